From an optimization exercise on the open Yosys and OpenROAD flow, aimed at small area; shortcuts taken in it are not production practice.
At most, simulation tests tie the RTL to the original design; equivalence was not proved.
The runs stand in the order in which they began. Some may have run side by side, so a run need not build on the results above it, and the first need not be the original design.
The series may have gaps, and a smaller design here may also do less where the tests do not look.
The RTL of runs 2 to 5 was laid out without a check of its function.
Power and IR drop assume default switching activity.

**config.mk**
```make
export PLATFORM = sky130hd
export DESIGN_NAME = quad_spi_top
export DESIGN_NICKNAME = quad_spi_top
export VERILOG_FILES = /design/flow/design.v
export SDC_FILE = /design/flow/constraint.sdc
export NUM_CORES = 4
export LEC_CHECK = 0
export CAP_MARGIN = 20
export CORE_MARGIN = 2
export CORE_UTILIZATION = 60
export SLEW_MARGIN = 20
```
**constraint.sdc**
```tcl
create_clock -name core_clock -period 10.0 [get_ports {hclk_i}]
set_input_delay 2.0000 -clock core_clock [delete_from_list [all_inputs] [get_ports {hclk_i}]]
set_output_delay 2.0000 -clock core_clock [all_outputs]
set_load 0.01 [all_outputs]
```
**design.v**
```verilog
module ffdc_128x8 (clk, rst_n, clr, wr, d, rd, q, nfull, nempty, used);
parameter CLR = 1;
input            clk;
input            rst_n;
input            clr;
input            wr;
input  [7:0]     d;
input            rd;
output reg [7:0] q;
output           nfull;
output           nempty;
output [4:0]     used;
reg  [7:0]  mem [0:15];
reg  [3:0]  rptr;
reg  [4:0]  cnt;
wire [3:0]  wptr = rptr + cnt[3:0];
wire        c    = CLR ? clr : 1'b0;
wire        do_wr = wr & ~cnt[4];
wire        do_rd = rd & (cnt != 5'd0);
assign nfull  = ~cnt[4];
assign nempty = (cnt != 5'd0);
assign used   = cnt;
always @(posedge clk) begin
  if (do_wr && !c)
    mem[wptr] <= d;
end
always @(posedge clk or negedge rst_n) begin
  if (!rst_n) begin
    rptr <= 4'd0;
    cnt  <= 5'd0;
    q    <= 8'h00;
  end
  else if (c) begin
    rptr <= 4'd0;
    cnt  <= 5'd0;
  end
  else begin
    if (do_rd) begin
      rptr <= rptr + 1'b1;
      q    <= mem[rptr];
    end
    cnt <= cnt + {4'd0, do_wr} - {4'd0, do_rd};
  end
end
endmodule
module qspi_clk_div (clk, rst_n, prescal, sclk, rise, fall);
input        clk;
input        rst_n;
input  [7:0] prescal;
output reg   sclk;
output       rise;
output       fall;
reg  [7:0] cnt;
wire [7:0] eff  = (prescal == 8'h0) ? 8'h1 : prescal;
wire       tick = (cnt == eff);
assign rise = tick & ~sclk;
assign fall = tick &  sclk;
always @(posedge clk or negedge rst_n) begin
  if (!rst_n) begin
    cnt  <= 8'h1;
    sclk <= 1'b0;
  end
  else begin
    if (cnt < eff)
      cnt <= cnt + 1'b1;
    else
      cnt <= 8'h1;
    if (tick)
      sclk <= ~sclk;
  end
end
endmodule
module qspi_ahb_slave_itf (
  clk, rst_n, hsel_i, haddr_i, htrans_i, hwrite_i, hsize_i, hburst_i,
  hready_o, hresp_o, hrdata_o,
  val_o, asel_o, rd_o, ben_o, rdata_i, ack_i
);
input         clk;
input         rst_n;
input         hsel_i;
input  [31:0] haddr_i;
input  [1:0]  htrans_i;
input         hwrite_i;
input  [2:0]  hsize_i;
input  [2:0]  hburst_i;
output        hready_o;
output [1:0]  hresp_o;
output [31:0] hrdata_o;
output        val_o;
output reg [2:0] asel_o;
output reg    rd_o;
output reg [3:0] ben_o;
input  [31:0] rdata_i;
input         ack_i;
reg        st_data;      
reg        st_err;       
reg [31:0] hrdata_r;
wire nseq  = (htrans_i == 2'b10);
wire seq   = (htrans_i == 2'b11);
wire legal = (hburst_i[2:1] == 2'b00) & ((hsize_i == 3'b000) | (hsize_i == 3'b001) | (hsize_i == 3'b010));
wire idle  = ~st_data & ~st_err;
wire start_ok  = idle & hsel_i & nseq & legal;
wire start_err = idle & hsel_i & (htrans_i[0] | (nseq & ~legal));
reg [2:0] asel_c;
reg [3:0] ben_c;
always @(*) begin
  case (haddr_i[15:2])
    14'h0000: asel_c = 3'd0;
    14'h0004: asel_c = 3'd1;
    14'h0005: asel_c = 3'd2;
    14'h0006: asel_c = 3'd3;
    14'h0008: asel_c = 3'd4;
    default:  asel_c = 3'd7;
  endcase
  case (hsize_i)
    3'b000:  ben_c = 4'b0001 << haddr_i[1:0];
    3'b001:  ben_c = haddr_i[1] ? 4'b1100 : 4'b0011;
    default: ben_c = 4'b1111;
  endcase
end
assign val_o    = st_data;
assign hready_o = st_data ? ack_i : ~(idle & hsel_i & htrans_i[0]);
assign hresp_o  = {1'b0, start_err | st_err};
assign hrdata_o = (st_data & ack_i) ? rdata_i : hrdata_r;
always @(posedge clk or negedge rst_n) begin
  if (!rst_n) begin
    st_data  <= 1'b0;
    st_err   <= 1'b0;
    hrdata_r <= 32'h0;
    rd_o     <= 1'b0;
    asel_o   <= 3'd0;
    ben_o    <= 4'b0000;
  end
  else begin
    hrdata_r <= hrdata_o;
    st_err   <= start_err;
    if (start_ok)
      st_data <= 1'b1;
    else if (st_data & ack_i & ~(hsel_i & seq))
      st_data <= 1'b0;
    if (start_ok)
      rd_o <= ~hwrite_i;
    if (start_ok | (st_data & seq)) begin
      asel_o <= asel_c;
      ben_o  <= ben_c;
    end
  end
end
endmodule
module qspi_ctrl_reg (
  clk, rst_n, val, asel, rd, ben, wdata, rdata, ack, busy, op_st,
  prescal, dlr, fmode, dmode, adsize, admode, imode, instr, faddr,
  tx_wr, tx_d, tx_nfull, rx_rd, rx_q, rx_nempty, cs_n
);
input             clk;
input             rst_n;
input             val;
input  [2:0]      asel;
input             rd;
input  [3:0]      ben;
input  [31:0]     wdata;
output [31:0]     rdata;
output reg        ack;
input             busy;
output reg        op_st;
output reg [7:0]  prescal;
output reg [31:0] dlr;
output reg [1:0]  fmode, dmode, adsize, admode, imode;
output reg [7:0]  instr;
output reg [31:0] faddr;
output reg        tx_wr;
output [7:0]      tx_d;
input             tx_nfull;
output reg        rx_rd;
input  [7:0]      rx_q;
input             rx_nempty;
input             cs_n;
localparam IDLE = 3'd0, RD_DAT = 3'd1, RD_ACK = 3'd2, WR_DAT = 3'd5, WR_ACK = 3'd6;
reg [2:0]  fst;
reg [3:0]  fcnt;
reg [31:0] rd_dat_r;
reg [31:0] wr_dat_r;
reg        rx_rd_r;
reg        wr_dr_r;
wire a_cr  = (asel == 3'd0);
wire a_dlr = (asel == 3'd1);
wire a_ccr = (asel == 3'd2);
wire a_ar  = (asel == 3'd3);
wire a_dr  = (asel == 3'd4);
wire wr_en = val & ~rd;
wire wr_dr = wr_en & a_dr;
wire rd_dr = val & rd & a_dr;
wire cfg   = wr_en & ~busy;     
assign rdata = ~rd ? 32'h0 : a_ccr ? {22'h0, imode, instr} : a_dr ? rd_dat_r : 32'h0;
assign tx_d  = wr_dat_r[7:0];
wire [1:0] imode_n  = (cfg & a_ccr & ben[1]) ? wdata[9:8]   : imode;
wire [1:0] admode_n = (cfg & a_ccr & ben[1]) ? wdata[11:10] : admode;
wire [1:0] fmode_n  = (cfg & a_ccr & ben[3]) ? wdata[27:26] : fmode;
wire [1:0] dmode_n  = (cfg & a_ccr & ben[3]) ? wdata[25:24] : dmode;
always @(posedge clk or negedge rst_n) begin
  if (!rst_n) begin
    prescal <= 8'h0;
    dlr     <= 32'h0;
    faddr   <= 32'h0;
    fmode   <= 2'h0;
    dmode   <= 2'h0;
    adsize  <= 2'h0;
    admode  <= 2'h0;
    imode   <= 2'h0;
    instr   <= 8'h0;
    op_st   <= 1'b0;
  end
  else begin
    if (cfg & a_cr & ben[3]) prescal <= wdata[31:24];
    if (cfg & a_dlr & ben[3]) dlr[31:24] <= wdata[31:24];
    if (cfg & a_dlr & ben[2]) dlr[23:16] <= wdata[23:16];
    if (cfg & a_dlr & ben[1]) dlr[15:8]  <= wdata[15:8];
    if (cfg & a_dlr & ben[0]) dlr[7:0]   <= wdata[7:0];
    if (cfg & a_ar & ben[3]) faddr[31:24] <= wdata[31:24];
    if (cfg & a_ar & ben[2]) faddr[23:16] <= wdata[23:16];
    if (cfg & a_ar & ben[1]) faddr[15:8]  <= wdata[15:8];
    if (cfg & a_ar & ben[0]) faddr[7:0]   <= wdata[7:0];
    fmode  <= fmode_n;
    dmode  <= dmode_n;
    imode  <= imode_n;
    admode <= admode_n;
    if (cfg & a_ccr & ben[1]) adsize <= wdata[13:12];
    if (cfg & a_ccr & ben[0]) instr  <= wdata[7:0];
    op_st <= (cfg & a_ccr & ben[0] & (imode_n != 2'b00) & (admode_n == 2'b00) &
              ((fmode_n == 2'b01) | (dmode_n == 2'b00))) |
             (cfg & a_ar & (ben != 4'h0) & (admode != 2'b00) &
              ((fmode == 2'b01) | (dmode == 2'b00))) |
             (cfg & a_dr & (ben != 4'h0) & (admode != 2'b00) &
              ((fmode == 2'b00) | (dmode != 2'b00)));
  end
end
reg [3:0] lim;    
reg       lim_ok;
always @(*) begin
  lim_ok = 1'b1;
  case (ben)
    4'hf:    lim = 4'h4;
    4'h3:    lim = 4'h2;
    4'h1:    lim = 4'h1;
    default: begin lim = 4'h0; lim_ok = 1'b0; end
  endcase
end
wire at_lim = (fcnt == lim);
always @(posedge clk or negedge rst_n) begin
  if (!rst_n) begin
    fst  <= IDLE;
    fcnt <= 4'h0;
  end
  else begin
    case (fst)
      IDLE: begin
        fcnt <= 4'h0;
        if (rd_dr && (fmode == 2'b01))
          fst <= RD_DAT;
        else if (wr_dr && (fmode == 2'b00))
          fst <= WR_DAT;
      end
      RD_DAT: begin
        if (!lim_ok || at_lim)
          fst <= RD_ACK;
        else if (ben != 4'hf || rx_nempty)
          fcnt <= fcnt + 1'b1;
        else if (cs_n)
          fst <= RD_ACK;
      end
      WR_DAT: begin
        if (!lim_ok || at_lim)
          fst <= WR_ACK;
        else if (tx_nfull)
          fcnt <= fcnt + 1'b1;
      end
      default: begin
        fcnt <= 4'h0;
        fst  <= IDLE;
      end
    endcase
  end
end
always @(*) begin
  rx_rd = 1'b0;
  tx_wr = 1'b0;
  case (fst)
    IDLE:   rx_rd = rd_dr & rx_nempty;
    RD_DAT: rx_rd = lim_ok & ~at_lim & rx_nempty;
    WR_DAT: tx_wr = lim_ok & ~at_lim & tx_nfull;
    default: ;
  endcase
end
always @(posedge clk or negedge rst_n) begin
  if (!rst_n) begin
    rx_rd_r  <= 1'b0;
    rd_dat_r <= 32'h0;
    wr_dr_r  <= 1'b0;
  end
  else begin
    rx_rd_r <= rx_rd;
    wr_dr_r <= wr_dr;
    if (rx_rd_r)
      rd_dat_r <= {rd_dat_r[23:0], rx_q};
  end
end
always @(posedge clk) begin
  if (wr_dr && !wr_dr_r)
    wr_dat_r <= wdata;
  else if (tx_wr)
    wr_dat_r <= {8'h00, wr_dat_r[31:8]};
end
always @(*) begin
  if (rd_dr)
    ack = (fst == RD_ACK) | ((fst == IDLE) & (fmode != 2'b01));
  else if (wr_dr)
    ack = (fst == WR_ACK) | ((fst == IDLE) & (fmode != 2'b00));
  else
    ack = 1'b1;
end
endmodule
module qspi_shifter (
  clk, rst_n, sclk, rise, fall, op_st, fmode, admode, imode, dmode,
  instr, faddr, adsize, dlr,
  busy, qspi_clk_o, qspi_cs_n_o, qspi_d_o, qspi_d_i, qspi_d_oe,
  rx_clr, rx_wr, rx_d, tx_rd, tx_q
);
input            clk;
input            rst_n;
input            sclk;
input            rise;
input            fall;
input            op_st;
input  [1:0]     fmode, admode, imode, dmode, adsize;
input  [7:0]     instr;
input  [31:0]    faddr;
input  [31:0]    dlr;
output           busy;
output           qspi_clk_o;
output           qspi_cs_n_o;
output reg [3:0] qspi_d_o;
input  [3:0]     qspi_d_i;
output reg [3:0] qspi_d_oe;
output           rx_clr;
output           rx_wr;
output reg [7:0] rx_d;
output           tx_rd;
input  [7:0]     tx_q;
localparam IDLE = 3'd0, START = 3'd1, INSTR = 3'd2, ADDR = 3'd3, WR_DA = 3'd4, RD_DA = 3'd5;
reg [2:0]  state, nst;
reg        start_pend;
reg        cs_n_r, cs_n_r1;
reg [2:0]  phase;
reg [7:0]  instr_r;
reg [31:0] addr_r;
reg [31:0] tcnt;
reg [7:0]  data_r;
reg        eo_instr, eo_addr, eo_wr, eo_rd;
reg        tx_rd_n;
reg        clk_oe;
reg [3:0]  d_o_c, d_oe_c;
reg        clk_oe_c;
wire start_req = op_st | start_pend;
assign busy = (state != IDLE) | start_req;
wire [2:0] ph_inst = (imode == 2'b01) ? 3'd7 : (imode == 2'b10) ? 3'd3 : (imode == 2'b11) ? 3'd1 : 3'd0;
wire [2:0] ph_addr = (admode == 2'b01) ? 3'd7 : (admode == 2'b10) ? 3'd3 : (admode == 2'b11) ? 3'd1 : 3'd0;
wire [2:0] ph_dat  = (dmode == 2'b01) ? 3'd7 : (dmode == 2'b10) ? 3'd3 : (dmode == 2'b11) ? 3'd1 : 3'd0;
wire       ph0     = (phase == 3'd0);
wire       tz      = (tcnt == 32'h0);
wire       byte_st = (phase == ph_dat);
always @(posedge clk or negedge rst_n) begin
  if (!rst_n)
    start_pend <= 1'b0;
  else
    start_pend <= start_req & ~(rise & (state == IDLE));
end
always @(posedge clk or negedge rst_n) begin
  if (!rst_n)
    state <= IDLE;
  else if (rise)
    state <= nst;
end
always @(*) begin
  case (state)
    IDLE:  nst = start_req ? START : IDLE;
    START: nst = (imode != 2'b00) ? INSTR : (admode != 2'b00) ? ADDR : IDLE;
    INSTR: begin
      if (!eo_instr)
        nst = INSTR;
      else if (admode != 2'b00)
        nst = ADDR;
      else if (dmode == 2'b00)
        nst = IDLE;
      else if (fmode == 2'b00)
        nst = WR_DA;
      else if (fmode == 2'b01)
        nst = RD_DA;
      else
        nst = IDLE;
    end
    ADDR: begin
      if (!eo_addr)
        nst = ADDR;
      else if ((dmode != 2'b00) && (fmode == 2'b00))
        nst = WR_DA;
      else if ((dmode != 2'b00) && (fmode == 2'b01))
        nst = RD_DA;
      else
        nst = IDLE;
    end
    WR_DA: nst = eo_wr ? IDLE : WR_DA;
    RD_DA: nst = eo_rd ? IDLE : RD_DA;
    default: nst = IDLE;
  endcase
end
always @(posedge clk or negedge rst_n) begin
  if (!rst_n) begin
    phase    <= 3'd0;
    cs_n_r   <= 1'b1;
    eo_instr <= 1'b0;
    addr_r   <= 32'h0;
    eo_addr  <= 1'b0;
    eo_wr    <= 1'b0;
    eo_rd    <= 1'b0;
    data_r   <= 8'hff;
    tx_rd_n  <= 1'b1;
    rx_d     <= 8'h00;
  end
  else if (rise) begin
    case (nst)
      IDLE: begin
        phase    <= 3'd0;
        cs_n_r   <= 1'b1;
        eo_instr <= 1'b0;
        eo_addr  <= 1'b0;
      end
      START: begin
        cs_n_r <= 1'b0;
        if (imode != 2'b00)
          phase <= ph_inst;
        else if (admode != 2'b00) begin
          phase <= ph_addr;
          case (adsize)
            2'b00: addr_r[31:24] <= faddr[7:0];
            2'b01: addr_r[31:16] <= faddr[15:0];
            2'b10: addr_r[31:8]  <= faddr[23:0];
            2'b11: addr_r[31:0]  <= faddr[31:0];
          endcase
        end
        else if (dmode != 2'b00)
          phase <= ph_dat;
        tx_rd_n <= ~((dmode != 2'b00) && (fmode == 2'b00));
      end
      INSTR: begin
        tx_rd_n <= 1'b1;
        if (ph0) begin
          eo_instr <= 1'b1;
          if (admode != 2'b00)
            phase <= ph_addr;
          else if (dmode != 2'b00)
            phase <= ph_dat;
        end
        else begin
          phase    <= phase - 1'b1;
          eo_instr <= 1'b0;
        end
      end
      ADDR: begin
        eo_instr <= 1'b0;
        tx_rd_n  <= 1'b1;
        if (ph0) begin
          if (tz) begin
            eo_addr <= 1'b1;
            if (dmode != 2'b00)
              phase <= ph_dat;
          end
          else begin
            phase   <= ph_addr;
            eo_addr <= 1'b0;
          end
        end
        else
          phase <= phase - 1'b1;
        case (admode)
          2'b00: addr_r <= 32'h0;
          2'b01: addr_r <= {addr_r[30:0], 1'b0};
          2'b10: addr_r <= {addr_r[29:0], 2'b00};
          2'b11: addr_r <= {addr_r[27:0], 4'b0000};
        endcase
      end
      WR_DA: begin
        eo_instr <= 1'b0;
        eo_addr  <= 1'b0;
        if (ph0) begin
          if (tz)
            eo_wr <= 1'b1;
          else begin
            phase <= ph_dat;
            eo_wr <= 1'b0;
          end
        end
        else
          phase <= phase - 1'b1;
        if (byte_st) begin
          case (dmode)
            2'b01: data_r <= {tx_q[6:0], 1'b0};
            2'b10: data_r <= {tx_q[5:0], 2'b00};
            2'b11: data_r <= {tx_q[3:0], 4'b0000};
            default: ;
          endcase
        end
        else begin
          case (dmode)
            2'b01: data_r <= {data_r[6:0], 1'b0};
            2'b10: data_r <= {data_r[5:0], 2'b00};
            2'b11: data_r <= {data_r[3:0], 4'b0000};
            default: ;
          endcase
        end
      end
      RD_DA: begin
        eo_instr <= 1'b0;
        eo_addr  <= 1'b0;
        if (ph0) begin
          if (tz)
            eo_rd <= 1'b1;
          else begin
            phase <= ph_dat;
            eo_rd <= 1'b0;
          end
        end
        else
          phase <= phase - 1'b1;
        case (dmode)
          2'b01: rx_d <= {rx_d[6:0], qspi_d_i[1]};
          2'b10: rx_d <= {rx_d[5:0], qspi_d_i[1:0]};
          2'b11: rx_d <= {rx_d[3:0], qspi_d_i[3:0]};
          default: ;
        endcase
      end
      default: ;
    endcase
  end
end
always @(posedge clk) begin
  if (rise) begin
    case (nst)
      IDLE: tcnt <= 32'h0;
      START: begin
        if (imode != 2'b00) begin
          instr_r <= instr;
          tcnt    <= 32'h0;
        end
        else if (admode != 2'b00)
          tcnt <= {30'h0, adsize};
        else if (dmode != 2'b00)
          tcnt <= dlr;
      end
      INSTR: begin
        if (ph0) begin
          if (admode != 2'b00)
            tcnt <= {30'h0, adsize};
          else if (dmode != 2'b00)
            tcnt <= dlr;
        end
        case (imode)
          2'b00: instr_r <= 8'h0;
          2'b01: instr_r <= {instr_r[6:0], 1'b0};
          2'b10: instr_r <= {instr_r[5:0], 2'b00};
          2'b11: instr_r <= {instr_r[3:0], 4'b0000};
        endcase
      end
      ADDR: begin
        if (ph0) begin
          if (tz) begin
            if (dmode != 2'b00)
              tcnt <= dlr;
          end
          else
            tcnt <= tcnt - 1'b1;
        end
      end
      WR_DA, RD_DA: begin
        if (ph0 && !tz)
          tcnt <= tcnt - 1'b1;
      end
      default: ;
    endcase
  end
end
always @(*) begin
  d_o_c    = 4'hf;
  d_oe_c   = 4'h0;
  clk_oe_c = 1'b0;
  case (nst)
    INSTR: begin
      clk_oe_c = 1'b1;
      case (imode)
        2'b01: begin d_o_c = {3'b111, instr_r[7]};   d_oe_c = 4'hd; end
        2'b10: begin d_o_c = {2'b11, instr_r[7:6]};  d_oe_c = 4'hf; end
        2'b11: begin d_o_c = instr_r[7:4];           d_oe_c = 4'hf; end
        default: ;
      endcase
    end
    ADDR: begin
      clk_oe_c = 1'b1;
      case (admode)
        2'b01: d_o_c = {3'b111, addr_r[31]};
        2'b10: d_o_c = {2'b11, addr_r[31:30]};
        2'b11: d_o_c = addr_r[31:28];
        default: ;
      endcase
    end
    RD_DA: clk_oe_c = 1'b1;
    WR_DA: begin
      clk_oe_c = 1'b1;
      case (dmode)
        2'b01: d_o_c = {3'b111, byte_st ? tx_q[7]   : data_r[7]};
        2'b10: d_o_c = {2'b11,  byte_st ? tx_q[7:6] : data_r[7:6]};
        2'b11: d_o_c = byte_st ? tx_q[7:4] : data_r[7:4];
        default: ;
      endcase
    end
    default: ;
  endcase
end
always @(posedge clk or negedge rst_n) begin
  if (!rst_n) begin
    cs_n_r1   <= 1'b1;
    qspi_d_o  <= 4'hf;
    qspi_d_oe <= 4'h0;
    clk_oe    <= 1'b1;
  end
  else if (fall) begin
    cs_n_r1   <= cs_n_r;
    qspi_d_o  <= d_o_c;
    qspi_d_oe <= d_oe_c;
    clk_oe    <= clk_oe_c;
  end
end
assign rx_clr      = rise & (nst == START) & (fmode == 2'b01);
assign rx_wr       = rise & (state == RD_DA) & (phase == 3'd7);
assign tx_rd       = ~tx_rd_n & rise;
assign qspi_clk_o  = clk_oe & sclk;
assign qspi_cs_n_o = cs_n_r & cs_n_r1;
endmodule
module quad_spi_top (
  hclk_i, hresetn_i, hsel_i, haddr_i, htrans_i, hwrite_i, hsize_i, hburst_i,
  hwdata_i, hrdata_o, hready_o, hresp_o,
  tx_fifo_space, rx_fifo_fill,
  qspi_clk_o, qspi_d_i, qspi_d_o, qspi_d_oe, qspi_cs_n_o
);
input            hclk_i;
input            hresetn_i;
input            hsel_i;
input   [31:0]   haddr_i;
input   [1:0]    htrans_i;
input            hwrite_i;
input   [2:0]    hsize_i;
input   [2:0]    hburst_i;
input   [31:0]   hwdata_i;
output  [31:0]   hrdata_o;
output           hready_o;
output  [1:0]    hresp_o;
output  [3:0]    tx_fifo_space;
output  [3:0]    rx_fifo_fill;
output           qspi_clk_o;
input   [3:0]    qspi_d_i;
output  [3:0]    qspi_d_o;
output  [3:0]    qspi_d_oe;
output           qspi_cs_n_o;
wire        val;
wire [2:0]  asel;
wire        rd;
wire [3:0]  ben;
wire [31:0] rdata;
wire        ack;
wire        busy;
wire        op_st;
wire [7:0]  prescal;
wire [1:0]  fmode, dmode, adsize, admode, imode;
wire [7:0]  instr;
wire [31:0] dlr, faddr;
wire        sclk, rise, fall;
wire        tx_wr, tx_rd, tx_nfull;
wire [7:0]  tx_d, tx_q;
wire [4:0]  tx_used;
wire        rx_wr, rx_rd, rx_nempty, rx_clr;
wire [7:0]  rx_d, rx_q;
wire [4:0]  rx_used;
assign tx_fifo_space = (tx_used == 5'd0) ? 4'hf : (4'd0 - tx_used[3:0]);
assign rx_fifo_fill  = rx_used[4] ? 4'hf : rx_used[3:0];
qspi_clk_div u_clk_div (
  .clk(hclk_i), .rst_n(hresetn_i), .prescal(prescal),
  .sclk(sclk), .rise(rise), .fall(fall));
qspi_ahb_slave_itf u_ahb_if (
  .clk(hclk_i), .rst_n(hresetn_i), .hsel_i(hsel_i), .haddr_i(haddr_i),
  .htrans_i(htrans_i), .hwrite_i(hwrite_i), .hsize_i(hsize_i), .hburst_i(hburst_i),
  .hready_o(hready_o), .hresp_o(hresp_o), .hrdata_o(hrdata_o),
  .val_o(val), .asel_o(asel), .rd_o(rd), .ben_o(ben), .rdata_i(rdata), .ack_i(ack));
qspi_ctrl_reg u_ctrl_reg (
  .clk(hclk_i), .rst_n(hresetn_i), .val(val), .asel(asel), .rd(rd), .ben(ben),
  .wdata(hwdata_i), .rdata(rdata), .ack(ack), .busy(busy), .op_st(op_st),
  .prescal(prescal), .dlr(dlr), .fmode(fmode), .dmode(dmode), .adsize(adsize),
  .admode(admode), .imode(imode), .instr(instr), .faddr(faddr),
  .tx_wr(tx_wr), .tx_d(tx_d), .tx_nfull(tx_nfull),
  .rx_rd(rx_rd), .rx_q(rx_q), .rx_nempty(rx_nempty), .cs_n(qspi_cs_n_o));
ffdc_128x8 #(.CLR(0)) u_wr_dat_fifo (
  .clk(hclk_i), .rst_n(hresetn_i), .clr(1'b0),
  .wr(tx_wr), .d(tx_d), .rd(tx_rd), .q(tx_q),
  .nfull(tx_nfull), .nempty(), .used(tx_used));
ffdc_128x8 #(.CLR(1)) u_rd_dat_fifo (
  .clk(hclk_i), .rst_n(hresetn_i), .clr(rx_clr),
  .wr(rx_wr), .d(rx_d), .rd(rx_rd), .q(rx_q),
  .nfull(), .nempty(rx_nempty), .used(rx_used));
qspi_shifter u_qspi_shifter (
  .clk(hclk_i), .rst_n(hresetn_i), .sclk(sclk), .rise(rise), .fall(fall),
  .op_st(op_st), .fmode(fmode), .admode(admode), .imode(imode), .dmode(dmode),
  .instr(instr), .faddr(faddr), .adsize(adsize), .dlr(dlr),
  .busy(busy), .qspi_clk_o(qspi_clk_o), .qspi_cs_n_o(qspi_cs_n_o),
  .qspi_d_o(qspi_d_o), .qspi_d_i(qspi_d_i), .qspi_d_oe(qspi_d_oe),
  .rx_clr(rx_clr), .rx_wr(rx_wr), .rx_d(rx_d), .tx_rd(tx_rd), .tx_q(tx_q));
endmodule
```
**run.sh**
```bash
#!/bin/bash
# synth_recipe.tcl (not shown) runs the flow's synth.tcl, then flattens the netlist and writes it again
# the make line also repeats each setting of config.mk as NAME=value (left out here)
make -C /OpenROAD-flow-scripts/flow DESIGN_CONFIG=/design/flow/config.mk WORK_HOME=/design/flow/orfs CLKGATE_MAP_FILE= SYNTH_SCRIPT=/design/flow/synth_recipe.tcl finish
```
==> parameters.txt, run 1 <==
Parameter                              Value

Run status
  Run status    finished clean

Floorplanning
  Initial standard-cell utilization of the core    61.2%
  Full die area    a little under 0.05 mm^2
  Number of placement rows    79
  Core region area    ~0.047 mm^2
  Chip Height    ~220 um
  Number of ports placed on the die boundary    133
  X dimension of the die    roughly 220 um

Cells and area
  # diodes    0
  Share of final-layout standard cells stronger than drive strength 1    18.8%
  Post-route cell area    about 0.033 mm^2
  Layout Area Growth over Synthesis    13.9%
  Net count of the finished layout    approximately 2,400
  Fill cell total of the finished layout    approximately 3,300

Timing
  Max-slew violations    0
  Headroom to the max-slew limit    between 20% and 30%
  Time the worst path needs with I/O delays and setup    6.10 ns
  Final setup violation count    0
  Tcrit/Tclk final    between 60 and 70%
  Pin slew with the least headroom to its limit    1.14 ns
  Fin Setup TNS    0 ns
  Hold slack final    between 0.4 and 0.5 ns
  Unrepaired setup endpoints after global routing    no
  Max Fclk    164 MHz
  Number of endpoints with negative hold slack in the final report    0
  Final worst setup slack    a little under 4 ns
  Post-Route Skew    around 0.019 ns

Pwr
  Peak supply drop    0.124 mV
  Pwr/cell area    about 190 mW/mm^2
  Total Power Consumption    approximately 0.0063 W
  Total leakage power    12.3 nW

Global routing
  Antenna violations before repair    3
  Vias in the first global route    roughly 18,000
  Aggregate global-route resource usage    28.5%
  Pin count of the biggest net entering global routing    172
  Global route total overflow    0
  Global-route wire length before repair    108,000 um

Clock network
  Post-CTS setup repair buffer count    0
  Clock transition at path regs    roughly 0.05 ns
  CTS sink count    around 610
  Total of hold buffers inserted after clock tree synthesis    0
  Post-CTS Resized    0
  CTS Buffer Depth    3
  Maximum level of the CTS H-tree    3
  TritonCTS clock tree    yes
  Later-pin clock latency in the skew report    around 0.60 ns
  CTS root buffer    sky130_fd_sc_hd__clkbuf_16
  Number of CTS-inserted buffers    66

Logic synthesis
  Post-synthesis area per instance    around 13 um^2
  Post-synth EDFFs    approximately 330
  Number of nets in the synthesized netlist    between 2,000 and 2,500
  Gate Count Post-Synth    between 2,000 and 2,500
  Post-synth top flop    sky130_fd_sc_hd__edfxtp_1
  Multiplexer area fraction after synthesis    approximately 14%
  Netlist cell types    90
  Synthesized-area fraction occupied by and/or/nand/nor cells    a little under a tenth
  Combinational family with the most area after synthesis    multiplexers
  Post-synthesis share of cell area spent on xor and xnor gates    between 1 and 1.5%
  Share of flip-flops with an asynchronous set or reset after synthesis    a little under half
  Complex-gate fraction of the synthesized area    between 10% and 20%
  Syn Std Cell Area    ~0.029 mm^2
  Area share of fa/ha/maj cells after synthesis    ~2.7%
  Synth Register Bits    between 600 and 700
  Register area share after synthesis    between 50% and 60%
  Warnings from Yosys    6

Worst setup path
  Cell with the most instances on the worst path    sky130_fd_sc_hd__clkdlybuf4s50_1
  Type of origin of the critical path    input port
  Worst-path cell with the longest stage delay    sky130_fd_sc_hd__a2111o_1
  Capturing element type of the critical path    output port
  Cell Chain, Critical Path    clkdlybuf4s50_1 > a2111o_1 > a21oi_1 > nor2b_1 > or2_2 > clkdlybuf4s50_1
  WS Path Type    in -> out
  Max FO, Critical Path    4
  CP required    8.00 ns
  Crit path largest cell delay    approximately 0.6 ns
  Arr. time, crit path    between 4 and 5 ns

Route
  Count of routing violations after the opening detailed-route iteration    2,141
  Vias per cell    around 6.4
  Total via count in the routed design    between 15,000 and 20,000
  Total DRC errors in the routed layout    0
  Antenna violation net count after detailed routing    0
  Wirelength, routed    around 70,000 um
  Average wire per cell in the routed design    roughly 24 um
  Pre-antenna DRT Iters    9

Hold path
  Worst hold path type    reg -> reg

Place
  Placed cell area    0.0302 mm^2
  Buffers on Ports    114
  HPWL after detailed placement    around 47,000 um
  Final estimated routing congestion in global placement    ~0.9
  Setup slack at placement    about 3.9 ns

Job
  Number of max-cap violations    0
==> cell usage after synthesis, types with 19 or more instances <==
library cell	instances	area share (%)
sky130_fd_sc_hd__edfxtp_1	328	34
sky130_fd_sc_hd__dfrtp_1	269	24
sky130_fd_sc_hd__nand2_1	173	2.3
sky130_fd_sc_hd__mux2_2	163	6.4
sky130_fd_sc_hd__nor2_1	130	1.7
sky130_fd_sc_hd__o21ai_0	99	1.7
sky130_fd_sc_hd__inv_1	84	1.1
sky130_fd_sc_hd__mux4_2	80	6.3
sky130_fd_sc_hd__clkbuf_1	72	0.95
sky130_fd_sc_hd__a21oi_1	68	1.2
sky130_fd_sc_hd__ha_1	55	2.4
sky130_fd_sc_hd__nor3_1	47	0.82
sky130_fd_sc_hd__nand3_1	44	0.77
sky130_fd_sc_hd__a222oi_1	40	1.4
sky130_fd_sc_hd__a22oi_1	32	0.84
sky130_fd_sc_hd__buf_2	30	0.53
sky130_fd_sc_hd__o21a_1	26	0.68
sky130_fd_sc_hd__mux2i_1	22	0.77
sky130_fd_sc_hd__nand2b_1	20	0.44
sky130_fd_sc_hd__xnor2_1	20	0.61
sky130_fd_sc_hd__and2_1	19	0.42
sky130_fd_sc_hd__o311ai_0	19	0.58
==> placed cells by master (no fill, tap or decap), types with 26 or more instances in the layout <==
| master | instances |
|---|---|
| sky130_fd_sc_hd__edfxtp_1 | 328 |
| sky130_fd_sc_hd__dfrtp_1 | 266 |
| sky130_fd_sc_hd__nand2_1 | 173 |
| sky130_fd_sc_hd__mux2_2 | 163 |
| sky130_fd_sc_hd__nor2_1 | 128 |
| sky130_fd_sc_hd__clkdlybuf4s50_1 | 113 |
| sky130_fd_sc_hd__o21ai_0 | 99 |
| sky130_fd_sc_hd__inv_1 | 84 |
| sky130_fd_sc_hd__mux4_2 | 80 |
| sky130_fd_sc_hd__clkbuf_16 | 71 |
| sky130_fd_sc_hd__a21oi_1 | 66 |
| sky130_fd_sc_hd__ha_1 | 53 |
| sky130_fd_sc_hd__nor3_1 | 46 |
| sky130_fd_sc_hd__nand3_1 | 44 |
| sky130_fd_sc_hd__a222oi_1 | 40 |
| sky130_fd_sc_hd__a22oi_1 | 32 |
| sky130_fd_sc_hd__o21a_1 | 26 |
==> metrics by stage <==
step | cells | utilization [%]
6_report | 2909 | 69.7
5_1_grt | 2909 | 69.7
4_1_cts | 2906 | 69.6
3_5_place_dp | 2786 | 64.7
3_3_place_gp | 2784 | 64.6
2_1_floorplan | 2164 | -
==> worst paths after layout <==
| check | from | end | slack (ns) | cells past startpoint |
|---|---|---|---|---|
| worst max register to register | u_ctrl_reg.prescal[5] | u_wr_dat_fifo.cnt[4] | 5.53 | 15 |
| worst min register to register | u_qspi_shifter.cs_n_r1 | u_qspi_shifter.cs_n_r1 | 0.46 | 2 |
| max in group asynchronous | hresetn_i | u_ctrl_reg.dlr[16] | 6.99 | 2 |
| min in group asynchronous | hresetn_i | u_qspi_shifter.rx_d[1] | 1.47 | 1 |
| worst min-delay path | u_qspi_shifter.cs_n_r1 | u_qspi_shifter.cs_n_r1 | 0.46 | 2 |
| worst max-delay path | hsize_i[0] | hresp_o[0] | 3.90 | 6 |
==> cell type report <==
type / count / area (um^2) / area share, %
Sequential cell: 614 / 17000 / 52.3
Multi-Input combinational cell: 1345 / 10800 / 33.1
Clock buffer: 95 / 1980 / 6.07
Timing Repair Buffer: 139 / 1400 / 4.30
Tap cell: 607 / 759 / 2.33
Inverter: 84 / 315 / 0.968
Clock inverter: 25 / 312 / 0.956
==> cells by family after synthesis <==
family,count (synthesis)
adders and majority gates,59
DFF,614
other,1
xor gates and xnor gates,34
buffers and inverters,205
AOI/OAI and AO/OA,432
and+or+nand+nor,545
muxes,274
==> routing by layer <==
metal / routed length, um / GRT usage (%) / part of all wire (%)
met4: 1230 / 6.26 / 1.8
met1: 31200 / 42.8 / 45
met3: 4890 / 5.18 / 7.0
met5: 0 / 0 / 0
met2: 32400 / 44.0 / 46
==> where the power goes <==
part	switching (W)	leakage, nW	internal (W)
clock network	0.000992	1.13	0.00156
registers	0.000110	6.68	0.00276
logic	0.000532	4.48	0.000332
==> state kept, by name, indices dropped and copies added, names as in the netlist, 32 cells and up <==
| register | flops |
|---|---|
| u_qspi_shifter.tcnt | 32 |
| u_ahb_if.hrdata_r | 32 |
| u_qspi_shifter.addr_r | 32 |
| u_wr_dat_fifo.mem | 128 |
| u_rd_dat_fifo.mem | 128 |
| u_ctrl_reg.faddr | 32 |
| u_ctrl_reg.dlr | 32 |
| u_ctrl_reg.wr_dat_r | 32 |
| u_ctrl_reg.rd_dat_r | 32 |
==> critical path, delay by kind of cell <==
family                 cells  cell delay [ns]
buffers and inverters      2             0.95
AO/OA/AOI/OAI              2             0.81
AND/OR/NAND/NOR            2             0.34
==> inputs of run 2 (changes only) <==
--- a/design.v
+++ b/design.v
@@ -17,6 +17,14 @@
 wire        c    = CLR ? clr : 1'b0;
 wire        do_wr = wr & ~cnt[4];
 wire        do_rd = rd & (cnt != 5'd0);
+wire [15:0] rsel  = 16'd1 << rptr;
+reg  [7:0]  rdata;
+integer     k;
+always @(*) begin
+  rdata = 8'h00;
+  for (k = 0; k < 16; k = k + 1)
+    rdata = rdata | (mem[k] & {8{rsel[k]}});
+end
 assign nfull  = ~cnt[4];
 assign nempty = (cnt != 5'd0);
 assign used   = cnt;
@@ -37,7 +45,7 @@
   else begin
     if (do_rd) begin
       rptr <= rptr + 1'b1;
-      q    <= mem[rptr];
+      q    <= rdata;
     end
     cnt <= cnt + {4'd0, do_wr} - {4'd0, do_rd};
   end
@@ -101,23 +109,14 @@
 wire idle  = ~st_data & ~st_err;
 wire start_ok  = idle & hsel_i & nseq & legal;
 wire start_err = idle & hsel_i & (htrans_i[0] | (nseq & ~legal));
-reg [2:0] asel_c;
-reg [3:0] ben_c;
-always @(*) begin
-  case (haddr_i[15:2])
-    14'h0000: asel_c = 3'd0;
-    14'h0004: asel_c = 3'd1;
-    14'h0005: asel_c = 3'd2;
-    14'h0006: asel_c = 3'd3;
-    14'h0008: asel_c = 3'd4;
-    default:  asel_c = 3'd7;
-  endcase
-  case (hsize_i)
-    3'b000:  ben_c = 4'b0001 << haddr_i[1:0];
-    3'b001:  ben_c = haddr_i[1] ? 4'b1100 : 4'b0011;
-    default: ben_c = 4'b1111;
-  endcase
-end
+wire [13:0] aw = haddr_i[15:2];
+wire [2:0]  asel_c = (aw == 14'h0000) ? 3'd0 :
+                     (aw == 14'h0004) ? 3'd1 :
+                     (aw == 14'h0005) ? 3'd2 :
+                     (aw == 14'h0006) ? 3'd3 :
+                     (aw == 14'h0008) ? 3'd4 : 3'd7;
+wire [3:0]  ben_c  = (hsize_i == 3'b000) ? (4'b0001 << haddr_i[1:0]) :
+                     (hsize_i == 3'b001) ? (haddr_i[1] ? 4'b1100 : 4'b0011) : 4'b1111;
 assign val_o    = st_data;
 assign hready_o = st_data ? ack_i : ~(idle & hsel_i & htrans_i[0]);
 assign hresp_o  = {1'b0, start_err | st_err};
@@ -351,10 +350,9 @@
 reg        start_pend;
 reg        cs_n_r, cs_n_r1;
 reg [2:0]  phase;
-reg [7:0]  instr_r;
-reg [31:0] addr_r;
+reg [7:0]  addr_t;      
+reg [23:0] addr_l;      
 reg [31:0] tcnt;
-reg [7:0]  data_r;
 reg        eo_instr, eo_addr, eo_wr, eo_rd;
 reg        tx_rd_n;
 reg        clk_oe;
@@ -367,7 +365,6 @@
 wire [2:0] ph_dat  = (dmode == 2'b01) ? 3'd7 : (dmode == 2'b10) ? 3'd3 : (dmode == 2'b11) ? 3'd1 : 3'd0;
 wire       ph0     = (phase == 3'd0);
 wire       tz      = (tcnt == 32'h0);
-wire       byte_st = (phase == ph_dat);
 always @(posedge clk or negedge rst_n) begin
   if (!rst_n)
     start_pend <= 1'b0;
@@ -418,11 +415,11 @@
     phase    <= 3'd0;
     cs_n_r   <= 1'b1;
     eo_instr <= 1'b0;
-    addr_r   <= 32'h0;
+    addr_t   <= 8'h0;
+    addr_l   <= 24'h0;
     eo_addr  <= 1'b0;
     eo_wr    <= 1'b0;
     eo_rd    <= 1'b0;
-    data_r   <= 8'hff;
     tx_rd_n  <= 1'b1;
     rx_d     <= 8'h00;
   end
@@ -441,14 +438,12 @@
         else if (admode != 2'b00) begin
           phase <= ph_addr;
           case (adsize)
-            2'b00: addr_r[31:24] <= faddr[7:0];
-            2'b01: addr_r[31:16] <= faddr[15:0];
-            2'b10: addr_r[31:8]  <= faddr[23:0];
-            2'b11: addr_r[31:0]  <= faddr[31:0];
+            2'b00: addr_t <= faddr[7:0];
+            2'b01: {addr_t, addr_l[23:16]} <= faddr[15:0];
+            2'b10: {addr_t, addr_l[23:8]}  <= faddr[23:0];
+            2'b11: {addr_t, addr_l}        <= faddr[31:0];
           endcase
         end
-        else if (dmode != 2'b00)
-          phase <= ph_dat;
         tx_rd_n <= ~((dmode != 2'b00) && (fmode == 2'b00));
       end
       INSTR: begin
@@ -457,7 +452,7 @@
           eo_instr <= 1'b1;
           if (admode != 2'b00)
             phase <= ph_addr;
-          else if (dmode != 2'b00)
+          else
             phase <= ph_dat;
         end
         else begin
@@ -471,8 +466,7 @@
         if (ph0) begin
           if (tz) begin
             eo_addr <= 1'b1;
-            if (dmode != 2'b00)
-              phase <= ph_dat;
+            phase   <= ph_dat;
           end
           else begin
             phase   <= ph_addr;
@@ -481,12 +475,10 @@
         end
         else
           phase <= phase - 1'b1;
-        case (admode)
-          2'b00: addr_r <= 32'h0;
-          2'b01: addr_r <= {addr_r[30:0], 1'b0};
-          2'b10: addr_r <= {addr_r[29:0], 2'b00};
-          2'b11: addr_r <= {addr_r[27:0], 4'b0000};
-        endcase
+        if (ph0) begin
+          addr_t <= addr_l[23:16];
+          addr_l <= {addr_l[15:0], 8'h00};
+        end
       end
       WR_DA: begin
         eo_instr <= 1'b0;
@@ -501,22 +493,6 @@
         end
         else
           phase <= phase - 1'b1;
-        if (byte_st) begin
-          case (dmode)
-            2'b01: data_r <= {tx_q[6:0], 1'b0};
-            2'b10: data_r <= {tx_q[5:0], 2'b00};
-            2'b11: data_r <= {tx_q[3:0], 4'b0000};
-            default: ;
-          endcase
-        end
-        else begin
-          case (dmode)
-            2'b01: data_r <= {data_r[6:0], 1'b0};
-            2'b10: data_r <= {data_r[5:0], 2'b00};
-            2'b11: data_r <= {data_r[3:0], 4'b0000};
-            default: ;
-          endcase
-        end
       end
       RD_DA: begin
         eo_instr <= 1'b0;
@@ -545,37 +521,20 @@
 always @(posedge clk) begin
   if (rise) begin
     case (nst)
-      IDLE: tcnt <= 32'h0;
-      START: begin
-        if (imode != 2'b00) begin
-          instr_r <= instr;
-          tcnt    <= 32'h0;
-        end
-        else if (admode != 2'b00)
-          tcnt <= {30'h0, adsize};
-        else if (dmode != 2'b00)
-          tcnt <= dlr;
-      end
+      START:
+        tcnt <= {30'h0, adsize};
       INSTR: begin
         if (ph0) begin
           if (admode != 2'b00)
             tcnt <= {30'h0, adsize};
-          else if (dmode != 2'b00)
+          else
             tcnt <= dlr;
         end
-        case (imode)
-          2'b00: instr_r <= 8'h0;
-          2'b01: instr_r <= {instr_r[6:0], 1'b0};
-          2'b10: instr_r <= {instr_r[5:0], 2'b00};
-          2'b11: instr_r <= {instr_r[3:0], 4'b0000};
-        endcase
       end
       ADDR: begin
         if (ph0) begin
-          if (tz) begin
-            if (dmode != 2'b00)
-              tcnt <= dlr;
-          end
+          if (tz)
+            tcnt <= dlr;
           else
             tcnt <= tcnt - 1'b1;
         end
@@ -588,6 +547,21 @@
     endcase
   end
 end
+reg [7:0] obyte;
+reg [1:0] omode;
+reg [3:0] obits;
+always @(*) begin
+  case (nst)
+    INSTR:   begin obyte = instr;  omode = imode;  end
+    ADDR:    begin obyte = addr_t; omode = admode; end
+    default: begin obyte = tx_q;   omode = dmode;  end
+  endcase
+  case (omode)
+    2'b10:   obits = {2'b11, obyte[{phase[1:0], 1'b1}], obyte[{phase[1:0], 1'b0}]};
+    2'b11:   obits = phase[0] ? obyte[7:4] : obyte[3:0];
+    default: obits = {3'b111, obyte[phase]};
+  endcase
+end
 always @(*) begin
   d_o_c    = 4'hf;
   d_oe_c   = 4'h0;
@@ -595,32 +569,14 @@
   case (nst)
     INSTR: begin
       clk_oe_c = 1'b1;
-      case (imode)
-        2'b01: begin d_o_c = {3'b111, instr_r[7]};   d_oe_c = 4'hd; end
-        2'b10: begin d_o_c = {2'b11, instr_r[7:6]};  d_oe_c = 4'hf; end
-        2'b11: begin d_o_c = instr_r[7:4];           d_oe_c = 4'hf; end
-        default: ;
-      endcase
+      d_o_c    = obits;
+      d_oe_c   = (imode == 2'b01) ? 4'hd : 4'hf;
     end
-    ADDR: begin
+    ADDR, WR_DA: begin
       clk_oe_c = 1'b1;
-      case (admode)
-        2'b01: d_o_c = {3'b111, addr_r[31]};
-        2'b10: d_o_c = {2'b11, addr_r[31:30]};
-        2'b11: d_o_c = addr_r[31:28];
-        default: ;
-      endcase
+      d_o_c    = obits;
     end
     RD_DA: clk_oe_c = 1'b1;
-    WR_DA: begin
-      clk_oe_c = 1'b1;
-      case (dmode)
-        2'b01: d_o_c = {3'b111, byte_st ? tx_q[7]   : data_r[7]};
-        2'b10: d_o_c = {2'b11,  byte_st ? tx_q[7:6] : data_r[7:6]};
-        2'b11: d_o_c = byte_st ? tx_q[7:4] : data_r[7:4];
-        default: ;
-      endcase
-    end
     default: ;
   endcase
 end
--- a/config.mk
+++ b/config.mk
@@ -8,4 +8,7 @@
 export CAP_MARGIN = 20
 export CORE_MARGIN = 2
 export CORE_UTILIZATION = 60
+export CTS_BUF_LIST = sky130_fd_sc_hd__clkbuf_8
+export CTS_CLUSTER_DIAMETER = 60
+export CTS_CLUSTER_SIZE = 16
 export SLEW_MARGIN = 20
==> run 2 against run 1 <==
First-iteration DRC count shrank 18%; critical path depth grew 2; sequential power fell by 6%; synthesized cell count grew 2.3%; clock power fell by 44%; clock skew up 0.016 ns; final cell count up 0.52%; area after synthesis down 4.5%; largest cell class unchanged.
==> parameters.txt, run 2 <==
Parameter                              Value

Route
  Total DRC errors in the routed layout    0 (unchanged)
  Average wire per cell in the routed design    22.6 um (was 23.9 um)
  Wirelength, routed    66,000 um (was 69,700 um)
  Pre-antenna DRT Iters    8 (was 9)
  Vias per cell    6.17 (was 6.42)
  Total via count in the routed design    18,100 (was 18,700)
  Count of routing violations after the opening detailed-route iteration    1,758 (was 2,141)
  Antenna violation net count after detailed routing    0 (unchanged)

Floorplanning
  Chip Height    217 um (was 222 um)
  X dimension of the die    217 um (was 222 um)
  Number of ports placed on the die boundary    133 (unchanged)
  Full die area    0.0472 mm^2 (was 0.0494 mm^2)
  Core region area    0.0452 mm^2 (was 0.0468 mm^2)
  Number of placement rows    78 (was 79)
  Initial standard-cell utilization of the core    60.4% (was 61.2%)

Timing
  Post-Route Skew    0.0359 ns (was 0.0195 ns)
  Max-slew violations    0 (unchanged)
  Number of endpoints with negative hold slack in the final report    0 (unchanged)
  Time the worst path needs with I/O delays and setup    6.14 ns (was 6.10 ns)
  Hold slack final    0.464 ns (about the same)
  Tcrit/Tclk final    61.4% (was 61.0%)
  Max Fclk    163 MHz (was 164 MHz)
  Headroom to the max-slew limit    25.2% (was 23.9%)
  Pin slew with the least headroom to its limit    1.12 ns (was 1.14 ns)
  Unrepaired setup endpoints after global routing    no (unchanged)
  Final setup violation count    0 (unchanged)
  Fin Setup TNS    0 ns (unchanged)

Clock network
  CTS sink count    598 (was 614)
  CTS Buffer Depth    3 (unchanged)
  Number of CTS-inserted buffers    48 (was 66)
  Post-CTS Resized    0 (unchanged)
  TritonCTS clock tree    yes (unchanged)
  Clock transition at path regs    0.10 ns (was 0.05 ns)
  Maximum level of the CTS H-tree    2 (was 3)
  Total of hold buffers inserted after clock tree synthesis    0 (unchanged)
  Post-CTS setup repair buffer count    0 (unchanged)
  CTS root buffer    sky130_fd_sc_hd__clkbuf_8 (was sky130_fd_sc_hd__clkbuf_16)
  Later-pin clock latency in the skew report    0.68 ns (was 0.60 ns)

Hold path
  Instance count along the most critical hold path    2 (unchanged)
  Worst hold path type    reg -> reg (unchanged)

Place
  Final estimated routing congestion in global placement    0.930 (was 0.880)
  HPWL after detailed placement    44,600 um (was 46,800 um)
  Buffers on Ports    114 (unchanged)
  Number of instances in the placed design    2,836 (was 2,786)

Logic synthesis
  Syn Std Cell Area    0.0273 mm^2 (was 0.0286 mm^2)
  Netlist cell types    102 (was 90)
  Post-synth EDFFs    320 (was 328)
  Multiplexer area fraction after synthesis    8.78% (was 13.8%)
  Post-synth top area share    35.2% (was 34.4%)
  Cell type with the largest total area after synthesis    sky130_fd_sc_hd__edfxtp_1 (unchanged)
  Area share of fa/ha/maj cells after synthesis    3.12% (was 2.69%)
  Complex-gate fraction of the synthesized area    11.9% (was 10.8%)
  Register area share after synthesis    60.7% (was 59.5%)
  Gate Count Post-Synth    2,213 (was 2,164)
  Synthesized-area fraction occupied by and/or/nand/nor cells    10.8% (was 9.19%)
  Combinational family with the most area after synthesis    compound AO/OA/AOI/OAI gates (was multiplexers)
  Synth Register Bits    598 (was 614)
  Share of flip-flops with an asynchronous set or reset after synthesis    46.5% (was 46.6%)
  Number of nets in the synthesized netlist    2,358 (was 2,303)
  Post-synthesis area per instance    12.3 um^2 (was 13.2 um^2)
  Post-synth top flop    sky130_fd_sc_hd__edfxtp_1 (unchanged)
  Ranking of synthesized cells by instance count    sky130_fd_sc_hd__edfxtp_1, sky130_fd_sc_hd__dfrtp_1, sky130_fd_sc_hd__nand2_1 (unchanged)
  Post-synthesis share of cell area spent on xor and xnor gates    1.89% (was 1.04%)
  Warnings from Yosys    6 (unchanged)
  Library cell with the highest instance count after synthesis    sky130_fd_sc_hd__edfxtp_1 (unchanged)
  Largest cells by area after synthesis    sky130_fd_sc_hd__edfxtp_1, sky130_fd_sc_hd__dfrtp_1, sky130_fd_sc_hd__mux2_2 (unchanged)

Worst setup path
  Setup slack of the worst register-to-register path    5.58 ns (was 5.53 ns)
  Arr. time, crit path    4.14 ns (was 4.10 ns)
  Capturing element type of the critical path    output port (unchanged)
  Critical path startpoint    u_ctrl_reg.fmode[0] (was hsize_i[0])
  WS Path Type    reg -> out (was in -> out)
  Last element of the critical path    hrdata_o[8] (was hresp_o[0])
  Worst R2R Path Depth    17 (was 15)
  CP required    8.00 ns (about the same)
  R2r startpoint    u_ctrl_reg.prescal[5] (unchanged)
  Max FO, Critical Path    64 (was 4)
  Type of origin of the critical path    flop (was input port)
  Reg-to-reg critical path endpoint    u_wr_dat_fifo.cnt[4] (unchanged)

Global routing
  Pin count of the biggest net entering global routing    83 (was 172)
  Aggregate global-route resource usage    28.3% (was 28.5%)
  Vias in the first global route    17,600 (was 18,000)
  Global route total overflow    0 (unchanged)
  Antenna violations before repair    0 (was 3)
  Global-route wire length before repair    103,000 um (was 108,000 um)

Pwr
  Peak supply drop    0.149 mV (was 0.124 mV)
  Total leakage power    11.7 nW (was 12.3 nW)
  Pwr/cell area    151 mW/mm^2 (was 193 mW/mm^2)

Cells and area
  Commonest non-fill, non-tap cell in the layout    sky130_fd_sc_hd__edfxtp_1 (unchanged)
  Number of non-filler instances in the completed layout    2,924 (was 2,909)
  Most frequent cells in the layout    sky130_fd_sc_hd__edfxtp_1, sky130_fd_sc_hd__dfrtp_1, sky130_fd_sc_hd__nand2_1 (unchanged)
  # diodes    0 (unchanged)
  Net count of the finished layout    2,431 (was 2,389)
  Share of final-layout standard cells stronger than drive strength 1    14.0% (was 18.8%)
  Largest registers ranked by flip-flop count    u_rd_dat_fifo.mem (128), u_wr_dat_fifo.mem (128) (unchanged)
  Layout Area Growth over Synthesis    9.54% (was 13.9%)

Run status
  Run status    finished clean (unchanged)

Job
  Number of max-cap violations    0 (unchanged)
-- run 2: through the flow --
stage,instance area (um^2),utilization (%),worst slack (ns),power [W]
2_1_floorplan,27300,-,4.97,0.00298
3_3_place_gp,28900,64.0,3.93,0.00314
3_5_place_dp,28900,64.0,3.92,0.00316
4_1_cts,29900,66.2,3.80,0.00456
5_1_grt,29900,66.2,3.49,0.00470
6_report,29900,66.2,3.86,0.00453
-- run 2: kinds of logic after synthesis --
logic type,count (synthesis)
buf+inv,179
compound gates,481
mux,216
xor+xnor,59
fa+ha+maj,66
other cells,1
flops,598
simple gates,613
-- run 2: how the worst min path moves through the flow --
stage	startpoint	to	slack, ns
finish	u_qspi_shifter.cs_n_r1	u_qspi_shifter.cs_n_r1	0.46
global route	u_qspi_shifter.cs_n_r1	u_qspi_shifter.cs_n_r1	0.50
CTS	u_qspi_shifter.cs_n_r1	u_qspi_shifter.cs_n_r1	0.46
detailed placement	u_qspi_shifter.cs_n_r1	u_qspi_shifter.cs_n_r1	0.45
global placement	u_qspi_shifter.cs_n_r1	u_qspi_shifter.cs_n_r1	0.45
floorplan	u_qspi_shifter.cs_n_r1	u_qspi_shifter.cs_n_r1	0.44
-- run 2: critical path: stages (launching register included) --
cell                              delay [ns]
sky130_fd_sc_hd__dfrtp_1                0.57
sky130_fd_sc_hd__xor2_1                 0.19
sky130_fd_sc_hd__nor2_1                 0.05
sky130_fd_sc_hd__nor2_1                 0.09
sky130_fd_sc_hd__o21ai_0                0.08
sky130_fd_sc_hd__o21ai_0                0.51
sky130_fd_sc_hd__nand2_2                0.70
sky130_fd_sc_hd__o31ai_1                0.64
sky130_fd_sc_hd__clkdlybuf4s50_1        0.62
-- run 2: layout make-up --
| type | count | area [um^2] |
|---|---|---|
| Fill cell | 3471 | 15300 |
| Inverter | 64 | 240 |
| Clock buffer | 52 | 716 |
| Clock inverter | 36 | 292 |
| Tap cell | 600 | 751 |
| Timing Repair Buffer | 138 | 1330 |
| Sequential cell | 598 | 16600 |
| Multi-Input combinational cell | 1436 | 10000 |
-- run 2: power by group --
part	switching (W)	internal, W	total, W	leakage [nW]
Clock	0.000821	0.000601	0.00142	0.586
Sequential	0.0000817	0.00263	0.00271	6.59
Combinational	0.000220	0.000177	0.000397	4.51
Total	0.00112	0.00341	0.00453	11.7
-- run 2: metal layers --
layer  global-route usage [%]  vias to the layer above  share of wire (%)
met1                     41.3                     9046                 45
met4                     8.22                        0                2.7
met5                        0                        -                  0
met2                     44.9                      575                 47
li1                         -                     8319                  -
met3                     3.98                      114                5.7
==> inputs of run 3 (changes only) <==
--- a/config.mk
+++ b/config.mk
@@ -8,7 +8,7 @@
 export CAP_MARGIN = 20
 export CORE_MARGIN = 2
 export CORE_UTILIZATION = 60
-export CTS_BUF_LIST = sky130_fd_sc_hd__clkbuf_8
-export CTS_CLUSTER_DIAMETER = 60
-export CTS_CLUSTER_SIZE = 16
+export CTS_BUF_LIST = sky130_fd_sc_hd__clkbuf_16
+export CTS_CLUSTER_DIAMETER = 100
+export CTS_CLUSTER_SIZE = 30
 export SLEW_MARGIN = 20
==> run 3 against run 2 <==
Worst hold slack better by 0.0017 ns; sequential share of layout area grew 0.68 points; maximum frequency is 0.87% higher; clock skew shrank 0.012 ns; critical path depth down 2; highest routed layer unchanged; sequential power hardly changed; die area is the same; first-iteration DRC count is 7.9% higher; global-route usage fell by 0.51 points.
==> parameters.txt, run 3 <==
Parameter                              Value

Worst setup path
  Crit path largest cell delay    0.56 ns (was 0.70 ns)
  Max FO, Critical Path    3 (was 64)
  Capturing element type of the critical path    output port (unchanged)
  Cell Chain, Critical Path    clkdlybuf4s50_1 > a2111oi_0 > nor2b_1 > o21a_1 > or2_2 > clkdlybuf4s50_1 (was xor2_1 > nor2_1 > nor2_1 > o21ai_0 > o21ai_0 > nand2_2 > o31ai_1 > clkdlybuf4s50_1)
  Cell with the most instances on the worst path    sky130_fd_sc_hd__clkdlybuf4s50_1
  Type of origin of the critical path    input port (was flop)
  Worst-path cell with the longest stage delay    sky130_fd_sc_hd__a2111oi_0 (was sky130_fd_sc_hd__nand2_2)
  Arr. time, crit path    4.09 ns (was 4.14 ns)
  CP required    8.00 ns (about the same)
  WS Path Type    in -> out (was reg -> out)

Timing
  Time the worst path needs with I/O delays and setup    6.09 ns (was 6.14 ns)
  Max Fclk    164 MHz (was 163 MHz)
  Headroom to the max-slew limit    25.7% (was 25.2%)
  Pin slew with the least headroom to its limit    1.11 ns (was 1.12 ns)
  Number of endpoints with negative hold slack in the final report    0 (unchanged)
  Tcrit/Tclk final    60.9% (was 61.4%)
  Post-Route Skew    0.0243 ns (was 0.0359 ns)
  Final setup violation count    0 (unchanged)
  Unrepaired setup endpoints after global routing    no (unchanged)
  Fin Setup TNS    0 ns (unchanged)
  Hold slack final    0.466 ns (was 0.464 ns)
  Max-slew violations    0 (unchanged)

Clock network
  Post-CTS setup repair buffer count    0 (unchanged)
  Maximum level of the CTS H-tree    1 (was 2)
  CTS sink count    598 (unchanged)
  CTS Buffer Depth    3 (unchanged)
  TritonCTS clock tree    yes (unchanged)
  Total of hold buffers inserted after clock tree synthesis    0 (unchanged)
  CTS root buffer    sky130_fd_sc_hd__clkbuf_16 (was sky130_fd_sc_hd__clkbuf_8)
  Clock transition at path regs    0.11 ns (was 0.10 ns)
  Later-pin clock latency in the skew report    0.59 ns (was 0.68 ns)
  Post-CTS Resized    0 (unchanged)
  Number of CTS-inserted buffers    23 (was 48)

Cells and area
  Fill cell total of the finished layout    3,484 (was 3,471)
  Post-route core utilization    65.4% (was 66.2%)
  Most frequent cells in the layout    sky130_fd_sc_hd__edfxtp_1, sky130_fd_sc_hd__dfrtp_1, sky130_fd_sc_hd__nand2_1 (unchanged)
  Multi-input gate area in the final layout    0.0100 mm^2 (unchanged)
  Commonest non-fill, non-tap cell in the layout    sky130_fd_sc_hd__edfxtp_1 (unchanged)
  Sequential standard cell area    0.0166 mm^2 (unchanged)
  # diodes    0 (unchanged)
  Share of final-layout standard cells stronger than drive strength 1    12.3% (was 14.0%)
  Layout Area Growth over Synthesis    8.21% (was 9.54%)
  Net count of the finished layout    2,406 (was 2,431)
  Largest registers ranked by flip-flop count    u_rd_dat_fifo.mem (128), u_wr_dat_fifo.mem (128) (unchanged)

Job
  Number of max-cap violations    0 (unchanged)

Global routing
  Global-route wire length before repair    102,000 um (was 103,000 um)
  Antenna violations before repair    0 (unchanged)
  Aggregate global-route resource usage    27.8% (was 28.3%)
  Pin count of the biggest net entering global routing    83 (unchanged)
  Vias in the first global route    17,300 (was 17,600)
  Global route total overflow    0 (unchanged)

Pwr
  Int Power    0.00323 W (was 0.00341 W)
  Switching power    0.00102 W (was 0.00112 W)
  Peak supply drop    0.129 mV (was 0.149 mV)
  Share of power burned in registers    63.7% (was 59.9%)
  Fraction of power consumed by the clock network    26.9% (was 31.4%)
  Net Sw Frac    24.0% (was 24.8%)
  Total leakage power    11.5 nW (was 11.7 nW)
  Total Power Consumption    0.00425 W (was 0.00453 W)
  Pwr/cell area    144 mW/mm^2 (was 151 mW/mm^2)
  Logic pwr share    9.3% (was 8.8%)

Logic synthesis
  Register area share after synthesis    60.7% (unchanged)
  Post-synth top flop    sky130_fd_sc_hd__edfxtp_1 (unchanged)
  Post-synth top area share    35.2% (unchanged)
  Library cell with the highest instance count after synthesis    sky130_fd_sc_hd__edfxtp_1 (unchanged)
  Syn Std Cell Area    0.0273 mm^2 (unchanged)
  Ranking of synthesized cells by instance count    sky130_fd_sc_hd__edfxtp_1, sky130_fd_sc_hd__dfrtp_1, sky130_fd_sc_hd__nand2_1 (unchanged)
  Post-synthesis area per instance    12.3 um^2 (unchanged)
  Netlist cell types    102 (unchanged)
  Largest cells by area after synthesis    sky130_fd_sc_hd__edfxtp_1, sky130_fd_sc_hd__dfrtp_1, sky130_fd_sc_hd__mux2_2 (unchanged)
  Warnings from Yosys    6 (unchanged)
  Post-synth EDFFs    320 (unchanged)
  Cell type with the largest total area after synthesis    sky130_fd_sc_hd__edfxtp_1 (unchanged)
  Gate Count Post-Synth    2,213 (unchanged)
  Number of nets in the synthesized netlist    2,358 (unchanged)
  Share of flip-flops with an asynchronous set or reset after synthesis    46.5% (unchanged)
  Synth Register Bits    598 (unchanged)

Floorplanning
  Initial standard-cell utilization of the core    60.4% (unchanged)
  Number of placement rows    78 (unchanged)
  X dimension of the die    217 um (unchanged)
  Number of ports placed on the die boundary    133 (unchanged)
  Chip Height    217 um (unchanged)
  Core region area    0.0452 mm^2 (unchanged)
  Full die area    0.0472 mm^2 (unchanged)

Route
  Pre-antenna DRT Iters    9 (was 8)
  Antenna violation net count after detailed routing    0 (unchanged)
  Total via count in the routed design    17,900 (was 18,100)
  Total DRC errors in the routed layout    0 (unchanged)
  Wirelength, routed    65,100 um (was 66,000 um)
  Vias per cell    6.22 (was 6.17)
  Average wire per cell in the routed design    22.6 um (about the same)
  Count of routing violations after the opening detailed-route iteration    1,897 (was 1,758)

Run status
  Run status    finished clean (unchanged)

Hold path
  Worst hold path type    reg -> reg (unchanged)

Place
  HPWL after detailed placement    44,600 um (unchanged)
  Buffers on Ports    114 (unchanged)
  Final estimated routing congestion in global placement    0.930 (unchanged)
[run 3: cell counts after synthesis]
Identical to the previous run, type by type.
[run 3: cells by family (layout without fill, tap and decap cells)]
group,count (synthesis),count (layout),synth area share [%]
AO/OA/AOI/OAI,481,481,11.9
XOR/XNOR,59,59,1.89
adder cells (fa/ha/maj),66,66,3.12
buffers and inverters,179,243,2.78
flip-flops,598,598,60.7
multiplexers,216,216,8.78
other,1,1,0.0137
AND/OR/NAND/NOR,613,613,10.8
[run 3: per-layer routing]
metal	vias to the layer above	GRT usage, %	routed length, um
li1	8254	-	-
met1	8992	41.1	29200
met2	570	44.7	30800
met3	86	3.02	3620
met4	0	6.78	1520
met5	-	0	0
[run 3: worst paths after layout]
kind / startpoint / end / slack [ns] / cells past startpoint
worst min-delay path: u_qspi_shifter.cs_n_r1 / u_qspi_shifter.cs_n_r1 / 0.47 / 2
worst max-delay path: hsize_i[0] / hresp_o[0] / 3.91 / 6
min in group asynchronous: hresetn_i / u_ahb_if.hrdata_r[18] / 1.40 / 1
worst max register to register: u_ctrl_reg.prescal[5] / u_wr_dat_fifo.cnt[4] / 5.57 / 17
max in group asynchronous: hresetn_i / u_ctrl_reg.dlr[27] / 6.69 / 3
worst min register to register: u_qspi_shifter.cs_n_r1 / u_qspi_shifter.cs_n_r1 / 0.47 / 2
[run 3: power groups by stage]
stage	Combinational, W	Clock [W]	Sequential [W]
after global placement	0.000385	0	0.00276
after detailed placement	0.000395	0	0.00276
after CTS	0.000399	0.00117	0.00271
after global routing	0.000441	0.00125	0.00272
final	0.000397	0.00114	0.00271
after floorplan	0.000264	0	0.00272
[run 3: area by class of cell]
type | instances | area share (%)
sequential | 598 | 56.1
tap | 600 | 2.54
clock inverter | 18 | 0.229
inverter | 64 | 0.813
clock buffer | 23 | 1.95
timing repair buffer | 138 | 4.50
multi-input combinational | 1436 | 33.9
[run 3: metrics by stage]
stage	cell area (um^2)	setup slack (ns)	std cells
after floorplan	27300	4.97	2213
after global placement	28900	3.93	2836
after detailed placement	28900	3.92	2836
after CTS	29500	3.90	2877
after global routing	29600	3.58	2877
final	29600	3.91	2877
[run 3: critical path: cells and delay by family]
family                 cells  cell delay [ns]
AO/OA/AOI/OAI              2             0.77
buffers and inverters      2             0.93
AND/OR/NAND/NOR            2             0.39
==> inputs of run 4 (changes only) <==
--- a/config.mk
+++ b/config.mk
@@ -7,8 +7,8 @@
 export LEC_CHECK = 0
 export CAP_MARGIN = 20
 export CORE_MARGIN = 2
-export CORE_UTILIZATION = 60
+export CORE_UTILIZATION = 75
 export CTS_BUF_LIST = sky130_fd_sc_hd__clkbuf_16
 export CTS_CLUSTER_DIAMETER = 100
-export CTS_CLUSTER_SIZE = 30
+export CTS_CLUSTER_SIZE = 24
 export SLEW_MARGIN = 20
==> run 4 against run 3 <==
Setup slack got worse by 0.021 ns; critical path type unchanged; area after synthesis is the same; clock skew rose by 0.0050 ns; first-iteration DRC count grew 31%; maximum frequency down 0.34%; clock power grew 11%; largest cell class unchanged; worst hold slack lost 0.0032 ns; power rose by 3.2%; final cell count shrank 4.5%; via count grew 4.7%; still clean; synthesized cell count unchanged; sequential cell count unchanged.
==> parameters.txt, run 4 <==
Parameter                              Value

Logic synthesis
  Post-synthesis area per instance    12.3 um^2 (unchanged)
  Register area share after synthesis    60.7% (unchanged)
  Number of nets in the synthesized netlist    2,358 (unchanged)
  Cell type with the largest total area after synthesis    sky130_fd_sc_hd__edfxtp_1 (unchanged)
  Post-synth top area share    35.2% (unchanged)
  Netlist cell types    102 (unchanged)
  Syn Std Cell Area    0.0273 mm^2 (unchanged)
  Post-synth EDFFs    320 (unchanged)
  Share of flip-flops with an asynchronous set or reset after synthesis    46.5% (unchanged)
  Synth Register Bits    598 (unchanged)
  Largest cells by area after synthesis    sky130_fd_sc_hd__edfxtp_1, sky130_fd_sc_hd__dfrtp_1, sky130_fd_sc_hd__mux2_2 (unchanged)
  Gate Count Post-Synth    2,213 (unchanged)
  Ranking of synthesized cells by instance count    sky130_fd_sc_hd__edfxtp_1, sky130_fd_sc_hd__dfrtp_1, sky130_fd_sc_hd__nand2_1 (unchanged)
  Library cell with the highest instance count after synthesis    sky130_fd_sc_hd__edfxtp_1 (unchanged)
  Warnings from Yosys    6 (unchanged)
  Post-synth top flop    sky130_fd_sc_hd__edfxtp_1 (unchanged)

Cells and area
  # diodes    0 (unchanged)
  Commonest non-fill, non-tap cell in the layout    sky130_fd_sc_hd__edfxtp_1 (unchanged)
  Number of non-filler instances in the completed layout    2,747 (was 2,877)
  Largest registers ranked by flip-flop count    u_rd_dat_fifo.mem (128), u_wr_dat_fifo.mem (128) (unchanged)
  Post-route core utilization    82.6% (was 65.4%)
  Layout Area Growth over Synthesis    8.14% (was 8.21%)
  Most frequent cells in the layout    sky130_fd_sc_hd__edfxtp_1, sky130_fd_sc_hd__dfrtp_1, sky130_fd_sc_hd__nand2_1 (unchanged)
  Net count of the finished layout    2,409 (was 2,406)
  Share of final-layout standard cells stronger than drive strength 1    12.4% (was 12.3%)

Run status
  Run status    finished clean (unchanged)

Timing
  Final setup violation count    0 (unchanged)
  Time the worst path needs with I/O delays and setup    6.11 ns (was 6.09 ns)
  Unrepaired setup endpoints after global routing    no (unchanged)
  Number of endpoints with negative hold slack in the final report    0 (unchanged)
  Max Fclk    164 MHz (about the same)
  Final worst setup slack    3.89 ns (was 3.91 ns)
  Post-Route Skew    0.0293 ns (was 0.0243 ns)
  Headroom to the max-slew limit    26.4% (was 25.7%)
  Hold slack final    0.463 ns (was 0.466 ns)
  Fin Setup TNS    0 ns (unchanged)
  Tcrit/Tclk final    61.1% (was 60.9%)
  Max-slew violations    0 (unchanged)
  Pin slew with the least headroom to its limit    1.10 ns (was 1.11 ns)

Worst setup path
  CP required    8.00 ns (about the same)
  Arr. time, crit path    4.11 ns (was 4.09 ns)
  Capturing element type of the critical path    output port (unchanged)
  Setup slack of the worst register-to-register path    5.56 ns (was 5.57 ns)
  WS Path Type    in -> out (unchanged)
  Worst R2R Path Depth    17 (unchanged)
  Type of origin of the critical path    input port (unchanged)
  Max FO, Critical Path    3 (unchanged)

Place
  Setup slack at placement    3.88 ns (was 3.92 ns)
  Number of instances in the placed design    2,695 (was 2,836)
  Final estimated routing congestion in global placement    0.934 (was 0.930)
  Buffers on Ports    114 (unchanged)
  HPWL after detailed placement    44,100 um (was 44,600 um)

Floorplanning
  Chip Height    195 um (was 217 um)
  Initial standard-cell utilization of the core    76.4% (was 60.4%)
  Number of ports placed on the die boundary    133 (unchanged)
  Number of placement rows    69 (was 78)
  X dimension of the die    195 um (was 217 um)
  Core region area    0.0357 mm^2 (was 0.0452 mm^2)
  Full die area    0.0380 mm^2 (was 0.0472 mm^2)

Clock network
  TritonCTS clock tree    yes (unchanged)
  CTS sink count    598 (unchanged)
  Clock transition at path regs    0.10 ns (was 0.11 ns)
  CTS Buffer Depth    3 (unchanged)
  Post-CTS Resized    0 (unchanged)
  Maximum level of the CTS H-tree    1 (unchanged)
  CTS root buffer    sky130_fd_sc_hd__clkbuf_16 (unchanged)
  Total of hold buffers inserted after clock tree synthesis    0 (unchanged)
  Post-CTS setup repair buffer count    0 (unchanged)
  Later-pin clock latency in the skew report    0.62 ns (was 0.59 ns)
  Number of CTS-inserted buffers    28 (was 23)

Global routing
  Vias in the first global route    18,500 (was 17,300)
  Aggregate global-route resource usage    35.5% (was 27.8%)
  Met3 GRT Util    5.15% (was 3.02%)
  Met1 Usage GRT    50.2% (was 41.1%)
  Pin count of the biggest net entering global routing    163 (was 83)
  Met2 routing resource usage after global routing    57.6% (was 44.7%)
  Antenna violations before repair    0 (unchanged)
  Busiest layer in global routing    met2 (unchanged)
  Global route total overflow    0 (unchanged)
  Global-route wire length before repair    104,000 um (was 102,000 um)

Route
  Average wire per cell in the routed design    24.0 um (was 22.6 um)
  Pre-antenna DRT Iters    7 (was 9)
  Antenna violation net count after detailed routing    0 (unchanged)
  Wirelength, routed    65,900 um (was 65,100 um)
  Total DRC errors in the routed layout    0 (unchanged)
  Count of routing violations after the opening detailed-route iteration    2,476 (was 1,897)
  Total via count in the routed design    18,700 (was 17,900)
  Vias per cell    6.82 (was 6.22)

Pwr
  Peak supply drop    0.198 mV (was 0.129 mV)
  Total leakage power    11.6 nW (was 11.5 nW)
  Pwr/cell area    149 mW/mm^2 (was 144 mW/mm^2)

Job
  Number of max-cap violations    0 (unchanged)

Hold path
  Instance count along the most critical hold path    2 (unchanged)
  Worst hold path type    reg -> reg (unchanged)
==> run 4: cell count changes in the layout (fill, tap and decap cells not counted), moves of 2 or more <==
cell                        before  now
sky130_fd_sc_hd__inv_1          77   82
sky130_fd_sc_hd__buf_4          23   21
sky130_fd_sc_hd__nor3_1         22   24
sky130_fd_sc_hd__nor3_2         10    8
sky130_fd_sc_hd__clkbuf_16      23   29
==> run 4: power by group <==
part	leakage (nW)	internal [W]	switching (W)
Combinational	4.49	0.000177	0.000227
Sequential	6.59	0.00263	0.0000813
Clock	0.479	0.000528	0.000746
==> run 4: area by class of cell <==
| class | instances | area, um^2 |
|---|---|---|
| sequential | 598 | 16600 |
| tap | 461 | 577 |
| clock buffer | 29 | 726 |
| multi-input combinational | 1436 | 10000 |
| fill | 1963 | 6200 |
| inverter | 64 | 240 |
| timing repair buffer | 136 | 1320 |
| clock inverter | 23 | 86.3 |
==> run 4: final timing paths <==
check | end | start
max | hresp_o[0] | hsize_i[0]
min | u_qspi_shifter.cs_n_r1 | u_qspi_shifter.cs_n_r1
max reg2reg | u_wr_dat_fifo.cnt[4] | u_ctrl_reg.prescal[5]
min reg2reg | u_qspi_shifter.cs_n_r1 | u_qspi_shifter.cs_n_r1
max in group asynchronous | u_ctrl_reg.dlr[6] | hresetn_i
min in group asynchronous | u_ahb_if.hrdata_r[18] | hresetn_i
==> run 4: stage by stage <==
step | power [W] | cell area (um^2)
CTS | 0.00439 | 29500
global placement | 0.00314 | 28700
finish | 0.00439 | 29500
global route | 0.00452 | 29500
detailed placement | 0.00316 | 28700
floorplan | 0.00298 | 27300
==> run 4: kinds of logic after synthesis <==
logic type | share of synthesized area, %
buffers and inverters | 2.78
other | 0.0137
multiplexers | 8.78
XOR/XNOR | 1.89
AO/OA/AOI/OAI | 11.9
flip-flops | 60.7
AND/OR/NAND/NOR | 10.8
adder cells (fa/ha/maj) | 3.12
==> run 4: metal layers <==
layer	vias to the layer above	wire length (um)
li1	8260	-
met1	9299	25600
met2	1015	31900
met3	170	6040
met4	0	2400
met5	-	0
==> run 4: worst max-delay path: stages <==
cell and delay [ns]:
sky130_fd_sc_hd__clkdlybuf4s50_1 0.44, sky130_fd_sc_hd__a2111oi_0 0.59, sky130_fd_sc_hd__nor2b_1 0.10, sky130_fd_sc_hd__o21a_1 0.21, sky130_fd_sc_hd__or2_2 0.29, sky130_fd_sc_hd__clkdlybuf4s50_1 0.48
==> inputs of run 5 (changes only) <==
==> flow/run.sh (new file) <==
#!/bin/bash
# The standard layout (standard.sh: standard synthesis, floorplan,
# placement, CTS, routing), with the smallest buffer as the port buffer cell.
# Every input and output port still gets its own buffer.
set -euo pipefail
export BUFFER_PORTS_ARGS="-buffer_cell sky130_fd_sc_hd__buf_1"
bash standard.sh > standard.log 2>&1
==> standard.sh (new file) <==
#!/bin/bash
# synth_recipe.tcl (not shown) runs the flow's synth.tcl, then flattens the netlist and writes it again
# the make line also repeats each setting of config.mk as NAME=value (left out here)
make -C /OpenROAD-flow-scripts/flow DESIGN_CONFIG=/design/flow/config.mk WORK_HOME=/design/flow/orfs CLKGATE_MAP_FILE= SYNTH_SCRIPT=/design/flow/synth_recipe.tcl "${@:-finish}"
--- a/config.mk
+++ b/config.mk
@@ -7,8 +7,8 @@
 export LEC_CHECK = 0
 export CAP_MARGIN = 20
 export CORE_MARGIN = 2
-export CORE_UTILIZATION = 75
+export CORE_UTILIZATION = 60
 export CTS_BUF_LIST = sky130_fd_sc_hd__clkbuf_16
 export CTS_CLUSTER_DIAMETER = 100
-export CTS_CLUSTER_SIZE = 24
+export CTS_CLUSTER_SIZE = 30
 export SLEW_MARGIN = 20
removed: run.sh
==> run 5 against run 4 <==
Area after synthesis did not move; worst hold slack improved by 0.0089 ns; wire length shrank 0.69%; sequential cell count stayed put; combinational power is about 10% lower; setup slack better by 0.55 ns; largest cell class unchanged.
==> parameters.txt, run 5 <==
Parameter                              Value

Clock network
  Post-CTS Resized    0 (unchanged)
  CTS sink count    598 (unchanged)
  TritonCTS clock tree    yes (unchanged)
  Number of CTS-inserted buffers    23 (was 28)
  Post-CTS setup repair buffer count    0 (unchanged)
  Maximum level of the CTS H-tree    1 (unchanged)
  CTS Buffer Depth    3 (unchanged)
  Total of hold buffers inserted after clock tree synthesis    0 (unchanged)
  CTS root buffer    sky130_fd_sc_hd__clkbuf_16 (unchanged)
  Later-pin clock latency in the skew report    0.59 ns (was 0.62 ns)
  Clock transition at path regs    0.11 ns (was 0.10 ns)

Worst setup path
  CP required    8.00 ns (about the same)
  WS Path Type    reg -> out (was in -> out)
  Setup slack of the worst register-to-register path    5.52 ns (was 5.56 ns)
  Critical path startpoint    u_ctrl_reg.fmode[0] (was hsize_i[0])
  Reg-to-reg critical path endpoint    u_wr_dat_fifo.cnt[4] (unchanged)
  Type of origin of the critical path    flop (was input port)
  Worst R2R Path Depth    17 (unchanged)
  Last element of the critical path    hrdata_o[6] (was hresp_o[0])
  R2r startpoint    u_ctrl_reg.prescal[4] (was u_ctrl_reg.prescal[5])
  Max FO, Critical Path    64 (was 3)
  Capturing element type of the critical path    output port (unchanged)
  Arr. time, crit path    3.56 ns (was 4.11 ns)

Floorplanning
  Number of placement rows    78 (was 69)
  X dimension of the die    217 um (was 195 um)
  Initial standard-cell utilization of the core    60.4% (was 76.4%)
  Chip Height    217 um (was 195 um)
  Full die area    0.0472 mm^2 (was 0.0380 mm^2)
  Number of ports placed on the die boundary    133 (unchanged)
  Core region area    0.0452 mm^2 (was 0.0357 mm^2)

Logic synthesis
  Post-synth top flop    sky130_fd_sc_hd__edfxtp_1 (unchanged)
  Share of flip-flops with an asynchronous set or reset after synthesis    46.5% (unchanged)
  Library cell with the highest instance count after synthesis    sky130_fd_sc_hd__edfxtp_1 (unchanged)
  Largest cells by area after synthesis    sky130_fd_sc_hd__edfxtp_1, sky130_fd_sc_hd__dfrtp_1, sky130_fd_sc_hd__mux2_2 (unchanged)
  Syn Std Cell Area    0.0273 mm^2 (unchanged)
  Ranking of synthesized cells by instance count    sky130_fd_sc_hd__edfxtp_1, sky130_fd_sc_hd__dfrtp_1, sky130_fd_sc_hd__nand2_1 (unchanged)
  Warnings from Yosys    6 (unchanged)
  Gate Count Post-Synth    2,213 (unchanged)
  Post-synth top area share    35.2% (unchanged)
  Register area share after synthesis    60.7% (unchanged)
  Post-synth EDFFs    320 (unchanged)
  Post-synthesis area per instance    12.3 um^2 (unchanged)
  Cell type with the largest total area after synthesis    sky130_fd_sc_hd__edfxtp_1 (unchanged)
  Number of nets in the synthesized netlist    2,358 (unchanged)
  Synth Register Bits    598 (unchanged)
  Netlist cell types    102 (unchanged)

Route
  Average wire per cell in the routed design    22.8 um (was 24.0 um)
  Count of routing violations after the opening detailed-route iteration    1,618 (was 2,476)
  Vias per cell    6.21 (was 6.82)
  Wirelength, routed    65,500 um (was 65,900 um)
  Total via count in the routed design    17,900 (was 18,700)
  Antenna violation net count after detailed routing    0 (unchanged)
  Total DRC errors in the routed layout    0 (unchanged)
  Pre-antenna DRT Iters    7 (unchanged)

Cells and area
  Layout Area Growth over Synthesis    5.64% (was 8.14%)
  Commonest non-fill, non-tap cell in the layout    sky130_fd_sc_hd__edfxtp_1 (unchanged)
  Net count of the finished layout    2,407 (was 2,409)
  # diodes    0 (unchanged)
  Share of final-layout standard cells stronger than drive strength 1    12.3% (was 12.4%)
  Multi-input gate area in the final layout    0.0100 mm^2 (about the same)
  Most frequent cells in the layout    sky130_fd_sc_hd__edfxtp_1, sky130_fd_sc_hd__dfrtp_1, sky130_fd_sc_hd__nand2_1 (unchanged)
  Largest registers ranked by flip-flop count    u_rd_dat_fifo.mem (128), u_wr_dat_fifo.mem (128) (unchanged)
  Sequential standard cell area    0.0166 mm^2 (about the same)
  Fill cell total of the finished layout    3,576 (was 1,963)

Pwr
  Total leakage power    11.2 nW (was 11.6 nW)
  Pwr/cell area    146 mW/mm^2 (was 149 mW/mm^2)
  Int Power    0.00320 W (was 0.00333 W)
  Logic pwr share    8.6% (was 9.2%)
  Fraction of power consumed by the clock network    27.2% (was 29.0%)
  Switching power    0.00102 W (was 0.00105 W)
  Share of power burned in registers    64.2% (was 61.8%)
  Total Power Consumption    0.00422 W (was 0.00439 W)
  Peak supply drop    0.146 mV (was 0.198 mV)
  Net Sw Frac    24.2% (was 24.0%)

Timing
  Max-slew violations    0 (unchanged)
  Number of endpoints with negative hold slack in the final report    0 (unchanged)
  Time the worst path needs with I/O delays and setup    5.56 ns (was 6.11 ns)
  Headroom to the max-slew limit    21.6% (was 26.4%)
  Max Fclk    180 MHz (was 164 MHz)
  Pin slew with the least headroom to its limit    1.17 ns (was 1.10 ns)
  Final worst setup slack    4.44 ns (was 3.89 ns)
  Unrepaired setup endpoints after global routing    no (unchanged)
  Hold slack final    0.472 ns (was 0.463 ns)
  Fin Setup TNS    0 ns (unchanged)
  Post-Route Skew    0.0152 ns (was 0.0293 ns)
  Tcrit/Tclk final    55.6% (was 61.1%)
  Final setup violation count    0 (unchanged)

Global routing
  Pin count of the biggest net entering global routing    142 (was 163)
  Antenna violations before repair    1 (was 0)
  Global-route wire length before repair    101,000 um (was 104,000 um)
  Global route total overflow    0 (unchanged)
  Vias in the first global route    17,400 (was 18,500)
  Aggregate global-route resource usage    27.9% (was 35.5%)

Place
  Final estimated routing congestion in global placement    0.929 (was 0.934)
  HPWL after detailed placement    44,400 um (was 44,100 um)
  Buffers on Ports    114 (unchanged)
  Setup slack at placement    4.63 ns (was 3.88 ns)

Run status
  Run status    finished clean (unchanged)

Hold path
  Worst hold path type    reg -> reg (unchanged)

Job
  Number of max-cap violations    0 (unchanged)
-- run 5: kinds of logic (layout without fill, tap and decap cells) --
family	Yosys count	after routing	synth area share, %
xor gates and xnor gates	59	59	1.89
adders and majority gates	66	66	3.12
other	1	1	0.0137
and+or+nand+nor	613	613	10.8
AOI/OAI and AO/OA	481	481	11.9
buffers and inverters	179	244	2.78
muxes	216	216	8.78
DFF	598	598	60.7
-- run 5: per-layer routing --
layer	vias up	part of all wire, %	global-route usage (%)
li1	8246	-	-
met1	9008	45	40.4
met2	529	47	45.2
met3	93	5.3	3.52
met4	2	2.5	6.76
met5	-	0.017	0
-- run 5: critical path, stage by stage (launching register included) --
cell and delay (ns):
sky130_fd_sc_hd__dfrtp_1 0.57, sky130_fd_sc_hd__xor2_1 0.18, sky130_fd_sc_hd__nor2_1 0.05, sky130_fd_sc_hd__nor2_1 0.09, sky130_fd_sc_hd__o21ai_0 0.07, sky130_fd_sc_hd__o21ai_0 0.48
sky130_fd_sc_hd__nand2_2 0.70, sky130_fd_sc_hd__o31ai_1 0.61, sky130_fd_sc_hd__buf_1 0.22
-- run 5: power groups by stage --
stage | Clock (W) | Combinational (W) | Sequential [W]
3_5_place_dp | 0 | 0.000360 | 0.00276
4_1_cts | 0.00117 | 0.000363 | 0.00271
2_1_floorplan | 0 | 0.000264 | 0.00272
5_1_grt | 0.00125 | 0.000408 | 0.00272
6_report | 0.00115 | 0.000361 | 0.00271
3_3_place_gp | 0 | 0.000348 | 0.00276
-- run 5: through the flow --
| step | cells | util [%] | cell area (um^2) |
|---|---|---|---|
| after floorplan | 2213 | - | 27300 |
| after global placement | 2837 | 62.4 | 28200 |
| after detailed placement | 2837 | 62.4 | 28200 |
| after CTS | 2878 | 63.9 | 28900 |
| after global routing | 2878 | 63.9 | 28900 |
| final | 2878 | 63.9 | 28900 |
-- run 5: cell type report --
cell class / instances / area share, %
Sequential cell: 598 / 57.4
Multi-Input combinational cell: 1436 / 34.7
Tap cell: 600 / 2.60
Timing Repair Buffer: 139 / 2.19
Clock buffer: 23 / 1.99
Inverter: 64 / 0.833
Clock inverter: 18 / 0.234
-- run 5: worst min-delay path by stage --
stage	start	endpoint	slack (ns)	depth (start not counted)
after global placement	u_qspi_shifter.cs_n_r1	u_qspi_shifter.cs_n_r1	0.45	2
after global routing	u_qspi_shifter.cs_n_r1	u_qspi_shifter.cs_n_r1	0.50	2
after CTS	u_qspi_shifter.cs_n_r1	u_qspi_shifter.cs_n_r1	0.47	2
final	u_qspi_shifter.cs_n_r1	u_qspi_shifter.cs_n_r1	0.47	2
after floorplan	u_qspi_shifter.cs_n_r1	u_qspi_shifter.cs_n_r1	0.44	2
after detailed placement	u_qspi_shifter.cs_n_r1	u_qspi_shifter.cs_n_r1	0.45	2
==> inputs of run 6 (changes only) <==
--- a/design.v
+++ b/design.v
@@ -1,5 +1,6 @@
-module ffdc_128x8 (clk, rst_n, clr, wr, d, rd, q, nfull, nempty, used);
-parameter CLR = 1;
+module ffdc_128x8 (clk, rst_n, clr, wr, d, rd, q, nfull, nempty, level);
+parameter CLR  = 1;
+parameter FREE = 0;
 input            clk;
 input            rst_n;
 input            clr;
@@ -9,14 +10,15 @@
 output reg [7:0] q;
 output           nfull;
 output           nempty;
-output [4:0]     used;
+output reg [4:0] level;
 reg  [7:0]  mem [0:15];
 reg  [3:0]  rptr;
-reg  [4:0]  cnt;
-wire [3:0]  wptr = rptr + cnt[3:0];
-wire        c    = CLR ? clr : 1'b0;
-wire        do_wr = wr & ~cnt[4];
-wire        do_rd = rd & (cnt != 5'd0);
+wire [3:0]  wptr  = FREE ? (rptr - level[3:0]) : (rptr + level[3:0]);
+wire        c     = CLR ? clr : 1'b0;
+wire        full  = FREE ? (level == 5'd0) : level[4];
+wire        empty = FREE ? level[4] : (level == 5'd0);
+wire        do_wr = wr & ~full;
+wire        do_rd = rd & ~empty;
 wire [15:0] rsel  = 16'd1 << rptr;
 reg  [7:0]  rdata;
 integer     k;
@@ -25,29 +27,31 @@
   for (k = 0; k < 16; k = k + 1)
     rdata = rdata | (mem[k] & {8{rsel[k]}});
 end
-assign nfull  = ~cnt[4];
-assign nempty = (cnt != 5'd0);
-assign used   = cnt;
+assign nfull  = ~full;
+assign nempty = ~empty;
 always @(posedge clk) begin
   if (do_wr && !c)
     mem[wptr] <= d;
 end
 always @(posedge clk or negedge rst_n) begin
   if (!rst_n) begin
-    rptr <= 4'd0;
-    cnt  <= 5'd0;
-    q    <= 8'h00;
+    rptr  <= 4'd0;
+    level <= FREE ? 5'd16 : 5'd0;
+    q     <= 8'h00;
   end
   else if (c) begin
-    rptr <= 4'd0;
-    cnt  <= 5'd0;
+    rptr  <= 4'd0;
+    level <= FREE ? 5'd16 : 5'd0;
   end
   else begin
     if (do_rd) begin
       rptr <= rptr + 1'b1;
       q    <= rdata;
     end
-    cnt <= cnt + {4'd0, do_wr} - {4'd0, do_rd};
+    if (FREE)
+      level <= level - {4'd0, do_wr} + {4'd0, do_rd};
+    else
+      level <= level + {4'd0, do_wr} - {4'd0, do_rd};
   end
 end
 endmodule
@@ -102,7 +106,8 @@
 input         ack_i;
 reg        st_data;      
 reg        st_err;       
-reg [31:0] hrdata_r;
+reg        hr_ok;        
+reg [31:0] hrdata_r;     
 wire nseq  = (htrans_i == 2'b10);
 wire seq   = (htrans_i == 2'b11);
 wire legal = (hburst_i[2:1] == 2'b00) & ((hsize_i == 3'b000) | (hsize_i == 3'b001) | (hsize_i == 3'b010));
@@ -120,18 +125,18 @@
 assign val_o    = st_data;
 assign hready_o = st_data ? ack_i : ~(idle & hsel_i & htrans_i[0]);
 assign hresp_o  = {1'b0, start_err | st_err};
-assign hrdata_o = (st_data & ack_i) ? rdata_i : hrdata_r;
+assign hrdata_o = (st_data & ack_i) ? rdata_i : (hr_ok ? hrdata_r : 32'h0);
 always @(posedge clk or negedge rst_n) begin
   if (!rst_n) begin
     st_data  <= 1'b0;
     st_err   <= 1'b0;
-    hrdata_r <= 32'h0;
+    hr_ok    <= 1'b0;
     rd_o     <= 1'b0;
     asel_o   <= 3'd0;
     ben_o    <= 4'b0000;
   end
   else begin
-    hrdata_r <= hrdata_o;
+    hr_ok    <= 1'b1;
     st_err   <= start_err;
     if (start_ok)
       st_data <= 1'b1;
@@ -145,6 +150,8 @@
     end
   end
 end
+always @(posedge clk)
+  hrdata_r <= hrdata_o;
 endmodule
 module qspi_ctrl_reg (
   clk, rst_n, val, asel, rd, ben, wdata, rdata, ack, busy, op_st,
@@ -352,7 +359,8 @@
 reg [2:0]  phase;
 reg [7:0]  addr_t;      
 reg [23:0] addr_l;      
-reg [31:0] tcnt;
+reg [31:0] tcnt;        
+reg [1:0]  acnt;        
 reg        eo_instr, eo_addr, eo_wr, eo_rd;
 reg        tx_rd_n;
 reg        clk_oe;
@@ -365,6 +373,7 @@
 wire [2:0] ph_dat  = (dmode == 2'b01) ? 3'd7 : (dmode == 2'b10) ? 3'd3 : (dmode == 2'b11) ? 3'd1 : 3'd0;
 wire       ph0     = (phase == 3'd0);
 wire       tz      = (tcnt == 32'h0);
+wire       az      = (acnt == 2'd0);
 always @(posedge clk or negedge rst_n) begin
   if (!rst_n)
     start_pend <= 1'b0;
@@ -464,7 +473,7 @@
         eo_instr <= 1'b0;
         tx_rd_n  <= 1'b1;
         if (ph0) begin
-          if (tz) begin
+          if (az) begin
             eo_addr <= 1'b1;
             phase   <= ph_dat;
           end
@@ -521,28 +530,19 @@
 always @(posedge clk) begin
   if (rise) begin
     case (nst)
-      START:
-        tcnt <= {30'h0, adsize};
-      INSTR: begin
-        if (ph0) begin
-          if (admode != 2'b00)
-            tcnt <= {30'h0, adsize};
-          else
-            tcnt <= dlr;
-        end
-      end
-      ADDR: begin
-        if (ph0) begin
-          if (tz)
-            tcnt <= dlr;
-          else
-            tcnt <= tcnt - 1'b1;
-        end
+      START: begin
+        tcnt <= dlr;
+        acnt <= adsize;
       end
-      WR_DA, RD_DA: begin
+      INSTR:
+        if (ph0)
+          acnt <= adsize;
+      ADDR:
+        if (ph0 && !az)
+          acnt <= acnt - 1'b1;
+      WR_DA, RD_DA:
         if (ph0 && !tz)
           tcnt <= tcnt - 1'b1;
-      end
       default: ;
     endcase
   end
@@ -640,11 +640,11 @@
 wire        sclk, rise, fall;
 wire        tx_wr, tx_rd, tx_nfull;
 wire [7:0]  tx_d, tx_q;
-wire [4:0]  tx_used;
+wire [4:0]  tx_free;
 wire        rx_wr, rx_rd, rx_nempty, rx_clr;
 wire [7:0]  rx_d, rx_q;
 wire [4:0]  rx_used;
-assign tx_fifo_space = (tx_used == 5'd0) ? 4'hf : (4'd0 - tx_used[3:0]);
+assign tx_fifo_space = tx_free[4] ? 4'hf : tx_free[3:0];
 assign rx_fifo_fill  = rx_used[4] ? 4'hf : rx_used[3:0];
 qspi_clk_div u_clk_div (
   .clk(hclk_i), .rst_n(hresetn_i), .prescal(prescal),
@@ -661,14 +661,14 @@
   .admode(admode), .imode(imode), .instr(instr), .faddr(faddr),
   .tx_wr(tx_wr), .tx_d(tx_d), .tx_nfull(tx_nfull),
   .rx_rd(rx_rd), .rx_q(rx_q), .rx_nempty(rx_nempty), .cs_n(qspi_cs_n_o));
-ffdc_128x8 #(.CLR(0)) u_wr_dat_fifo (
+ffdc_128x8 #(.CLR(0), .FREE(1)) u_wr_dat_fifo (
   .clk(hclk_i), .rst_n(hresetn_i), .clr(1'b0),
   .wr(tx_wr), .d(tx_d), .rd(tx_rd), .q(tx_q),
-  .nfull(tx_nfull), .nempty(), .used(tx_used));
-ffdc_128x8 #(.CLR(1)) u_rd_dat_fifo (
+  .nfull(tx_nfull), .nempty(), .level(tx_free));
+ffdc_128x8 #(.CLR(1), .FREE(0)) u_rd_dat_fifo (
   .clk(hclk_i), .rst_n(hresetn_i), .clr(rx_clr),
   .wr(rx_wr), .d(rx_d), .rd(rx_rd), .q(rx_q),
-  .nfull(), .nempty(rx_nempty), .used(rx_used));
+  .nfull(), .nempty(rx_nempty), .level(rx_used));
 qspi_shifter u_qspi_shifter (
   .clk(hclk_i), .rst_n(hresetn_i), .sclk(sclk), .rise(rise), .fall(fall),
   .op_st(op_st), .fmode(fmode), .admode(admode), .imode(imode), .dmode(dmode),
--- a/config.mk
+++ b/config.mk
@@ -10,5 +10,5 @@
 export CORE_UTILIZATION = 60
 export CTS_BUF_LIST = sky130_fd_sc_hd__clkbuf_16
 export CTS_CLUSTER_DIAMETER = 100
-export CTS_CLUSTER_SIZE = 30
+export CTS_CLUSTER_SIZE = 28
 export SLEW_MARGIN = 20
==> run 6 against run 5 <==
Combinational power rose to 2.7 times the previous value; first-iteration DRC count rose by 31%; sequential cell count up 3; synthesized cell count decreased by 2.3%; sequential share of layout area increased by 0.20 points; register-to-register slack better by 0.30 ns; clock power up 6%.
==> parameters.txt, run 6 <==
Parameter                              Value

Route
  Total via count in the routed design    17,600 (was 17,900)
  Antenna violation net count after detailed routing    0 (unchanged)
  Count of routing violations after the opening detailed-route iteration    2,127 (was 1,618)
  Average wire per cell in the routed design    23.1 um (was 22.8 um)
  Vias per cell    6.24 (was 6.21)
  Total DRC errors in the routed layout    0 (unchanged)
  Wirelength, routed    65,200 um (was 65,500 um)
  Pre-antenna DRT Iters    6 (was 7)

Pwr
  Peak supply drop    0.180 mV (was 0.146 mV)
  Pwr/cell area    176 mW/mm^2 (was 146 mW/mm^2)
  Total leakage power    11.1 nW (was 11.2 nW)

Timing
  Pin slew with the least headroom to its limit    1.10 ns (was 1.17 ns)
  Tcrit/Tclk final    57.1% (was 55.6%)
  Fin Setup TNS    0 ns (unchanged)
  Post-Route Skew    0.0168 ns (was 0.0152 ns)
  Hold slack final    0.470 ns (was 0.472 ns)
  Max Fclk    175 MHz (was 180 MHz)
  Max-slew violations    0 (unchanged)
  Unrepaired setup endpoints after global routing    no (unchanged)
  Time the worst path needs with I/O delays and setup    5.71 ns (was 5.56 ns)
  Number of endpoints with negative hold slack in the final report    0 (unchanged)
  Final setup violation count    0 (unchanged)
  Headroom to the max-slew limit    26.6% (was 21.6%)

Worst setup path
  Crit path largest cell delay    0.89 ns (was 0.70 ns)
  Worst-path cell with the longest stage delay    sky130_fd_sc_hd__a2111oi_0 (was sky130_fd_sc_hd__nand2_2)
  Type of origin of the critical path    input port (was flop)
  Capturing element type of the critical path    output port (unchanged)
  Total buffers and inverters traversed by the critical path    2 (was 1)
  Cell Chain, Critical Path    buf_1 > a2111oi_0 > nor2b_1 > o21a_1 > or2_2 > buf_1 (was xor2_1 > nor2_1 > nor2_1 > o21ai_0 > o21ai_0 > nand2_2 > o31ai_1 > buf_1)
  CP required    8.00 ns (about the same)
  Max FO, Critical Path    3 (was 64)
  R2r startpoint    u_ctrl_reg.prescal[1] (was u_ctrl_reg.prescal[4])
  WS Path Type    in -> out (was reg -> out)
  Crit path max-delay family    compound AO/OA/AOI/OAI gates (unchanged)
  Cell with the most instances on the worst path    sky130_fd_sc_hd__buf_1
  Critical path startpoint    hsize_i[0] (was u_ctrl_reg.fmode[0])
  Arr. time, crit path    3.71 ns (was 3.56 ns)

Hold path
  Launch point of the worst hold path    u_qspi_shifter.cs_n_r1 (unchanged)
  Worst hold path type    reg -> reg (unchanged)

Cells and area
  Most frequent cells in the layout    sky130_fd_sc_hd__edfxtp_1, sky130_fd_sc_hd__dfrtp_1, sky130_fd_sc_hd__nand2_1 (unchanged)
  Net count of the finished layout    2,361 (was 2,407)
  Share of final-layout standard cells stronger than drive strength 1    12.4% (was 12.3%)
  Layout Area Growth over Synthesis    6.17% (was 5.64%)
  Largest registers ranked by flip-flop count    u_rd_dat_fifo.mem (128), u_wr_dat_fifo.mem (128) (unchanged)
  Commonest non-fill, non-tap cell in the layout    sky130_fd_sc_hd__edfxtp_1 (unchanged)
  Post-route cell area    0.0286 mm^2 (was 0.0289 mm^2)
  Post-route core utilization    64.6% (was 63.9%)

Floorplanning
  Initial standard-cell utilization of the core    60.9% (was 60.4%)
  Core region area    0.0443 mm^2 (was 0.0452 mm^2)
  X dimension of the die    216 um (was 217 um)
  Number of placement rows    77 (was 78)
  Full die area    0.0467 mm^2 (was 0.0472 mm^2)
  Number of ports placed on the die boundary    133 (unchanged)
  Chip Height    216 um (was 217 um)

Global routing
  Global route total overflow    0 (unchanged)
  Pin count of the biggest net entering global routing    164 (was 142)
  Vias in the first global route    16,900 (was 17,400)
  Global-route wire length before repair    101,000 um (about the same)
  Antenna violations before repair    1 (unchanged)
  Aggregate global-route resource usage    28.1% (was 27.9%)

Logic synthesis
  Library cell with the highest instance count after synthesis    sky130_fd_sc_hd__edfxtp_1 (unchanged)
  Largest cells by area after synthesis    sky130_fd_sc_hd__edfxtp_1, sky130_fd_sc_hd__dfrtp_1, sky130_fd_sc_hd__mux2_2 (unchanged)
  Post-synth top flop    sky130_fd_sc_hd__edfxtp_1 (unchanged)
  Post-synth top area share    35.9% (was 35.2%)
  Warnings from Yosys    6 (unchanged)
  Post-synth EDFFs    322 (was 320)
  Synth Register Bits    601 (was 598)
  Ranking of synthesized cells by instance count    sky130_fd_sc_hd__edfxtp_1, sky130_fd_sc_hd__dfrtp_1, sky130_fd_sc_hd__nand2_1 (unchanged)
  Post-synthesis area per instance    12.5 um^2 (was 12.3 um^2)
  Netlist cell types    89 (was 102)
  Number of nets in the synthesized netlist    2,308 (was 2,358)
  Cell type with the largest total area after synthesis    sky130_fd_sc_hd__edfxtp_1 (unchanged)
  Share of flip-flops with an asynchronous set or reset after synthesis    41.1% (was 46.5%)
  Gate Count Post-Synth    2,163 (was 2,213)
  Register area share after synthesis    61.2% (was 60.7%)
  Syn Std Cell Area    0.0270 mm^2 (was 0.0273 mm^2)

Clock network
  CTS root buffer    sky130_fd_sc_hd__clkbuf_16 (unchanged)
  Post-CTS setup repair buffer count    0 (unchanged)
  TritonCTS clock tree    yes (unchanged)
  Clock transition at path regs    0.11 ns (about the same)
  Number of CTS-inserted buffers    25 (was 23)
  CTS sink count    601 (was 598)
  Total of hold buffers inserted after clock tree synthesis    0 (unchanged)
  Later-pin clock latency in the skew report    0.60 ns (was 0.59 ns)
  Post-CTS Resized    0 (unchanged)
  Maximum level of the CTS H-tree    1 (unchanged)
  CTS Buffer Depth    3 (unchanged)

Place
  Buffers on Ports    114 (unchanged)
  HPWL after detailed placement    44,800 um (was 44,400 um)
  Final estimated routing congestion in global placement    0.895 (was 0.929)
  Placed cell area    0.0279 mm^2 (was 0.0282 mm^2)

Job
  Number of max-cap violations    0 (unchanged)

Run status
  Run status    finished clean (unchanged)
[run 6: worst paths after layout]
check,endpoint,cells past startpoint,slack [ns]
min,u_qspi_shifter.cs_n_r1,2,0.47
min reg2reg,u_qspi_shifter.cs_n_r1,2,0.47
max reg2reg,u_rd_dat_fifo.mem[14][7],8,5.82
max in group asynchronous,u_qspi_shifter.rx_d[7],2,7.32
max,hresp_o[0],6,4.29
min in group asynchronous,u_ctrl_reg.rd_dat_r[31],1,1.38
[run 6: per-stage QoR]
stage | total power, W | worst slack [ns] | instances
2_1_floorplan | 0.00355 | 4.97 | 2163
3_3_place_gp | 0.00383 | 4.41 | 2779
3_5_place_dp | 0.00385 | 4.37 | 2780
4_1_cts | 0.00504 | 4.37 | 2825
5_1_grt | 0.00527 | 4.21 | 2826
6_report | 0.00503 | 4.29 | 2827
[run 6: worst register-to-register path, delay by kind of cell (launching register included)]
kind                     cells  cell delay [ns]
AND/OR/NAND/NOR              6             3.04
adder cells (fa/ha/maj)      1             0.12
AO/OA/AOI/OAI                1             0.22
flip-flops                   1             0.42
[run 6: logic make-up after synthesis]
family | share of synthesized area (%)
AO/OA/AOI/OAI | 12.8
XOR/XNOR | 1.88
adder cells (fa/ha/maj) | 3.16
buffers and inverters | 2.79
flip-flops | 61.2
multiplexers | 8.77
other | 0.0278
AND/OR/NAND/NOR | 9.41
[run 6: area by class of cell]
type                            instances  area, um^2
Sequential cell                       601       16500
Fill cell                            3402       15700
Multi-Input combinational cell       1382        9750
Tap cell                              592         741
Timing Repair Buffer                  143         686
Clock buffer                           25         626
Inverter                               63         236
Clock inverter                         20        87.6
Antenna cell                            1        2.50
[run 6: power breakdown]
group / internal (W) / switching (W) / total (W)
clock network: 0.000464 / 0.000751 / 0.00122
registers: 0.00271 / 0.000127 / 0.00284
logic: 0.000328 / 0.000648 / 0.000976
total: 0.00351 / 0.00153 / 0.00503
[run 6: per-layer routing]
layer / share of wire, % / vias to the layer above / global-route usage, %
li1: - / 8131 / -
met1: 46 / 8870 / 43.3
met2: 46 / 583 / 42.9
met3: 6.6 / 62 / 4.16
met4: 1.9 / 0 / 5.53
met5: 0 / - / 0
==> inputs of run 7 (changes only) <==
==> run.sh (new file) <==
#!/bin/bash
# synth_recipe.tcl (not shown) runs the flow's synth.tcl, then flattens the netlist and writes it again
# the make line also repeats each setting of config.mk as NAME=value (left out here)
make -C /OpenROAD-flow-scripts/flow DESIGN_CONFIG=/design/flow/config.mk WORK_HOME=/design/flow/orfs CLKGATE_MAP_FILE= SYNTH_SCRIPT=/design/flow/synth_recipe.tcl finish
removed: flow/run.sh
removed: standard.sh
==> run 7 against run 6 <==
Still clean; sequential power about the same; final cell count decreased by 0.18%; sequential cell count unchanged; sequential share of layout area is 1.4 points lower; maximum frequency is 9.2% lower; critical path depth unchanged; die area unchanged; via count about the same; power rose by 1.1%; non-clock buffer count fell by 4; design area up 2.5%; largest cell class unchanged.
==> parameters.txt, run 7 <==
Parameter                              Value

Global routing
  Met1 Usage GRT    43.1% (was 43.3%)
  Busiest layer in global routing    met1 (unchanged)
  Met3 GRT Util    3.24% (was 4.16%)
  Global-route wire length before repair    101,000 um (about the same)
  Pin count of the biggest net entering global routing    159 (was 164)
  Global route total overflow    0 (unchanged)
  Antenna violations before repair    0 (was 1)
  Vias in the first global route    16,900 (about the same)
  Met2 routing resource usage after global routing    42.9% (about the same)
  Aggregate global-route resource usage    27.9% (was 28.1%)

Route
  Vias per cell    6.25 (was 6.24)
  Total DRC errors in the routed layout    0 (unchanged)
  Antenna violation net count after detailed routing    0 (unchanged)
  Wirelength, routed    64,900 um (was 65,200 um)
  Average wire per cell in the routed design    23.0 um (was 23.1 um)
  Count of routing violations after the opening detailed-route iteration    1,779 (was 2,127)
  Total via count in the routed design    17,600 (about the same)
  Pre-antenna DRT Iters    6 (unchanged)

Place
  Number of instances in the placed design    2,777 (was 2,780)
  HPWL after detailed placement    44,600 um (was 44,800 um)
  Buffers on Ports    114 (unchanged)
  Final estimated routing congestion in global placement    0.901 (was 0.895)
  Setup slack at placement    3.71 ns (was 4.37 ns)

Timing
  Hold slack final    0.464 ns (was 0.470 ns)
  Max-slew violations    0 (unchanged)
  Number of endpoints with negative hold slack in the final report    0 (unchanged)
  Headroom to the max-slew limit    17.3% (was 26.6%)
  Max Fclk    159 MHz (was 175 MHz)
  Final setup violation count    0 (unchanged)
  Fin Setup TNS    0 ns (unchanged)
  Pin slew with the least headroom to its limit    1.24 ns (was 1.10 ns)
  Time the worst path needs with I/O delays and setup    6.29 ns (was 5.71 ns)
  Post-Route Skew    0.0145 ns (was 0.0168 ns)
  Final worst setup slack    3.71 ns (was 4.29 ns)
  Tcrit/Tclk final    62.9% (was 57.1%)
  Unrepaired setup endpoints after global routing    no (unchanged)

Cells and area
  Fill cell total of the finished layout    3,361 (was 3,402)
  Largest registers ranked by flip-flop count    u_rd_dat_fifo.mem (128), u_wr_dat_fifo.mem (128) (unchanged)
  Layout Area Growth over Synthesis    8.80% (was 6.17%)
  # diodes    0 (was 1)
  Net count of the finished layout    2,357 (was 2,361)
  Number of non-filler instances in the completed layout    2,822 (was 2,827)
  Share of final-layout standard cells stronger than drive strength 1    12.3% (was 12.4%)
  Most frequent cells in the layout    sky130_fd_sc_hd__edfxtp_1, sky130_fd_sc_hd__dfrtp_1, sky130_fd_sc_hd__nand2_1 (unchanged)
  Commonest non-fill, non-tap cell in the layout    sky130_fd_sc_hd__edfxtp_1 (unchanged)

Pwr
  Total leakage power    11.4 nW (was 11.1 nW)
  Pwr/cell area    173 mW/mm^2 (was 176 mW/mm^2)
  Peak supply drop    0.156 mV (was 0.180 mV)

Logic synthesis
  Gate Count Post-Synth    2,163 (unchanged)
  Post-synth top area share    35.9% (unchanged)
  Post-synthesis area per instance    12.5 um^2 (unchanged)
  Largest cells by area after synthesis    sky130_fd_sc_hd__edfxtp_1, sky130_fd_sc_hd__dfrtp_1, sky130_fd_sc_hd__mux2_2 (unchanged)
  Cell type with the largest total area after synthesis    sky130_fd_sc_hd__edfxtp_1 (unchanged)
  Synth Register Bits    601 (unchanged)
  Register area share after synthesis    61.2% (unchanged)
  Ranking of synthesized cells by instance count    sky130_fd_sc_hd__edfxtp_1, sky130_fd_sc_hd__dfrtp_1, sky130_fd_sc_hd__nand2_1 (unchanged)
  Netlist cell types    89 (unchanged)
  Number of nets in the synthesized netlist    2,308 (unchanged)
  Post-synth EDFFs    322 (unchanged)
  Post-synth top flop    sky130_fd_sc_hd__edfxtp_1 (unchanged)
  Warnings from Yosys    6 (unchanged)
  Share of flip-flops with an asynchronous set or reset after synthesis    41.1% (unchanged)
  Library cell with the highest instance count after synthesis    sky130_fd_sc_hd__edfxtp_1 (unchanged)
  Syn Std Cell Area    0.0270 mm^2 (unchanged)

Clock network
  Post-CTS Resized    0 (unchanged)
  TritonCTS clock tree    yes (unchanged)
  Later-pin clock latency in the skew report    0.59 ns (was 0.60 ns)
  CTS root buffer    sky130_fd_sc_hd__clkbuf_16 (unchanged)
  CTS sink count    601 (unchanged)
  Number of CTS-inserted buffers    25 (unchanged)
  Total of hold buffers inserted after clock tree synthesis    0 (unchanged)
  Clock transition at path regs    0.11 ns (about the same)
  Post-CTS setup repair buffer count    0 (unchanged)
  Maximum level of the CTS H-tree    1 (unchanged)
  CTS Buffer Depth    3 (unchanged)

Worst setup path
  Crit path max-delay family    compound AO/OA/AOI/OAI gates (unchanged)
  Capturing element type of the critical path    output port (unchanged)
  Arr. time, crit path    4.29 ns (was 3.71 ns)
  WS Path Type    in -> out (unchanged)
  CP required    8.00 ns (about the same)
  Cell Chain, Critical Path    clkdlybuf4s50_1 > a2111oi_0 > nor2b_1 > o21a_1 > or2_2 > clkdlybuf4s50_1 (was buf_1 > a2111oi_0 > nor2b_1 > o21a_1 > or2_2 > buf_1)
  Type of origin of the critical path    input port (unchanged)
  Cell with the most instances on the worst path    sky130_fd_sc_hd__clkdlybuf4s50_1 (was sky130_fd_sc_hd__buf_1)
  Worst-path cell with the longest stage delay    sky130_fd_sc_hd__a2111oi_0 (unchanged)
  Total buffers and inverters traversed by the critical path    2 (unchanged)
  Max FO, Critical Path    3 (unchanged)
  Crit path largest cell delay    0.77 ns (was 0.89 ns)

Run status
  Run status    finished clean (unchanged)

Floorplanning
  Full die area    0.0467 mm^2 (unchanged)
  Chip Height    216 um (unchanged)
  Core region area    0.0443 mm^2 (unchanged)
  Number of placement rows    77 (unchanged)
  Initial standard-cell utilization of the core    60.9% (unchanged)
  Number of ports placed on the die boundary    133 (unchanged)
  X dimension of the die    216 um (unchanged)

Job
  Number of max-cap violations    0 (unchanged)

Hold path
  Worst hold path type    reg -> reg (unchanged)
## run 7: final timing paths
check	start	endpoint	slack (ns)	cells after the start
hold / removal	u_qspi_shifter.cs_n_r1	u_qspi_shifter.cs_n_r1	0.46	2
max in group asynchronous	hresetn_i	u_ctrl_reg.dlr[23]	7.26	2
setup / recovery	hsize_i[0]	hresp_o[0]	3.71	6
setup reg to reg	u_ctrl_reg.prescal[1]	u_rd_dat_fifo.mem[14][7]	5.75	8
hold reg to reg	u_qspi_shifter.cs_n_r1	u_qspi_shifter.cs_n_r1	0.46	2
min in group asynchronous	hresetn_i	u_ctrl_reg.rd_dat_r[20]	1.39	1
## run 7: layout make-up
class,count,area (um^2),share of cell area (%)
timing repair buffer,139,1370,4.66
inverter,63,236,0.806
tap,592,741,2.52
clock buffer,25,626,2.13
sequential,601,16500,56.3
multi-input combinational,1382,9750,33.2
clock inverter,20,115,0.392
## run 7: layer usage
layer | vias to the layer above | part of all wire [%]
met2 | 562 | 46
met3 | 77 | 5.6
met4 | 0 | 2.4
li1 | 8141 | -
met5 | - | 0
met1 | 8869 | 46
## run 7: metrics by stage
stage	power, W	area, um^2	util, %
after floorplan	0.00355	27000	-
after global placement	0.00386	28600	64.4
after detailed placement	0.00389	28600	64.5
after CTS	0.00510	29300	66.2
after global routing	0.00531	29300	66.2
final	0.00509	29300	66.2
## run 7: cell families (layout without fill, tap and decap cells)
group,after synthesis,in the layout,synth area share [%]
AOI/OAI and AO/OA,499,499,12.8
xor gates and xnor gates,58,58,1.88
buffers and inverters,180,247,2.79
other,2,2,0.0278
adders and majority gates,66,66,3.16
muxes,210,210,8.77
DFF,601,601,61.2
and+or+nand+nor,547,547,9.41
## run 7: power breakdown
| part | internal [W] | switching [W] | leakage [nW] |
|---|---|---|---|
| Combinational | 0.000363 | 0.000648 | 4.40 |
| Sequential | 0.00271 | 0.000122 | 6.59 |
| Clock | 0.000491 | 0.000748 | 0.431 |
| Total | 0.00357 | 0.00152 | 11.4 |
## run 7: worst register-to-register path, delay by kind of cell (launching register included)
family	cells	cell delay (ns)
adders and majority gates	1	0.13
and+or+nand+nor	6	3.13
AOI/OAI and AO/OA	1	0.22
DFF	1	0.42
==> inputs of run 8 (changes only) <==
--- a/design.v
+++ b/design.v
@@ -430,7 +430,6 @@
     eo_wr    <= 1'b0;
     eo_rd    <= 1'b0;
     tx_rd_n  <= 1'b1;
-    rx_d     <= 8'h00;
   end
   else if (rise) begin
     case (nst)
@@ -516,12 +515,6 @@
         end
         else
           phase <= phase - 1'b1;
-        case (dmode)
-          2'b01: rx_d <= {rx_d[6:0], qspi_d_i[1]};
-          2'b10: rx_d <= {rx_d[5:0], qspi_d_i[1:0]};
-          2'b11: rx_d <= {rx_d[3:0], qspi_d_i[3:0]};
-          default: ;
-        endcase
       end
       default: ;
     endcase
@@ -547,6 +540,10 @@
     endcase
   end
 end
+always @(posedge clk) begin
+  if (rise && nst == RD_DA)
+    rx_d <= {rx_d[6:0], qspi_d_i[1]};
+end
 reg [7:0] obyte;
 reg [1:0] omode;
 reg [3:0] obits;
==> flow/run.sh (new file) <==
#!/bin/bash
# The standard layout (standard.sh: standard synthesis, floorplan,
# placement, CTS, routing), with the smallest buffer as the port buffer cell.
# Every input and output port still gets its own buffer.
set -euo pipefail
export BUFFER_PORTS_ARGS="-buffer_cell sky130_fd_sc_hd__buf_1"
bash standard.sh > standard.log 2>&1
==> standard.sh (new file) <==
#!/bin/bash
# synth_recipe.tcl (not shown) runs the flow's synth.tcl, then flattens the netlist and writes it again
# the make line also repeats each setting of config.mk as NAME=value (left out here)
make -C /OpenROAD-flow-scripts/flow DESIGN_CONFIG=/design/flow/config.mk WORK_HOME=/design/flow/orfs CLKGATE_MAP_FILE= SYNTH_SCRIPT=/design/flow/synth_recipe.tcl "${@:-finish}"
--- a/config.mk
+++ b/config.mk
@@ -5,10 +5,10 @@
 export SDC_FILE = /design/flow/constraint.sdc
 export NUM_CORES = 4
 export LEC_CHECK = 0
-export CAP_MARGIN = 20
+export CAP_MARGIN = 0
 export CORE_MARGIN = 2
 export CORE_UTILIZATION = 60
 export CTS_BUF_LIST = sky130_fd_sc_hd__clkbuf_16
 export CTS_CLUSTER_DIAMETER = 100
 export CTS_CLUSTER_SIZE = 28
-export SLEW_MARGIN = 20
+export SLEW_MARGIN = 0
removed: run.sh
==> run 8 against run 7 <==
Combinational power is 16% lower; final cell count is 1.7% lower; via count is 1.5% lower; largest cell class unchanged; die area is 1.4% lower; area after synthesis is 1.5% lower; power is 4.3% lower; synthesized cell count is 2.1% lower; still clean on timing, DRC and antenna; critical path depth is 1 higher; first-iteration DRC count is 5.6% higher; sequential power is 1% lower; clock-buffer cell count stayed put; sequential cell count stayed put.
==> parameters.txt, run 8 <==
Parameter                              Value

Logic synthesis
  Library cell with the highest instance count after synthesis    sky130_fd_sc_hd__edfxtp_1 (unchanged)
  Post-synth top flop    sky130_fd_sc_hd__edfxtp_1 (unchanged)
  Share of flip-flops with an asynchronous set or reset after synthesis    39.8% (was 41.1%)
  Syn Std Cell Area    0.0266 mm^2 (was 0.0270 mm^2)
  Gate Count Post-Synth    2,118 (was 2,163)
  Register area share after synthesis    62.3% (was 61.2%)
  Post-synth EDFFs    330 (was 322)
  Number of nets in the synthesized netlist    2,261 (was 2,308)
  Post-synthesis area per instance    12.5 um^2 (about the same)
  Warnings from Yosys    6 (unchanged)
  Post-synth top area share    37.3% (was 35.9%)
  Synth Register Bits    601 (unchanged)
  Netlist cell types    83 (was 89)
  Cell type with the largest total area after synthesis    sky130_fd_sc_hd__edfxtp_1 (unchanged)
  Ranking of synthesized cells by instance count    sky130_fd_sc_hd__edfxtp_1, sky130_fd_sc_hd__dfrtp_1, sky130_fd_sc_hd__nand2_1 (unchanged)
  Largest cells by area after synthesis    sky130_fd_sc_hd__edfxtp_1, sky130_fd_sc_hd__dfrtp_1, sky130_fd_sc_hd__mux2_2 (unchanged)

Pwr
  Total leakage power    10.6 nW (was 11.4 nW)
  Pwr/cell area    172 mW/mm^2 (was 173 mW/mm^2)
  Share of power burned in registers    57.6% (was 55.7%)
  Net Sw Frac    28.9% (was 29.9%)
  Switching power    0.00141 W (was 0.00152 W)
  Int Power    0.00346 W (was 0.00357 W)
  Peak supply drop    0.180 mV (was 0.156 mV)
  Fraction of power consumed by the clock network    24.9% (was 24.4%)
  Logic pwr share    17.4% (was 19.9%)
  Total Power Consumption    0.00487 W (was 0.00509 W)

Place
  Buffers on Ports    111 (was 114)
  Number of instances in the placed design    2,729 (was 2,777)
  Final estimated routing congestion in global placement    0.937 (was 0.901)
  HPWL after detailed placement    44,000 um (was 44,600 um)

Floorplanning
  X dimension of the die    214 um (was 216 um)
  Number of placement rows    77 (unchanged)
  Number of ports placed on the die boundary    133 (unchanged)
  Full die area    0.0460 mm^2 (was 0.0467 mm^2)
  Initial standard-cell utilization of the core    60.5% (was 60.9%)
  Core region area    0.0439 mm^2 (was 0.0443 mm^2)
  Chip Height    214 um (was 216 um)

Route
  Vias per cell    6.27 (was 6.25)
  Count of routing violations after the opening detailed-route iteration    1,878 (was 1,779)
  Pre-antenna DRT Iters    6 (unchanged)
  Antenna violation net count after detailed routing    0 (unchanged)
  Wirelength, routed    64,700 um (was 64,900 um)
  Total DRC errors in the routed layout    0 (unchanged)
  Total via count in the routed design    17,400 (was 17,600)
  Average wire per cell in the routed design    23.3 um (was 23.0 um)

Cells and area
  Multi-input gate area in the final layout    0.00935 mm^2 (was 0.00975 mm^2)
  Largest registers ranked by flip-flop count    u_rd_dat_fifo.mem (128), u_wr_dat_fifo.mem (128) (unchanged)
  Sequential standard cell area    0.0165 mm^2 (about the same)
  Commonest non-fill, non-tap cell in the layout    sky130_fd_sc_hd__edfxtp_1 (unchanged)
  Net count of the finished layout    2,307 (was 2,357)
  Share of final-layout standard cells stronger than drive strength 1    12.0% (was 12.3%)
  # diodes    0 (unchanged)
  Fill cell total of the finished layout    3,469 (was 3,361)
  Number of non-filler instances in the completed layout    2,775 (was 2,822)
  Layout Area Growth over Synthesis    6.21% (was 8.80%)
  Most frequent cells in the layout    sky130_fd_sc_hd__edfxtp_1, sky130_fd_sc_hd__dfrtp_1, sky130_fd_sc_hd__nand2_1 (unchanged)

Worst setup path
  Capturing element type of the critical path    output port (unchanged)
  CP required    8.00 ns (about the same)
  WS Path Type    in -> out (unchanged)
  Type of origin of the critical path    input port (unchanged)
  Total buffers and inverters traversed by the critical path    3 (was 2)
  Setup slack of the worst register-to-register path    5.54 ns (was 5.75 ns)
  Crit path largest cell delay    0.73 ns (was 0.77 ns)
  Arr. time, crit path    3.71 ns (was 4.29 ns)
  Crit path max-delay family    compound AO/OA/AOI/OAI gates (unchanged)
  Cell with the most instances on the worst path    sky130_fd_sc_hd__buf_1 (was sky130_fd_sc_hd__clkdlybuf4s50_1)
  Max FO, Critical Path    3 (unchanged)
  Worst-path cell with the longest stage delay    sky130_fd_sc_hd__a2111oi_1 (was sky130_fd_sc_hd__a2111oi_0)
  Cell Chain, Critical Path    buf_1 > a2111oi_1 > buf_4 > nor2b_1 > o21a_1 > or2_2 > buf_1 (was clkdlybuf4s50_1 > a2111oi_0 > nor2b_1 > o21a_1 > or2_2 > clkdlybuf4s50_1)

Hold path
  Worst hold path type    reg -> reg (unchanged)

Timing
  Max-slew violations    0 (unchanged)
  Tcrit/Tclk final    57.1% (was 62.9%)
  Time the worst path needs with I/O delays and setup    5.71 ns (was 6.29 ns)
  Unrepaired setup endpoints after global routing    no (unchanged)
  Number of endpoints with negative hold slack in the final report    0 (unchanged)
  Headroom to the max-slew limit    24.8% (was 17.3%)
  Max Fclk    175 MHz (was 159 MHz)
  Post-Route Skew    0.0231 ns (was 0.0145 ns)
  Pin slew with the least headroom to its limit    1.12 ns (was 1.24 ns)
  Final setup violation count    0 (unchanged)
  Fin Setup TNS    0 ns (unchanged)

Global routing
  Global route total overflow    0 (unchanged)
  Aggregate global-route resource usage    28.0% (was 27.9%)
  Pin count of the biggest net entering global routing    80 (was 159)
  Antenna violations before repair    3 (was 0)
  Vias in the first global route    16,600 (was 16,900)
  Global-route wire length before repair    99,400 um (was 101,000 um)

Run status
  Run status    finished clean (unchanged)

Clock network
  CTS root buffer    sky130_fd_sc_hd__clkbuf_16 (unchanged)
  Number of CTS-inserted buffers    25 (unchanged)
  TritonCTS clock tree    yes (unchanged)
  CTS sink count    601 (unchanged)
  Later-pin clock latency in the skew report    0.60 ns (was 0.59 ns)
  Post-CTS Resized    0 (unchanged)
  CTS Buffer Depth    3 (unchanged)
  Clock transition at path regs    0.10 ns (was 0.11 ns)
  Maximum level of the CTS H-tree    1 (unchanged)
  Total of hold buffers inserted after clock tree synthesis    0 (unchanged)
  Post-CTS setup repair buffer count    0 (unchanged)

Job
  Number of max-cap violations    0 (unchanged)
## run 8: changes by cell type after synthesis, moves of 8 or more
cell / delta
sky130_fd_sc_hd__a211oi_1: -10
sky130_fd_sc_hd__a21oi_1: +38
sky130_fd_sc_hd__a22o_1: +13
sky130_fd_sc_hd__a22oi_1: -10
sky130_fd_sc_hd__buf_2: -8
sky130_fd_sc_hd__clkbuf_1: +15
sky130_fd_sc_hd__dfrtp_1: -8
sky130_fd_sc_hd__edfxtp_1: +8
sky130_fd_sc_hd__mux2_2: -15
sky130_fd_sc_hd__nand2_1: -27
sky130_fd_sc_hd__nor4_1: +12
sky130_fd_sc_hd__o21ai_0: -10
sky130_fd_sc_hd__o21ai_1: -12
## run 8: power by group through the flow
stage / clock network, W / logic [W] / registers (W)
after floorplan: 0 / 0.000634 / 0.00279
after global placement: 0 / 0.000819 / 0.00285
after detailed placement: 0 / 0.000838 / 0.00285
after CTS: 0.00124 / 0.000842 / 0.00280
after global routing: 0.00131 / 0.000944 / 0.00282
final: 0.00121 / 0.000848 / 0.00280
## run 8: per-stage QoR
| step | cell area, um^2 | worst slack [ns] | utilization, % | hold slack (ns) |
|---|---|---|---|---|
| after floorplan | 26600 | 4.97 | - | 0.436 |
| after global placement | 27500 | 4.20 | 62.6 | 0.444 |
| after detailed placement | 27500 | 4.14 | 62.6 | 0.453 |
| after CTS | 28200 | 4.15 | 64.3 | 0.465 |
| after global routing | 28200 | 4.15 | 64.3 | 0.489 |
| final | 28200 | 4.29 | 64.3 | 0.465 |
## run 8: area by class of cell
class / instances / share of cell area [%]
clock buffers: 25 / 2.22
clock inverters: 21 / 0.328
inverters: 62 / 0.824
multi-input cells: 1334 / 33.1
flip-flops and latches: 601 / 58.6
well taps: 592 / 2.62
repair buffers: 140 / 2.26
## run 8: cell families (layout without fill, tap and decap cells)
logic type,after synthesis,after routing,share of synthesized area [%]
other,2,2,0.0283
buffers and inverters,183,248,2.71
DFF,601,601,62.3
adders and majority gates,64,64,3.12
AOI/OAI and AO/OA,492,492,12.5
xor gates and xnor gates,57,57,1.88
muxes,195,195,8.26
and+or+nand+nor,524,524,9.27
## run 8: worst register-to-register path, stage by stage, from the launching register on
cell and delay [ns]:
sky130_fd_sc_hd__dfrtp_1 0.46, sky130_fd_sc_hd__inv_1 0.17, sky130_fd_sc_hd__ha_1 0.33, sky130_fd_sc_hd__or3b_1 0.38
sky130_fd_sc_hd__a21oi_1 0.73, sky130_fd_sc_hd__nor4_2 0.12, sky130_fd_sc_hd__buf_4 0.24, sky130_fd_sc_hd__or3_1 0.63
sky130_fd_sc_hd__nor4_4 0.60, sky130_fd_sc_hd__nor2b_1 0.40, sky130_fd_sc_hd__nor2_1 0.20, sky130_fd_sc_hd__a31oi_1 0.05
## run 8: metal layers
layer | global-route usage [%] | vias to the layer above | share of wire (%)
li1 | - | 7979 | -
met1 | 41.8 | 8785 | 45
met2 | 45.4 | 560 | 48
met3 | 2.27 | 66 | 5.5
met4 | 6.04 | 0 | 1.9
met5 | 0 | - | 0
## run 8: path summary, 6_finish.rpt
path / from / end / cells past startpoint
max: hsize_i[0] / hresp_o[0] / 7
min: u_qspi_shifter.cs_n_r1 / u_qspi_shifter.cs_n_r1 / 2
max reg2reg: u_ctrl_reg.imode[1] / u_rd_dat_fifo.q[6] / 11
min reg2reg: u_qspi_shifter.cs_n_r1 / u_qspi_shifter.cs_n_r1 / 2
max in group asynchronous: hresetn_i / u_qspi_shifter.eo_instr / 3
min in group asynchronous: hresetn_i / u_ctrl_reg.dlr[13] / 1
==> inputs of run 9 (changes only) <==
--- a/config.mk
+++ b/config.mk
@@ -5,10 +5,10 @@
 export SDC_FILE = /design/flow/constraint.sdc
 export NUM_CORES = 4
 export LEC_CHECK = 0
-export CAP_MARGIN = 0
+export CAP_MARGIN = 20
 export CORE_MARGIN = 2
 export CORE_UTILIZATION = 60
 export CTS_BUF_LIST = sky130_fd_sc_hd__clkbuf_16
 export CTS_CLUSTER_DIAMETER = 100
 export CTS_CLUSTER_SIZE = 28
-export SLEW_MARGIN = 0
+export SLEW_MARGIN = 20
==> run 9 against run 8 <==
Wire length unchanged; still clean; final cell count unchanged; critical endpoint unchanged; clock power about the same.
==> parameters.txt, run 9 <==
Parameter                              Value

Floorplanning
  Full die area    0.0460 mm^2 (unchanged)
  Number of placement rows    77 (unchanged)
  X dimension of the die    214 um (unchanged)
  Number of ports placed on the die boundary    133 (unchanged)
  Chip Height    214 um (unchanged)
  Core region area    0.0439 mm^2 (unchanged)
  Initial standard-cell utilization of the core    60.5% (unchanged)

Clock network
  Clock transition at path regs    0.10 ns (about the same)
  CTS root buffer    sky130_fd_sc_hd__clkbuf_16 (unchanged)
  Total of hold buffers inserted after clock tree synthesis    0 (unchanged)
  Post-CTS Resized    0 (unchanged)
  Maximum level of the CTS H-tree    1 (unchanged)
  TritonCTS clock tree    yes (unchanged)
  Later-pin clock latency in the skew report    0.60 ns (about the same)
  Post-CTS setup repair buffer count    0 (unchanged)
  CTS Buffer Depth    3 (unchanged)
  Number of CTS-inserted buffers    25 (unchanged)
  CTS sink count    601 (unchanged)

Route
  Count of routing violations after the opening detailed-route iteration    1,878 (unchanged)
  Antenna violation net count after detailed routing    0 (unchanged)
  Total via count in the routed design    17,400 (unchanged)
  Wirelength, routed    64,700 um (unchanged)
  Vias per cell    6.27 (unchanged)
  Total DRC errors in the routed layout    0 (unchanged)
  Average wire per cell in the routed design    23.3 um (unchanged)
  Pre-antenna DRT Iters    6 (unchanged)

Worst setup path
  Setup slack of the worst register-to-register path    5.54 ns (about the same)
  Cell with the most instances on the worst path    sky130_fd_sc_hd__buf_1 (unchanged)
  Worst R2R Path Depth    11 (unchanged)
  Crit path max-delay family    compound AO/OA/AOI/OAI gates (unchanged)
  Total buffers and inverters traversed by the critical path    3 (unchanged)
  Arr. time, crit path    3.71 ns (about the same)
  Worst-path cell with the longest stage delay    sky130_fd_sc_hd__a2111oi_1 (unchanged)
  Capturing element type of the critical path    output port (unchanged)
  WS Path Type    in -> out (unchanged)
  CP required    8.00 ns (about the same)
  Type of origin of the critical path    input port (unchanged)
  Crit path largest cell delay    0.73 ns (about the same)
  Cell Chain, Critical Path    buf_1 > a2111oi_1 > buf_4 > nor2b_1 > o21a_1 > or2_2 > buf_1 (unchanged)
  Max FO, Critical Path    3 (unchanged)
  R2r startpoint    u_ctrl_reg.imode[1] (unchanged)
  Reg-to-reg critical path endpoint    u_rd_dat_fifo.q[6] (unchanged)

Timing
  Tcrit/Tclk final    57.1% (unchanged)
  Max Fclk    175 MHz (unchanged)
  Number of endpoints with negative hold slack in the final report    0 (unchanged)
  Post-Route Skew    0.0231 ns (unchanged)
  Fin Setup TNS    0 ns (unchanged)
  Unrepaired setup endpoints after global routing    no (unchanged)
  Final setup violation count    0 (unchanged)
  Headroom to the max-slew limit    24.8% (unchanged)
  Time the worst path needs with I/O delays and setup    5.71 ns (unchanged)
  Max-slew violations    0 (unchanged)
  Pin slew with the least headroom to its limit    1.12 ns (unchanged)

Global routing
  Vias in the first global route    16,600 (unchanged)
  Aggregate global-route resource usage    28.0% (unchanged)
  Global route total overflow    0 (unchanged)
  Global-route wire length before repair    99,400 um (unchanged)
  Antenna violations before repair    3 (unchanged)
  Pin count of the biggest net entering global routing    80 (unchanged)

Cells and area
  Multi-input gate area in the final layout    0.00935 mm^2 (unchanged)
  Sequential standard cell area    0.0165 mm^2 (unchanged)
  Share of final-layout standard cells stronger than drive strength 1    12.0% (unchanged)
  Fill cell total of the finished layout    3,469 (unchanged)
  Number of non-filler instances in the completed layout    2,775 (unchanged)
  Most frequent cells in the layout    sky130_fd_sc_hd__edfxtp_1, sky130_fd_sc_hd__dfrtp_1, sky130_fd_sc_hd__nand2_1 (unchanged)
  # diodes    0 (unchanged)
  Layout Area Growth over Synthesis    6.21% (unchanged)
  Largest registers ranked by flip-flop count    u_rd_dat_fifo.mem (128), u_wr_dat_fifo.mem (128) (unchanged)
  Commonest non-fill, non-tap cell in the layout    sky130_fd_sc_hd__edfxtp_1 (unchanged)
  Post-route cell area    0.0282 mm^2 (unchanged)
  Net count of the finished layout    2,307 (unchanged)

Place
  HPWL after detailed placement    44,000 um (unchanged)
  Final estimated routing congestion in global placement    0.937 (unchanged)
  Number of instances in the placed design    2,729 (unchanged)
  Buffers on Ports    111 (unchanged)
  Placed cell area    0.0275 mm^2 (unchanged)

Pwr
  Peak supply drop    0.180 mV (unchanged)
  Fraction of power consumed by the clock network    24.9% (about the same)
  Logic pwr share    17.4% (about the same)
  Net Sw Frac    28.9% (unchanged)
  Total leakage power    10.6 nW (unchanged)
  Total Power Consumption    0.00487 W (unchanged)
  Int Power    0.00346 W (unchanged)
  Share of power burned in registers    57.6% (about the same)
  Switching power    0.00141 W (unchanged)
  Pwr/cell area    172 mW/mm^2 (unchanged)

Logic synthesis
  Complex-gate fraction of the synthesized area    12.5% (unchanged)
  Warnings from Yosys    6 (unchanged)
  Cell type with the largest total area after synthesis    sky130_fd_sc_hd__edfxtp_1 (unchanged)
  Synth Register Bits    601 (unchanged)
  Library cell with the highest instance count after synthesis    sky130_fd_sc_hd__edfxtp_1 (unchanged)
  Post-synth EDFFs    330 (unchanged)
  Post-synth top flop    sky130_fd_sc_hd__edfxtp_1 (unchanged)
  Post-synth top area share    37.3% (unchanged)
  Share of flip-flops with an asynchronous set or reset after synthesis    39.8% (unchanged)
  Post-synthesis area per instance    12.5 um^2 (unchanged)
  Post-synthesis share of cell area spent on xor and xnor gates    1.88% (unchanged)
  Combinational family with the most area after synthesis    compound AO/OA/AOI/OAI gates (unchanged)
  Area share of fa/ha/maj cells after synthesis    3.12% (unchanged)
  Gate Count Post-Synth    2,118 (unchanged)
  Multiplexer area fraction after synthesis    8.26% (unchanged)
  Synthesized-area fraction occupied by and/or/nand/nor cells    9.27% (unchanged)
  Register area share after synthesis    62.3% (unchanged)
  Netlist cell types    83 (unchanged)
  Largest cells by area after synthesis    sky130_fd_sc_hd__edfxtp_1, sky130_fd_sc_hd__dfrtp_1, sky130_fd_sc_hd__mux2_2 (unchanged)
  Syn Std Cell Area    0.0266 mm^2 (unchanged)
  Number of nets in the synthesized netlist    2,261 (unchanged)
  Ranking of synthesized cells by instance count    sky130_fd_sc_hd__edfxtp_1, sky130_fd_sc_hd__dfrtp_1, sky130_fd_sc_hd__nand2_1 (unchanged)

Hold path
  Instance count along the most critical hold path    2 (unchanged)
  Worst hold path type    reg -> reg (unchanged)
  Launch point of the worst hold path    u_qspi_shifter.cs_n_r1 (unchanged)
  Endpoint with the worst hold slack    u_qspi_shifter.cs_n_r1 (unchanged)

Run status
  Run status    finished clean (unchanged)

Job
  Number of max-cap violations    0 (unchanged)
-- run 9: cell counts after synthesis --
Identical to the previous run, type by type.
-- run 9: worst max path at each step --
stage | start | end | slack (ns) | depth (start not counted)
after global routing | hsize_i[0] | hresp_o[0] | 4.15 | 7
final | hsize_i[0] | hresp_o[0] | 4.29 | 7
after detailed placement | hsize_i[0] | hresp_o[0] | 4.14 | 7
after CTS | hsize_i[0] | hresp_o[0] | 4.15 | 7
after global placement | hsize_i[0] | hresp_o[0] | 4.20 | 7
after floorplan | hsize_i[0] | hresp_o[0] | 4.97 | 4
-- run 9: worst min-delay path, stage by stage, from the launching register on --
cell and delay [ns]:
sky130_fd_sc_hd__dfstp_2 0.38, sky130_fd_sc_hd__nand2_1 0.05, sky130_fd_sc_hd__nand2_1 0.05
-- run 9: per-layer routing --
metal | wire (um) | part of all wire (%) | track usage [%]
met1 | 29000 | 45 | 41.8
met2 | 30800 | 48 | 45.4
met3 | 3590 | 5.5 | 2.27
met4 | 1250 | 1.9 | 6.04
met5 | 0 | 0 | 0
-- run 9: metrics by stage --
step | hold slack [ns] | util, % | setup WS (ns)
CTS | 0.465 | 64.3 | 4.15
detailed placement | 0.453 | 62.6 | 4.14
floorplan | 0.436 | - | 4.97
global placement | 0.444 | 62.6 | 4.20
finish | 0.465 | 64.3 | 4.29
global route | 0.489 | 64.3 | 4.15
-- run 9: power groups by stage --
stage          registers, W  logic (W)  clock network [W]
5_1_grt             0.00282   0.000944            0.00131
3_3_place_gp        0.00285   0.000819                  0
6_report            0.00280   0.000848            0.00121
3_5_place_dp        0.00285   0.000838                  0
4_1_cts             0.00280   0.000842            0.00124
2_1_floorplan       0.00279   0.000634                  0
-- run 9: kinds of logic (layout without fill, tap and decap cells) --
kind of cell	after synthesis	in the layout
multiplexers	195	195
AO/OA/AOI/OAI	492	492
flip-flops	601	601
adder cells (fa/ha/maj)	64	64
other	2	2
buffers and inverters	183	248
XOR/XNOR	57	57
AND/OR/NAND/NOR	524	524
-- run 9: cell type report --
| class | count | share of cell area [%] |
|---|---|---|
| clock buffers | 25 | 2.22 |
| flip-flops and latches | 601 | 58.6 |
| clock inverters | 21 | 0.328 |
| inverters | 62 | 0.824 |
| repair buffers | 140 | 2.26 |
| well taps | 592 | 2.62 |
| multi-input cells | 1334 | 33.1 |
==> inputs of run 10 (changes only) <==
--- a/design.v
+++ b/design.v
@@ -131,9 +131,6 @@
     st_data  <= 1'b0;
     st_err   <= 1'b0;
     hr_ok    <= 1'b0;
-    rd_o     <= 1'b0;
-    asel_o   <= 3'd0;
-    ben_o    <= 4'b0000;
   end
   else begin
     hr_ok    <= 1'b1;
@@ -142,12 +139,14 @@
       st_data <= 1'b1;
     else if (st_data & ack_i & ~(hsel_i & seq))
       st_data <= 1'b0;
-    if (start_ok)
-      rd_o <= ~hwrite_i;
-    if (start_ok | (st_data & seq)) begin
-      asel_o <= asel_c;
-      ben_o  <= ben_c;
-    end
+  end
+end
+always @(posedge clk) begin
+  if (start_ok)
+    rd_o <= ~hwrite_i;
+  if (start_ok | (st_data & seq)) begin
+    asel_o <= asel_c;
+    ben_o  <= ben_c;
   end
 end
 always @(posedge clk)
--- a/config.mk
+++ b/config.mk
@@ -5,10 +5,10 @@
 export SDC_FILE = /design/flow/constraint.sdc
 export NUM_CORES = 4
 export LEC_CHECK = 0
-export CAP_MARGIN = 20
+export CAP_MARGIN = 0
 export CORE_MARGIN = 2
 export CORE_UTILIZATION = 60
 export CTS_BUF_LIST = sky130_fd_sc_hd__clkbuf_16
 export CTS_CLUSTER_DIAMETER = 100
 export CTS_CLUSTER_SIZE = 28
-export SLEW_MARGIN = 20
+export SLEW_MARGIN = 0
==> run 10 against run 9 <==
Worst hold slack worse by 0.0016 ns; critical path type unchanged; utilization hardly changed; power is 0.24% lower; still clean.
==> parameters.txt, run 10 <==
Parameter                              Value

Run status
  Run status    finished clean (unchanged)

Clock network
  Later-pin clock latency in the skew report    0.61 ns (was 0.60 ns)
  CTS Buffer Depth    3 (unchanged)
  Post-CTS setup repair buffer count    0 (unchanged)
  CTS sink count    601 (unchanged)
  CTS root buffer    sky130_fd_sc_hd__clkbuf_16 (unchanged)
  Clock transition at path regs    0.11 ns (was 0.10 ns)
  TritonCTS clock tree    yes (unchanged)
  Post-CTS Resized    0 (unchanged)
  Total of hold buffers inserted after clock tree synthesis    0 (unchanged)
  Maximum level of the CTS H-tree    1 (unchanged)
  Number of CTS-inserted buffers    25 (unchanged)

Logic synthesis
  Number of nets in the synthesized netlist    2,251 (was 2,261)
  Gate Count Post-Synth    2,109 (was 2,118)
  Syn Std Cell Area    0.0266 mm^2 (about the same)
  Share of flip-flops with an asynchronous set or reset after synthesis    38.4% (was 39.8%)
  Post-synthesis area per instance    12.6 um^2 (was 12.5 um^2)
  Library cell with the highest instance count after synthesis    sky130_fd_sc_hd__edfxtp_1 (unchanged)
  Post-synth top flop    sky130_fd_sc_hd__edfxtp_1 (unchanged)
  Ranking of synthesized cells by instance count    sky130_fd_sc_hd__edfxtp_1, sky130_fd_sc_hd__dfrtp_1, sky130_fd_sc_hd__nand2_1 (unchanged)
  Largest cells by area after synthesis    sky130_fd_sc_hd__edfxtp_1, sky130_fd_sc_hd__dfrtp_1, sky130_fd_sc_hd__mux2_2 (unchanged)
  Synth Register Bits    601 (unchanged)
  Post-synth EDFFs    338 (was 330)
  Cell type with the largest total area after synthesis    sky130_fd_sc_hd__edfxtp_1 (unchanged)
  Post-synth top area share    38.1% (was 37.3%)
  Netlist cell types    96 (was 83)
  Warnings from Yosys    6 (unchanged)
  Register area share after synthesis    62.3% (about the same)

Pwr
  Total leakage power    10.6 nW (about the same)
  Pwr/cell area    172 mW/mm^2 (about the same)
  Peak supply drop    0.155 mV (was 0.180 mV)

Worst setup path
  Setup slack of the worst register-to-register path    5.80 ns (was 5.54 ns)
  CP required    8.00 ns (about the same)
  Critical path startpoint    hsize_i[0] (unchanged)
  WS Path Type    in -> out (unchanged)
  Type of origin of the critical path    input port (unchanged)
  Cell Chain, Critical Path    buf_1 > a2111oi_0 > nor2b_1 > o21a_1 > or2_2 > buf_1 (was buf_1 > a2111oi_1 > buf_4 > nor2b_1 > o21a_1 > or2_2 > buf_1)
  Arr. time, crit path    3.77 ns (was 3.71 ns)
  Max FO, Critical Path    3 (unchanged)
  Worst-path cell with the longest stage delay    sky130_fd_sc_hd__a2111oi_0 (was sky130_fd_sc_hd__a2111oi_1)
  Crit path max-delay family    compound AO/OA/AOI/OAI gates (unchanged)
  Capturing element type of the critical path    output port (unchanged)
  Crit path largest cell delay    0.94 ns (was 0.73 ns)
  R2r startpoint    u_ctrl_reg.prescal[5] (was u_ctrl_reg.imode[1])
  Cell with the most instances on the worst path    sky130_fd_sc_hd__buf_1 (unchanged)
  Total buffers and inverters traversed by the critical path    2 (was 3)

Floorplanning
  Number of ports placed on the die boundary    133 (unchanged)
  Core region area    0.0440 mm^2 (was 0.0439 mm^2)
  Chip Height    215 um (was 214 um)
  Initial standard-cell utilization of the core    60.5% (about the same)
  Full die area    0.0461 mm^2 (was 0.0460 mm^2)
  Number of placement rows    77 (unchanged)
  X dimension of the die    215 um (was 214 um)

Timing
  Final setup violation count    0 (unchanged)
  Fin Setup TNS    0 ns (unchanged)
  Unrepaired setup endpoints after global routing    no (unchanged)
  Pin slew with the least headroom to its limit    1.16 ns (was 1.12 ns)
  Number of endpoints with negative hold slack in the final report    0 (unchanged)
  Max Fclk    173 MHz (was 175 MHz)
  Tcrit/Tclk final    57.7% (was 57.1%)
  Hold slack final    0.464 ns (was 0.465 ns)
  Headroom to the max-slew limit    22.3% (was 24.8%)
  Max-slew violations    0 (unchanged)
  Time the worst path needs with I/O delays and setup    5.77 ns (was 5.71 ns)
  Post-Route Skew    0.0321 ns (was 0.0231 ns)

Global routing
  Global-route wire length before repair    98,100 um (was 99,400 um)
  Antenna violations before repair    1 (was 3)
  Pin count of the biggest net entering global routing    79 (was 80)
  Global route total overflow    0 (unchanged)
  Vias in the first global route    17,000 (was 16,600)
  Aggregate global-route resource usage    27.5% (was 28.0%)

Cells and area
  Post-route core utilization    64.3% (about the same)
  Number of non-filler instances in the completed layout    2,778 (was 2,775)
  Most frequent cells in the layout    sky130_fd_sc_hd__edfxtp_1, sky130_fd_sc_hd__dfrtp_1, sky130_fd_sc_hd__nand2_1 (unchanged)
  Share of final-layout standard cells stronger than drive strength 1    12.7% (was 12.0%)
  Post-route cell area    0.0283 mm^2 (was 0.0282 mm^2)
  Fill cell total of the finished layout    3,451 (was 3,469)
  Net count of the finished layout    2,308 (was 2,307)
  Layout Area Growth over Synthesis    6.26% (was 6.21%)
  Commonest non-fill, non-tap cell in the layout    sky130_fd_sc_hd__edfxtp_1 (unchanged)
  Largest registers ranked by flip-flop count    u_rd_dat_fifo.mem (128), u_wr_dat_fifo.mem (128) (unchanged)

Route
  Average wire per cell in the routed design    22.7 um (was 23.3 um)
  Count of routing violations after the opening detailed-route iteration    1,599 (was 1,878)
  Pre-antenna DRT Iters    8 (was 6)
  Total via count in the routed design    17,100 (was 17,400)
  Antenna violation net count after detailed routing    0 (unchanged)
  Wirelength, routed    63,100 um (was 64,700 um)
  Total DRC errors in the routed layout    0 (unchanged)
  Vias per cell    6.16 (was 6.27)

Place
  HPWL after detailed placement    43,000 um (was 44,000 um)
  Buffers on Ports    111 (unchanged)
  Placed cell area    0.0276 mm^2 (was 0.0275 mm^2)
  Final estimated routing congestion in global placement    0.861 (was 0.937)
  Number of instances in the placed design    2,731 (was 2,729)

Job
  Number of max-cap violations    0 (unchanged)

Hold path
  Worst hold path type    reg -> reg (unchanged)
  Launch point of the worst hold path    u_qspi_shifter.cs_n_r1 (unchanged)
## run 10: worst reg2reg max path, stage by stage (launching register included)
cell                      delay [ns]
sky130_fd_sc_hd__dfrtp_1        0.42
sky130_fd_sc_hd__nor4_1         0.31
sky130_fd_sc_hd__a41o_1         0.22
sky130_fd_sc_hd__ha_1           0.12
sky130_fd_sc_hd__nand4_1        0.19
sky130_fd_sc_hd__or3_1          0.57
sky130_fd_sc_hd__nor4_1         0.77
sky130_fd_sc_hd__nand3_1        0.31
sky130_fd_sc_hd__nor2_1         0.92
## run 10: final timing paths
check | endpoint | cells after the start
worst min-delay path | u_qspi_shifter.cs_n_r1 | 2
worst min register to register | u_qspi_shifter.cs_n_r1 | 2
worst max-delay path | hresp_o[0] | 6
worst max register to register | u_rd_dat_fifo.mem[5][6] | 8
min in group asynchronous | u_wr_dat_fifo.rptr[1] | 1
max in group asynchronous | u_clk_div.cnt[4] | 3
## run 10: through the flow
step,setup WS (ns),total power (W)
floorplan,4.98,0.00342
global placement,4.21,0.00367
detailed placement,4.14,0.00368
CTS,4.14,0.00487
global route,4.16,0.00508
finish,4.23,0.00485
## run 10: kinds of logic after synthesis
family	Yosys count	share of synthesized area (%)
other	2	0.0282
adder cells (fa/ha/maj)	63	3.06
buffers and inverters	180	2.87
AO/OA/AOI/OAI	459	11.8
AND/OR/NAND/NOR	549	9.74
flip-flops	601	62.3
multiplexers	197	8.28
XOR/XNOR	58	1.91
## run 10: metal layers
| metal | up-vias | track usage (%) | routed length, um |
|---|---|---|---|
| met5 | - | 0 | 0 |
| met4 | 0 | 7.59 | 1680 |
| met3 | 77 | 3.70 | 3870 |
| met2 | 501 | 45.2 | 30200 |
| met1 | 8607 | 38.9 | 27300 |
| li1 | 7940 | - | - |
## run 10: power by group
| part | total, W | internal [W] | switching, W |
|---|---|---|---|
| Clock | 0.00121 | 0.000470 | 0.000745 |
| Combinational | 0.000865 | 0.000304 | 0.000561 |
| Sequential | 0.00277 | 0.00269 | 0.0000853 |
| Total | 0.00485 | 0.00346 | 0.00139 |
## run 10: area by class of cell
type	instances	area, um^2	share of cell area [%]
inverters	68	255	0.902
multi-input cells	1328	9320	33.0
diodes	1	2.50	0.00884
clock buffers	25	626	2.21
flip-flops and latches	601	16600	58.6
clock inverters	21	108	0.380
repair buffers	142	653	2.31
well taps	592	741	2.62
==> inputs of run 11 (changes only) <==
==> config.mk (replaced) <==
export PLATFORM = sky130hd
export DESIGN_NAME = quad_spi_top
export DESIGN_NICKNAME = quad_spi_top
export VERILOG_FILES = /design/flow/design.v
export SDC_FILE = /design/flow/constraint.sdc
export NUM_CORES = 4
export LEC_CHECK = 0
export CAP_MARGIN = 20
export CORE_MARGIN = 2
export CORE_UTILIZATION = 60
export CTS_BUF_LIST = sky130_fd_sc_hd__clkbuf_8 sky130_fd_sc_hd__clkbuf_16
export CTS_CLUSTER_DIAMETER = 80
export CTS_CLUSTER_SIZE = 20
export SLEW_MARGIN = 20
==> run 11 against run 10 <==
Highest routed layer unchanged; critical endpoint unchanged; critical path type unchanged; sequential share of layout area decreased by 0.76 points; clock power grew 25%; largest cell class unchanged; global-route usage up 0.37 points; combinational power is essentially flat; clock-buffer cell count is 14 higher; non-clock buffer count increased by 1; worst hold slack lost 0.0028 ns.
==> parameters.txt, run 11 <==
Parameter                              Value

Cells and area
  Largest registers ranked by flip-flop count    u_rd_dat_fifo.mem (128), u_wr_dat_fifo.mem (128) (unchanged)
  Number of non-filler instances in the completed layout    2,798 (was 2,778)
  Most frequent cells in the layout    sky130_fd_sc_hd__edfxtp_1, sky130_fd_sc_hd__dfrtp_1, sky130_fd_sc_hd__nand2_1 (unchanged)
  Post-route core utilization    65.1% (was 64.3%)
  Layout Area Growth over Synthesis    7.65% (was 6.26%)
  Post-route cell area    0.0287 mm^2 (was 0.0283 mm^2)
  Net count of the finished layout    2,320 (was 2,308)
  Commonest non-fill, non-tap cell in the layout    sky130_fd_sc_hd__edfxtp_1 (unchanged)
  # diodes    0 (was 1)
  Share of final-layout standard cells stronger than drive strength 1    13.4% (was 12.7%)

Place
  HPWL after detailed placement    43,000 um (unchanged)
  Final estimated routing congestion in global placement    0.861 (unchanged)
  Number of instances in the placed design    2,731 (unchanged)
  Placed cell area    0.0276 mm^2 (unchanged)
  Buffers on Ports    111 (unchanged)

Timing
  Tcrit/Tclk final    57.7% (about the same)
  Time the worst path needs with I/O delays and setup    5.77 ns (about the same)
  Number of endpoints with negative hold slack in the final report    0 (unchanged)
  Max-slew violations    0 (unchanged)
  Max Fclk    173 MHz (about the same)
  Final setup violation count    0 (unchanged)
  Fin Setup TNS    0 ns (unchanged)
  Post-Route Skew    0.0197 ns (was 0.0321 ns)
  Headroom to the max-slew limit    21.1% (was 22.3%)
  Pin slew with the least headroom to its limit    1.18 ns (was 1.16 ns)
  Unrepaired setup endpoints after global routing    no (unchanged)

Route
  Vias per cell    6.15 (was 6.16)
  Antenna violation net count after detailed routing    0 (unchanged)
  Average wire per cell in the routed design    22.7 um (about the same)
  Total DRC errors in the routed layout    0 (unchanged)
  Total via count in the routed design    17,200 (was 17,100)
  Pre-antenna DRT Iters    8 (unchanged)
  Count of routing violations after the opening detailed-route iteration    1,687 (was 1,599)
  Wirelength, routed    63,700 um (was 63,100 um)

Clock network
  Clock transition at path regs    0.09 ns (was 0.11 ns)
  CTS sink count    601 (unchanged)
  Post-CTS Resized    0 (unchanged)
  Total of hold buffers inserted after clock tree synthesis    0 (unchanged)
  Maximum level of the CTS H-tree    2 (was 1)
  Later-pin clock latency in the skew report    0.58 ns (was 0.61 ns)
  CTS Buffer Depth    3 (unchanged)
  Number of CTS-inserted buffers    36 (was 25)
  CTS root buffer    sky130_fd_sc_hd__clkbuf_16 (unchanged)
  Post-CTS setup repair buffer count    0 (unchanged)
  TritonCTS clock tree    yes (unchanged)

Logic synthesis
  Post-synth EDFFs    338 (unchanged)
  Post-synth top area share    38.1% (unchanged)
  Warnings from Yosys    6 (unchanged)
  Post-synth top flop    sky130_fd_sc_hd__edfxtp_1 (unchanged)
  Post-synthesis area per instance    12.6 um^2 (unchanged)
  Number of nets in the synthesized netlist    2,251 (unchanged)
  Netlist cell types    96 (unchanged)
  Syn Std Cell Area    0.0266 mm^2 (unchanged)
  Share of flip-flops with an asynchronous set or reset after synthesis    38.4% (unchanged)
  Ranking of synthesized cells by instance count    sky130_fd_sc_hd__edfxtp_1, sky130_fd_sc_hd__dfrtp_1, sky130_fd_sc_hd__nand2_1 (unchanged)
  Gate Count Post-Synth    2,109 (unchanged)
  Register area share after synthesis    62.3% (unchanged)
  Synth Register Bits    601 (unchanged)
  Largest cells by area after synthesis    sky130_fd_sc_hd__edfxtp_1, sky130_fd_sc_hd__dfrtp_1, sky130_fd_sc_hd__mux2_2 (unchanged)
  Cell type with the largest total area after synthesis    sky130_fd_sc_hd__edfxtp_1 (unchanged)
  Library cell with the highest instance count after synthesis    sky130_fd_sc_hd__edfxtp_1 (unchanged)

Worst setup path
  CP required    8.00 ns (about the same)
  Cell Chain, Critical Path    buf_1 > a2111oi_0 > nor2b_1 > o21a_1 > or2_2 > buf_1 (unchanged)
  Crit path max-delay family    compound AO/OA/AOI/OAI gates (unchanged)
  WS Path Type    in -> out (unchanged)
  Max FO, Critical Path    3 (unchanged)
  Arr. time, crit path    3.77 ns (about the same)
  Worst R2R Path Depth    8 (unchanged)
  Type of origin of the critical path    input port (unchanged)
  Crit path largest cell delay    0.94 ns (about the same)
  Total buffers and inverters traversed by the critical path    2 (unchanged)
  Reg-to-reg critical path endpoint    u_rd_dat_fifo.mem[5][1] (was u_rd_dat_fifo.mem[5][6])
  R2r startpoint    u_ctrl_reg.prescal[5] (unchanged)
  Setup slack of the worst register-to-register path    5.76 ns (was 5.80 ns)
  Worst-path cell with the longest stage delay    sky130_fd_sc_hd__a2111oi_0 (unchanged)
  Capturing element type of the critical path    output port (unchanged)
  Cell with the most instances on the worst path    sky130_fd_sc_hd__buf_1 (unchanged)

Global routing
  Global route total overflow    0 (unchanged)
  Global-route wire length before repair    98,600 um (was 98,100 um)
  Pin count of the biggest net entering global routing    79 (unchanged)
  Aggregate global-route resource usage    27.8% (was 27.5%)
  Antenna violations before repair    1 (unchanged)
  Vias in the first global route    17,000 (about the same)

Pwr
  Total Power Consumption    0.00515 W (was 0.00485 W)
  Logic pwr share    16.8% (was 17.8%)
  Switching power    0.00145 W (was 0.00139 W)
  Pwr/cell area    180 mW/mm^2 (was 172 mW/mm^2)
  Total leakage power    10.7 nW (was 10.6 nW)
  Int Power    0.00370 W (was 0.00346 W)
  Peak supply drop    0.175 mV (was 0.155 mV)
  Share of power burned in registers    53.9% (was 57.2%)
  Net Sw Frac    28.2% (was 28.7%)
  Fraction of power consumed by the clock network    29.3% (was 25.0%)

Run status
  Run status    finished clean (unchanged)

Floorplanning
  Full die area    0.0461 mm^2 (unchanged)
  Chip Height    215 um (unchanged)
  Number of ports placed on the die boundary    133 (unchanged)
  X dimension of the die    215 um (unchanged)
  Core region area    0.0440 mm^2 (unchanged)
  Number of placement rows    77 (unchanged)
  Initial standard-cell utilization of the core    60.5% (unchanged)

Hold path
  Endpoint with the worst hold slack    u_qspi_shifter.cs_n_r1 (unchanged)
  Worst hold path type    reg -> reg (unchanged)
  Instance count along the most critical hold path    2 (unchanged)
  Launch point of the worst hold path    u_qspi_shifter.cs_n_r1 (unchanged)

Job
  Number of max-cap violations    0 (unchanged)
-- run 11: cell counts after synthesis --
No cell type changed its count.
-- run 11: per-stage QoR --
stage          worst slack, ns  hold slack [ns]
6_report                  4.23            0.461
5_1_grt                   4.16            0.489
4_1_cts                   4.14            0.461
3_5_place_dp              4.14            0.448
3_3_place_gp              4.21            0.444
2_1_floorplan             4.98            0.436
-- run 11: tightest hold or removal path, stage by stage (launching register included) --
cell and delay (ns):
sky130_fd_sc_hd__dfstp_2 0.38, sky130_fd_sc_hd__nand2_1 0.05, sky130_fd_sc_hd__nand2_1 0.05
-- run 11: layout make-up --
| cell class | count | area [um^2] |
|---|---|---|
| Fill cell | 3403 | 15400 |
| Multi-Input combinational cell | 1328 | 9340 |
| Timing Repair Buffer | 143 | 664 |
| Inverter | 68 | 255 |
| Sequential cell | 601 | 16600 |
| Tap cell | 592 | 741 |
| Clock buffer | 39 | 965 |
| Clock inverter | 27 | 119 |
-- run 11: worst max path at each step --
stage                          start         end  slack [ns]  depth (start not counted)
after floorplan           hsize_i[0]  hresp_o[0]        4.98                          4
after global routing      hsize_i[0]  hresp_o[0]        4.16                          6
after detailed placement  hsize_i[0]  hresp_o[0]        4.14                          6
after global placement    hsize_i[0]  hresp_o[0]        4.21                          6
final                     hsize_i[0]  hresp_o[0]        4.23                          6
after CTS                 hsize_i[0]  hresp_o[0]        4.14                          6
-- run 11: cell families after synthesis --
| logic type | Yosys count | synth area share [%] |
|---|---|---|
| DFF | 601 | 62.3 |
| and+or+nand+nor | 549 | 9.74 |
| AOI/OAI and AO/OA | 459 | 11.8 |
| muxes | 197 | 8.28 |
| buffers and inverters | 180 | 2.87 |
| adders and majority gates | 63 | 3.06 |
| xor gates and xnor gates | 58 | 1.91 |
| other | 2 | 0.0282 |
-- run 11: power groups by stage --
stage / registers (W) / clock network, W / logic (W)
after floorplan: 0.00279 / 0 / 0.000633
after global placement: 0.00282 / 0 / 0.000842
after detailed placement: 0.00283 / 0 / 0.000858
after CTS: 0.00277 / 0.00154 / 0.000863
after global routing: 0.00278 / 0.00163 / 0.000966
final: 0.00277 / 0.00151 / 0.000867
-- run 11: layer usage --
layer | vias to the layer above | wire [um] | global-route usage (%)
met5 | - | 0 | 0
met4 | 0 | 1630 | 7.94
met3 | 86 | 3730 | 4.79
met2 | 470 | 30500 | 45.3
met1 | 8657 | 27800 | 39.0
li1 | 7986 | - | -
==> inputs of run 12 (changes only) <==
--- a/design.v
+++ b/design.v
@@ -131,6 +131,9 @@
     st_data  <= 1'b0;
     st_err   <= 1'b0;
     hr_ok    <= 1'b0;
+    rd_o     <= 1'b0;
+    asel_o   <= 3'd0;
+    ben_o    <= 4'b0000;
   end
   else begin
     hr_ok    <= 1'b1;
@@ -139,14 +142,12 @@
       st_data <= 1'b1;
     else if (st_data & ack_i & ~(hsel_i & seq))
       st_data <= 1'b0;
-  end
-end
-always @(posedge clk) begin
-  if (start_ok)
-    rd_o <= ~hwrite_i;
-  if (start_ok | (st_data & seq)) begin
-    asel_o <= asel_c;
-    ben_o  <= ben_c;
+    if (start_ok)
+      rd_o <= ~hwrite_i;
+    if (start_ok | (st_data & seq)) begin
+      asel_o <= asel_c;
+      ben_o  <= ben_c;
+    end
   end
 end
 always @(posedge clk)
==> run.sh (new file) <==
#!/bin/bash
# synth_recipe.tcl (not shown) runs the flow's synth.tcl, then flattens the netlist and writes it again
# the make line also repeats each setting of config.mk as NAME=value (left out here)
make -C /OpenROAD-flow-scripts/flow DESIGN_CONFIG=/design/flow/config.mk WORK_HOME=/design/flow/orfs CLKGATE_MAP_FILE= SYNTH_SCRIPT=/design/flow/synth_recipe.tcl finish
--- a/config.mk
+++ b/config.mk
@@ -8,7 +8,7 @@
 export CAP_MARGIN = 20
 export CORE_MARGIN = 2
 export CORE_UTILIZATION = 60
-export CTS_BUF_LIST = sky130_fd_sc_hd__clkbuf_8 sky130_fd_sc_hd__clkbuf_16
-export CTS_CLUSTER_DIAMETER = 80
-export CTS_CLUSTER_SIZE = 20
+export CTS_BUF_LIST = sky130_fd_sc_hd__clkbuf_16
+export CTS_CLUSTER_DIAMETER = 100
+export CTS_CLUSTER_SIZE = 28
 export SLEW_MARGIN = 20
removed: flow/run.sh
removed: standard.sh
==> run 12 against run 11 <==
Still clean; power decreased by 4.9%; maximum frequency decreased by 11%; non-clock buffer count is 8 lower; worst hold slack about the same; setup slack worse by 0.68 ns; die area is 0.19% lower; clock-buffer cell count is 14 lower; largest power group unchanged.
==> parameters.txt, run 12 <==
Parameter                              Value

Logic synthesis
  Register area share after synthesis    62.3% (about the same)
  Synth Register Bits    601 (unchanged)
  Netlist cell types    83 (was 96)
  Post-synthesis area per instance    12.5 um^2 (was 12.6 um^2)
  Gate Count Post-Synth    2,118 (was 2,109)
  Post-synth top flop    sky130_fd_sc_hd__edfxtp_1 (unchanged)
  Number of nets in the synthesized netlist    2,261 (was 2,251)
  Library cell with the highest instance count after synthesis    sky130_fd_sc_hd__edfxtp_1 (unchanged)
  Largest cells by area after synthesis    sky130_fd_sc_hd__edfxtp_1, sky130_fd_sc_hd__dfrtp_1, sky130_fd_sc_hd__mux2_2 (unchanged)
  Ranking of synthesized cells by instance count    sky130_fd_sc_hd__edfxtp_1, sky130_fd_sc_hd__dfrtp_1, sky130_fd_sc_hd__nand2_1 (unchanged)
  Syn Std Cell Area    0.0266 mm^2 (about the same)
  Share of flip-flops with an asynchronous set or reset after synthesis    39.8% (was 38.4%)
  Post-synth EDFFs    330 (was 338)
  Warnings from Yosys    6 (unchanged)
  Cell type with the largest total area after synthesis    sky130_fd_sc_hd__edfxtp_1 (unchanged)
  Post-synth top area share    37.3% (was 38.1%)

Place
  HPWL after detailed placement    44,400 um (was 43,000 um)
  Buffers on Ports    111 (unchanged)
  Final estimated routing congestion in global placement    0.904 (was 0.861)
  Number of instances in the placed design    2,724 (was 2,731)

Clock network
  Clock transition at path regs    0.11 ns (was 0.09 ns)
  CTS sink count    601 (unchanged)
  Total of hold buffers inserted after clock tree synthesis    0 (unchanged)
  Post-CTS setup repair buffer count    0 (unchanged)
  TritonCTS clock tree    yes (unchanged)
  CTS root buffer    sky130_fd_sc_hd__clkbuf_16 (unchanged)
  Post-CTS Resized    0 (unchanged)
  Maximum level of the CTS H-tree    1 (was 2)
  Later-pin clock latency in the skew report    0.60 ns (was 0.58 ns)
  Number of CTS-inserted buffers    25 (was 36)
  CTS Buffer Depth    3 (unchanged)

Pwr
  Total leakage power    10.8 nW (was 10.7 nW)
  Int Power    0.00349 W (was 0.00370 W)
  Logic pwr share    17.9% (was 16.8%)
  Switching power    0.00140 W (was 0.00145 W)
  Pwr/cell area    169 mW/mm^2 (was 180 mW/mm^2)
  Share of power burned in registers    57.2% (was 53.9%)
  Fraction of power consumed by the clock network    24.9% (was 29.3%)
  Peak supply drop    0.176 mV (was 0.175 mV)
  Total Power Consumption    0.00489 W (was 0.00515 W)
  Net Sw Frac    28.7% (was 28.2%)

Cells and area
  Net count of the finished layout    2,302 (was 2,320)
  Most frequent cells in the layout    sky130_fd_sc_hd__edfxtp_1, sky130_fd_sc_hd__dfrtp_1, sky130_fd_sc_hd__nand2_1 (unchanged)
  Commonest non-fill, non-tap cell in the layout    sky130_fd_sc_hd__edfxtp_1 (unchanged)
  Fill cell total of the finished layout    3,394 (was 3,403)
  # diodes    0 (unchanged)
  Post-route core utilization    65.8% (was 65.1%)
  Share of final-layout standard cells stronger than drive strength 1    11.8% (was 13.4%)
  Layout Area Growth over Synthesis    8.74% (was 7.65%)
  Largest registers ranked by flip-flop count    u_rd_dat_fifo.mem (128), u_wr_dat_fifo.mem (128) (unchanged)
  Number of non-filler instances in the completed layout    2,770 (was 2,798)

Worst setup path
  WS Path Type    in -> out (unchanged)
  Arr. time, crit path    4.45 ns (was 3.77 ns)
  CP required    8.00 ns (about the same)
  Worst R2R Path Depth    11 (was 8)
  Max FO, Critical Path    3 (unchanged)
  Capturing element type of the critical path    output port (unchanged)
  Setup slack of the worst register-to-register path    5.49 ns (was 5.76 ns)
  Type of origin of the critical path    input port (unchanged)

Global routing
  Pin count of the biggest net entering global routing    104 (was 79)
  Aggregate global-route resource usage    27.9% (was 27.8%)
  Vias in the first global route    16,700 (was 17,000)
  Antenna violations before repair    3 (was 1)
  Global route total overflow    0 (unchanged)
  Global-route wire length before repair    99,600 um (was 98,600 um)

Route
  Wirelength, routed    64,700 um (was 63,700 um)
  Pre-antenna DRT Iters    6 (was 8)
  Antenna violation net count after detailed routing    0 (unchanged)
  Total DRC errors in the routed layout    0 (unchanged)
  Vias per cell    6.28 (was 6.15)
  Count of routing violations after the opening detailed-route iteration    1,810 (was 1,687)
  Average wire per cell in the routed design    23.3 um (was 22.7 um)
  Total via count in the routed design    17,400 (was 17,200)

Timing
  Time the worst path needs with I/O delays and setup    6.45 ns (was 5.77 ns)
  Hold slack final    0.461 ns (about the same)
  Max Fclk    155 MHz (was 173 MHz)
  Max-slew violations    0 (unchanged)
  Number of endpoints with negative hold slack in the final report    0 (unchanged)
  Pin slew with the least headroom to its limit    1.05 ns (was 1.18 ns)
  Post-Route Skew    0.0238 ns (was 0.0197 ns)
  Tcrit/Tclk final    64.5% (was 57.7%)
  Headroom to the max-slew limit    29.5% (was 21.1%)
  Unrepaired setup endpoints after global routing    no (unchanged)
  Fin Setup TNS    0 ns (unchanged)
  Final setup violation count    0 (unchanged)

Floorplanning
  Full die area    0.0460 mm^2 (was 0.0461 mm^2)
  Initial standard-cell utilization of the core    60.5% (about the same)
  X dimension of the die    214 um (was 215 um)
  Chip Height    214 um (was 215 um)
  Core region area    0.0439 mm^2 (was 0.0440 mm^2)
  Number of ports placed on the die boundary    133 (unchanged)
  Number of placement rows    77 (unchanged)

Hold path
  Worst hold path type    reg -> reg (unchanged)
  Instance count along the most critical hold path    2 (unchanged)

Run status
  Run status    finished clean (unchanged)

Job
  Number of max-cap violations    0 (unchanged)
run 12: critical path, stage by stage:
cell	delay [ns]
sky130_fd_sc_hd__clkdlybuf4s50_1	0.45
sky130_fd_sc_hd__a2111oi_1	0.77
sky130_fd_sc_hd__buf_4	0.26
sky130_fd_sc_hd__nor2b_1	0.05
sky130_fd_sc_hd__o21a_1	0.17
sky130_fd_sc_hd__or2_2	0.27
sky130_fd_sc_hd__clkdlybuf4s50_1	0.48
run 12: cell type report:
class | instances | area [um^2] | share of cell area (%)
flip-flops and latches | 601 | 16500 | 57.2
well taps | 592 | 741 | 2.56
multi-input cells | 1334 | 9360 | 32.4
repair buffers | 135 | 1300 | 4.49
inverters | 62 | 233 | 0.805
clock buffers | 25 | 626 | 2.16
clock inverters | 21 | 96.3 | 0.333
run 12: kinds of logic (layout without fill, tap and decap cells):
family          Yosys count  count (layout)  synth area share (%)
other cells               2               2                0.0283
simple gates            524             524                  9.27
fa+ha+maj                64              64                  3.12
flops                   601             601                  62.3
compound gates          492             492                  12.5
xor+xnor                 57              57                  1.88
mux                     195             195                  8.26
buf+inv                 183             243                  2.71
run 12: path summary, 6_finish.rpt:
kind / start / end
hold reg to reg: u_qspi_shifter.cs_n_r1 / u_qspi_shifter.cs_n_r1
setup / recovery: hsize_i[0] / hresp_o[0]
min in group asynchronous: hresetn_i / u_ctrl_reg.dlr[13]
setup reg to reg: u_ctrl_reg.imode[1] / u_rd_dat_fifo.q[6]
max in group asynchronous: hresetn_i / u_ctrl_reg.rd_dat_r[29]
hold / removal: u_qspi_shifter.cs_n_r1 / u_qspi_shifter.cs_n_r1
run 12: metal layers:
metal / up-vias / GRT usage [%] / wire, um
met4: 0 / 5.79 / 1440
met3: 83 / 3.63 / 3990
met5: - / 0 / 0
met2: 584 / 45.0 / 31000
met1: 8769 / 41.1 / 28200
li1: 7962 / - / -
run 12: power by group through the flow:
stage                     registers, W  logic (W)  clock network [W]
after floorplan                0.00279   0.000634                  0
after global placement         0.00285   0.000845                  0
after detailed placement       0.00285   0.000867                  0
after CTS                      0.00280   0.000872            0.00124
after global routing           0.00281   0.000975            0.00132
final                          0.00280   0.000875            0.00122
run 12: through the flow:
step	area, um^2	setup slack, ns
2_1_floorplan	26600	4.97
3_3_place_gp	28200	3.49
3_5_place_dp	28200	3.46
4_1_cts	28900	3.46
5_1_grt	28900	3.44
6_report	28900	3.55

==> afterwards: timing with drivers on the ports <==
In the flow no input, the clock included, has a driving cell. The finished layouts below were timed again as built, in two steps. Step 1 sets driving cells, clkbuf_16 on the clock port and buf_2 on the other inputs (assumed; they add their load-dependent delay and slew). Step 2 adds t to the input delays and takes it off the output delays; t is the mean of the earliest and latest rising clock arrival at the registers after step 1. Input paths then give back, and output paths get back, about the clock's delay inside the block. Three values: no drivers, after step 1, after step 2; two values: the first two.
run | t, ns | slack for setup (ns) | hold WS [ns] | worst setup path at the end | worst slew at a driven data input, ns
run 1 | 0.647 | 3.897 / 3.873 / 3.873 | 0.464 / 0.464 / 0.464 | input to output | 0.05
run 2 | 0.718 | 3.860 / 3.804 / 3.884 | 0.464 / 0.464 / 0.464 | input to output | 0.06
run 3 | 0.637 | 3.913 / 3.891 / 3.891 | 0.466 / 0.466 / 0.466 | input to output | 0.07
run 4 | 0.659 | 3.892 / 3.871 / 3.871 | 0.463 / 0.463 / 0.463 | input to output | 0.05
run 5 | 0.633 | 4.441 / 4.381 / 4.622 | 0.472 / 0.472 / 0.472 | input to output | 0.06
run 6 | 0.651 | 4.295 / 4.275 / 4.275 | 0.470 / 0.470 / 0.470 | input to output | 0.06
run 7 | 0.648 | 3.714 / 3.691 / 3.691 | 0.464 / 0.464 / 0.464 | input to output | 0.07
run 8 | 0.643 | 4.294 / 4.274 / 4.274 | 0.465 / 0.465 / 0.465 | input to output | 0.05
run 9 | 0.643 | 4.294 / 4.274 / 4.274 | 0.465 / 0.465 / 0.465 | input to output | 0.05
run 10 | 0.655 | 4.231 / 4.210 / 4.210 | 0.464 / 0.464 / 0.464 | input to output | 0.06
run 11 | 0.627 | 4.234 / 4.214 / 4.214 | 0.461 / 0.461 / 0.461 | input to output | 0.06
run 12 | 0.645 | 3.551 / 3.524 / 3.524 | 0.461 / 0.461 / 0.461 | input to output | 0.05
After both steps every run listed still meets setup and hold. For run 12, which loses most, drivers alone change the setup slack by -0.027 ns; drivers and shift together by -0.027 ns.
